What follows belongs to an exercise in optimizing a design on an open flow for small area; a production flow would make more cautious choices.
RTL that was checked went through simulation tests only; none was proved equivalent to the original.
Order is by start time. A run may have started before the one above it ended, and the first run may already hold edits.
Not every run is shown, and edits may drop behaviour that the tests do not exercise.
For run 5, only the layout was checked, not whether the RTL still works.
In runs 13 to 19 the design's own scripts or RTL, not TritonCTS, make the clock network.
The clock port is modelled as an ideal driver, which makes a skipped or thinned clock tree look cheaper than it is; a real chip needs a root buffer or a tree.

### flow/design.v
`timescale 1ns / 1ps
module Car_Alarm_System_S (
input Brake_depressed_switch , Hidden_switch , Ignition_switch , Driver_door , Passenger_door ,Clock, System_reset,
output Fuel_pump_power , Siren , Status_indicator
);
  wire [3:0] value;
  wire [1:0] interval;
  wire expired,start_timer, one_hz;
 wire Brake_depressed_switch_d , Hidden_switch_d , Ignition_switch_d , Driver_door_d , Passenger_door_d , System_reset_d;
    Debouncer D1 (Clock, System_reset, System_reset_d);
    Debouncer D2 (Clock, Ignition_switch, Ignition_switch_d);
    Debouncer D3 (Clock, Brake_depressed_switch, Brake_depressed_switch_d);
    Debouncer D4 (Clock, Hidden_switch, Hidden_switch_d);
    Debouncer D5 (Clock, Driver_door, Driver_door_d);
    Debouncer D6 (Clock, Passenger_door, Passenger_door_d);
  fuel_pump_logic FPL(Clock,System_reset_d, Brake_depressed_switch_d , Hidden_switch_d , Ignition_switch_d , Fuel_pump_power);
  Anti_theft_FSM ATF( System_reset_d,Clock , Ignition_switch_d , Driver_door_d , Passenger_door_d, expired , one_hz , start_timer , Siren , Status_indicator , interval);
  time_parameters TP(interval,  Clock , value );
  timer T ( System_reset_d, Clock ,start_timer, value, expired, one_hz);
endmodule
module Debouncer (input clock, I, output reg O);
    localparam DEBOUNCE = 2000;
    reg [10:0] count;
    reg IReg;
    always @ (posedge clock)
        begin
            if (IReg != I)
                begin
                    IReg <= I;
                    count <= 11'd0;
                end
            else if (count == DEBOUNCE)
                O <= IReg;
            else
                count <= count + 1'b1;
        end
endmodule
module fuel_pump_logic (
input Clock,System_reset,  Brake_depressed_switch , Hidden_switch , Ignition_switch,
  output reg Fuel_pump_power
);
  reg Fuel_pump_power_1;
  always @(System_reset or Ignition_switch or Brake_depressed_switch or Hidden_switch or Fuel_pump_power_1)
    begin
      Fuel_pump_power = ~System_reset && Ignition_switch && Brake_depressed_switch && Hidden_switch || ~System_reset && Ignition_switch && Fuel_pump_power_1;
    end
    always @(posedge Clock)
     Fuel_pump_power_1 <= Fuel_pump_power;
endmodule
module Anti_theft_FSM(
  input System_reset, clk ,ig_sw , driver_door , passenger_door, expired, one_hz,
  output reg start_timer , siren, output status_indicator, output reg [1:0] interval);
reg [2:0] state;
  parameter Armed = 3'b000,
            Triggered = 3'b001 ,
            Sound_Alarm = 3'b010 ,
            Disarmed = 3'b011 ,
            Ignition_off = 3'b 100 ,
            Door_open = 3'b101 ,
            Door_close = 3'b110,
            Alarm_on = 3'b111;
  reg [2:0] next_state;
  reg [1:0] led_state;
  always @(posedge clk)
    begin
    case(state)
      Armed : begin led_state <= 2'b01; siren <= 0; if(ig_sw == 0 && (driver_door == 1)) begin interval <= 2'b01; start_timer <= 1;  end  else if(ig_sw == 0 && passenger_door == 1) begin  interval <= 2'b10; start_timer <= 1;  end else start_timer <= 0;  end
      Triggered : begin led_state <= 2'b10; siren <= 0;start_timer <= 0; end
      Sound_Alarm : begin led_state <= 2'b10; siren <= 1;if((driver_door == 0 && passenger_door == 0) || ig_sw == 1) begin  interval <= 2'b11; start_timer <= 1; end   end
      Alarm_on : begin siren <= 1;start_timer <= 0; end
      Disarmed : begin led_state <= 2'b00 ; siren <= 0; end
      Ignition_off : begin led_state <= 2'b00; siren <= 0; start_timer <= 0; end
      Door_open : begin led_state <= 2'b00 ; siren <= 0; if(driver_door == 0 && passenger_door == 0) begin interval <= 2'b00;  start_timer <= 1;end end
      Door_close : begin start_timer <= 0;end
    endcase
    end
    always @(posedge clk)
    begin
    if(System_reset)
       state <= Armed;
    else
       state <= next_state;
      end
  always @(*)
    begin
      if(state == Armed)
        begin
          if(ig_sw == 1)
            next_state = Disarmed;
          else if(driver_door == 1 || passenger_door == 1)
            next_state = Triggered;
          else
            next_state = Armed;
        end
      else if(state == Triggered)
        begin
          if(ig_sw == 1)
            next_state = Disarmed;
          else if(expired == 1)
            next_state = Sound_Alarm;
          else
             next_state = Triggered;
        end
      else if(state == Sound_Alarm)
        begin
          if(driver_door == 0 && passenger_door == 0 || ig_sw == 1)
            next_state  = Alarm_on;
          else
             next_state = Sound_Alarm;
        end
      else if(state == Alarm_on)
        begin
          if(expired == 1)
            begin
              if(driver_door == 0 && passenger_door == 0)
                next_state = Armed;
              else if(ig_sw ==1)
                next_state = Disarmed;
              else
                next_state = Alarm_on;
            end
          else
            next_state = Alarm_on;
        end
     else if(state == Disarmed)
        begin
          if(ig_sw == 1)
            next_state = Disarmed;
          else
            next_state = Ignition_off;
        end
      else if(state == Ignition_off)
        begin
          if(driver_door == 1)
            next_state = Door_open;
            else
              next_state = Ignition_off;
        end
      else if(state == Door_open)
        begin
          if(driver_door == 0 && passenger_door == 0)
            next_state = Door_close;
          else
            next_state = Door_open;
        end
      else
        begin
          if(expired)
            next_state = Armed;
          else if(driver_door == 1 || passenger_door == 1)
            next_state = Door_open;
          else
            next_state = Door_close;
        end
    end
  led L(led_state ,clk, System_reset, one_hz,status_indicator);
 endmodule
module led (input [1:0] status_indicator_led ,input clk ,rst, one_hz, output  status_indicator);
reg status_indicator_2;
     assign status_indicator = status_indicator_2;
  always @(posedge clk)
    begin
      if (rst)
        status_indicator_2 <= 0;
      else if (one_hz)
      case(status_indicator_led)
        2'b 00 : status_indicator_2 <= 0;
        2'b 01 : status_indicator_2 <= ~status_indicator_2;
        2'b 10 : status_indicator_2 <= 1;
        2'b 11 : status_indicator_2 <= 0;
      endcase
    end
endmodule
module time_parameters (
  input [1:0]  interval, input clk,
  output reg [3:0] value
);
  always @(interval)
    begin
      case(interval)
        2'b00 : value = 4'b0110;
        2'b01 : value = 4'b0010;   
        2'b10 : value = 4'b1111;
        2'b11 : value = 4'b1010;
        default : value = 4'b0000;
      endcase
    end
endmodule
 module timer (input System_reset , Clk , Start_timer , input [3:0] value , output reg expired , output enable);
reg count;
reg [3:0] counter;
wire reset = Start_timer || System_reset;
freq_divider FD(Clk , reset , enable);
always @(posedge Clk)
begin
  if (System_reset)
    begin count <= 1'b0; expired <= 1'b0; counter <= 4'd0; end
  else if (Start_timer)
    begin count <= 1'b1; expired <= 1'b0; counter <= value; end
  else if (enable && count)
    begin
      if (counter <= 4'd1)
        begin count <= 1'b0; expired <= 1'b1; counter <= 4'd0; end
      else
        begin expired <= 1'b0; counter <= counter - 1'b1; end
    end
  else
    expired <= 1'b0;
end
endmodule
module freq_divider (input clk , rst , output led);
  reg [13:0] Cout;
  always @(posedge clk)
    if (rst)
      Cout <= 14'd0;
    else
      Cout <= Cout + 1'b1;
  assign led = &Cout;
endmodule
### flow/run.sh
#!/bin/bash
# synth_recipe.tcl (not shown) runs the flow's synth.tcl, then flattens the netlist and writes it again
# the make line also repeats each setting of config.mk as NAME=value (left out here)
make -C /OpenROAD-flow-scripts/flow DESIGN_CONFIG=/design/flow/config.mk WORK_HOME=/design/flow/orfs CLKGATE_MAP_FILE= SYNTH_SCRIPT=/design/flow/synth_recipe.tcl finish
### flow/config.mk
export PLATFORM = sky130hd
export DESIGN_NAME = Car_Alarm_System_S
export DESIGN_NICKNAME = Car_Alarm_System_S
export VERILOG_FILES = /design/flow/design.v
export SDC_FILE = /design/flow/constraint.sdc
export NUM_CORES = 4
export LEC_CHECK = 0
export CAP_MARGIN = 20
export CORE_MARGIN = 2
export CORE_UTILIZATION = 40
export SLEW_MARGIN = 20
### flow/constraint.sdc
create_clock -name core_clock -period 10.0 [get_ports {Clock}]
set_input_delay 2.0000 -clock core_clock [delete_from_list [all_inputs] [get_ports {Clock}]]
set_output_delay 2.0000 -clock core_clock [all_outputs]
set_load 0.01 [all_outputs]
==> impl_results.md, run 1 <==
- WL final: 8550 um
- Fraction of registers with async set/reset: 0%
- Fin. Hold Viols: 0
- Die Area: 13500 um^2
- Area growth syn-to-layout: 10.6%
- Number of I/O pins: 10
- I/O Buffers: 9
- Placer Congestion: 0.769
- Slew @ Worst Pin: 0.957 ns
- Largest family of logic cells by synthesized area: simple AND/OR/NAND/NOR gates
- Syn_nets: 564
- Post-synthesis mux area share: 3.16%
- Largest cells by area after synthesis: dfxtp_1, edfxtp_1, nor2_1
- Number of CTS-inserted buffers: 9
- Cell count of the worst reg-to-reg path: 4
- Final min period: 3.89 ns
- Instance count of the mapped netlist: 542
- Initial antenna violation count: 0
- FF-to-FF Start: D5.O
- Design Area, Final: 5560 um^2
- # rows: 40
- Fmax: 0.257 GHz
- Syn avg cell area: 9.28 um^2
- Fraction of the yosys area taken by sequential cells: 47.0%
- DRT iter0 DRCs: 136
- DR DRC count: 0
- Area after DPL: 5290 um^2
- HP Class: register to register
- Post-Syn Area: 5030 um^2
- Post-synth top cells: dfxtp_1, nor2_1, nand2_1
- Die Width: 116 um
- First-pass GRT wire length: 15000 um
- Clock latency on the worst-skew pair: 0.35 ns
- TritonCTS Sinks: 109
- Clock slew at the register clock pins of the worst setup and hold paths: 0.07 ns
- Final Max Tran Viols: 0
- Worst Path Required: 8.00 ns
- CP endpoint kind: primary output
- Synth top area share: 36.2%
- Register-to-register path setup slack: 8.07 ns
- Crit path kind: register to primary output
- Share of layout cells above drive strength 1: 7.73%
- Fin crit share: 38.9%
- CTS root buf: clkbuf_16
- Status: timing/DRC/antenna clean
- Post-CTS Hold Fix Bufs: 0
- Worst Path Arrival: 1.89 ns
- Startpoint types: register
- Clk buf depth: 2
- Final Setup Violations: 0
- Routed wire per std cell: 11.8 um
- Largest net degree at the start of global routing: 19
- Setup Fix Bufs, Post-CTS: 0
- H-Tree Depth: 3
- Count leader, synth: dfxtp_1
- Die height: 116 um
- Dominant synthesized flop cell: dfxtp_1
- Simple-gate portion of the synthesized area: 25.6%
- Synth Area in XOR/XNOR: 10.8%
- Yosys cell types: 47
- Worst hold stages: 1
- CP peak stage delay: 0.60 ns
- Hold_ws: 0.465 ns
- Top cell type by total area after synthesis: dfxtp_1
- Cell chain of the critical path: nor3b_1 -> clkdlybuf4s50_1
- Global route overflow: 0
- CP Max Fanout: 12
- Rel. slew slack: 36.0%
- Post-CTS resize count: 0
- HPWL after DPL: 6030 um
- Max-cap viol count: 0
- Core area: 12200 um^2
- Via-to-Cell Ratio: 5.05
- Clock Skews: 0.00778 ns
- Synthesis Warnings: 7
- First-pass DRT Iterations: 4
- NumNets Final: 573
- Total Neg Setup Slack: 0 ns
- Diode count: 0
- Crit-path slowest cell: clkdlybuf4s50_1
- Vias: 3659
- Synthesized-area fraction occupied by adder cells: 3.93%
- CTS tree: yes
- Post-synth EDFFs: 18
- Post-synthesis compound-gate area fraction: 7.04%
- FF+latch count, synth: 109
- CP top delay family: buffers and inverters
- Reg2reg end: ATF.interval[0]
- Routed Antenna Nets: 0
- Starting Density: 41.4%
- Aggregate global-route resource usage: 13.9%
- RSZ-0062 raised after global routing: false
- Bufs and invs on worst path: 1
- Hold Crit Endpoint: T.FD.Cout[0]
- Vias in the first global route: 3503
- Min-delay src: T.FD.Cout[0]
[metal layers]
| metal | global-route usage, % | wire length [um] |
|---|---|---|
| met2 | 23.7 | 4020 |
| met5 | 0 | 0 |
| met4 | 4.76 | 127 |
| met1 | 16.5 | 4110 |
| met3 | 4.72 | 300 |
[how the worst max path moves through the flow]
| stage | from | to | slack, ns | cells after the start |
|---|---|---|---|---|
| floorplan | D1.O | Fuel_pump_power | 7.04 | 2 |
| global placement | System_reset | D1.O | 6.31 | 3 |
| detailed placement | Driver_door | D5.O | 6.25 | 3 |
| CTS | D1.O | Fuel_pump_power | 6.04 | 2 |
| global route | D1.O | Fuel_pump_power | 6.00 | 2 |
| finish | D1.O | Fuel_pump_power | 6.11 | 2 |
[layout make-up]
cell class	count	area [um^2]
fill	1181	6600
clock inverter	6	45.0
tap	168	210
clock buffer	10	229
multi-input combinational	400	2540
inverter	22	82.6
timing repair buffer	9	90.1
sequential	109	2360
[worst reg2reg max path, delay by kind of cell, from the launching register on]
| kind | cells | cell delay (ns) |
|---|---|---|
| AO/OA/AOI/OAI | 1 | 0.39 |
| AND/OR/NAND/NOR | 2 | 0.62 |
| flip-flops | 1 | 0.43 |
| XOR/XNOR | 1 | 0.16 |
[cells by family after synthesis]
group | Yosys count
buffers and inverters | 33
flip-flops | 109
AND/OR/NAND/NOR | 248
multiplexers | 15
AO/OA/AOI/OAI | 59
adder cells (fa/ha/maj) | 16
XOR/XNOR | 62
[through the flow]
step / util (%) / cells / setup WS [ns]
4_1_cts: 45.7 / 724 / 6.04
3_5_place_dp: 43.5 / 708 / 6.25
5_1_grt: 45.7 / 724 / 6.00
3_3_place_gp: 43.5 / 708 / 6.31
2_1_floorplan: - / 542 / 7.04
6_report: 45.7 / 724 / 6.11
[flip-flops by register name, summed over array words and instances, names as in the netlist, 2 cells and up]
register	flops
D4.count	11
ATF.led_state	2
T.FD.Cout	14
D3.count	11
D6.count	11
D5.count	11
T.counter	4
ATF.state	3
D2.count	11
ATF.interval	2
D1.count	11
[placed cells by master (no fill, tap or decap), types with 8 or more instances in the layout]
master	count
a21oi_1	16
clkbuf_16	9
clkdlybuf4s50_1	9
dfxtp_1	91
edfxtp_1	18
ha_1	15
inv_1	22
mux2i_1	8
nand2_1	48
nand3_1	26
nand4_1	15
nor2_1	79
nor3_1	23
o21ai_0	18
or3_1	10
xnor2_1	30
xor2_1	32
Power of run 1 is not shown: the default activity estimate is doubtful for this run.
==> run 2: changes to the inputs <==
==> flow/design.v (replaced) <==
`timescale 1ns / 1ps
module Car_Alarm_System_S (
input Brake_depressed_switch , Hidden_switch , Ignition_switch , Driver_door , Passenger_door ,Clock, System_reset,
output Fuel_pump_power , Siren , Status_indicator
);
  wire rst, ig, brk, hid, dd, pd;
  Debouncer D1 (Clock, System_reset, rst);
  Debouncer D2 (Clock, Ignition_switch, ig);
  Debouncer D3 (Clock, Brake_depressed_switch, brk);
  Debouncer D4 (Clock, Hidden_switch, hid);
  Debouncer D5 (Clock, Driver_door, dd);
  Debouncer D6 (Clock, Passenger_door, pd);
  reg fp_q;
  assign Fuel_pump_power = ~rst & ig & ((brk & hid) | fp_q);
  always @(posedge Clock) fp_q <= Fuel_pump_power;
  localparam Armed = 3'b000, Triggered = 3'b001, Sound_Alarm = 3'b010, Disarmed = 3'b011,
             Ignition_off = 3'b100, Door_open = 3'b101, Door_close = 3'b110, Alarm_on = 3'b111;
  reg [2:0] state, next_state;
  reg [1:0] cls;
  reg start, drv;
  reg expired;
  wire tick;
  wire door = dd | pd;
  always @(*) begin
    case (state)
      Armed:        next_state = ig ? Disarmed : door ? Triggered : Armed;
      Triggered:    next_state = ig ? Disarmed : expired ? Sound_Alarm : Triggered;
      Sound_Alarm:  next_state = (~door | ig) ? Alarm_on : Sound_Alarm;
      Alarm_on:     next_state = ~expired ? Alarm_on : ~door ? Armed : ig ? Disarmed : Alarm_on;
      Disarmed:     next_state = ig ? Disarmed : Ignition_off;
      Ignition_off: next_state = dd ? Door_open : Ignition_off;
      Door_open:    next_state = ~door ? Door_close : Door_open;
      default:      next_state = expired ? Armed : door ? Door_open : Door_close;
    endcase
  end
  always @(posedge Clock) begin
    state <= rst ? Armed : next_state;
    case (state)
      Armed:                 cls <= 2'b01;
      Triggered:             cls <= 2'b10;
      Sound_Alarm, Alarm_on: cls <= 2'b11;
      default:               cls <= 2'b00;
    endcase
    start <= (state == Armed & ~ig & door) | (state == Sound_Alarm & (~door | ig)) |
             (state == Door_open & ~door);
    drv <= dd;
  end
  assign Siren = cls[1] & cls[0];
  reg [3:0] counter;
  wire [3:0] value = (cls == 2'b01) ? (drv ? 4'd2 : 4'd15) : cls[1] ? 4'd10 : 4'd6;
  always @(posedge Clock) begin
    if (rst)
      counter <= 4'd0;
    else if (start)
      counter <= value;
    else if (tick && counter != 4'd0)
      counter <= counter - 1'b1;
    expired <= ~rst & ~start & tick & (counter == 4'd1);
  end
  TickDivider TD (Clock, rst | start, tick);
  reg led;
  assign Status_indicator = led;
  always @(posedge Clock)
    if (rst)
      led <= 1'b0;
    else if (tick)
      led <= cls[1] | (cls[0] & ~led);
endmodule
module Debouncer (input clock, I, output reg O);
  reg [10:0] r;
  reg IReg;
  wire diff = IReg ^ I;
  wire at_end = (r[10:1] == 10'b0101010101);
  always @(posedge clock) begin
    IReg <= I;
    if (diff)
      r <= 11'b01010100111;
    else
      r <= {~r[9:0], r[10] ^ r[8]};
    if (!diff && at_end)
      O <= IReg;
  end
endmodule
module TickDivider (input clk, rst, output tick);
  reg [13:0] q;
  wire z = (q[12:0] == 13'b1010101010101);
  assign tick = z & ~q[13];
  always @(posedge clk)
    if (rst)
      q <= 14'b01010101010100;
    else
      q <= {~q[12:0], q[13] ^ q[4] ^ q[2] ^ q[0] ^ z};
endmodule
==> impl_results.md, run 2 <==
- Synthesis Warnings: 3 (-4)
- Rel. slew slack: 48.7% (+13 points)
- Routed wire per std cell: 11.6 um (-2.2%)
- Post-synth top cells: dfxtp_1, nor2_1, nand2_1
- Core area: 8220 um^2 (-32%)
- Worst Path Required: 8.00 ns (about the same)
- Synth Area in XOR/XNOR: 6.07% (-4.7 points)
- TritonCTS Sinks: 106 (-2.8%)
- Status: timing/DRC/antenna clean
- Max-cap viol count: 0 (unchanged)
- RSZ-0062 raised after global routing: false
- Largest cells by area after synthesis: dfxtp_1, nor2_1, nand2_1
- Global route overflow: 0 (unchanged)
- CP endpoint kind: primary output
- Cell chain of the critical path: nor3_1 -> clkdlybuf4s50_1
- DR DRC count: 0 (unchanged)
- # rows: 33 (-18%)
- Clk buf depth: 2 (unchanged)
- Die Width: 96.2 um (-17%)
- Setup Fix Bufs, Post-CTS: 0 (unchanged)
- Slew @ Worst Pin: 0.767 ns (-0.190 ns)
- Die Area: 9260 um^2 (-31%)
- Yosys cell types: 45 (-4.3%)
- Die height: 96.2 um (-17%)
- Syn_nets: 330 (-41%)
- Most common cell after layout, fill and taps aside: dfxtp_1
- Via-to-Cell Ratio: 4.78 (-5.5%)
- Top cell type by total area after synthesis: dfxtp_1
- Instance count of the mapped netlist: 321 (-41%)
- NumNets Final: 344 (-40%)
- CP Max Fanout: 10 (-2)
- Fin crit share: 37.9% (-1.0 points)
- Final worst setup slack: 6.21 ns (+0.101 ns)
- Vias: 2126 (-42%)
- Register name with the most flops: TD.q
- Post-CTS Hold Fix Bufs: 0 (unchanged)
- Area growth syn-to-layout: 11.6%
- Clock latency on the worst-skew pair: 0.36 ns (about the same)
- Initial antenna violation count: 0 (unchanged)
- Dominant synthesized flop cell: dfxtp_1
- Share of layout cells above drive strength 1: 6.76% (-0.97 points)
- CTS root buf: clkbuf_8
- HP Class: register to register
- Final core utilization: 46.2% (+0.46 points)
- Aggregate global-route resource usage: 12.7% (-1.2 points)
- Clock Skews: 0.0106 ns (+0.00284 ns)
- Final Max Tran Viols: 0 (unchanged)
- Fraction of the yosys area taken by sequential cells: 64.2% (+17 points)
- Diode count: 0 (unchanged)
- Largest net degree at the start of global routing: 18 (-1)
- Worst Path Arrival: 1.79 ns (-0.10 ns)
- Post-synth EDFFs: 6 (-12)
- Final min period: 3.79 ns (-0.101 ns)
- Largest family of logic cells by synthesized area: simple AND/OR/NAND/NOR gates
- Synthesized-area fraction occupied by adder cells: 0.736% (-3.2 points)
- Fmax: 0.264 GHz (+2.7%)
- Syn avg cell area: 10.6 um^2 (+14%)
- Largest register FFs: 14 (unchanged)
- I/O Buffers: 9 (unchanged)
- First-pass GRT wire length: 8910 um (-41%)
- Post-CTS resize count: 0 (unchanged)
- Vias in the first global route: 2002 (-43%)
- WL final: 5140 um (-40%)
- Post-Syn Area: 3400 um^2 (-32%)
- Post-synthesis compound-gate area fraction: 5.92% (-1.1 points)
- FF+latch count, synth: 106 (-2.8%)
- Number of I/O pins: 10 (unchanged)
- Crit path kind: register to primary output
- Starting Density: 41.4% (about the same)
- Worst Setup Slack post-DPL: 6.45 ns (+0.202 ns)
- Post-synthesis mux area share: 0.883% (-2.3 points)
- Clock slew at the register clock pins of the worst setup and hold paths: 0.09 ns (+0.02 ns)
- Startpoint types: register
- DRT iter0 DRCs: 99 (-27%)
- Routed Antenna Nets: 0 (unchanged)
- Fraction of registers with async set/reset: 0% (unchanged)
- Number of CTS-inserted buffers: 9 (unchanged)
- H-Tree Depth: 3 (unchanged)
- Placer Congestion: 0.830 (+7.9%)
- HPWL after DPL: 3510 um (-42%)
- Total Neg Setup Slack: 0 ns (unchanged)
- First-pass DRT Iterations: 4 (unchanged)
- Synth top area share: 58.9% (+23 points)
- Commonest non-fill, non-tap cells in the layout: dfxtp_1, nor2_1, nand2_1, xnor2_1, clkbuf_8
- CP peak stage delay: 0.59 ns (about the same)
- Crit-path slowest cell: clkdlybuf4s50_1
- Simple-gate portion of the synthesized area: 20.6% (-5.1 points)
- Count leader, synth: dfxtp_1
- Final Setup Violations: 0 (unchanged)
- CTS tree: yes
- Fin. Hold Viols: 0 (unchanged)
run 2: cell count changes after synthesis, moves of 14 or more:
cell,change
nor3_1,-19
xor2_1,-26
nor2_1,-28
xnor2_1,-15
nand3_1,-17
inv_1,-14
run 2: stage by stage:
stage / instance area (um^2) / hold slack (ns) / cells
final: 3800 / 0.368 / 445
after global routing: 3800 / 0.385 / 445
after CTS: 3800 / 0.371 / 445
after detailed placement: 3600 / 0.351 / 429
after global placement: 3600 / 0.344 / 429
after floorplan: 3400 / 0.343 / 321
run 2: area by class of cell:
type	count	area, um^2
Sequential cell	106	2180
Multi-Input combinational cell	201	1160
Fill cell	790	4420
Clock buffer	10	138
Clock inverter	6	62.6
Tap cell	105	131
Inverter	8	30.0
Timing Repair Buffer	9	90.1
run 2: cell families after synthesis:
group | Yosys count
DFF | 106
buffers and inverters | 14
xor gates and xnor gates | 22
and+or+nand+nor | 144
AOI/OAI and AO/OA | 30
adders and majority gates | 2
muxes | 3
run 2: worst paths after layout:
path | cells after the start | slack, ns | start | to
setup reg to reg | 3 | 8.32 | D1.O | expired
hold reg to reg | 1 | 0.37 | D1.r[0] | D1.r[1]
hold / removal | 1 | 0.37 | D1.r[0] | D1.r[1]
setup / recovery | 2 | 6.21 | D1.O | Fuel_pump_power
run 2: per-layer routing:
layer,track usage (%),up-vias,part of all wire [%]
li1,-,1109,-
met1,16.0,991,51
met2,19.3,21,44
met3,5.87,5,3.4
met4,3.93,0,1.3
met5,0,-,0
run 2: critical path: cells and delay by family, from the launching register on:
family        cells  cell delay (ns)
buf+inv           1             0.59
flops             1             0.54
simple gates      1             0.31
Power of run 2 is not shown: the default activity estimate is doubtful for this run.
==> run 3: changes to the inputs <==
--- a/flow/config.mk
+++ b/flow/config.mk
@@ -6,4 +6,5 @@
 export NUM_CORES = 4
 export LEC_CHECK = 0
+export ABC_AREA = 1
 export CAP_MARGIN = 20
 export CORE_MARGIN = 2
==> impl_results.md, run 3 <==
- Design Area, Final: 3950 um^2 (+4.1%)
- Setup Fix Bufs, Post-CTS: 0 (unchanged)
- Final min period: 3.85 ns (+0.0558 ns)
- Die Area: 9580 um^2 (+3.5%)
- Fraction of the yosys area taken by sequential cells: 61.9% (-2.3 points)
- Dominant synthesized flop cell: dfxtp_1
- First-pass GRT wire length: 9400 um (+5.5%)
- First-pass DRT Iterations: 4 (unchanged)
- HP Class: register to register
- Via-to-Cell Ratio: 4.59 (-4.0%)
- Fin. Hold Viols: 0 (unchanged)
- Count leader, synth: dfxtp_1
- I/O Buffers: 9 (unchanged)
- Fin crit share: 38.5% (+0.56 points)
- Register name with the most flops: TD.q
- Post-synth top cells: dfxtp_1, nand2_1, nor2_1
- HPWL after DPL: 3890 um (+11%)
- Area growth syn-to-layout: 12.1%
- Area after DPL: 3740 um^2 (+4.0%)
- Clock slew at the register clock pins of the worst setup and hold paths: 0.11 ns (+0.02 ns)
- CP Max Fanout: 7 (-3)
- Crit path kind: register to primary output
- Post-CTS Hold Fix Bufs: 0 (unchanged)
- Post-Layout Cell Count: 497 (+12%)
- Initial antenna violation count: 0 (unchanged)
- Routed Antenna Nets: 0 (unchanged)
- Fmax: 0.260 GHz (-1.4%)
- Largest cells by area after synthesis: dfxtp_1, nand2_1, nor2_1
- WL final: 5310 um (+3.4%)
- Worst Path Required: 8.00 ns (about the same)
- Core area: 8640 um^2 (+5.1%)
- Commonest non-fill, non-tap cells in the layout: dfxtp_1, nand2_1, nor2_1, inv_1, nand3_1
- # rows: 34 (+3.0%)
- Synthesis Warnings: 3 (unchanged)
- Syn avg cell area: 9.66 um^2 (-8.9%)
- Register-to-register path setup slack: 8.63 ns (+0.31 ns)
- Yosys cell types: 36 (-20%)
- Largest register FFs: 14 (unchanged)
- Final core utilization: 45.8% (-0.43 points)
- Aggregate global-route resource usage: 12.1% (-0.61 points)
- Number of I/O pins: 10 (unchanged)
- Clk buf depth: 2 (unchanged)
- Syn_nets: 374 (+13%)
- Diode count: 0 (unchanged)
- DRT iter0 DRCs: 95 (-4.0%)
- Final Max Tran Viols: 0 (unchanged)
- Status: timing/DRC/antenna clean
- FF+latch count, synth: 106 (unchanged)
- Worst Path Arrival: 1.85 ns (+0.06 ns)
- Slew @ Worst Pin: 0.321 ns (-0.446 ns)
- Placer Congestion: 0.839 (+1.0%)
- Max-cap viol count: 0 (unchanged)
- Number of CTS-inserted buffers: 9 (unchanged)
- Total Neg Setup Slack: 0 ns (unchanged)
- Post-Syn Area: 3520 um^2 (+3.6%)
- TritonCTS Sinks: 106 (unchanged)
- DP Cell Count: 481 (+12%)
- Most common cell after layout, fill and taps aside: dfxtp_1
- Die height: 97.9 um (+1.7%)
- Final Setup Violations: 0 (unchanged)
- Rel. slew slack: 78.5% (+30 points)
- Global route overflow: 0 (unchanged)
- CTS tree: yes
- Largest net degree at the start of global routing: 21 (+3)
- Vias in the first global route: 2141 (+6.9%)
- Instance count of the mapped netlist: 365 (+14%)
- Vias: 2279 (+7.2%)
- Post-CTS resize count: 0 (unchanged)
- DR DRC count: 0 (unchanged)
- Die Width: 97.9 um (+1.7%)
- NumNets Final: 393 (+14%)
- Post-synth EDFFs: 6 (unchanged)
- Share of layout cells above drive strength 1: 12.3% (+5.6 points)
- Routed wire per std cell: 10.7 um (-7.4%)
- Clock Skews: 0.0144 ns (+0.00374 ns)
- Startpoint types: register
- CTS root buf: clkbuf_8
- Starting Density: 40.8% (-0.57 points)
- H-Tree Depth: 3 (unchanged)
- Clock latency on the worst-skew pair: 0.36 ns (about the same)
- Fraction of registers with async set/reset: 0% (unchanged)
- RSZ-0062 raised after global routing: false
- Synth top area share: 56.8% (-2.1 points)
- Top cell type by total area after synthesis: dfxtp_1
- CP endpoint kind: primary output
-- run 3: cell count changes after synthesis, moves of 5 or more --
cell,change
xor2_1,-5
nand2_1,+23
xnor2_1,-7
inv_2,+5
nor3_1,+7
nor2_2,+7
xnor2_2,+6
inv_1,+18
-- run 3: kinds of logic (layout without fill, tap and decap cells) --
group           count (synthesis)  in the layout  share of synthesized area, %
xor+xnor                       15             15                          5.01
compound gates                 25             25                          4.58
fa+ha+maj                       2              2                         0.710
simple gates                  184            184                          24.1
buf+inv                        33             57                          3.73
flops                         106            106                          61.9
-- run 3: critical path: stages, from the launching register on --
cell	delay (ns)
edfxtp_1	0.50
inv_1	0.13
nor3_1	0.28
clkdlybuf4s50_1	0.59
-- run 3: per-layer routing --
layer  part of all wire (%)  global-route usage [%]  routed length (um)  up-vias
met5                      0                       0                   0        -
met2                     45                    18.5                2410       34
met1                     50                    16.0                2670     1030
li1                       -                       -                   -     1211
met3                    3.4                    4.29                 182        4
met4                   0.87                    4.17                  46        0
-- run 3: final cells by class --
cell class / count / area (um^2)
Fill cell: 842 / 4680
Multi-Input combinational cell: 226 / 1210
Inverter: 32 / 120
Clock inverter: 6 / 86.3
Tap cell: 108 / 135
Clock buffer: 10 / 128
Sequential cell: 106 / 2180
Timing Repair Buffer: 9 / 90.1
-- run 3: metrics by stage --
stage / hold slack [ns] / setup slack [ns]
after floorplan: 0.352 / 7.07
after global placement: 0.354 / 6.54
after detailed placement: 0.357 / 6.47
after CTS: 0.374 / 6.09
after global routing: 0.386 / 6.01
final: 0.372 / 6.15
-- run 3: worst paths after layout --
path / start / end / depth (start not counted)
max: D2.O / Fuel_pump_power / 3
min: D5.r[0] / D5.r[1] / 1
max reg2reg: D3.IReg / D3.O / 3
min reg2reg: D5.r[0] / D5.r[1] / 1
Power of run 3 is not shown: the default activity estimate is doubtful for this run.
==> run 4: changes to the inputs <==
--- a/flow/config.mk
+++ b/flow/config.mk
@@ -9,4 +9,4 @@
 export CAP_MARGIN = 20
 export CORE_MARGIN = 2
-export CORE_UTILIZATION = 40
+export CORE_UTILIZATION = 75
 export SLEW_MARGIN = 20
==> impl_results.md, run 4 <==
- NumNets Final: 393 (unchanged)
- Global route overflow: 0 (unchanged)
- Commonest non-fill, non-tap cells in the layout: dfxtp_1, nand2_1, nor2_1, inv_1, nand3_1
- Number of I/O pins: 10 (unchanged)
- Top cell type by total area after synthesis: dfxtp_1
- Register name with the most flops: TD.q
- DR DRC count: 0 (unchanged)
- Worst Path Arrival: 1.91 ns (+0.06 ns)
- CTS tree: yes
- Largest net degree at the start of global routing: 18 (-14%)
- Die Width: 72.6 um (-26%)
- Synthesis Warnings: 3 (unchanged)
- Clock slew at the register clock pins of the worst setup and hold paths: 0.09 ns (-0.02 ns)
- Status: timing/DRC/antenna clean
- Fin. Hold Viols: 0 (unchanged)
- Fin crit share: 39.1% (+0.62 points)
- Setup Fix Bufs, Post-CTS: 0 (unchanged)
- Post-Syn Area: 3520 um^2 (unchanged)
- Post-CTS Hold Fix Bufs: 0 (unchanged)
- Min-delay src: D6.r[0]
- Via-to-Cell Ratio: 5.50 (+20%)
- Starting Density: 79.3% (+38 points)
- Final min period: 3.91 ns (+0.0618 ns)
- Syn avg cell area: 9.66 um^2 (unchanged)
- Fraction of the yosys area taken by sequential cells: 61.9% (unchanged)
- Reg2reg end: D4.O
- # rows: 24 (-29%)
- Clock latency on the worst-skew pair: 0.37 ns (about the same)
- Max-cap viol count: 0 (unchanged)
- Slew @ Worst Pin: 0.345 ns (+0.0244 ns)
- Sequential Area: 2180 um^2 (unchanged)
- HPWL after DPL: 4000 um (+2.9%)
- Largest cells by area after synthesis: dfxtp_1, nand2_1, nor2_1
- Vias in the first global route: 2260 (+5.6%)
- Clk buf depth: 2 (unchanged)
- Area of the multi-input gates: 1210 um^2 (unchanged)
- Clock Skews: 0.00966 ns (-0.00470 ns)
- Fmax: 0.256 GHz (-1.6%)
- CP endpoint kind: primary output
- Post-synth top cells: dfxtp_1, nand2_1, nor2_1
- Crit path kind: register to primary output
- Vias: 2427 (+6.5%)
- TritonCTS Sinks: 106 (unchanged)
- Hold Crit Endpoint: D6.r[1]
- Post-synth EDFFs: 6 (unchanged)
- H-Tree Depth: 3 (unchanged)
- Rel. slew slack: 76.8% (-1.7 points)
- Placer Congestion: 0.865 (+3.1%)
- RSZ-0062 raised after global routing: false
- Die height: 72.6 um (-26%)
- Dominant synthesized flop cell: dfxtp_1
- Worst hold stages: 1 (unchanged)
- Initial antenna violation count: 0 (unchanged)
- Area growth syn-to-layout: 10.3%
- FF-to-FF Start: D4.IReg
- Most common cell after layout, fill and taps aside: dfxtp_1
- DRT iter0 DRCs: 108 (+14%)
- Syn_nets: 374 (unchanged)
- WL final: 6210 um (+17%)
- Fraction of registers with async set/reset: 0% (unchanged)
- Instance count of the mapped netlist: 365 (unchanged)
- Aggregate global-route resource usage: 26.4% (+14 points)
- Number of CTS-inserted buffers: 9 (unchanged)
- Synth top area share: 56.8% (unchanged)
- I/O Buffers: 9 (unchanged)
- Die Area: 5260 um^2 (-45%)
- Largest register FFs: 14 (unchanged)
- CP Max Fanout: 7 (unchanged)
- Final Setup Violations: 0 (unchanged)
- Post-CTS resize count: 0 (unchanged)
- Routed Antenna Nets: 0 (unchanged)
- First-pass GRT wire length: 10400 um (+10%)
- Core area: 4440 um^2 (-49%)
- Share of layout cells above drive strength 1: 12.1% (-0.26 points)
- Yosys cell types: 36 (unchanged)
- Worst Path Required: 8.00 ns (about the same)
- Diode count: 0 (unchanged)
- HP Class: register to register
- CTS root buf: clkbuf_8
- Routed wire per std cell: 14.1 um (+32%)
- FF+latch count, synth: 106 (unchanged)
- Hold_ws: 0.378 ns (+0.00546 ns)
- Final Max Tran Viols: 0 (unchanged)
- Count leader, synth: dfxtp_1
- Cell count of the worst reg-to-reg path: 3 (unchanged)
- Total Neg Setup Slack: 0 ns (unchanged)
- Filler Cell Count: 218 (-74%)
- First-pass DRT Iterations: 4 (unchanged)
- Startpoint types: register
- Register-to-register path setup slack: 8.60 ns (-0.03 ns)
==> run 4: through the flow <==
stage | instances | setup slack [ns] | instance area (um^2) | util [%]
after floorplan | 365 | 7.07 | 3520 | -
after global placement | 425 | 6.51 | 3670 | 82.5
after detailed placement | 425 | 6.45 | 3670 | 82.5
after CTS | 441 | 6.07 | 3890 | 87.5
after global routing | 441 | 5.96 | 3890 | 87.5
final | 441 | 6.09 | 3890 | 87.5
==> run 4: worst max path at each step <==
stage	startpoint	endpoint	slack, ns	cells after the start
final	D2.O	Fuel_pump_power	6.09	3
after global routing	D2.O	Fuel_pump_power	5.96	3
after CTS	D2.O	Fuel_pump_power	6.07	3
after detailed placement	Brake_depressed_switch	D3.O	6.45	4
after global placement	D2.O	Fuel_pump_power	6.51	3
after floorplan	Hidden_switch	D4.O	7.07	3
==> run 4: layer usage <==
metal / up-vias / part of all wire [%] / track usage [%]
li1: 1217 / - / -
met1: 1117 / 43 / 31.3
met2: 78 / 50 / 43.8
met3: 15 / 5.3 / 10.1
met4: 0 / 1.9 / 9.47
met5: - / 0 / 0
==> run 4: area by class of cell <==
| class | instances | area share [%] |
|---|---|---|
| inverters | 32 | 3.09 |
| clock inverters | 5 | 2.25 |
| well taps | 52 | 1.67 |
| multi-input cells | 226 | 31.2 |
| repair buffers | 9 | 2.32 |
| flip-flops and latches | 106 | 56.1 |
| clock buffers | 11 | 3.38 |
==> run 4: logic make-up after synthesis <==
kind of cell | count (synthesis) | synth area share (%)
and+or+nand+nor | 184 | 24.1
DFF | 106 | 61.9
buffers and inverters | 33 | 3.73
AOI/OAI and AO/OA | 25 | 4.58
xor gates and xnor gates | 15 | 5.01
adders and majority gates | 2 | 0.710
==> run 4: worst max-delay path, cell delays in order, from the launching register on <==
cell             delay [ns]
edfxtp_1               0.47
inv_1                  0.13
nor3_1                 0.34
clkdlybuf4s50_1        0.61
Power of run 4 is not shown: the default activity estimate is doubtful for this run.
==> run 5: changes to the inputs <==
--- a/flow/design.v
+++ b/flow/design.v
@@ -67,17 +67,17 @@
       led <= cls[1] | (cls[0] & ~led);
 endmodule
-module Debouncer (input clock, I, output reg O);
+module Debouncer (input clock, I, output O);
   reg [10:0] r;
   reg IReg;
   wire diff = IReg ^ I;
-  wire at_end = (r[10:1] == 10'b0101010101);
+  wire z = (r[9:0] == 10'b1010101010);
+  wire settled = z & ~r[10];
+  assign O = settled ? IReg : ~IReg;
   always @(posedge clock) begin
     IReg <= I;
     if (diff)
-      r <= 11'b01010100111;
+      r <= settled ? 11'b11010101100 : 11'b01010101010;
     else
-      r <= {~r[9:0], r[10] ^ r[8]};
-    if (!diff && at_end)
-      O <= IReg;
+      r <= {~r[9:0], ~z & (r[10] ^ r[8])};
   end
 endmodule
--- a/flow/config.mk
+++ b/flow/config.mk
@@ -6,5 +6,4 @@
 export NUM_CORES = 4
 export LEC_CHECK = 0
-export ABC_AREA = 1
 export CAP_MARGIN = 20
 export CORE_MARGIN = 2
==> impl_results.md, run 5 <==
- Status: timing/DRC/antenna clean
- Sequential Area: 2000 um^2 (-8.3%)
- Die Area: 5140 um^2 (-2.4%)
- Largest net degree at the start of global routing: 15 (-3)
- TritonCTS Sinks: 100 (-5.7%)
- RSZ-0062 raised after global routing: false
- Global route overflow: 0 (unchanged)
- Fin crit share: 47.1% (+8.0 points)
- Synthesis Warnings: 3 (unchanged)
- Instance count of the mapped netlist: 330 (-9.6%)
- Min-delay src: D3.r[4]
- Startpoint types: register
- Reg2reg end: counter[0]
- Commonest non-fill, non-tap cells in the layout: dfxtp_1, nand2_1, nor2_1, o21ai_0, xnor2_1
- Share of layout cells above drive strength 1: 6.30% (-5.8 points)
- Filler Cell Count: 254 (+17%)
- Worst Setup Slack post-DPL: 5.65 ns (-0.805 ns)
- Count leader, synth: dfxtp_1
- Area growth syn-to-layout: 9.32%
- Initial antenna violation count: 0 (unchanged)
- Worst Path Required: 8.00 ns (about the same)
- Top cell type by total area after synthesis: dfxtp_1
- CP peak stage delay: 0.56 ns (-0.05 ns)
- Crit path top cell by count: nor2_1
- Die height: 71.7 um (-1.2%)
- Fin. Hold Viols: 0 (unchanged)
- Final Max Tran Viols: 0 (unchanged)
- Area of the multi-input gates: 1400 um^2 (+16%)
- Number of CTS-inserted buffers: 9 (unchanged)
- Via-to-Cell Ratio: 5.72 (+3.9%)
- Most common cell after layout, fill and taps aside: dfxtp_1
- Placer Congestion: 0.794 (-8.2%)
- Post-CTS resize count: 0 (unchanged)
- Aggregate global-route resource usage: 25.5% (-0.95 points)
- Fraction of the yosys area taken by sequential cells: 58.3% (-3.6 points)
- Yosys cell types: 46 (+28%)
- FF+latch count, synth: 100 (-5.7%)
- CP top delay family: simple AND/OR/NAND/NOR gates
- Cell count of the worst reg-to-reg path: 6 (+3)
- Final worst setup slack: 5.29 ns (-0.796 ns)
- Number of I/O pins: 10 (unchanged)
- Largest cells by area after synthesis: dfxtp_1, nand2_1, nor2_1
- Post-synth top cells: dfxtp_1, nand2_1, nor2_1
- # rows: 24 (unchanged)
- Largest register FFs: 14 (unchanged)
- Synth top area share: 58.3% (+1.5 points)
- First-pass DRT Iterations: 5 (+1)
- WL final: 5770 um (-7.2%)
- Worst hold stages: 1 (unchanged)
- Post-synth EDFFs: 0 (-6)
- CP endpoint kind: primary output
- DRT iter0 DRCs: 80 (-26%)
- Final Setup Violations: 0 (unchanged)
- Fraction of registers with async set/reset: 0% (unchanged)
- Bufs and invs on worst path: 1 (-1)
- CTS tree: yes
- Dominant synthesized flop cell: dfxtp_1
- HPWL after DPL: 3770 um (-5.8%)
- NumNets Final: 354 (-9.9%)
- Routed Antenna Nets: 0 (unchanged)
- Vias: 2292 (-5.6%)
- Clock slew at the register clock pins of the worst setup and hold paths: 0.08 ns (about the same)
- H-Tree Depth: 3 (unchanged)
- CTS root buf: clkbuf_8
- Worst Path Arrival: 2.71 ns (+0.80 ns)
- Slew @ Worst Pin: 0.694 ns (+0.349 ns)
- DR DRC count: 0 (unchanged)
- CP Max Fanout: 7 (unchanged)
- Register-to-register path setup slack: 7.87 ns (-0.73 ns)
- HP Class: register to register
- Rel. slew slack: 53.4% (-23 points)
- Crit-path slowest cell: clkdlybuf4s50_1
- Fmax: 0.213 GHz (-17%)
- Clock Skews: 0.0114 ns (+0.00177 ns)
- I/O Buffers: 9 (unchanged)
- Post-CTS Hold Fix Bufs: 0 (unchanged)
- Starting Density: 78.4% (-0.94 points)
- Hold Crit Endpoint: D3.r[5]
- Total Neg Setup Slack: 0 ns (unchanged)
- Syn_nets: 339 (-9.4%)
- Vias in the first global route: 2228 (-1.4%)
- Clock latency on the worst-skew pair: 0.36 ns (about the same)
- Core area: 4380 um^2 (-1.4%)
- Final min period: 4.71 ns (+0.796 ns)
- Syn avg cell area: 10.4 um^2 (+7.8%)
- Cell chain of the critical path: nor4b_1 -> nand4b_1 -> nor2_1 -> xor2_1 -> nand2_1 -> nor2_1 -> clkdlybuf4s50_1
- Die Width: 71.7 um (-1.2%)
- First-pass GRT wire length: 10100 um (-2.7%)
- Register name with the most flops: TD.q
- FF-to-FF Start: TD.q[0]
- Max-cap viol count: 0 (unchanged)
- Post-Syn Area: 3440 um^2 (-2.5%)
- Routed wire per std cell: 14.4 um (+2.1%)
- Diode count: 0 (unchanged)
- Crit path kind: register to primary output
- Setup Fix Bufs, Post-CTS: 0 (unchanged)
- Clk buf depth: 2 (unchanged)
==> run 5: cell type report <==
| class | count | share of cell area, % |
|---|---|---|
| clock buffer | 13 | 3.96 |
| clock inverter | 2 | 0.933 |
| inverter | 3 | 0.300 |
| multi-input combinational | 222 | 37.4 |
| sequential | 100 | 53.3 |
| tap | 52 | 1.73 |
| timing repair buffer | 9 | 2.40 |
==> run 5: through the flow <==
step	cells	hold WS, ns	utilization, %	instance area (um^2)
after floorplan	330	0.353	-	3440
after global placement	386	0.362	81.5	3570
after detailed placement	386	0.363	81.5	3570
after CTS	401	0.382	85.7	3760
after global routing	401	0.404	85.7	3760
final	401	0.382	85.7	3760
==> run 5: worst register-to-register path: stages, from the launching register on <==
cell      delay, ns
dfxtp_1        0.37
nor4bb_1       0.30
nand3_1        0.14
nor3_1         0.60
nand2_1        0.23
xnor2_1        0.19
o211a_1        0.21
==> run 5: how the worst max path moves through the flow <==
stage | end | depth (start not counted) | slack (ns) | startpoint
finish | Fuel_pump_power | 7 | 5.29 | D1.r[6]
CTS | Fuel_pump_power | 7 | 5.25 | D1.r[6]
global route | Fuel_pump_power | 7 | 5.04 | D1.r[6]
detailed placement | Fuel_pump_power | 7 | 5.65 | D1.r[6]
global placement | Fuel_pump_power | 7 | 5.74 | D1.r[6]
floorplan | Fuel_pump_power | 6 | 6.34 | D3.r[0]
==> run 5: cell families (layout without fill, tap and decap cells) <==
kind of cell    count (synthesis)  in the layout  synth area share (%)
simple gates                  142            142                  22.8
flops                         100            100                  58.3
compound gates                 45             45                  8.85
xor+xnor                       31             31                  7.90
buf+inv                         8             27                 0.874
fa+ha+maj                       2              2                 0.728
mux                             2              2                 0.619
==> run 5: per-layer routing <==
layer / part of all wire [%] / routed length [um] / vias to the layer above / track usage (%)
met5: 0 / 0 / - / 0
met3: 3.7 / 212 / 10 / 8.44
met4: 2.0 / 113 / 0 / 10.3
met1: 45 / 2580 / 1085 / 30.9
met2: 50 / 2860 / 38 / 41.9
li1: - / - / 1159 / -
Power of run 5 is not shown: the default activity estimate is doubtful for this run.
==> run 6: changes to the inputs <==
--- a/flow/design.v
+++ b/flow/design.v
@@ -67,17 +67,17 @@
       led <= cls[1] | (cls[0] & ~led);
 endmodule
-module Debouncer (input clock, I, output O);
+module Debouncer (input clock, I, output reg O);
   reg [10:0] r;
   reg IReg;
   wire diff = IReg ^ I;
-  wire z = (r[9:0] == 10'b1010101010);
-  wire settled = z & ~r[10];
-  assign O = settled ? IReg : ~IReg;
+  wire at_end = (r[10:1] == 10'b0101010101);
   always @(posedge clock) begin
     IReg <= I;
     if (diff)
-      r <= settled ? 11'b11010101100 : 11'b01010101010;
+      r <= 11'b01010100111;
     else
-      r <= {~r[9:0], ~z & (r[10] ^ r[8])};
+      r <= {~r[9:0], r[10] ^ r[8]};
+    if (!diff && at_end)
+      O <= IReg;
   end
 endmodule
==> flow/flow/run.sh (new file) <==
#!/bin/bash
# Standard ORFS layout with a leaner clock tree (no dummy loads, clkbuf_8 sink
# buffers) and minimum-size port buffers. Synthesis is the standard one.
set -euo pipefail
export CTS_ARGS="-sink_clustering_enable -repair_clock_nets -dont_use_dummy_load -buf_list sky130_fd_sc_hd__clkbuf_8"
export BUFFER_PORTS_ARGS="-buffer_cell sky130_fd_sc_hd__buf_1"
bash standard.sh finish > standard_make.log 2>&1
==> flow/standard.sh (new file) <==
#!/bin/bash
# synth_recipe.tcl (not shown) runs the flow's synth.tcl, then flattens the netlist and writes it again
# the make line also repeats each setting of config.mk as NAME=value (left out here)
make -C /OpenROAD-flow-scripts/flow DESIGN_CONFIG=/design/flow/config.mk WORK_HOME=/design/flow/orfs CLKGATE_MAP_FILE= SYNTH_SCRIPT=/design/flow/synth_recipe.tcl "${@:-finish}"
--- a/flow/config.mk
+++ b/flow/config.mk
@@ -8,4 +8,5 @@
 export CAP_MARGIN = 20
 export CORE_MARGIN = 2
-export CORE_UTILIZATION = 75
+export CORE_UTILIZATION = 40
+export GPL_TIMING_DRIVEN = 0
 export SLEW_MARGIN = 20
removed: flow/run.sh
==> impl_results.md, run 6 <==
- Status: timing/DRC/antenna clean
- Post-synth top cells: dfxtp_1, nor2_1, nand2_1
- Max-cap viol count: 0 (unchanged)
- Largest cells by area after synthesis: dfxtp_1, nor2_1, nand2_1
- Area growth syn-to-layout: 8.50%
- HPWL after DPL: 3520 um (-6.6%)
- Rel. slew slack: 63.7% (+10 points)
- Commonest non-fill, non-tap cells in the layout: dfxtp_1, nor2_1, nand2_1, xnor2_1
- Worst Path Arrival: 1.37 ns (-1.34 ns)
- Yosys cell types: 45 (-2.2%)
- Post-CTS resize count: 0 (unchanged)
- Fin crit share: 33.7% (-13 points)
- Total Neg Setup Slack: 0 ns (unchanged)
- Synth top area share: 58.9% (+0.60 points)
- Register name with the most flops: TD.q
- Clock Skews: 0.0278 ns (+0.0164 ns)
- # rows: 33 (+38%)
- Diode count: 0 (unchanged)
- Number of I/O pins: 10 (unchanged)
- Dominant synthesized flop cell: dfxtp_1
- Aggregate global-route resource usage: 12.0% (-13 points)
- Routed Antenna Nets: 0 (unchanged)
- Most common cell after layout, fill and taps aside: dfxtp_1
- Fmax: 0.296 GHz (+39%)
- Via-to-Cell Ratio: 4.75 (-17%)
- Post-CTS Hold Fix Bufs: 0 (unchanged)
- Largest net degree at the start of global routing: 19 (+4)
- Final min period: 3.37 ns (-1.33 ns)
- Instance count of the mapped netlist: 321 (-2.7%)
- Die Area: 9260 um^2 (+80%)
- Die height: 96.2 um (+34%)
- Initial antenna violation count: 0 (unchanged)
- Post-Syn Area: 3400 um^2 (-1.0%)
- Crit path kind: register to primary output
- HP Class: register to register
- First-pass GRT wire length: 8620 um (-15%)
- I/O Buffers: 9 (unchanged)
- Post-synth EDFFs: 6 (+6)
- CP peak stage delay: 0.46 ns (-0.10 ns)
- Share of layout cells above drive strength 1: 5.60% (-0.70 points)
- Fraction of the yosys area taken by sequential cells: 64.2% (+5.9 points)
- Fraction of registers with async set/reset: 0% (unchanged)
- Setup Fix Bufs, Post-CTS: 0 (unchanged)
- Routed wire per std cell: 11.2 um (-22%)
- CP Max Fanout: 6 (-1)
- Top cell type by total area after synthesis: dfxtp_1
- Slew @ Worst Pin: 0.543 ns (-0.151 ns)
- Clk buf depth: 2 (unchanged)
- Filler Cell Count: 778 (+210%)
- Bufs and invs on worst path: 2 (+1)
- Crit-path slowest cell: edfxtp_1
- Placer Congestion: 0.817 (+2.9%)
- Fin. Hold Viols: 0 (unchanged)
- Sequential Area: 2180 um^2 (+9.0%)
- First-pass DRT Iterations: 4 (-1)
- CP top delay family: flip-flops
- Synthesis Warnings: 3 (unchanged)
- Number of CTS-inserted buffers: 9 (unchanged)
- Starting Density: 41.4% (-37 points)
- Final Max Tran Viols: 0 (unchanged)
- DRT iter0 DRCs: 122 (+53%)
- Count leader, synth: dfxtp_1
- Core area: 8220 um^2 (+87%)
- CTS tree: yes
- FF+latch count, synth: 106 (+6.0%)
- H-Tree Depth: 3 (unchanged)
- DR DRC count: 0 (unchanged)
- RSZ-0062 raised after global routing: false
- Vias in the first global route: 1990 (-11%)
- Clock slew at the register clock pins of the worst setup and hold paths: 0.09 ns (about the same)
- CP endpoint kind: primary output
- WL final: 4950 um (-14%)
- Startpoint types: register
- Final core utilization: 44.9% (-41 points)
- Largest register FFs: 14 (unchanged)
- Cell chain of the critical path: inv_1 -> nor3_1 -> buf_1
- Die Width: 96.2 um (+34%)
- Worst Path Required: 8.00 ns (about the same)
- Clock latency on the worst-skew pair: 0.35 ns (about the same)
- Syn_nets: 330 (-2.7%)
- CTS root buf: clkbuf_8
- Area of the multi-input gates: 1160 um^2 (-17%)
- Global route overflow: 0 (unchanged)
- NumNets Final: 350 (-1.1%)
- TritonCTS Sinks: 106 (+6.0%)
- Syn avg cell area: 10.6 um^2 (+1.8%)
- Final Setup Violations: 0 (unchanged)
- Vias: 2111 (-7.9%)
## run 6: path summary, 6_finish.rpt
path	cells past startpoint	slack [ns]	start	endpoint
worst max-delay path	3	6.63	D2.O	Fuel_pump_power
worst min-delay path	1	0.36	TD.q[1]	TD.q[2]
worst max register to register	4	8.43	D5.O	state[0]
worst min register to register	1	0.36	TD.q[1]	TD.q[2]
## run 6: area by class of cell
type,count,share of cell area [%]
well taps,105,3.56
multi-input cells,201,31.5
plain buffers,6,0.712
clock buffers,9,3.36
inverters,8,0.814
repair buffers,9,0.916
flip-flops and latches,106,59.1
## run 6: kinds of logic after synthesis
| logic type | count (synthesis) | synth area share (%) |
|---|---|---|
| flops | 106 | 64.2 |
| simple gates | 144 | 20.6 |
| mux | 3 | 0.883 |
| compound gates | 30 | 5.92 |
| buf+inv | 14 | 1.66 |
| fa+ha+maj | 2 | 0.736 |
| xor+xnor | 22 | 6.07 |
## run 6: metrics by stage
stage / cells / cell area, um^2 / worst slack (ns) / hold slack (ns)
3_3_place_gp: 435 / 3570 / 6.78 / 0.345
4_1_cts: 444 / 3690 / 6.56 / 0.368
3_5_place_dp: 435 / 3570 / 6.79 / 0.351
2_1_floorplan: 321 / 3400 / 7.05 / 0.343
6_report: 444 / 3690 / 6.63 / 0.364
5_1_grt: 444 / 3690 / 6.45 / 0.384
## run 6: per-layer routing
| metal | GRT usage (%) | wire length (um) | vias up | share of wire, % |
|---|---|---|---|---|
| li1 | - | - | 1107 | - |
| met1 | 15.1 | 2510 | 973 | 51 |
| met2 | 18.8 | 2180 | 23 | 44 |
| met3 | 4.93 | 192 | 8 | 3.9 |
| met4 | 3.93 | 73 | 0 | 1.5 |
| met5 | 0 | 0 | - | 0 |
Power of run 6 is not shown: the default activity estimate is doubtful for this run.
==> run 7: changes to the inputs <==
==> flow/run.sh (new file) <==
#!/bin/bash
# synth_recipe.tcl (not shown) runs the flow's synth.tcl, then flattens the netlist and writes it again
# the make line also repeats each setting of config.mk as NAME=value (left out here)
make -C /OpenROAD-flow-scripts/flow DESIGN_CONFIG=/design/flow/config.mk WORK_HOME=/design/flow/orfs CLKGATE_MAP_FILE= SYNTH_SCRIPT=/design/flow/synth_recipe.tcl finish
removed: flow/flow/run.sh
removed: flow/standard.sh
==> impl_results.md, run 7 <==
- HPWL after DPL: 3410 um (-3.3%)
- Clk buf depth: 2 (unchanged)
- Core area: 8220 um^2 (unchanged)
- H-Tree Depth: 3 (unchanged)
- FF+latch count, synth: 106 (unchanged)
- Die height: 96.2 um (unchanged)
- I/O Buffers: 9 (unchanged)
- Global route overflow: 0 (unchanged)
- Routed Antenna Nets: 0 (unchanged)
- Clock latency on the worst-skew pair: 0.35 ns (about the same)
- Largest family of logic cells by synthesized area: simple AND/OR/NAND/NOR gates
- Most common cell after layout, fill and taps aside: dfxtp_1
- Commonest non-fill, non-tap cells in the layout: dfxtp_1, nor2_1, nand2_1, xnor2_1, clkbuf_8
- Synth Area in XOR/XNOR: 6.07% (unchanged)
- HP Class: register to register
- Simple-gate portion of the synthesized area: 20.6% (unchanged)
- Vias in the first global route: 2033 (+2.2%)
- Post-synth EDFFs: 6 (unchanged)
- Max-cap viol count: 0 (unchanged)
- Diode count: 0 (unchanged)
- Min-delay src: D3.r[0]
- Sequential Area: 2180 um^2 (unchanged)
- RSZ-0062 raised after global routing: false
- Area of the multi-input gates: 1160 um^2 (unchanged)
- Post-CTS resize count: 0 (unchanged)
- Crit-path slowest cell: clkdlybuf4s50_1
- Number of I/O pins: 10 (unchanged)
- Post-synthesis mux area share: 0.883% (unchanged)
- WL final: 4880 um (-1.6%)
- Total Neg Setup Slack: 0 ns (unchanged)
- Cell count of the worst reg-to-reg path: 5 (+1)
- Top cell type by total area after synthesis: dfxtp_1
- Worst hold stages: 1 (unchanged)
- CP Max Fanout: 6 (unchanged)
- Synth top area share: 58.9% (unchanged)
- Largest cells by area after synthesis: dfxtp_1, nor2_1, nand2_1
- Register-to-register path setup slack: 8.49 ns (+0.06 ns)
- Bufs and invs on worst path: 2 (unchanged)
- Register name with the most flops: TD.q
- Fmax: 0.265 GHz (-11%)
- Aggregate global-route resource usage: 12.2% (+0.11 points)
- Die Width: 96.2 um (unchanged)
- Via-to-Cell Ratio: 4.75 (about the same)
- Slew @ Worst Pin: 0.527 ns (-0.0162 ns)
- Routed wire per std cell: 10.8 um (-3.1%)
- Worst Path Required: 8.00 ns (about the same)
- CTS root buf: clkbuf_8
- Syn_nets: 330 (unchanged)
- Reg2reg end: counter[3]
- Initial antenna violation count: 0 (unchanged)
- Area growth syn-to-layout: 12.4%
- Worst Setup Slack post-DPL: 6.38 ns (-0.403 ns)
- CTS tree: yes
- Count leader, synth: dfxtp_1
- Setup Fix Bufs, Post-CTS: 0 (unchanged)
- Fraction of the yosys area taken by sequential cells: 64.2% (unchanged)
- Clock Skews: 0.00638 ns (-0.0214 ns)
- Worst Path Arrival: 1.77 ns (+0.40 ns)
- Clock slew at the register clock pins of the worst setup and hold paths: 0.09 ns (about the same)
- Post-synthesis compound-gate area fraction: 5.92% (unchanged)
- Post-synth top cells: dfxtp_1, nor2_1, nand2_1
- First-pass DRT Iterations: 4 (unchanged)
- Share of layout cells above drive strength 1: 7.23% (+1.6 points)
- Starting Density: 41.4% (unchanged)
- DRT iter0 DRCs: 72 (-41%)
- First-pass GRT wire length: 8660 um (+0.48%)
- Placer Congestion: 0.767 (-6.2%)
- Final worst setup slack: 6.23 ns (-0.398 ns)
- Fraction of registers with async set/reset: 0% (unchanged)
- Final Setup Violations: 0 (unchanged)
- Filler Cell Count: 785 (+0.90%)
- CP peak stage delay: 0.59 ns (+0.13 ns)
- Dominant synthesized flop cell: dfxtp_1
- Status: timing/DRC/antenna clean
- Final min period: 3.77 ns (+0.398 ns)
- Syn avg cell area: 10.6 um^2 (unchanged)
- Rel. slew slack: 64.7% (+1.1 points)
- Post-Syn Area: 3400 um^2 (unchanged)
- DR DRC count: 0 (unchanged)
- Fin. Hold Viols: 0 (unchanged)
- NumNets Final: 350 (unchanged)
- Fin crit share: 37.7% (+4.0 points)
- Largest register FFs: 14 (unchanged)
- TritonCTS Sinks: 106 (unchanged)
- FF-to-FF Start: counter[0]
- Crit path kind: register to primary output
- # rows: 33 (unchanged)
- Die Area: 9260 um^2 (unchanged)
- Largest net degree at the start of global routing: 18 (-1)
- Cell chain of the critical path: inv_1 -> nor3_1 -> clkdlybuf4s50_1
- CP top delay family: buffers and inverters
- Yosys cell types: 45 (unchanged)
- Hold Crit Endpoint: D3.r[1]
- Synthesized-area fraction occupied by adder cells: 0.736% (unchanged)
- Instance count of the mapped netlist: 321 (unchanged)
- Startpoint types: register
- Post-CTS Hold Fix Bufs: 0 (unchanged)
- Critical path depth: 3 (unchanged)
- Vias: 2144 (+1.6%)
- Number of CTS-inserted buffers: 9 (unchanged)
- CP endpoint kind: primary output
- Synthesis Warnings: 3 (unchanged)
- Final Max Tran Viols: 0 (unchanged)
==> run 7: kinds of logic (layout without fill, tap and decap cells) <==
family / after synthesis / count (layout)
muxes: 3 / 3
DFF: 106 / 106
xor gates and xnor gates: 22 / 22
buffers and inverters: 14 / 39
adders and majority gates: 2 / 2
AOI/OAI and AO/OA: 30 / 30
and+or+nand+nor: 144 / 144
==> run 7: worst max path at each step <==
stage                             start              end  slack [ns]
after global placement    Hidden_switch             D4.O        6.41
after detailed placement  Hidden_switch             D4.O        6.38
after floorplan           Hidden_switch             D4.O        7.05
after CTS                          D2.O  Fuel_pump_power        6.16
after global routing               D2.O  Fuel_pump_power        6.07
final                              D2.O  Fuel_pump_power        6.23
==> run 7: final cells by class <==
| cell class | instances | area share (%) |
|---|---|---|
| Sequential cell | 106 | 57.1 |
| Multi-Input combinational cell | 201 | 30.4 |
| Clock buffer | 10 | 3.60 |
| Tap cell | 105 | 3.44 |
| Timing Repair Buffer | 9 | 2.36 |
| Clock inverter | 6 | 1.67 |
| Inverter | 8 | 0.785 |
| Buffer | 6 | 0.687 |
==> run 7: metal layers <==
metal / up-vias / track usage [%] / routed length [um]
li1: 1125 / - / -
met3: 9 / 5.25 / 205
met2: 29 / 18.8 / 2180
met5: - / 0 / 0
met1: 981 / 14.8 / 2420
met4: 0 / 5.12 / 74
==> run 7: worst reg2reg max path, cell delays in order, from the launching register on <==
cell     delay [ns]
dfxtp_1        0.39
inv_1          0.07
ha_1           0.23
or4_1          0.40
o31a_1         0.26
o21ai_2        0.10
==> run 7: through the flow <==
stage | cells | hold slack [ns] | area [um^2] | utilization (%)
2_1_floorplan | 321 | 0.343 | 3400 | -
3_5_place_dp | 435 | 0.351 | 3620 | 44.1
4_1_cts | 451 | 0.373 | 3820 | 46.5
6_report | 451 | 0.369 | 3820 | 46.5
3_3_place_gp | 435 | 0.345 | 3620 | 44.1
5_1_grt | 451 | 0.383 | 3820 | 46.5
Power of run 7 is not shown: the default activity estimate is doubtful for this run.
==> run 8: changes to the inputs <==
==> flow/flow/run.sh (new file) <==
#!/bin/bash
# Standard ORFS layout with a leaner clock tree (no dummy loads, clkbuf_8 sink
# buffers) and minimum-size port buffers. Synthesis is the standard one.
set -euo pipefail
export CTS_ARGS="-sink_clustering_enable -repair_clock_nets -dont_use_dummy_load -buf_list sky130_fd_sc_hd__clkbuf_8 -sink_clustering_size 30 -sink_clustering_max_diameter 150"
export BUFFER_PORTS_ARGS="-buffer_cell sky130_fd_sc_hd__buf_1"
bash standard.sh finish > standard_make.log 2>&1
==> flow/standard.sh (new file) <==
#!/bin/bash
# synth_recipe.tcl (not shown) runs the flow's synth.tcl, then flattens the netlist and writes it again
# the make line also repeats each setting of config.mk as NAME=value (left out here)
make -C /OpenROAD-flow-scripts/flow DESIGN_CONFIG=/design/flow/config.mk WORK_HOME=/design/flow/orfs CLKGATE_MAP_FILE= SYNTH_SCRIPT=/design/flow/synth_recipe.tcl "${@:-finish}"
--- a/flow/config.mk
+++ b/flow/config.mk
@@ -8,5 +8,4 @@
 export CAP_MARGIN = 20
 export CORE_MARGIN = 2
-export CORE_UTILIZATION = 40
-export GPL_TIMING_DRIVEN = 0
+export CORE_UTILIZATION = 70
 export SLEW_MARGIN = 20
removed: flow/run.sh
==> impl_results.md, run 8 <==
- CTS tree: yes
- Via-to-Cell Ratio: 5.51 (+16%)
- Diode count: 0 (unchanged)
- Number of I/O pins: 10 (unchanged)
- Final Setup Violations: 0 (unchanged)
- Final min period: 3.38 ns (-0.397 ns)
- Register name with the most flops: TD.q
- Count leader, synth: dfxtp_1
- Setup Fix Bufs, Post-CTS: 0 (unchanged)
- Reg2reg end: counter[2]
- Rel. slew slack: 53.0% (-12 points)
- CP endpoint kind: primary output
- DRT iter0 DRCs: 90 (+25%)
- HPWL after DPL: 3520 um (+3.5%)
- First-pass GRT wire length: 8940 um (+3.3%)
- Post-Syn Area: 3400 um^2 (unchanged)
- Fin. Hold Viols: 0 (unchanged)
- Post-CTS Hold Fix Bufs: 0 (unchanged)
- Dominant synthesized flop cell: dfxtp_1
- Starting Density: 72.5% (+31 points)
- Number of CTS-inserted buffers: 9 (unchanged)
- Yosys cell types: 45 (unchanged)
- Most common cell after layout, fill and taps aside: dfxtp_1
- Syn avg cell area: 10.6 um^2 (unchanged)
- Vias: 2133 (-0.51%)
- Fin crit share: 33.8% (-4.0 points)
- TritonCTS Sinks: 106 (unchanged)
- Post-synth EDFFs: 6 (unchanged)
- Largest register FFs: 14 (unchanged)
- Routed wire per std cell: 13.1 um (+21%)
- I/O Buffers: 9 (unchanged)
- Commonest non-fill, non-tap cells in the layout: dfxtp_1, nor2_1, nand2_1, xnor2_1
- Startpoint types: register
- Syn_nets: 330 (unchanged)
- NumNets Final: 344 (-1.7%)
- Max-cap viol count: 0 (unchanged)
- Routed Antenna Nets: 0 (unchanged)
- Cell count of the worst reg-to-reg path: 4 (-1)
- Clock latency on the worst-skew pair: 0.36 ns (about the same)
- Die Width: 73.7 um (-23%)
- Hold Crit Endpoint: D1.r[7]
- Largest net degree at the start of global routing: 18 (unchanged)
- FF+latch count, synth: 106 (unchanged)
- HP Class: register to register
- WL final: 5050 um (+3.6%)
- Clock Skews: 0.0285 ns (+0.0221 ns)
- Aggregate global-route resource usage: 21.9% (+9.8 points)
- FF-to-FF Start: D1.O
- Die height: 73.7 um (-23%)
- Clk buf depth: 2 (unchanged)
- # rows: 25 (-24%)
- Top cell type by total area after synthesis: dfxtp_1
- Filler Cell Count: 321 (-59%)
- Total Neg Setup Slack: 0 ns (unchanged)
- Area growth syn-to-layout: 5.85%
- Slew @ Worst Pin: 0.702 ns (+0.175 ns)
- Fraction of registers with async set/reset: 0% (unchanged)
- Worst Path Required: 8.00 ns (about the same)
- Final worst setup slack: 6.62 ns (+0.397 ns)
- CTS root buf: clkbuf_8
- Vias in the first global route: 2078 (+2.2%)
- Global route overflow: 0 (unchanged)
- Share of layout cells above drive strength 1: 4.80% (-2.4 points)
- Clock slew at the register clock pins of the worst setup and hold paths: 0.08 ns (about the same)
- DR DRC count: 0 (unchanged)
- Status: timing/DRC/antenna clean
- Post-synth top cells: dfxtp_1, nor2_1, nand2_1
- CP Max Fanout: 6 (unchanged)
- Min-delay src: D1.r[6]
- Worst Setup Slack post-DPL: 6.75 ns (+0.363 ns)
- Worst hold stages: 1 (unchanged)
- Post-CTS resize count: 0 (unchanged)
- Register-to-register path setup slack: 8.38 ns (-0.11 ns)
- Crit path kind: register to primary output
- Placer Congestion: 0.774 (+0.91%)
- Fmax: 0.296 GHz (+12%)
- Instance count of the mapped netlist: 321 (unchanged)
- H-Tree Depth: 3 (unchanged)
- Largest cells by area after synthesis: dfxtp_1, nor2_1, nand2_1
- Initial antenna violation count: 0 (unchanged)
- Final Max Tran Viols: 0 (unchanged)
- Core area: 4690 um^2 (-43%)
- Worst Path Arrival: 1.38 ns (-0.39 ns)
- Fraction of the yosys area taken by sequential cells: 64.2% (unchanged)
- RSZ-0062 raised after global routing: false
- Die Area: 5430 um^2 (-41%)
- First-pass DRT Iterations: 4 (unchanged)
- Synthesis Warnings: 3 (unchanged)
- Synth top area share: 58.9% (unchanged)
[run 8: cell counts after synthesis]
Identical to the previous run, type by type.
[run 8: worst max path at each step]
stage                        startpoint              end  slack [ns]  depth (start not counted)
final                              D2.O  Fuel_pump_power        6.62                          3
after global routing               D2.O  Fuel_pump_power        6.47                          3
after CTS                          D2.O  Fuel_pump_power        6.57                          3
after detailed placement    Driver_door             D5.O        6.75                          4
after global placement    Hidden_switch             D4.O        6.88                          5
after floorplan           Hidden_switch             D4.O        7.05                          4
[run 8: final cells by class]
class                   count  area (um^2)  area share [%]
clock buffers               9          124            3.44
inverters                   8         30.0           0.834
multi-input cells         201         1160            32.3
flip-flops and latches    106         2180            60.6
well taps                  54         67.6            1.88
repair buffers              9         33.8           0.938
[run 8: through the flow]
stage	instance area (um^2)	util, %	hold slack (ns)	cells
floorplan	3400	-	0.343	321
global placement	3480	74.1	0.344	378
detailed placement	3480	74.1	0.348	378
CTS	3600	76.7	0.373	387
global route	3600	76.7	0.386	387
finish	3600	76.7	0.369	387
[run 8: layer usage]
layer  wire length, um  global-route usage (%)
met1              2390                    27.2
met2              2450                    34.6
met3               185                    8.37
met4                33                    8.69
met5                 0                       0
[run 8: cells by family after synthesis]
| group | synth area share, % |
|---|---|
| adder cells (fa/ha/maj) | 0.736 |
| flip-flops | 64.2 |
| multiplexers | 0.883 |
| XOR/XNOR | 6.07 |
| AO/OA/AOI/OAI | 5.92 |
| AND/OR/NAND/NOR | 20.6 |
| buffers and inverters | 1.66 |
[run 8: worst max-delay path: stages (launching register included)]
cell	delay, ns
edfxtp_1	0.47
inv_1	0.12
nor3_1	0.26
buf_1	0.18
Power of run 8 is not shown: the default activity estimate is doubtful for this run.
==> run 9: changes to the inputs <==
--- a/flow/design.v
+++ b/flow/design.v
@@ -14,6 +14,5 @@
   assign Fuel_pump_power = ~rst & ig & ((brk & hid) | fp_q);
   always @(posedge Clock) fp_q <= Fuel_pump_power;
-  localparam Armed = 3'b000, Triggered = 3'b001, Sound_Alarm = 3'b010, Disarmed = 3'b011,
-             Ignition_off = 3'b100, Door_open = 3'b101, Door_close = 3'b110, Alarm_on = 3'b111;
+  localparam Armed = 3'b000, Triggered = 3'b010, Sound_Alarm = 3'b011, Disarmed = 3'b001, Ignition_off = 3'b101, Door_open = 3'b110, Door_close = 3'b100, Alarm_on = 3'b111;
   reg [2:0] state, next_state;
   reg [1:0] cls;
==> flow/flow/run.sh (replaced) <==
#!/bin/bash
# Standard ORFS layout (the standard synthesis) with a leaner clock tree:
# no dummy loads and small sink buffers; minimum-size port buffers.
set -euo pipefail
export CTS_ARGS="-sink_clustering_enable -repair_clock_nets -dont_use_dummy_load -buf_list sky130_fd_sc_hd__clkbuf_2 -root_buf sky130_fd_sc_hd__clkbuf_8"
export BUFFER_PORTS_ARGS="-buffer_cell sky130_fd_sc_hd__buf_1"
bash standard.sh finish > standard_make.log 2>&1
==> impl_results.md, run 9 <==
- Status: timing/DRC/antenna clean
- Synthesis Warnings: 3 (unchanged)
- CP startpoint: D1.O
- Synthesized-area fraction occupied by adder cells: 0.754% (+0.018 points)
- Fmax: 0.294 GHz (-0.64%)
- CP Max Fanout: 13 (+7)
- H-Tree Depth: 3 (unchanged)
- Area growth syn-to-layout: 6.22%
- # rows: 25 (unchanged)
- Via-to-Cell Ratio: 5.54 (+0.50%)
- Post-CTS Hold Fix Bufs: 0 (unchanged)
- Total Neg Setup Slack: 0 ns (unchanged)
- Cell chain of the critical path: nor3_1 -> buf_1
- Commonest non-fill, non-tap cells in the layout: dfxtp_1, nand2_1, nor2_1, xnor2_1
- Final Setup Violations: 0 (unchanged)
- Register name with the most flops: TD.q
- Fraction of the yosys area taken by sequential cells: 65.7% (+1.6 points)
- Syn avg cell area: 10.5 um^2 (-0.53%)
- Yosys cell types: 43 (-4.4%)
- Final Max Tran Viols: 0 (unchanged)
- Bufs and invs on worst path: 1 (-1)
- Largest family of logic cells by synthesized area: simple AND/OR/NAND/NOR gates
- Most common cell after layout, fill and taps aside: dfxtp_1
- Core area: 4660 um^2 (-0.67%)
- Clk buf depth: 2 (unchanged)
- Rel. slew slack: 52.6% (-0.48 points)
- Die Area: 5310 um^2 (-2.3%)
- Routed Antenna Nets: 0 (unchanged)
- Final min period: 3.40 ns (+0.0217 ns)
- HP Class: register to register
- Starting Density: 71.2% (-1.3 points)
- Global route overflow: 0 (unchanged)
- Synth Area in XOR/XNOR: 5.28% (-0.79 points)
- Largest net degree at the start of global routing: 18 (unchanged)
- Clock Skews: 0.0190 ns (-0.00950 ns)
- Clock latency on the worst-skew pair: 0.35 ns (about the same)
- Fraction of registers with async set/reset: 0% (unchanged)
- Routed wire per std cell: 12.7 um (-2.7%)
- Crit-path slowest cell: edfxtp_1
- Top cell type by total area after synthesis: dfxtp_1
- Placer Congestion: 0.787 (+1.7%)
- First-pass DRT Iterations: 4 (unchanged)
- Share of layout cells above drive strength 1: 4.27% (-0.54 points)
- Post-synthesis compound-gate area fraction: 5.73% (-0.19 points)
- CTS tree: yes
- Filler Cell Count: 347 (+8.1%)
- Fin. Hold Viols: 0 (unchanged)
- CP peak stage delay: 0.57 ns (+0.10 ns)
- Synth top area share: 60.3% (+1.4 points)
- Aggregate global-route resource usage: 21.0% (-0.88 points)
- Area after DPL: 3400 um^2 (-2.1%)
- Max-cap viol count: 0 (unchanged)
- Simple-gate portion of the synthesized area: 20.8% (+0.28 points)
- Die Width: 72.9 um (-1.1%)
- Vias in the first global route: 1956 (-5.9%)
- Startpoint types: register
- Setup Fix Bufs, Post-CTS: 0 (unchanged)
- Worst Path Required: 8.00 ns (about the same)
- Post-CTS resize count: 0 (unchanged)
- HPWL after DPL: 3500 um (-0.55%)
- CP top delay family: flip-flops
- NumNets Final: 339 (-1.5%)
- First-pass GRT wire length: 8510 um (-4.8%)
- Count leader, synth: dfxtp_1
- Post-synth EDFFs: 6 (unchanged)
- Post-Syn Area: 3320 um^2 (-2.4%)
- Slew @ Worst Pin: 0.706 ns (+0.00390 ns)
- DR DRC count: 0 (unchanged)
- Post-synthesis mux area share: 0.302% (-0.58 points)
- Largest register FFs: 14 (unchanged)
- Design Area, Final: 3530 um^2 (-2.1%)
- RSZ-0062 raised after global routing: false
- Largest cells by area after synthesis: dfxtp_1, nand2_1, edfxtp_1
- Dominant synthesized flop cell: dfxtp_1
- FF-to-FF Start: TD.q[7]
- DRT iter0 DRCs: 60 (-33%)
- I/O Buffers: 9 (unchanged)
- CP endpoint kind: primary output
- Min-delay src: D6.r[0]
- Worst Path Arrival: 1.40 ns (+0.02 ns)
- Instance count of the mapped netlist: 315 (-1.9%)
- FF+latch count, synth: 106 (unchanged)
- Number of I/O pins: 10 (unchanged)
- Diode count: 0 (unchanged)
- Post-synth top cells: dfxtp_1, nand2_1, nor2_1
- Clock slew at the register clock pins of the worst setup and hold paths: 0.08 ns (about the same)
- Fin crit share: 34.0% (+0.22 points)
- Initial antenna violation count: 0 (unchanged)
- WL final: 4850 um (-3.9%)
- Die height: 72.9 um (-1.1%)
- Vias: 2116 (-0.80%)
- Syn_nets: 324 (-1.8%)
- Number of CTS-inserted buffers: 9 (unchanged)
- CTS root buf: clkbuf_8
- TritonCTS Sinks: 106 (unchanged)
- Crit path kind: register to primary output
[run 9: cell count changes in the layout (fill, tap and decap cells not counted), sizes merged, moves of 3 or more]
cell   previous run  this run
nor4b             4         1
nand3             9         6
nor2             51        48
nor4              4        10
[run 9: cell type report]
cell class	instances	area [um^2]	share of cell area (%)
Sequential cell	106	2180	61.9
Inverter	7	26.3	0.745
Clock buffer	9	124	3.51
Multi-Input combinational cell	197	1090	31.0
Timing Repair Buffer	9	33.8	0.958
Tap cell	54	67.6	1.92
[run 9: metrics by stage]
stage	util (%)	hold WS, ns	std cells	setup WS (ns)
6_report	75.7	0.371	382	6.60
5_1_grt	75.7	0.378	382	6.49
4_1_cts	75.7	0.376	382	6.58
3_5_place_dp	73.0	0.354	373	6.85
3_3_place_gp	73.0	0.344	373	6.94
2_1_floorplan	-	0.343	315	7.06
[run 9: final timing paths]
| path | end | slack [ns] | cells after the start |
|---|---|---|---|
| hold / removal | D6.r[1] | 0.37 | 1 |
| setup reg to reg | counter[2] | 8.02 | 4 |
| setup / recovery | Fuel_pump_power | 6.60 | 2 |
| hold reg to reg | D6.r[1] | 0.37 | 1 |
[run 9: layer usage]
metal  GRT usage, %  wire, um
met2           32.5      2340
met5              0         0
met1           27.3      2340
met4           8.02        15
met3           7.46       166
[run 9: cell families after synthesis]
family / Yosys count
and+or+nand+nor: 145
AOI/OAI and AO/OA: 29
buffers and inverters: 12
DFF: 106
xor gates and xnor gates: 20
adders and majority gates: 2
muxes: 1
Power of run 9 is not shown: the default activity estimate is doubtful for this run.
==> run 10: changes to the inputs <==
==> flow/flow/run.sh (replaced) <==
#!/bin/bash
# Standard ORFS layout (the standard synthesis) with a leaner clock tree:
# no dummy loads and small clock buffers; minimum-size port buffers.
set -euo pipefail
export CTS_ARGS="-sink_clustering_enable -repair_clock_nets -dont_use_dummy_load -buf_list sky130_fd_sc_hd__clkbuf_4 -root_buf sky130_fd_sc_hd__clkbuf_8 -tree_buf sky130_fd_sc_hd__clkbuf_4"
export BUFFER_PORTS_ARGS="-buffer_cell sky130_fd_sc_hd__buf_1"
bash standard.sh finish > standard_make.log 2>&1
==> impl_results.md, run 10 <==
- Die height: 72.9 um (unchanged)
- Most common cell after layout, fill and taps aside: dfxtp_1
- CP Max Fanout: 13 (unchanged)
- Post-CTS resize count: 0 (unchanged)
- I/O Buffers: 9 (unchanged)
- Filler Cell Count: 347 (unchanged)
- Final Setup Violations: 0 (unchanged)
- Clock slew at the register clock pins of the worst setup and hold paths: 0.08 ns (about the same)
- Largest cells by area after synthesis: dfxtp_1, nand2_1, edfxtp_1
- Total Neg Setup Slack: 0 ns (unchanged)
- HP Class: register to register
- Crit-path slowest cell: edfxtp_1
- WL final: 4850 um (unchanged)
- Number of CTS-inserted buffers: 9 (unchanged)
- Clock latency on the worst-skew pair: 0.35 ns (about the same)
- CP Capture Point: Fuel_pump_power
- Number of I/O pins: 10 (unchanged)
- Max-cap viol count: 0 (unchanged)
- Commonest non-fill, non-tap cells in the layout: dfxtp_1, nand2_1, nor2_1, xnor2_1
- Fmax: 0.294 GHz (unchanged)
- Initial antenna violation count: 0 (unchanged)
- Die Area: 5310 um^2 (unchanged)
- Rel. slew slack: 52.6% (unchanged)
- Starting Density: 71.2% (unchanged)
- Diode count: 0 (unchanged)
- TritonCTS Sinks: 106 (unchanged)
- Dominant synthesized flop cell: dfxtp_1
- Largest register FFs: 14 (unchanged)
- CP endpoint kind: primary output
- Instance count of the mapped netlist: 315 (unchanged)
- Clk buf depth: 2 (unchanged)
- Placer Congestion: 0.787 (unchanged)
- CP peak stage delay: 0.57 ns (about the same)
- Post-Syn Area: 3320 um^2 (unchanged)
- Aggregate global-route resource usage: 21.0% (unchanged)
- Cell chain of the critical path: nor3_1 -> buf_1
- Register-to-register path setup slack: 8.02 ns (about the same)
- Post-synth EDFFs: 6 (unchanged)
- Critical path depth: 2 (unchanged)
- Yosys cell types: 43 (unchanged)
- RSZ-0062 raised after global routing: false
- Count leader, synth: dfxtp_1
- Post-synth top cells: dfxtp_1, nand2_1, nor2_1
- Crit path kind: register to primary output
- Share of layout cells above drive strength 1: 4.27% (unchanged)
- First-pass DRT Iterations: 4 (unchanged)
- First-pass GRT wire length: 8510 um (unchanged)
- Syn avg cell area: 10.5 um^2 (unchanged)
- Bufs and invs on worst path: 1 (unchanged)
- Global route overflow: 0 (unchanged)
- Register name with the most flops: TD.q
- DRT iter0 DRCs: 60 (unchanged)
- Worst Path Required: 8.00 ns (about the same)
- Cell count of the worst reg-to-reg path: 4 (unchanged)
- Top cell type by total area after synthesis: dfxtp_1
- Via-to-Cell Ratio: 5.54 (unchanged)
- CTS root buf: clkbuf_8
- Final Max Tran Viols: 0 (unchanged)
- Post-CTS Hold Fix Bufs: 0 (unchanged)
- Vias: 2116 (unchanged)
- Die Width: 72.9 um (unchanged)
- Syn_nets: 324 (unchanged)
- Largest net degree at the start of global routing: 18 (unchanged)
- Final min period: 3.40 ns (unchanged)
- Setup Fix Bufs, Post-CTS: 0 (unchanged)
- FF+latch count, synth: 106 (unchanged)
- Fin crit share: 34.0% (unchanged)
- Slew @ Worst Pin: 0.706 ns (unchanged)
- Startpoint types: register
- HPWL after DPL: 3500 um (unchanged)
- Routed wire per std cell: 12.7 um (unchanged)
- Routed Antenna Nets: 0 (unchanged)
- Synth top area share: 60.3% (unchanged)
- Status: timing/DRC/antenna clean
- Fin. Hold Viols: 0 (unchanged)
- FF-to-FF Start: TD.q[7]
- Fraction of the yosys area taken by sequential cells: 65.7% (unchanged)
- # rows: 25 (unchanged)
- Core area: 4660 um^2 (unchanged)
- CP top delay family: flip-flops
- Synthesis Warnings: 3 (unchanged)
- Fraction of registers with async set/reset: 0% (unchanged)
- DR DRC count: 0 (unchanged)
- Reg2reg end: counter[2]
- Area growth syn-to-layout: 6.22% (unchanged)
- NumNets Final: 339 (unchanged)
- Vias in the first global route: 1956 (unchanged)
- CTS tree: yes
- H-Tree Depth: 3 (unchanged)
- Clock Skews: 0.0190 ns (unchanged)
- CP startpoint: D1.O
- Worst Path Arrival: 1.40 ns (about the same)
[run 10: cell families (layout without fill, tap and decap cells)]
logic type,after synthesis,after routing,synth area share (%)
xor+xnor,20,20,5.28
simple gates,145,145,20.8
compound gates,29,29,5.73
flops,106,106,65.7
fa+ha+maj,2,2,0.754
buf+inv,12,25,1.36
mux,1,1,0.302
[run 10: layer usage]
metal,global-route usage (%),share of wire [%],vias to the layer above
li1,-,-,1090
met2,32.5,48,30
met5,0,0,-
met1,27.3,48,994
met3,7.46,3.4,2
met4,8.02,0.31,0
[run 10: layout make-up]
type | count | area [um^2] | share of cell area [%]
Multi-Input combinational cell | 197 | 1090 | 31.0
Inverter | 7 | 26.3 | 0.745
Clock buffer | 9 | 124 | 3.51
Tap cell | 54 | 67.6 | 1.92
Timing Repair Buffer | 9 | 33.8 | 0.958
Sequential cell | 106 | 2180 | 61.9
[run 10: how the worst min path moves through the flow]
stage | start | endpoint | cells past startpoint
3_3_place_gp | D5.r[0] | D5.r[1] | 1
5_1_grt | D1.r[0] | D1.r[1] | 1
6_report | D6.r[0] | D6.r[1] | 1
3_5_place_dp | D4.r[0] | D4.r[1] | 1
4_1_cts | D1.r[0] | D1.r[1] | 1
2_1_floorplan | D1.r[0] | D1.r[1] | 1
[run 10: worst register-to-register path: cells and delay by family (launching register included)]
| family | cells | cell delay (ns) |
|---|---|---|
| and+or+nand+nor | 3 | 1.25 |
| DFF | 1 | 0.32 |
| AOI/OAI and AO/OA | 1 | 0.29 |
[run 10: through the flow]
| step | instance area (um^2) | util, % | cells | setup WS, ns | hold slack, ns |
|---|---|---|---|---|---|
| after detailed placement | 3400 | 73.0 | 373 | 6.85 | 0.354 |
| after floorplan | 3320 | - | 315 | 7.06 | 0.343 |
| final | 3530 | 75.7 | 382 | 6.60 | 0.371 |
| after global routing | 3530 | 75.7 | 382 | 6.49 | 0.378 |
| after CTS | 3530 | 75.7 | 382 | 6.58 | 0.376 |
| after global placement | 3400 | 73.0 | 373 | 6.94 | 0.344 |
Power of run 10 is not shown: the default activity estimate is doubtful for this run.
==> run 11: changes to the inputs <==
==> flow/flow/run.sh (replaced) <==
#!/bin/bash
# Standard ORFS layout (the standard synthesis) with a leaner clock tree:
# no dummy loads and small sink buffers; minimum-size port buffers.
set -euo pipefail
export CTS_ARGS="-sink_clustering_enable -repair_clock_nets -dont_use_dummy_load -buf_list sky130_fd_sc_hd__clkbuf_4 -root_buf sky130_fd_sc_hd__clkbuf_8"
export BUFFER_PORTS_ARGS="-buffer_cell sky130_fd_sc_hd__buf_1"
bash standard.sh finish > standard_make.log 2>&1
==> impl_results.md, run 11 <==
- Aggregate global-route resource usage: 21.0% (unchanged)
- Die height: 72.9 um (unchanged)
- Final Setup Violations: 0 (unchanged)
- Instance count of the mapped netlist: 315 (unchanged)
- Status: timing/DRC/antenna clean
- CP top delay family: flip-flops
- Final min period: 3.40 ns (unchanged)
- Rel. slew slack: 52.6% (unchanged)
- Core area: 4660 um^2 (unchanged)
- Syn_nets: 324 (unchanged)
- Number of CTS-inserted buffers: 9 (unchanged)
- Slew @ Worst Pin: 0.706 ns (unchanged)
- Fin crit share: 34.0% (unchanged)
- Crit path kind: register to primary output
- Routed Antenna Nets: 0 (unchanged)
- Global route overflow: 0 (unchanged)
- Fraction of registers with async set/reset: 0% (unchanged)
- Largest cells by area after synthesis: dfxtp_1, nand2_1, edfxtp_1
- Crit-path slowest cell: edfxtp_1
- Area growth syn-to-layout: 6.22% (unchanged)
- Vias in the first global route: 1956 (unchanged)
- Top cell type by total area after synthesis: dfxtp_1
- Synth top area share: 60.3% (unchanged)
- # rows: 25 (unchanged)
- Syn avg cell area: 10.5 um^2 (unchanged)
- NumNets Final: 339 (unchanged)
- Clk buf depth: 2 (unchanged)
- CP endpoint kind: primary output
- Clock latency on the worst-skew pair: 0.35 ns (about the same)
- Register name with the most flops: TD.q
- Count leader, synth: dfxtp_1
- Number of I/O pins: 10 (unchanged)
- Largest net degree at the start of global routing: 18 (unchanged)
- Setup Fix Bufs, Post-CTS: 0 (unchanged)
- Fmax: 0.294 GHz (unchanged)
- First-pass GRT wire length: 8510 um (unchanged)
- Via-to-Cell Ratio: 5.54 (unchanged)
- CTS root buf: clkbuf_8
- CP Max Fanout: 13 (unchanged)
- I/O Buffers: 9 (unchanged)
- Dominant synthesized flop cell: dfxtp_1
- Initial antenna violation count: 0 (unchanged)
- Max-cap viol count: 0 (unchanged)
- RSZ-0062 raised after global routing: false
- Vias: 2116 (unchanged)
- Diode count: 0 (unchanged)
- Bufs and invs on worst path: 1 (unchanged)
- Cell chain of the critical path: nor3_1 -> buf_1
- Startpoint types: register
- Fin. Hold Viols: 0 (unchanged)
- Placer Congestion: 0.787 (unchanged)
- Post-synth top cells: dfxtp_1, nand2_1, nor2_1
- Worst Path Required: 8.00 ns (about the same)
- Die Area: 5310 um^2 (unchanged)
- Fraction of the yosys area taken by sequential cells: 65.7% (unchanged)
- Starting Density: 71.2% (unchanged)
- CP peak stage delay: 0.57 ns (about the same)
- Register-to-register path setup slack: 8.02 ns (about the same)
- Post-Syn Area: 3320 um^2 (unchanged)
- DR DRC count: 0 (unchanged)
- Clock Skews: 0.0190 ns (unchanged)
- Worst Path Arrival: 1.40 ns (about the same)
- Synthesis Warnings: 3 (unchanged)
- Post-CTS resize count: 0 (unchanged)
- Clock slew at the register clock pins of the worst setup and hold paths: 0.08 ns (about the same)
- TritonCTS Sinks: 106 (unchanged)
- Yosys cell types: 43 (unchanged)
- HP Class: register to register
- Final Max Tran Viols: 0 (unchanged)
- Post-CTS Hold Fix Bufs: 0 (unchanged)
- FF+latch count, synth: 106 (unchanged)
- Post-synth EDFFs: 6 (unchanged)
- WL final: 4850 um (unchanged)
- Most common cell after layout, fill and taps aside: dfxtp_1
- Share of layout cells above drive strength 1: 4.27% (unchanged)
- CTS tree: yes
- Largest register FFs: 14 (unchanged)
- Total Neg Setup Slack: 0 ns (unchanged)
- Commonest non-fill, non-tap cells in the layout: dfxtp_1, nand2_1, nor2_1, xnor2_1
- H-Tree Depth: 3 (unchanged)
- DRT iter0 DRCs: 60 (unchanged)
- HPWL after DPL: 3500 um (unchanged)
- First-pass DRT Iterations: 4 (unchanged)
- Routed wire per std cell: 12.7 um (unchanged)
- Die Width: 72.9 um (unchanged)
## run 11: layout make-up
type	count	area [um^2]
Sequential cell	106	2180
Fill cell	347	1130
Multi-Input combinational cell	197	1090
Clock buffer	9	124
Tap cell	54	67.6
Timing Repair Buffer	9	33.8
Inverter	7	26.3
## run 11: path summary, 6_finish.rpt
check / startpoint / endpoint / cells past startpoint
max reg2reg: TD.q[7] / counter[2] / 4
min: D6.r[0] / D6.r[1] / 1
min reg2reg: D6.r[0] / D6.r[1] / 1
max: D1.O / Fuel_pump_power / 2
## run 11: metal layers
metal	part of all wire, %	vias to the layer above	global-route usage [%]
met5	0	-	0
met4	0.31	0	8.02
met3	3.4	2	7.46
met2	48	30	32.5
met1	48	994	27.3
li1	-	1090	-
## run 11: logic make-up after synthesis
family,synth area share [%]
AOI/OAI and AO/OA,5.73
xor gates and xnor gates,5.28
adders and majority gates,0.754
buffers and inverters,1.36
DFF,65.7
muxes,0.302
and+or+nand+nor,20.8
## run 11: stage by stage
| stage | area [um^2] | setup WS [ns] | hold slack, ns | instances | util, % |
|---|---|---|---|---|---|
| floorplan | 3320 | 7.06 | 0.343 | 315 | - |
| global placement | 3400 | 6.94 | 0.344 | 373 | 73.0 |
| detailed placement | 3400 | 6.85 | 0.354 | 373 | 73.0 |
| CTS | 3530 | 6.58 | 0.376 | 382 | 75.7 |
| global route | 3530 | 6.49 | 0.378 | 382 | 75.7 |
| finish | 3530 | 6.60 | 0.371 | 382 | 75.7 |
## run 11: worst reg2reg max path, cell delays in order, from the launching register on
cell	delay, ns
dfxtp_1	0.32
or3_4	0.40
or4_4	0.49
o311a_1	0.29
or3_1	0.36
Power of run 11 is not shown: the default activity estimate is doubtful for this run.
==> run 12: changes to the inputs <==
==> flow/flow/run.sh (replaced) <==
#!/bin/bash
set -euo pipefail
export CTS_ARGS="-sink_clustering_enable -repair_clock_nets -dont_use_dummy_load -buf_list sky130_fd_sc_hd__clkbuf_16 -root_buf sky130_fd_sc_hd__clkbuf_16 -sink_clustering_size 50 -sink_clustering_max_diameter 500"
export BUFFER_PORTS_ARGS="-buffer_cell sky130_fd_sc_hd__buf_1"
bash standard.sh finish > standard_make.log 2>&1
==> impl_results.md, run 12 <==
- Status: timing/DRC/antenna clean
- TritonCTS Sinks: 106 (unchanged)
- Vias: 2153 (+1.7%)
- First-pass GRT wire length: 9030 um (+6.0%)
- Hold_ws: 0.366 ns (-0.00443 ns)
- Vias in the first global route: 2073 (+6.0%)
- Min-delay src: D6.r[0]
- Largest cells by area after synthesis: dfxtp_1, nand2_1, edfxtp_1
- GR Util met3: 8.43% (+0.97 points)
- Core area: 4660 um^2 (unchanged)
- Gr busiest metal: met2
- Final core utilization: 77.8% (+2.2 points)
- Synthesized-area fraction occupied by adder cells: 0.754% (unchanged)
- Slew @ Worst Pin: 0.761 ns (+0.0550 ns)
- I/O Buffers: 9 (unchanged)
- Synth top area share: 60.3% (unchanged)
- Final Setup Violations: 0 (unchanged)
- Clock latency on the worst-skew pair: 0.33 ns (-0.02 ns)
- # rows: 25 (unchanged)
- NumNets Final: 339 (unchanged)
- Max-cap viol count: 0 (unchanged)
- Number of CTS-inserted buffers: 9 (unchanged)
- CP Max Fanout: 13 (unchanged)
- Share of layout cells above drive strength 1: 4.27% (unchanged)
- Fmax: 0.296 GHz (+0.65%)
- Reg2reg end: counter[1]
- Placer Congestion: 0.787 (unchanged)
- Clk buf depth: 2 (unchanged)
- Post-CTS Hold Fix Bufs: 0 (unchanged)
- Post-synthesis mux area share: 0.302% (unchanged)
- Area growth syn-to-layout: 9.27%
- FF+latch count, synth: 106 (unchanged)
- Worst Path Arrival: 1.38 ns (-0.02 ns)
- Final min period: 3.38 ns (-0.0219 ns)
- Diode count: 0 (unchanged)
- Fraction of the yosys area taken by sequential cells: 65.7% (unchanged)
- CTS tree: yes
- Fraction of registers with async set/reset: 0% (unchanged)
- Global route overflow: 0 (unchanged)
- Register name with the most flops: TD.q
- Most common cell after layout, fill and taps aside: dfxtp_1
- Fin. Hold Viols: 0 (unchanged)
- Syn_nets: 324 (unchanged)
- Simple-gate portion of the synthesized area: 20.8% (unchanged)
- Initial antenna violation count: 0 (unchanged)
- Rel. slew slack: 48.9% (-3.7 points)
- Met2 Usage GRT: 36.7% (+4.1 points)
- Post-Syn Area: 3320 um^2 (unchanged)
- Total Neg Setup Slack: 0 ns (unchanged)
- Routed Antenna Nets: 0 (unchanged)
- Yosys cell types: 43 (unchanged)
- Worst Path Required: 8.00 ns (about the same)
- HP Class: register to register
- WL final: 5200 um (+7.2%)
- Dominant synthesized flop cell: dfxtp_1
- Crit path kind: register to primary output
- Synth Area in XOR/XNOR: 5.28% (unchanged)
- CTS root buf: clkbuf_16
- Synthesis Warnings: 3 (unchanged)
- Clock slew at the register clock pins of the worst setup and hold paths: 0.06 ns (-0.02 ns)
- Top cell type by total area after synthesis: dfxtp_1
- Aggregate global-route resource usage: 22.2% (+1.1 points)
- Largest register FFs: 14 (unchanged)
- Routed wire per std cell: 13.6 um (+7.2%)
- Post-CTS resize count: 0 (unchanged)
- Fin crit share: 33.8% (-0.22 points)
- Die Width: 72.9 um (unchanged)
- Cell count of the worst reg-to-reg path: 4 (unchanged)
- Via-to-Cell Ratio: 5.64 (+1.7%)
- Post-synth top cells: dfxtp_1, nand2_1, nor2_1
- Syn avg cell area: 10.5 um^2 (unchanged)
- Post-synth EDFFs: 6 (unchanged)
- Clock Skews: 0.0135 ns (-0.00542 ns)
- DRT iter0 DRCs: 54 (-10%)
- Largest family of logic cells by synthesized area: simple AND/OR/NAND/NOR gates
- Final Max Tran Viols: 0 (unchanged)
- H-Tree Depth: 3 (unchanged)
- Met1 Track Usage GR: 27.3% (about the same)
- Die Area: 5310 um^2 (unchanged)
- Post-synthesis compound-gate area fraction: 5.73% (unchanged)
- Register-to-register path setup slack: 7.95 ns (-0.07 ns)
- Count leader, synth: dfxtp_1
- HPWL after DPL: 3500 um (unchanged)
- Hold Crit Endpoint: D6.r[1]
- Startpoint types: register
- CP startpoint: D1.O
- CP endpoint kind: primary output
- Setup Fix Bufs, Post-CTS: 0 (unchanged)
- Instance count of the mapped netlist: 315 (unchanged)
- Commonest non-fill, non-tap cells in the layout: dfxtp_1, nand2_1, nor2_1, xnor2_1
- DR DRC count: 0 (unchanged)
- Number of I/O pins: 10 (unchanged)
- Starting Density: 71.2% (unchanged)
- Worst hold stages: 1 (unchanged)
- RSZ-0062 raised after global routing: false
- Die height: 72.9 um (unchanged)
- First-pass DRT Iterations: 6 (+2)
- FF-to-FF Start: TD.q[7]
- DP Cell Count: 373 (unchanged)
- Largest net degree at the start of global routing: 18 (unchanged)
- Post-Layout Cell Count: 382 (unchanged)
## run 12: cell types whose count changed in the layout (fill, tap and decap cells not counted)
cell       previous run  this run
clkbuf_8              9         0
clkbuf_16             0         9
## run 12: routing by layer
layer  vias up  share of wire, %
met5         -                 0
met4         0              0.58
met3         4               4.2
met2        42                49
met1      1010                46
li1       1097                 -
## run 12: critical path: stages, from the launching register on
cell	delay (ns)
edfxtp_1	0.57
nor3_1	0.30
buf_1	0.19
## run 12: kinds of logic (layout without fill, tap and decap cells)
| logic type | after synthesis | after routing |
|---|---|---|
| mux | 1 | 1 |
| simple gates | 145 | 145 |
| xor+xnor | 20 | 20 |
| flops | 106 | 106 |
| buf+inv | 12 | 25 |
| compound gates | 29 | 29 |
| fa+ha+maj | 2 | 2 |
## run 12: cell type report
cell class              count  area (um^2)
flip-flops and latches    106         2180
multi-input cells         197         1090
fillers                   336         1030
clock buffers               9          225
well taps                  54         67.6
repair buffers              9         33.8
inverters                   7         26.3
## run 12: metrics by stage
step	worst slack, ns	instance area [um^2]
after floorplan	7.06	3320
after global placement	6.94	3400
after detailed placement	6.85	3400
after CTS	6.61	3630
after global routing	6.52	3630
final	6.62	3630
## run 12: how the worst max path moves through the flow
stage                     slack, ns               to
after floorplan                7.06  Fuel_pump_power
after global placement         6.94             D5.O
after detailed placement       6.85             D5.O
after CTS                      6.61  Fuel_pump_power
after global routing           6.52  Fuel_pump_power
final                          6.62  Fuel_pump_power
Power of run 12 is not shown: the default activity estimate is doubtful for this run.
==> run 13: changes to the inputs <==
==> flow/flow/run.sh (replaced) <==
#!/bin/bash
# Standard ORFS layout on the standard synthesis, except:
#  - port buffers are buf_1 (the smallest buffer);
#  - after CTS, the clock tree is rebuilt as three clkbuf_16 leaf buffers fed by
#    the clock port (flow/post_cts.tcl), a balanced one-level tree.
set -euo pipefail
export CTS_ARGS="-sink_clustering_enable -repair_clock_nets -dont_use_dummy_load -buf_list sky130_fd_sc_hd__clkbuf_8 -root_buf sky130_fd_sc_hd__clkbuf_8"
export BUFFER_PORTS_ARGS="-buffer_cell sky130_fd_sc_hd__buf_1"
export POST_CTS_TCL="$PWD/flow/post_cts.tcl"
bash standard.sh finish > standard_make.log 2>&1
==> flow/flow/post_cts.tcl (new file) <==
# Sourced by ORFS's cts.tcl after clock_tree_synthesis (POST_CTS_TCL): replaces
# the H-tree by three large leaf buffers driven by the clock port, each driving
# one cluster of flip-flops, then legalizes the new buffers.
source [file join [file dirname [info script]] tree.tcl]
rebuild_clock_tree 3 sky130_fd_sc_hd__clkbuf_16
detailed_placement
check_placement -verbose
estimate_parasitics -placement
report_clock_skew
==> flow/flow/tree.tcl (new file) <==
# Rebuild the clock tree: the clock port drives a few leaf buffers directly,
# each leaf buffer drives one cluster of flip-flops (k-means on position).
proc rebuild_clock_tree {nleaf leafcell} {
  set block [ord::get_db_block]
  set db [ord::get_db]
  set clk [$block findNet Clock]
  set sinks {}
  set bufs {}
  set todo [list $clk]
  while {[llength $todo]} {
    set net [lindex $todo 0]
    set todo [lrange $todo 1 end]
    foreach it [$net getITerms] {
      if {![$it isInputSignal] && [$it getIoType] ne "INPUT"} { continue }
      set inst [$it getInst]
      set m [[$inst getMaster] getName]
      if {[string match "*clkbuf*" $m] || [string match "*clkinv*" $m] || [string match "*buf_*" $m]} {
        lappend bufs $inst
        foreach o [$inst getITerms] {
          if {[$o getIoType] eq "OUTPUT" && [$o getNet] ne "NULL"} { lappend todo [$o getNet] }
        }
      } else {
        lappend sinks $it
      }
    }
  }
  set oldnets {}
  foreach it $sinks { $it disconnect }
  foreach inst $bufs {
    foreach o [$inst getITerms] {
      if {[$o getIoType] eq "OUTPUT" && [$o getNet] ne "NULL"} { lappend oldnets [$o getNet] }
    }
    odb::dbInst_destroy $inst
  }
  foreach n $oldnets { if {[llength [$n getITerms]] == 0} { odb::dbNet_destroy $n } }
  # positions
  set pts {}
  foreach it $sinks {
    set b [[$it getInst] getBBox]
    lappend pts [list [expr {([$b xMin]+[$b xMax])/2.0}] [expr {([$b yMin]+[$b yMax])/2.0}]]
  }
  # k-means, initial centres spread along sorted x then y
  set n [llength $pts]
  set cs {}
  for {set k 0} {$k < $nleaf} {incr k} {
    lappend cs [lindex $pts [expr {int(($k + 0.5) * $n / $nleaf)}]]
  }
  for {set iter 0} {$iter < 30} {incr iter} {
    set asg {}
    foreach p $pts {
      set best 0; set bd 1e30
      for {set k 0} {$k < $nleaf} {incr k} {
        set c [lindex $cs $k]
        set d [expr {abs([lindex $p 0]-[lindex $c 0]) + abs([lindex $p 1]-[lindex $c 1])}]
        if {$d < $bd} { set bd $d; set best $k }
      }
      lappend asg $best
    }
    set ncs {}
    for {set k 0} {$k < $nleaf} {incr k} {
      set sx 0; set sy 0; set cnt 0
      foreach p $pts a $asg { if {$a == $k} { set sx [expr {$sx+[lindex $p 0]}]; set sy [expr {$sy+[lindex $p 1]}]; incr cnt } }
      if {$cnt} { lappend ncs [list [expr {$sx/$cnt}] [expr {$sy/$cnt}]] } else { lappend ncs [lindex $cs $k] }
    }
    set cs $ncs
  }
  set master [$db findMaster $leafcell]
  for {set k 0} {$k < $nleaf} {incr k} {
    set inst [odb::dbInst_create $block $master "clkleaf_$k"]
    set net [odb::dbNet_create $block "clknet_leaf_$k"]
    $net setSigType CLOCK
    [$inst findITerm A] connect $clk
    [$inst findITerm X] connect $net
    set c [lindex $cs $k]
    $inst setLocation [expr {int([lindex $c 0])}] [expr {int([lindex $c 1])}]
    $inst setPlacementStatus PLACED
    foreach it $sinks a $asg { if {$a == $k} { $it connect $net } }
    puts "clock leaf $k: [llength [$net getITerms]] pins"
  }
}
==> impl_results.md, run 13 <==
- Status: timing/DRC/antenna clean
- Most common cell after layout, fill and taps aside: dfxtp_1
- FF+latch count, synth: 106 (unchanged)
- Bufs and invs on worst path: 1 (unchanged)
- Synth top area share: 60.3% (unchanged)
- Startpoint types: register
- CP endpoint kind: primary output
- Routed wire per std cell: 13.1 um (-4.0%)
- Die Width: 72.9 um (unchanged)
- CP top delay family: flip-flops
- Core area: 4660 um^2 (unchanged)
- WL final: 4910 um (-5.5%)
- Synthesis Warnings: 3 (unchanged)
- Post-synth EDFFs: 6 (unchanged)
- Placer Congestion: 0.787 (unchanged)
- Syn_nets: 324 (unchanged)
- Largest cells by area after synthesis: dfxtp_1, nand2_1, edfxtp_1
- I/O Buffers: 9 (unchanged)
- Syn avg cell area: 10.5 um^2 (unchanged)
- RSZ-0062 raised after global routing: false
- Worst Setup Slack post-DPL: 6.85 ns (unchanged)
- Filler Cell Count: 363 (+8.0%)
- Area of the multi-input gates: 1090 um^2 (unchanged)
- Share of layout cells above drive strength 1: 2.48% (-1.8 points)
- First-pass GRT wire length: 8540 um (-5.4%)
- Global route overflow: 0 (unchanged)
- Total Neg Setup Slack: 0 ns (unchanged)
- Starting Density: 71.2% (unchanged)
- Fraction of registers with async set/reset: 0% (unchanged)
- Post-Syn Area: 3320 um^2 (unchanged)
- Sequential Area: 2180 um^2 (unchanged)
- Largest register FFs: 14 (unchanged)
- Area growth syn-to-layout: 4.75%
- Routed Antenna Nets: 0 (unchanged)
- # rows: 25 (unchanged)
- Count leader, synth: dfxtp_1
- Design Area, Final: 3480 um^2 (-4.1%)
- Crit-path slowest cell: edfxtp_1
- Slew @ Worst Pin: 0.753 ns (-0.00795 ns)
- Worst Path Required: 8.00 ns (about the same)
- HPWL after DPL: 3500 um (unchanged)
- Diode count: 0 (unchanged)
- Aggregate global-route resource usage: 20.1% (-2.0 points)
- Largest net degree at the start of global routing: 37 (+19)
- Vias in the first global route: 1967 (-5.1%)
- CP peak stage delay: 0.59 ns (+0.02 ns)
- Clock latency on the worst-skew pair: 0.18 ns (-0.15 ns)
- Fin. Hold Viols: 0 (unchanged)
- Clock Skews: 0.00910 ns (-0.00445 ns)
- First-pass DRT Iterations: 4 (-2)
- Number of I/O pins: 10 (unchanged)
- Fmax: 0.308 GHz (+4.1%)
- Dominant synthesized flop cell: dfxtp_1
- Max-cap viol count: 0 (unchanged)
- Vias: 2055 (-4.6%)
- Final Setup Violations: 0 (unchanged)
- Initial antenna violation count: 0 (unchanged)
- NumNets Final: 333 (-1.8%)
- CP Max Fanout: 13 (unchanged)
- Commonest non-fill, non-tap cells in the layout: dfxtp_1, nand2_1, nor2_1, xnor2_1
- Rel. slew slack: 49.4% (+0.53 points)
- Via-to-Cell Ratio: 5.47 (-3.0%)
- DR DRC count: 0 (unchanged)
- HP Class: register to register
- Cell chain of the critical path: nor3_1 -> buf_1
- Final Max Tran Viols: 0 (unchanged)
- Area after DPL: 3400 um^2 (unchanged)
- Register-to-register path setup slack: 7.97 ns (+0.02 ns)
- TritonCTS Sinks: 106 (unchanged)
- Top cell type by total area after synthesis: dfxtp_1
- Final core utilization: 74.6% (-3.2 points)
- Register name with the most flops: TD.q
- DRT iter0 DRCs: 47 (-13%)
- Yosys cell types: 43 (unchanged)
- Final min period: 3.24 ns (-0.132 ns)
- Crit path kind: register to primary output
- Die height: 72.9 um (unchanged)
- Instance count of the mapped netlist: 315 (unchanged)
- Worst Path Arrival: 1.24 ns (-0.14 ns)
- Fraction of the yosys area taken by sequential cells: 65.7% (unchanged)
- Post-synth top cells: dfxtp_1, nand2_1, nor2_1
- Final worst setup slack: 6.76 ns (+0.132 ns)
- Clock slew at the register clock pins of the worst setup and hold paths: 0.12 ns (+0.06 ns)
- Die Area: 5310 um^2 (unchanged)
- Fin crit share: 32.4% (-1.3 points)
## run 13: cells by family (layout without fill, tap and decap cells)
logic type | after synthesis | count (layout) | share of synthesized area [%]
AND/OR/NAND/NOR | 145 | 145 | 20.8
flip-flops | 106 | 106 | 65.7
AO/OA/AOI/OAI | 29 | 29 | 5.73
XOR/XNOR | 20 | 20 | 5.28
buffers and inverters | 12 | 19 | 1.36
adder cells (fa/ha/maj) | 2 | 2 | 0.754
multiplexers | 1 | 1 | 0.302
## run 13: path summary, 6_finish.rpt
check | cells past startpoint | startpoint | to
max | 2 | D1.O | Fuel_pump_power
min | 1 | D1.r[0] | D1.r[1]
max reg2reg | 4 | TD.q[7] | counter[1]
min reg2reg | 1 | D1.r[0] | D1.r[1]
## run 13: layout make-up
type,instances,area share (%)
buffer,3,2.16
timing repair buffer,9,0.972
tap,54,1.94
inverter,7,0.756
multi-input combinational,197,31.4
sequential,106,62.8
## run 13: through the flow
step / instances / hold WS [ns]
global route: 376 / 0.387
finish: 376 / 0.381
global placement: 373 / 0.344
detailed placement: 373 / 0.354
floorplan: 315 / 0.343
## run 13: metal layers
layer | track usage (%) | up-vias | routed length, um
met5 | 0 | - | 0
met4 | 3.09 | 0 | 36
met3 | 3.73 | 3 | 84
met2 | 34.2 | 13 | 2300
met1 | 27.5 | 957 | 2490
li1 | - | 1082 | -
Power of run 13 is not shown: the default activity estimate is doubtful for this run.
==> run 14: changes to the inputs <==
--- a/flow/flow/run.sh
+++ b/flow/flow/run.sh
@@ -2,5 +2,5 @@
 # Standard ORFS layout on the standard synthesis, except:
 #  - port buffers are buf_1 (the smallest buffer);
-#  - after CTS, the clock tree is rebuilt as three clkbuf_16 leaf buffers fed by
+#  - after CTS, the clock tree is rebuilt as four clkbuf_16 leaf buffers fed by
 #    the clock port (flow/post_cts.tcl), a balanced one-level tree.
 set -euo pipefail
==> flow/flow/post_cts.tcl (replaced) <==
# Sourced by ORFS's cts.tcl after clock_tree_synthesis (POST_CTS_TCL): replaces
# the H-tree by four large leaf buffers driven by the clock port, each driving
# one cluster of flip-flops, then legalizes the new buffers.
source [file join [file dirname [info script]] tree.tcl]
rebuild_clock_tree 4 sky130_fd_sc_hd__clkbuf_16
detailed_placement
check_placement -verbose
estimate_parasitics -placement
report_clock_skew
==> impl_results.md, run 14 <==
- Routed Antenna Nets: 0 (unchanged)
- Aggregate global-route resource usage: 20.6% (+0.50 points)
- Clock latency on the worst-skew pair: 0.16 ns (-0.02 ns)
- Clock slew at the register clock pins of the worst setup and hold paths: 0.10 ns (-0.02 ns)
- Global route overflow: 0 (unchanged)
- Top cell type by total area after synthesis: dfxtp_1
- Final Setup Violations: 0 (unchanged)
- CP peak stage delay: 0.57 ns (-0.02 ns)
- Register name with the most flops: TD.q
- Placer Congestion: 0.787 (unchanged)
- Startpoint types: register
- Syn avg cell area: 10.5 um^2 (unchanged)
- Worst Path Arrival: 1.21 ns (-0.03 ns)
- Final Max Tran Viols: 0 (unchanged)
- Largest cells by area after synthesis: dfxtp_1, nand2_1, edfxtp_1
- Die Area: 5310 um^2 (unchanged)
- CP startpoint: D1.O
- I/O Buffers: 9 (unchanged)
- Share of layout cells above drive strength 1: 2.79% (+0.30 points)
- Count leader, synth: dfxtp_1
- Post-synth EDFFs: 6 (unchanged)
- Largest register FFs: 14 (unchanged)
- Register-to-register path setup slack: 8.01 ns (+0.04 ns)
- Worst Path Required: 8.00 ns (about the same)
- Routed wire per std cell: 13.3 um (+1.7%)
- Die height: 72.9 um (unchanged)
- Diode count: 0 (unchanged)
- RSZ-0062 raised after global routing: false
- HPWL after DPL: 3500 um (unchanged)
- Fmax: 0.312 GHz (+1.1%)
- CP Max Fanout: 13 (unchanged)
- Clock Skews: 0.0168 ns (+0.00771 ns)
- Critical path depth: 2 (unchanged)
- Vias in the first global route: 1980 (+0.66%)
- TritonCTS Sinks: 106 (unchanged)
- Die Width: 72.9 um (unchanged)
- FF+latch count, synth: 106 (unchanged)
- Synth top area share: 60.3% (unchanged)
- Post-Syn Area: 3320 um^2 (unchanged)
- CP Capture Point: Fuel_pump_power
- Via-to-Cell Ratio: 5.52 (+1.0%)
- Crit-path slowest cell: edfxtp_1
- Dominant synthesized flop cell: dfxtp_1
- Post-synth top cells: dfxtp_1, nand2_1, nor2_1
- Starting Density: 71.2% (unchanged)
- First-pass DRT Iterations: 4 (unchanged)
- DRT iter0 DRCs: 73 (+55%)
- Number of I/O pins: 10 (unchanged)
- First-pass GRT wire length: 8620 um (+0.89%)
- Status: timing/DRC/antenna clean
- Commonest non-fill, non-tap cells in the layout: dfxtp_1, nand2_1, nor2_1, xnor2_1
- Vias: 2081 (+1.3%)
- Slew @ Worst Pin: 0.697 ns (-0.0557 ns)
- Rel. slew slack: 53.1% (+3.7 points)
- Largest net degree at the start of global routing: 30 (-19%)
- Fraction of registers with async set/reset: 0% (unchanged)
- Most common cell after layout, fill and taps aside: dfxtp_1
- Reg2reg end: counter[2]
- Cell chain of the critical path: nor3_1 -> buf_1
- Final min period: 3.21 ns (-0.0360 ns)
- Cell count of the worst reg-to-reg path: 4 (unchanged)
- FF-to-FF Start: TD.q[7]
- Core area: 4660 um^2 (unchanged)
- Fraction of the yosys area taken by sequential cells: 65.7% (unchanged)
- # rows: 25 (unchanged)
- Crit path kind: register to primary output
- Yosys cell types: 43 (unchanged)
- NumNets Final: 334 (+0.30%)
- Synthesis Warnings: 3 (unchanged)
- Bufs and invs on worst path: 1 (unchanged)
- CP endpoint kind: primary output
- HP Class: register to register
- Instance count of the mapped netlist: 315 (unchanged)
- Syn_nets: 324 (unchanged)
- Max-cap viol count: 0 (unchanged)
- Fin crit share: 32.1% (-0.36 points)
- WL final: 5010 um (+2.0%)
- CP top delay family: flip-flops
- Area growth syn-to-layout: 5.50%
- Initial antenna violation count: 0 (unchanged)
- Total Neg Setup Slack: 0 ns (unchanged)
- DR DRC count: 0 (unchanged)
- Fin. Hold Viols: 0 (unchanged)
run 14: area by class of cell:
type	count	area (um^2)
inverter	7	26.3
fill	348	1160
tap	54	67.6
buffer	4	100
multi-input combinational	197	1090
timing repair buffer	9	33.8
sequential	106	2180
run 14: cell families (layout without fill, tap and decap cells):
family	after synthesis	count (layout)	synth area share, %
simple gates	145	145	20.8
flops	106	106	65.7
compound gates	29	29	5.73
xor+xnor	20	20	5.28
buf+inv	12	20	1.36
fa+ha+maj	2	2	0.754
mux	1	1	0.302
run 14: layer usage:
| layer | GRT usage, % | vias to the layer above | routed length, um |
|---|---|---|---|
| li1 | - | 1081 | - |
| met1 | 28.0 | 978 | 2420 |
| met2 | 34.2 | 20 | 2420 |
| met3 | 4.56 | 2 | 131 |
| met4 | 4.32 | 0 | 37 |
| met5 | 0 | - | 0 |
run 14: how the worst min path moves through the flow:
stage | slack (ns) | cells after the start | endpoint | from
3_3_place_gp | 0.34 | 1 | D5.r[1] | D5.r[0]
3_5_place_dp | 0.35 | 1 | D4.r[1] | D4.r[0]
5_1_grt | 0.38 | 1 | D5.r[1] | D5.r[0]
6_report | 0.36 | 1 | D5.r[1] | D5.r[0]
2_1_floorplan | 0.34 | 1 | D1.r[1] | D1.r[0]
run 14: worst register-to-register path, delay by kind of cell, from the launching register on:
family | cells | cell delay, ns
flip-flops | 1 | 0.33
AO/OA/AOI/OAI | 1 | 0.29
AND/OR/NAND/NOR | 3 | 1.27
run 14: stage by stage:
step / cells / hold WS, ns / worst slack [ns] / utilization, % / cell area (um^2)
floorplan: 315 / 0.343 / 7.06 / - / 3320
detailed placement: 373 / 0.354 / 6.85 / 73.0 / 3400
global placement: 373 / 0.344 / 6.94 / 73.0 / 3400
finish: 377 / 0.364 / 6.79 / 75.1 / 3500
global route: 377 / 0.375 / 6.68 / 75.1 / 3500
Power of run 14 is not shown: the default activity estimate is doubtful for this run.
==> run 15: changes to the inputs <==
==> flow/flow/run.sh (replaced) <==
#!/bin/bash
set -euo pipefail
WORK="$PWD"
RES="$WORK/orfs/results/${FLOW_PLATFORM}/Car_Alarm_System_S/base"
export CTS_ARGS="-sink_clustering_enable -repair_clock_nets -dont_use_dummy_load -buf_list sky130_fd_sc_hd__clkbuf_8 -root_buf sky130_fd_sc_hd__clkbuf_8"
export BUFFER_PORTS_ARGS="-buffer_cell sky130_fd_sc_hd__buf_1"
export POST_CTS_TCL="$WORK/flow/post_cts.tcl"

bash standard.sh synth > standard_synth.log 2>&1

cp "$RES/1_2_yosys.v" "$WORK/standard_1_2_yosys.v"
LIB="$FLOW_HOME/platforms/${FLOW_PLATFORM}/lib/sky130_fd_sc_hd__tt_025C_1v80.lib" \
NETLIST_IN="$WORK/standard_1_2_yosys.v" NETLIST_OUT="$WORK/remapped.v" \
ABC_SCRIPT="$WORK/flow/area.abc" \
  "$FLOW_HOME/../tools/install/yosys/bin/yosys" -c "$WORK/flow/remap.tcl" > remap.log 2>&1
cp "$WORK/remapped.v" "$RES/1_2_yosys.v"
rm -f "$RES/1_synth.odb" "$RES/1_synth.sdc"

bash standard.sh finish > standard_finish.log 2>&1
==> flow/flow/area.abc (new file) <==
strash
&get -n
&fraig -x
&put
scorr
dc2
strash
&get -n
&dch -f
&nf -R 1000
&put
strash
&get -n
&dch -f
&nf -R 1000
&put
==> flow/flow/post_cts.tcl (replaced) <==
# Sourced by ORFS's cts.tcl after clock_tree_synthesis (POST_CTS_TCL): replaces
# the H-tree by three large leaf buffers driven by the clock port, each driving
# one cluster of flip-flops, then legalizes the new buffers.
source [file join [file dirname [info script]] tree.tcl]
rebuild_clock_tree 3 sky130_fd_sc_hd__clkbuf_16
detailed_placement
check_placement -verbose
estimate_parasitics -placement
report_clock_skew
==> flow/flow/remap.tcl (new file) <==
# Re-maps the combinational logic of the standard synthesis netlist for
# area. The flip-flops are kept as they are (same instances, names and cells):
# their cell modules are kept as hierarchy, so only the logic between them is
# flattened and given to ABC.
yosys -import
set lib $::env(LIB)
set top $::env(FLOW_TOP)
read_liberty -ignore_miss_func $lib
read_verilog $::env(NETLIST_IN)
hierarchy -top $top
setattr -mod -set keep_hierarchy 1 sky130_fd_sc_hd__dfxtp_1 sky130_fd_sc_hd__edfxtp_1
flatten
opt_clean
abc -liberty $lib -dont_use sky130_fd_sc_hd__lpflow* -dont_use sky130_fd_sc_hd__probe* -script $::env(ABC_SCRIPT)
opt_clean -purge
hilomap -singleton -hicell sky130_fd_sc_hd__conb_1 HI -locell sky130_fd_sc_hd__conb_1 LO
splitnets
opt_clean -purge
tee -o $::env(NETLIST_OUT).stat stat -liberty $lib
select $top
write_verilog -noattr -nohex -nodec -selected $::env(NETLIST_OUT)
==> impl_results.md, run 15 <==
- Cell count of the worst reg-to-reg path: 6 (+2)
- Startpoint types: register
- Core area: 4380 um^2 (-5.9%)
- # rows: 24 (-4.0%)
- Rel. slew slack: 58.6% (+5.4 points)
- CP Max Fanout: 11 (-2)
- I/O Buffers: 9 (unchanged)
- Routed Antenna Nets: 0 (unchanged)
- FF-to-FF Start: TD.q[1]
- Diode count: 0 (unchanged)
- Share of layout cells above drive strength 1: 0.943% (-1.8 points)
- Clock slew at the register clock pins of the worst setup and hold paths: 0.12 ns (+0.02 ns)
- HP Class: register to register
- Final Max Tran Viols: 0 (unchanged)
- NumNets Final: 327 (-2.1%)
- Commonest non-fill, non-tap cells in the layout: dfxtp_1, nor2_1, nand2_1, xnor2_1
- Fin. Hold Viols: 0 (unchanged)
- Die Width: 71.6 um (-1.7%)
- Hold Crit Endpoint: D2.r[1]
- Initial antenna violation count: 0 (unchanged)
- Design Area, Final: 3370 um^2 (-3.7%)
- Fin crit share: 32.3% (+0.21 points)
- Register-to-register path setup slack: 8.20 ns (+0.19 ns)
- Final min period: 3.23 ns (+0.0206 ns)
- Largest register FFs: 14 (unchanged)
- Worst Path Arrival: 1.23 ns (+0.02 ns)
- CP endpoint kind: primary output
- Vias in the first global route: 1899 (-4.1%)
- Status: timing/DRC/antenna clean
- Via-to-Cell Ratio: 5.42 (-1.9%)
- Register name with the most flops: TD.q
- Die Area: 5130 um^2 (-3.5%)
- Instance count of the mapped netlist: 306 (-2.9%)
- Area after DPL: 3300 um^2 (-3.1%)
- Number of I/O pins: 10 (unchanged)
- Filler Cell Count: 281 (-19%)
- Reg2reg end: counter[2]
- First-pass DRT Iterations: 4 (unchanged)
- Die height: 71.6 um (-1.7%)
- Placer Congestion: 0.791 (+0.51%)
- TritonCTS Sinks: 106 (unchanged)
- Syn avg cell area: 10.5 um^2 (-0.82%)
- Clock latency on the worst-skew pair: 0.17 ns (about the same)
- Worst hold stages: 1 (unchanged)
- Post-Syn Area: 3200 um^2 (-3.7%)
- Largest net degree at the start of global routing: 38 (+27%)
- Global route overflow: 0 (unchanged)
- Crit path kind: register to primary output
- Starting Density: 72.9% (+1.7 points)
- First-pass GRT wire length: 8010 um (-7.1%)
- HPWL after DPL: 3220 um (-8.1%)
- Final Setup Violations: 0 (unchanged)
- Synthesis Warnings: 3 (unchanged)
- Slew @ Worst Pin: 0.619 ns (-0.0782 ns)
- Syn_nets: 313 (-3.4%)
- Total Neg Setup Slack: 0 ns (unchanged)
- Fmax: 0.310 GHz (-0.64%)
- Worst Path Required: 8.00 ns (about the same)
- Min-delay src: D2.r[0]
- Clock Skews: 0.0116 ns (-0.00518 ns)
- Max-cap viol count: 0 (unchanged)
- Routed wire per std cell: 12.4 um (-6.7%)
- WL final: 4590 um (-8.4%)
- Vias: 2004 (-3.7%)
- Area growth syn-to-layout: 5.44% (about the same)
- Aggregate global-route resource usage: 19.4% (-1.2 points)
- RSZ-0062 raised after global routing: false
- DR DRC count: 0 (unchanged)
- DRT iter0 DRCs: 94 (+29%)
- Most common cell after layout, fill and taps aside: dfxtp_1
-- run 15: worst max path at each step --
stage,cells after the start,to,startpoint,slack [ns]
2_1_floorplan,3,D5.O,Driver_door,7.09
3_3_place_gp,4,D5.O,Driver_door,6.91
3_5_place_dp,4,D5.O,Driver_door,6.84
5_1_grt,2,Fuel_pump_power,D1.O,6.69
6_report,2,Fuel_pump_power,D1.O,6.77
-- run 15: metrics by stage --
stage / std cells / util, % / hold slack, ns / setup slack (ns)
floorplan: 306 / - / 0.343 / 7.09
global placement: 367 / 75.2 / 0.346 / 6.91
detailed placement: 367 / 75.2 / 0.352 / 6.84
global route: 370 / 76.9 / 0.394 / 6.69
finish: 370 / 76.9 / 0.376 / 6.77
-- run 15: cell type report --
| cell class | count | area, um^2 | area share [%] |
|---|---|---|---|
| sequential | 106 | 2180 | 64.7 |
| multi-input combinational | 197 | 1000 | 29.8 |
| buffer | 3 | 75.1 | 2.23 |
| tap | 52 | 65.1 | 1.93 |
| timing repair buffer | 9 | 33.8 | 1.00 |
| inverter | 3 | 11.3 | 0.334 |
-- run 15: per-layer routing --
layer	share of wire (%)	vias up	GRT usage, %
met5	0	-	0
met4	1.3	0	5.45
met3	3.0	6	3.52
met2	46	35	32.9
met1	49	920	25.7
li1	-	1043	-
-- run 15: worst max-delay path: stages, from the launching register on --
cell	delay (ns)
edfxtp_1	0.57
nor3_1	0.30
buf_1	0.18
Power of run 15 is not shown: the default activity estimate is doubtful for this run.
==> run 16: changes to the inputs <==
--- a/flow/design.v
+++ b/flow/design.v
@@ -14,5 +14,5 @@
   assign Fuel_pump_power = ~rst & ig & ((brk & hid) | fp_q);
   always @(posedge Clock) fp_q <= Fuel_pump_power;
-  localparam Armed = 3'b000, Triggered = 3'b010, Sound_Alarm = 3'b011, Disarmed = 3'b001, Ignition_off = 3'b101, Door_open = 3'b110, Door_close = 3'b100, Alarm_on = 3'b111;
+  localparam Armed = 3'b000, Triggered = 3'b111, Sound_Alarm = 3'b100, Disarmed = 3'b010, Ignition_off = 3'b011, Door_open = 3'b001, Door_close = 3'b101, Alarm_on = 3'b110;
   reg [2:0] state, next_state;
   reg [1:0] cls;
@@ -66,17 +66,17 @@
       led <= cls[1] | (cls[0] & ~led);
 endmodule
-module Debouncer (input clock, I, output reg O);
+module Debouncer (input clock, I, output O);
   reg [10:0] r;
   reg IReg;
   wire diff = IReg ^ I;
-  wire at_end = (r[10:1] == 10'b0101010101);
+  wire z = (r[9:0] == 10'b1010101010);
+  wire settled = z & ~r[10];
+  assign O = settled ? IReg : ~IReg;
   always @(posedge clock) begin
     IReg <= I;
     if (diff)
-      r <= 11'b01010100111;
+      r <= settled ? 11'b11010101100 : 11'b01010101010;
     else
-      r <= {~r[9:0], r[10] ^ r[8]};
-    if (!diff && at_end)
-      O <= IReg;
+      r <= {~r[9:0], ~z & (r[10] ^ r[8])};
   end
 endmodule
==> flow/flow/post_cts.tcl (replaced) <==
# Sourced by ORFS's cts.tcl after clock_tree_synthesis (POST_CTS_TCL): replaces
# the H-tree by three large leaf buffers driven by the clock port, each driving
# one cluster of equal size, then legalizes the new buffers.
source [file join [file dirname [info script]] tree.tcl]
rebuild_clock_tree [lrepeat 3 sky130_fd_sc_hd__clkbuf_16]
detailed_placement
check_placement -verbose
estimate_parasitics -placement
report_clock_skew
--- a/flow/flow/tree.tcl
+++ b/flow/flow/tree.tcl
@@ -1,5 +1,7 @@
 # Rebuild the clock tree: the clock port drives a few leaf buffers directly,
 # each leaf buffer drives one cluster of flip-flops (k-means on position).
-proc rebuild_clock_tree {nleaf leafcell} {
+# leafcells lists the leaf buffer cells; the largest cluster gets the first.
+proc rebuild_clock_tree {leafcells} {
+  set nleaf [llength $leafcells]
   set block [ord::get_db_block]
   set db [ord::get_db]
@@ -46,14 +48,24 @@
     lappend cs [lindex $pts [expr {int(($k + 0.5) * $n / $nleaf)}]]
   }
+  # k-means with equal cluster sizes (at most ceil(n/nleaf) flip-flops each):
+  # each round assigns the closest (flip-flop, centre) pairs first
+  set cap [expr {($n + $nleaf - 1) / $nleaf}]
   for {set iter 0} {$iter < 30} {incr iter} {
-    set asg {}
+    set pairs {}
+    set i 0
     foreach p $pts {
-      set best 0; set bd 1e30
       for {set k 0} {$k < $nleaf} {incr k} {
         set c [lindex $cs $k]
-        set d [expr {abs([lindex $p 0]-[lindex $c 0]) + abs([lindex $p 1]-[lindex $c 1])}]
-        if {$d < $bd} { set bd $d; set best $k }
+        lappend pairs [list [expr {abs([lindex $p 0]-[lindex $c 0]) + abs([lindex $p 1]-[lindex $c 1])}] $i $k]
       }
-      lappend asg $best
+      incr i
+    }
+    set asg [lrepeat $n -1]
+    set fill [lrepeat $nleaf 0]
+    foreach pr [lsort -real -index 0 $pairs] {
+      lassign $pr d i k
+      if {[lindex $asg $i] >= 0 || [lindex $fill $k] >= $cap} { continue }
+      lset asg $i $k
+      lset fill $k [expr {[lindex $fill $k] + 1}]
     }
     set ncs {}
@@ -65,6 +77,16 @@
     set cs $ncs
   }
-  set master [$db findMaster $leafcell]
+  # the largest clusters get the first (strongest) cells of the list
+  set sizes {}
   for {set k 0} {$k < $nleaf} {incr k} {
+    set cnt 0
+    foreach a $asg { if {$a == $k} { incr cnt } }
+    lappend sizes [list $k $cnt]
+  }
+  set order {}
+  foreach kc [lsort -integer -decreasing -index 1 $sizes] { lappend order [lindex $kc 0] }
+  for {set j 0} {$j < $nleaf} {incr j} {
+    set k [lindex $order $j]
+    set master [$db findMaster [lindex $leafcells $j]]
     set inst [odb::dbInst_create $block $master "clkleaf_$k"]
     set net [odb::dbNet_create $block "clknet_leaf_$k"]
==> impl_results.md, run 16 <==
- Status: timing/DRC/antenna clean
- Total Neg Setup Slack: 0 ns (unchanged)
- Initial antenna violation count: 0 (unchanged)
- Final min period: 4.11 ns (+0.881 ns)
- Largest register FFs: 14 (unchanged)
- CP Max Fanout: 11 (unchanged)
- HP Class: register to register
- Max-cap viol count: 0 (unchanged)
- Syn_nets: 318 (+1.6%)
- Die height: 70.9 um (-0.91%)
- HPWL after DPL: 3390 um (+5.3%)
- TritonCTS Sinks: 100 (-5.7%)
- Most common cell after layout, fill and taps aside: dfxtp_1
- Startpoint types: register
- Via-to-Cell Ratio: 5.54 (+2.4%)
- First-pass DRT Iterations: 4 (unchanged)
- Crit path kind: register to primary output
- Number of I/O pins: 10 (unchanged)
- NumNets Final: 332 (+1.5%)
- Worst Path Arrival: 2.11 ns (+0.88 ns)
- Fin crit share: 41.1% (+8.8 points)
- DRT iter0 DRCs: 91 (-3.2%)
- First-pass GRT wire length: 8310 um (+3.7%)
- Fmax: 0.243 GHz (-21%)
- Largest net degree at the start of global routing: 35 (-7.9%)
- Core area: 4320 um^2 (-1.4%)
- RSZ-0062 raised after global routing: false
- Area of the multi-input gates: 1120 um^2 (+12%)
- Final Max Tran Viols: 0 (unchanged)
- Share of layout cells above drive strength 1: 0.929% (-0.015 points)
- CP endpoint kind: primary output
- DR DRC count: 0 (unchanged)
- Vias in the first global route: 1958 (+3.1%)
- Rel. slew slack: 44.7% (-14 points)
- Fin. Hold Viols: 0 (unchanged)
- Vias: 2079 (+3.7%)
- Commonest non-fill, non-tap cells in the layout: dfxtp_1, nand2_1, nor2_1, o21ai_0, xor2_1
- Die Area: 5030 um^2 (-1.8%)
- Clock latency on the worst-skew pair: 0.17 ns (about the same)
- Diode count: 0 (unchanged)
- Final worst setup slack: 5.89 ns (-0.881 ns)
- Global route overflow: 0 (unchanged)
- Routed wire per std cell: 12.9 um (+4.0%)
- Worst Setup Slack post-DPL: 6.09 ns (-0.754 ns)
- Instance count of the mapped netlist: 311 (+1.6%)
- Synthesis Warnings: 3 (unchanged)
- # rows: 24 (unchanged)
- Post-Syn Area: 3140 um^2 (-1.9%)
- Sequential Area: 2000 um^2 (-8.3%)
- Syn avg cell area: 10.1 um^2 (-3.5%)
- I/O Buffers: 9 (unchanged)
- Area growth syn-to-layout: 5.54%
- Clock slew at the register clock pins of the worst setup and hold paths: 0.12 ns (about the same)
- Final Setup Violations: 0 (unchanged)
- Filler Cell Count: 289 (+2.8%)
- Worst Path Required: 8.00 ns (about the same)
- Routed Antenna Nets: 0 (unchanged)
- Hold_ws: 0.391 ns (+0.0142 ns)
- Placer Congestion: 0.853 (+7.8%)
- Slew @ Worst Pin: 0.823 ns (+0.205 ns)
- Clock Skews: 0.00832 ns (-0.00331 ns)
- Die Width: 70.9 um (-0.91%)
- Starting Density: 72.5% (-0.40 points)
- WL final: 4840 um (+5.4%)
- Register name with the most flops: TD.q
- Aggregate global-route resource usage: 20.1% (+0.67 points)
[run 16: changes by cell type in the layout (fill, tap and decap cells not counted), sizes merged, moves of 3 or more]
| cell | change |
|---|---|
| edfxtp | -6 |
| nor2 | -15 |
| nand2 | -8 |
| o21ai | +16 |
| nand3 | +4 |
| a21boi | +6 |
| xor2 | +8 |
| a21oi | +4 |
| nor3 | +3 |
[run 16: worst paths after layout]
kind | slack, ns | end | from | cells past startpoint
max reg2reg | 7.68 | expired | D1.r[8] | 8
min reg2reg | 0.39 | D6.r[3] | D6.r[2] | 1
min | 0.39 | D6.r[3] | D6.r[2] | 1
max | 5.89 | Fuel_pump_power | D1.r[8] | 8
[run 16: layout make-up]
class | count | area share [%]
sequential | 100 | 60.5
multi-input combinational | 208 | 33.9
buffer | 3 | 2.27
tap | 52 | 1.97
timing repair buffer | 9 | 1.02
inverter | 3 | 0.340
[run 16: worst max-delay path, stage by stage (launching register included)]
cell,delay (ns)
dfxtp_1,0.36
nor3_1,0.19
nand2_1,0.08
nor4_1,0.18
nand3_1,0.14
nor2_1,0.19
xnor2_1,0.27
nor3_1,0.35
buf_1,0.18
[run 16: per-layer routing]
layer | track usage [%] | wire length [um] | up-vias
met2 | 33.0 | 2240 | 41
met5 | 0 | 0 | -
met4 | 5.03 | 53 | 0
met1 | 27.5 | 2360 | 955
li1 | - | - | 1077
met3 | 4.13 | 183 | 6
[run 16: through the flow]
step | cells | utilization, % | area (um^2)
after floorplan | 311 | - | 3140
after global placement | 372 | 74.8 | 3240
after detailed placement | 372 | 74.8 | 3240
after global routing | 375 | 76.6 | 3310
final | 375 | 76.6 | 3310
Power of run 16 is not shown: the default activity estimate is doubtful for this run.
==> run 17: changes to the inputs <==
==> flow/flow/area.abc (replaced) <==
strash
&get -n
&fraig -x
&deepsyn -T 120
&put
strash
&get -n
&dch -f
&nf -R 1000
&put
strash
&get -n
&dch -f
&nf -R 1000
&put
==> impl_results.md, run 17 <==
- Routed wire per std cell: 13.0 um (+0.60%)
- Worst Path Arrival: 2.02 ns (-0.09 ns)
- Die height: 70.8 um (-0.13%)
- HP Class: register to register
- RSZ-0062 raised after global routing: false
- CP endpoint kind: primary output
- Post-Syn Area: 3130 um^2 (-0.28%)
- Final min period: 4.02 ns (-0.0849 ns)
- Area after DPL: 3230 um^2 (-0.27%)
- DR DRC count: 0 (unchanged)
- # rows: 24 (unchanged)
- I/O Buffers: 9 (unchanged)
- DRT iter0 DRCs: 90 (-1.1%)
- Startpoint types: register
- Instance count of the mapped netlist: 314 (+0.96%)
- Syn avg cell area: 9.96 um^2 (-1.2%)
- DP Cell Count: 375 (+0.81%)
- Share of layout cells above drive strength 1: 0.920% (-0.0085 points)
- CP peak stage delay: 0.48 ns (+0.12 ns)
- Post-Layout Cell Count: 378 (+0.80%)
- Fin crit share: 40.2% (-0.85 points)
- Syn_nets: 321 (+0.94%)
- Largest register FFs: 14 (unchanged)
- Global route overflow: 0 (unchanged)
- Status: timing/DRC/antenna clean
- Total Neg Setup Slack: 0 ns (unchanged)
- Die Area: 5020 um^2 (-0.27%)
- HPWL after DPL: 3610 um (+6.4%)
- Synthesis Warnings: 3 (unchanged)
- Crit path kind: register to primary output
- Cell chain of the critical path: nor2_1 -> nand3_1 -> or4_1 -> nor2_1 -> xnor2_1 -> o21ai_0 -> nor2_1 -> buf_1
- Clock Skews: 0.00470 ns (-0.00362 ns)
- Clock slew at the register clock pins of the worst setup and hold paths: 0.11 ns (about the same)
- Register name with the most flops: TD.q
- Core area: 4320 um^2 (unchanged)
- CP top delay family: simple AND/OR/NAND/NOR gates
- Vias: 2107 (+1.3%)
- Clock latency on the worst-skew pair: 0.17 ns (about the same)
- Routed Antenna Nets: 0 (unchanged)
- First-pass GRT wire length: 8520 um (+2.6%)
- Area growth syn-to-layout: 5.56% (about the same)
- Hold_ws: 0.391 ns (+0.0000370 ns)
- Design Area, Final: 3300 um^2 (-0.26%)
- TritonCTS Sinks: 100 (unchanged)
- Via-to-Cell Ratio: 5.57 (+0.54%)
- Slew @ Worst Pin: 0.760 ns (-0.0631 ns)
- Rel. slew slack: 49.0% (+4.2 points)
- Diode count: 0 (unchanged)
- NumNets Final: 335 (+0.90%)
- Final Setup Violations: 0 (unchanged)
- Max-cap viol count: 0 (unchanged)
- Initial antenna violation count: 0 (unchanged)
- Commonest non-fill, non-tap cells in the layout: dfxtp_1, nor2_1, nand2_1, o21ai_0, xnor2_1
- Starting Density: 72.3% (-0.20 points)
- Fin. Hold Viols: 0 (unchanged)
- Bufs and invs on worst path: 1 (unchanged)
- Number of I/O pins: 10 (unchanged)
- Fmax: 0.248 GHz (+2.1%)
- WL final: 4910 um (+1.4%)
- Crit path top cell by count: nor2_1
- Placer Congestion: 0.835 (-2.1%)
- Final Max Tran Viols: 0 (unchanged)
- Largest net degree at the start of global routing: 35 (unchanged)
- Worst Path Required: 8.00 ns (about the same)
- Most common cell after layout, fill and taps aside: dfxtp_1
- Crit-path slowest cell: or4_1
- Die Width: 70.8 um (-0.13%)
- Aggregate global-route resource usage: 20.8% (+0.70 points)
- Vias in the first global route: 1994 (+1.8%)
- CP Max Fanout: 4 (-7)
- First-pass DRT Iterations: 4 (unchanged)
run 17: per-stage QoR:
step / setup slack, ns / util (%)
5_1_grt: 5.78 / 76.4
3_5_place_dp: 6.19 / 74.6
3_3_place_gp: 6.21 / 74.6
2_1_floorplan: 6.44 / -
6_report: 5.98 / 76.4
run 17: worst paths after layout:
kind                              start              end  slack, ns  depth (start not counted)
worst max-delay path            D2.r[4]  Fuel_pump_power       5.98                          8
worst min-delay path            D1.r[4]          D1.r[5]       0.39                          1
worst max register to register  D1.r[4]         state[1]       7.79                          9
worst min register to register  D1.r[4]          D1.r[5]       0.39                          1
run 17: final cells by class:
type	count	area (um^2)
Buffer	3	75.1
Fill cell	307	1020
Inverter	3	11.3
Multi-Input combinational cell	211	1110
Sequential cell	100	2000
Tap cell	52	65.1
Timing Repair Buffer	9	33.8
run 17: metal layers:
| layer | up-vias | GRT usage (%) | wire length (um) |
|---|---|---|---|
| met4 | 0 | 6.08 | 68 |
| met3 | 8 | 2.71 | 151 |
| li1 | 1085 | - | - |
| met2 | 40 | 36.2 | 2370 |
| met5 | - | 0 | 0 |
| met1 | 974 | 27.3 | 2320 |
Power of run 17 is not shown: the default activity estimate is doubtful for this run.
==> run 18: changes to the inputs <==
--- a/flow/design.v
+++ b/flow/design.v
@@ -14,11 +14,21 @@
   assign Fuel_pump_power = ~rst & ig & ((brk & hid) | fp_q);
   always @(posedge Clock) fp_q <= Fuel_pump_power;
-  localparam Armed = 3'b000, Triggered = 3'b111, Sound_Alarm = 3'b100, Disarmed = 3'b010, Ignition_off = 3'b011, Door_open = 3'b001, Door_close = 3'b101, Alarm_on = 3'b110;
+  localparam Armed = 3'b000, Triggered = 3'b001, Sound_Alarm = 3'b011, Disarmed = 3'b100, Ignition_off = 3'b101, Door_open = 3'b111, Door_close = 3'b110, Alarm_on = 3'b010;
   reg [2:0] state, next_state;
   reg [1:0] cls;
-  reg start, drv;
+  reg start;
   reg expired;
   wire tick;
   wire door = dd | pd;
+  wire load = (state == Armed & ~ig & door) | (state == Sound_Alarm & (~door | ig)) |
+              (state == Door_open & ~door);
+  reg [3:0] value;
+  always @(*) begin
+    case (state)
+      Armed:       value = dd ? 4'b0110 : 4'b1010;
+      Sound_Alarm: value = 4'b1110;
+      default:     value = 4'b0010;
+    endcase
+  end
   always @(*) begin
     case (state)
@@ -41,19 +51,19 @@
       default:               cls <= 2'b00;
     endcase
-    start <= (state == Armed & ~ig & door) | (state == Sound_Alarm & (~door | ig)) |
-             (state == Door_open & ~door);
-    drv <= dd;
+    start <= load;
   end
   assign Siren = cls[1] & cls[0];
   reg [3:0] counter;
-  wire [3:0] value = (cls == 2'b01) ? (drv ? 4'd2 : 4'd15) : cls[1] ? 4'd10 : 4'd6;
+  wire at_end = (counter == 4'b1101);
   always @(posedge Clock) begin
-    if (rst)
+    if (load)
+      counter <= value;
+    else if (rst)
       counter <= 4'd0;
     else if (start)
-      counter <= value;
-    else if (tick && counter != 4'd0)
-      counter <= counter - 1'b1;
-    expired <= ~rst & ~start & tick & (counter == 4'd1);
+      counter <= counter;
+    else if (tick)
+      counter <= at_end ? 4'd0 : {counter[2:0], counter[3] ^ counter[2]};
+    expired <= ~rst & ~start & tick & at_end;
   end
   TickDivider TD (Clock, rst | start, tick);
==> flow/flow/run.sh (replaced) <==
#!/bin/bash
set -euo pipefail
WORK="$PWD"
RES="$WORK/orfs/results/${FLOW_PLATFORM}/Car_Alarm_System_S/base"
YOSYS="$FLOW_HOME/../tools/install/yosys/bin/yosys"
export CTS_ARGS="-sink_clustering_enable -repair_clock_nets -dont_use_dummy_load -buf_list sky130_fd_sc_hd__clkbuf_8 -root_buf sky130_fd_sc_hd__clkbuf_8"
export BUFFER_PORTS_ARGS="-buffer_cell sky130_fd_sc_hd__buf_1"
export POST_CTS_TCL="$WORK/flow/post_cts.tcl"

bash standard.sh synth > standard_synth.log 2>&1

cp "$RES/1_2_yosys.v" "$WORK/standard_1_2_yosys.v"
export LIB="$FLOW_HOME/platforms/${FLOW_PLATFORM}/lib/sky130_fd_sc_hd__tt_025C_1v80.lib"
export NETLIST_IN="$WORK/standard_1_2_yosys.v"
for s in 0 1 2 3; do
  sed "s/SEED/$s/" "$WORK/flow/area.abc" > "$WORK/area_$s.abc"
  NETLIST_OUT="$WORK/remapped_$s.v" ABC_SCRIPT="$WORK/area_$s.abc" \
    "$YOSYS" -c "$WORK/flow/remap.tcl" > "remap_$s.log" 2>&1 &
done
wait
best=""
best_area=""
for s in 0 1 2 3; do
  a=$(grep "Chip area for module '\\\\${FLOW_TOP}'" "$WORK/remapped_$s.v.stat" | tail -1 | awk '{print $NF}') || continue
  [[ -n "$a" ]] || continue
  if [[ -z "$best" ]] || awk -v a="$a" -v b="$best_area" 'BEGIN{exit !(a < b)}'; then
    best=$s; best_area=$a
  fi
done
echo "remap: kept seed $best, area $best_area" > remap_choice.log
cp "$WORK/remapped_$best.v" "$RES/1_2_yosys.v"
rm -f "$RES/1_synth.odb" "$RES/1_synth.sdc"

bash standard.sh finish > standard_finish.log 2>&1
==> flow/flow/area.abc (replaced) <==
strash
&get -n
&fraig -x
&deepsyn -T 120 -S SEED
&put
strash
&get -n
&dch -f
&nf -R 1000
&put
strash
&get -n
&dch -f
&nf -R 1000
&put
==> impl_results.md, run 18 <==
- Status: timing/DRC/antenna clean
- Vias in the first global route: 1916 (-3.9%)
- Min-delay src: D6.r[6]
- Synthesis Warnings: 3 (unchanged)
- Slew @ Worst Pin: 0.644 ns (-0.116 ns)
- Hold Crit Endpoint: D6.r[7]
- Via-to-Cell Ratio: 5.42 (-2.8%)
- Largest net degree at the start of global routing: 34 (-2.9%)
- # rows: 24 (unchanged)
- Most common cell after layout, fill and taps aside: dfxtp_1
- Diode count: 0 (unchanged)
- FF-to-FF Start: D2.r[4]
- Fin crit share: 40.8% (+0.57 points)
- WL met2: 2110 um (-11%)
- Routed Antenna Nets: 0 (unchanged)
- Clock latency on the worst-skew pair: 0.17 ns (about the same)
- Post-Syn Area: 3080 um^2 (-1.4%)
- Max-cap viol count: 0 (unchanged)
- NumNets Final: 320 (-4.5%)
- Final min period: 4.08 ns (+0.0574 ns)
- Final Max Tran Viols: 0 (unchanged)
- Register-to-register path setup slack: 7.02 ns (-0.77 ns)
- TritonCTS Sinks: 99 (-1.0%)
- Worst Path Arrival: 2.08 ns (+0.06 ns)
- Number of I/O pins: 10 (unchanged)
- WL final: 4610 um (-6.0%)
- DR DRC count: 0 (unchanged)
- Fmax: 0.245 GHz (-1.4%)
- Starting Density: 71.8% (-0.51 points)
- Initial antenna violation count: 0 (unchanged)
- Rel. slew slack: 56.8% (+7.8 points)
- Vias: 1967 (-6.6%)
- Register name with the most flops: TD.q
- Wire length on met1: 2320 um (+0.35%)
- HPWL after DPL: 3280 um (-9.1%)
- Commonest non-fill, non-tap cells in the layout: dfxtp_1, nor2_1, nand2_1, a21oi_1, xnor2_1
- Placer Congestion: 0.764 (-8.5%)
- Startpoint types: register
- Global route overflow: 0 (unchanged)
- Reg2reg end: counter[0]
- CP endpoint kind: primary output
- Cell count of the worst reg-to-reg path: 11 (+2)
- DR WL met3: 122 um (-19%)
- First-pass DRT Iterations: 5 (+1)
- Top Layer Used: met4
- Routed wire per std cell: 12.7 um (-2.2%)
- Worst Path Required: 8.00 ns (about the same)
- DRT iter0 DRCs: 77 (-14%)
- Final Setup Violations: 0 (unchanged)
- Die height: 70.4 um (-0.66%)
- Syn avg cell area: 10.3 um^2 (+3.5%)
- Fin. Hold Viols: 0 (unchanged)
- I/O Buffers: 9 (unchanged)
- Area growth syn-to-layout: 5.64% (about the same)
- Worst hold stages: 1 (unchanged)
- Core area: 4290 um^2 (-0.69%)
- Instance count of the mapped netlist: 299 (-4.8%)
- HP Class: register to register
- CP Max Fanout: 5 (+1)
- First-pass GRT wire length: 8140 um (-4.4%)
- RSZ-0062 raised after global routing: false
- Clock Skews: 0.00812 ns (+0.00342 ns)
- Largest register FFs: 14 (unchanged)
- Clock slew at the register clock pins of the worst setup and hold paths: 0.11 ns (about the same)
- Die Area: 4950 um^2 (-1.3%)
- Total Neg Setup Slack: 0 ns (unchanged)
- Share of layout cells above drive strength 1: 0.965% (+0.044 points)
- Die Width: 70.4 um (-0.66%)
- Aggregate global-route resource usage: 19.9% (-0.93 points)
- Crit path kind: register to primary output
- Syn_nets: 306 (-4.7%)
-- run 18: area by class of cell --
| cell class | count | area (um^2) |
|---|---|---|
| buffer | 3 | 75.1 |
| fill | 305 | 1040 |
| inverter | 3 | 11.3 |
| multi-input combinational | 197 | 1050 |
| sequential | 99 | 2020 |
| tap | 52 | 65.1 |
| timing repair buffer | 9 | 33.8 |
-- run 18: layer usage --
| layer | up-vias | global-route usage [%] |
|---|---|---|
| met3 | 6 | 3.17 |
| met4 | 0 | 5.34 |
| li1 | 1031 | - |
| met1 | 897 | 27.4 |
| met5 | - | 0 |
| met2 | 33 | 32.6 |
-- run 18: how the worst max path moves through the flow --
stage	from	to	slack, ns	cells past startpoint
global route	D2.r[4]	Fuel_pump_power	5.75	7
floorplan	D2.r[4]	Fuel_pump_power	6.43	6
detailed placement	D2.r[4]	Fuel_pump_power	6.14	7
finish	D2.r[4]	Fuel_pump_power	5.92	7
global placement	D2.r[4]	Fuel_pump_power	6.24	7
-- run 18: metrics by stage --
step / utilization, % / worst slack, ns / area, um^2 / instances / hold slack [ns]
final: 75.9 / 5.92 / 3260 / 363 / 0.391
after floorplan: - / 6.43 / 3080 / 299 / 0.353
after global placement: 74.1 / 6.24 / 3180 / 360 / 0.360
after detailed placement: 74.1 / 6.14 / 3180 / 360 / 0.364
after global routing: 75.9 / 5.75 / 3260 / 363 / 0.402
-- run 18: worst max-delay path, cell delays in order (launching register included) --
cell     delay [ns]
dfxtp_1        0.34
nor2_1         0.10
nand3_1        0.09
or4_1          0.49
nor2_1         0.17
xor2_1         0.40
nor3_1         0.15
buf_1          0.16
Power of run 18 is not shown: the default activity estimate is doubtful for this run.
==> run 19: changes to the inputs <==
--- a/flow/design.v
+++ b/flow/design.v
@@ -46,12 +46,12 @@
     state <= rst ? Armed : next_state;
     case (state)
-      Armed:                 cls <= 2'b01;
-      Triggered:             cls <= 2'b10;
-      Sound_Alarm, Alarm_on: cls <= 2'b11;
-      default:               cls <= 2'b00;
+      Armed:                 cls <= 2'b11;
+      Triggered:             cls <= 2'b01;
+      Sound_Alarm, Alarm_on: cls <= 2'b00;
+      default:               cls <= 2'b10;
     endcase
     start <= load;
   end
-  assign Siren = cls[1] & cls[0];
+  assign Siren = ~(cls[1] | cls[0]);
   reg [3:0] counter;
   wire at_end = (counter == 4'b1101);
@@ -74,5 +74,5 @@
       led <= 1'b0;
     else if (tick)
-      led <= cls[1] | (cls[0] & ~led);
+      led <= ~cls[1] | (cls[0] & ~led);
 endmodule
 module Debouncer (input clock, I, output O);
--- a/flow/flow/remap.tcl
+++ b/flow/flow/remap.tcl
@@ -2,5 +2,5 @@
 # area. The flip-flops are kept as they are (same instances, names and cells):
 # their cell modules are kept as hierarchy, so only the logic between them is
-# flattened and given to ABC.
+# flattened and given to ABC (run on the top module only).
 yosys -import
 set lib $::env(LIB)
@@ -12,5 +12,5 @@
 flatten
 opt_clean
-abc -liberty $lib -dont_use sky130_fd_sc_hd__lpflow* -dont_use sky130_fd_sc_hd__probe* -script $::env(ABC_SCRIPT)
+abc -liberty $lib -dont_use sky130_fd_sc_hd__lpflow* -dont_use sky130_fd_sc_hd__probe* -script $::env(ABC_SCRIPT) $top
 opt_clean -purge
 hilomap -singleton -hicell sky130_fd_sc_hd__conb_1 HI -locell sky130_fd_sc_hd__conb_1 LO
==> impl_results.md, run 19 <==
- Clock Skews: 0.0119 ns (+0.00382 ns)
- Worst Path Required: 8.00 ns (about the same)
- GR Util met3: 3.61% (+0.43 points)
- DRT iter0 DRCs: 80 (+3.9%)
- Gr busiest metal: met2
- Post-Syn Area: 3080 um^2 (-0.28%)
- Syn_nets: 304 (-0.65%)
- Worst hold stages: 1 (unchanged)
- Largest net degree at the start of global routing: 34 (unchanged)
- HP Class: register to register
- Starting Density: 71.6% (-0.20 points)
- Cell count of the worst reg-to-reg path: 10 (-1)
- Die height: 70.3 um (-0.13%)
- Max-cap viol count: 0 (unchanged)
- Diode count: 0 (unchanged)
- Critical path depth: 7 (unchanged)
- Vias: 1980 (+0.66%)
- NumNets Final: 319 (-0.31%)
- Final Max Tran Viols: 0 (unchanged)
- CP endpoint kind: primary output
- Most common cell after layout, fill and taps aside: dfxtp_1
- Slew @ Worst Pin: 0.601 ns (-0.0425 ns)
- Die Width: 70.3 um (-0.13%)
- Clock slew at the register clock pins of the worst setup and hold paths: 0.11 ns (about the same)
- I/O Buffers: 9 (unchanged)
- Core area: 4290 um^2 (unchanged)
- Routed wire per std cell: 13.1 um (+3.5%)
- Crit-path slowest cell: or4_1
- DR DRC count: 0 (unchanged)
- Fmax: 0.255 GHz (+4.1%)
- Status: timing/DRC/antenna clean
- Bufs and invs on worst path: 1 (unchanged)
- Crit path top cell by count: nor2_1
- # rows: 24 (unchanged)
- Global route overflow: 0 (unchanged)
- Number of I/O pins: 10 (unchanged)
- Vias in the first global route: 1892 (-1.3%)
- Final min period: 3.92 ns (-0.162 ns)
- Clock latency on the worst-skew pair: 0.17 ns (about the same)
- Commonest non-fill, non-tap cells in the layout: dfxtp_1, nor2_1, nand2_1, o21ai_0, xnor2_1
- Fin crit share: 39.2% (-1.6 points)
- Placer Congestion: 0.803 (+5.2%)
- Worst Path Arrival: 1.92 ns (-0.16 ns)
- TritonCTS Sinks: 99 (unchanged)
- Register name with the most flops: TD.q
- Area growth syn-to-layout: 5.90%
- Initial antenna violation count: 0 (unchanged)
- DP Cell Count: 359 (-0.28%)
- First-pass DRT Iterations: 6 (+1)
- Startpoint types: register
- CP peak stage delay: 0.50 ns (about the same)
- Met2 Usage GRT: 34.8% (+2.2 points)
- Syn avg cell area: 10.4 um^2 (+0.39%)
- WL final: 4760 um (+3.2%)
- Instance count of the mapped netlist: 297 (-0.67%)
- Synthesis Warnings: 3 (unchanged)
- Crit path kind: register to primary output
- Aggregate global-route resource usage: 20.7% (+0.84 points)
- RSZ-0062 raised after global routing: false
- Largest register FFs: 14 (unchanged)
- HPWL after DPL: 3430 um (+4.6%)
- Final Setup Violations: 0 (unchanged)
- Routed Antenna Nets: 0 (unchanged)
- Total Neg Setup Slack: 0 ns (unchanged)
- First-pass GRT wire length: 8250 um (+1.4%)
- Fin. Hold Viols: 0 (unchanged)
- Cell chain of the critical path: nor2_1 -> nand3_1 -> or4_1 -> nor2_1 -> xor2_1 -> nor3_1 -> buf_1
- Rel. slew slack: 59.6% (+2.9 points)
- CP Max Fanout: 4 (-1)
- Die Area: 4940 um^2 (-0.26%)
- Via-to-Cell Ratio: 5.47 (+0.94%)
- Met1 Track Usage GR: 27.7% (+0.22 points)
- Post-Layout Cell Count: 362 (-0.28%)
- CP top delay family: simple AND/OR/NAND/NOR gates
- Share of layout cells above drive strength 1: 1.29% (+0.33 points)
-- run 19: area by class of cell --
type	instances	area (um^2)
flip-flops and latches	99	2020
multi-input cells	195	1040
fillers	317	1040
plain buffers	3	75.1
well taps	52	65.1
repair buffers	10	41.3
inverters	3	11.3
-- run 19: metrics by stage --
stage	hold slack, ns	setup slack [ns]	utilization, %	instance area [um^2]
after floorplan	0.353	6.46	-	3080
after global placement	0.361	6.36	74.1	3180
after detailed placement	0.363	6.30	74.1	3180
after global routing	0.398	5.85	75.8	3260
final	0.389	6.08	75.8	3260
-- run 19: per-layer routing --
metal / wire (um) / share of wire [%]
met1: 2300 / 48
met2: 2300 / 48
met3: 115 / 2.4
met4: 46 / 0.97
met5: 0 / 0
-- run 19: worst paths after layout --
path            from         endpoint  slack (ns)
min reg2reg  D4.r[6]          D4.r[7]        0.39
max reg2reg  D2.r[4]       counter[1]        7.51
min          D4.r[6]          D4.r[7]        0.39
max          D2.r[4]  Fuel_pump_power        6.08
Power of run 19 is not shown: the default activity estimate is doubtful for this run.

-- what the ideal ports hide --
The flow's constraints put no driver on any port. The routed layouts listed below were extracted and timed again, unchanged, in two steps. Step 1, drivers: a clkbuf_16 drives Clock and a buf_2 each remaining input, both assumed. Step 2, shift: input delay + t, output delay - t, t = (earliest + latest rising clock arrival at the registers) / 2. This alone moves slack from input paths to output paths. Slacks: no drivers / after step 1 / after step 2; pairs: no drivers / after step 1.
run	shift t [ns]	setup WS [ns]	hold WS [ns]
run 1	0.386	6.107 / 6.066 / 6.275	0.465 / 0.465 / 0.465
run 2	0.379	6.208 / 6.180 / 6.457	0.368 / 0.368 / 0.368
run 3	0.385	6.152 / 6.122 / 6.474	0.372 / 0.372 / 0.372
run 4	0.392	6.090 / 6.063 / 6.439	0.378 / 0.378 / 0.378
run 5	0.386	5.294 / 5.265 / 5.651	0.382 / 0.382 / 0.382
run 6	0.369	6.625 / 6.596 / 6.754	0.364 / 0.364 / 0.364
run 7	0.377	6.227 / 6.199 / 6.369	0.369 / 0.369 / 0.369
run 8	0.370	6.624 / 6.595 / 6.791	0.369 / 0.369 / 0.369
run 9	0.366	6.602 / 6.574 / 6.871	0.371 / 0.371 / 0.371
run 10	0.366	6.602 / 6.574 / 6.871	0.371 / 0.371 / 0.371
run 11	0.366	6.602 / 6.574 / 6.871	0.371 / 0.371 / 0.371
run 12	0.357	6.624 / 6.592 / 6.864	0.366 / 0.366 / 0.366
run 13	0.233	6.756 / 6.698 / 6.866	0.381 / 0.381 / 0.381
run 14	0.228	6.792 / 6.719 / 6.857	0.364 / 0.364 / 0.364
run 15	0.227	6.771 / 6.713 / 6.848	0.376 / 0.376 / 0.376
run 16	0.228	5.890 / 5.833 / 6.061	0.391 / 0.391 / 0.391
run 17	0.228	5.975 / 5.917 / 6.145	0.391 / 0.391 / 0.391
run 18	0.229	5.918 / 5.858 / 6.087	0.391 / 0.391 / 0.391
run 19	0.225	6.080 / 6.020 / 6.245	0.389 / 0.389 / 0.389
After both steps every run listed still meets setup and hold.
